This design comes from an exercise in tuning for small area on the open sky130 flow, not from production work.
RTL that was checked went through simulation tests only; none was proved equivalent to the original.
Runs are listed by start time; runs that overlapped did not see each other's results, and the first one shown may already differ from the original design.
The series may have gaps, and a smaller design here may also do less where the tests do not look.
Function not checked in runs 2 to 5, 14 and 17: the RTL went through the layout flow alone.
The clock cells of runs 16 to 20 and 23 to 25 come from the design's own scripts or RTL, not from TritonCTS.
The clock input has no modelled driver; a real chip could not lean on it and would need a root buffer or a full tree.

===== design/flow/config.mk =====
export PLATFORM = sky130hd
export DESIGN_NAME = controlx
export DESIGN_NICKNAME = controlx
export VERILOG_FILES = /design/flow/design.v
export SDC_FILE = /design/flow/constraint.sdc
export NUM_CORES = 4
export LEC_CHECK = 0
export CAP_MARGIN = 20
export CORE_MARGIN = 2
export CORE_UTILIZATION = 40
export SLEW_MARGIN = 20

===== design/flow/constraint.sdc =====
create_clock -name core_clock -period 10.0 [get_ports {clk}]
set_input_delay 2.0000 -clock core_clock [delete_from_list [all_inputs] [get_ports {clk}]]
set_output_delay 2.0000 -clock core_clock [all_outputs]
set_load 0.01 [all_outputs]

===== design/flow/design.v =====
module controlx(
  input  wire        clk,
  input  wire [31:0] inp1, inp2,
  output wire [31:0] out,
  output wire        underflow,
  output wire        overflow
);
  reg  [5:0]  cnt;
  reg         bq;       
  reg  [24:0] acc;      
  reg  [22:0] mant;
  reg         nf;
  wire [63:0] bsel = {40'd0, 1'b1, inp2[22:0]};
  wire [23:0] ma   = {1'b1, inp1[22:0]};
  always @(posedge clk) begin
    cnt <= cnt + 6'd1;
    bq  <= bsel[cnt];
    acc <= {1'b0, acc[24:1]} + (bq ? {1'b0, ma} : 25'd0);
  end
  always @(posedge clk) begin
    if ((cnt == 6'd25 && !acc[24]) || (cnt == 6'd26 && acc[23])) begin
      mant <= acc[22:0];
      nf   <= cnt[1];
    end
  end
  wire [8:0] esum = {1'b0, inp1[30:23]} + {1'b0, inp2[30:23]};
  wire [9:0] d    = {1'b0, esum} - 10'd127;
  assign underflow = d[9];
  wire [8:0] st   = underflow ? 9'd1 : d[8:0];
  assign overflow  = st[8];
  assign out[31]    = inp1[31] ^ inp2[31];
  assign out[30:23] = st[7:0] + {7'd0, nf};
  assign out[22:0]  = mant;
endmodule

===== design/flow/run.sh =====
#!/bin/bash
# synth_recipe.tcl (not shown) runs the flow's synth.tcl, then flattens the netlist and writes it again
# the make line also repeats each setting of config.mk as NAME=value (left out here)
make -C /OpenROAD-flow-scripts/flow DESIGN_CONFIG=/design/flow/config.mk WORK_HOME=/design/flow/orfs CLKGATE_MAP_FILE= SYNTH_SCRIPT=/design/flow/synth_recipe.tcl finish

==> results_dict.tcl, run 1 <==
set metrics [dict create \
    drv_slew 0 \
    setup_ws_ns 2.11 \
    min_period_ns 7.89 \
    clock_latency_ns 0.30 \
    endpoint_kind "output port" \
    relSlewSlack 0.547 \
    drt-total-wl_mm 8.45 \
    antenna_found_initial 0 \
    mappedNetlistArea_sq_mm 0.00376 \
    drive_gt1_frac 0.0529 \
    timing.final.crit_share 0.789 \
    start_kind "input port" \
    core.rowCount 35 \
    yosysTopAreaCellShare 0.191 \
    synth-main-ff-cell "dfxtp_1" \
    vias 3057 \
    io_buffers 98 \
    yosys-top-cells-area "edfxtp_1 (19%), dfxtp_1 (17%), ha_1 (15%)" \
    h-tree-depth 2 \
    ioPinCount 99 \
    final_hold_viol_count 0 \
    critPathKind "in -> out" \
    track_usage 0.167 \
    fillers 879 \
    tritoncts "done" \
    min_path_type "reg -> reg" \
    core_sq_mm 0.00920 \
    seq_area_sq_mm 0.00136 \
    fin_area_sq_mm 0.00493 \
    clock_sinks 56 \
    yosys.area.top_type "edfxtp_1" \
    cts_buffer_depth 2 \
    status "timing/DRC/antenna clean" \
    ant_nets 0 \
    synth-warning-count 1 \
    arrival_ns 5.89 \
    hpwl_mm 6.56 \
    post_cts_resized 0 \
    synth_common_cells "ha_1 (44), dfxtp_1 (32), a21oi_1 (28)" \
    synth_cell_type_count 56 \
    fin_nets 583 \
    grt_pass1_vias 3011 \
    required_ns 8.00 \
    grt_overflow 0 \
    multiInputGateArea_sq_mm 0.00227 \
    skew_ns 0.0105 \
    die_y_microns 101 \
    syn_area_per_cell_sq_um 9.80 \
    drv_cap 0 \
    syn_inst 384 \
    ctsHoldBuffers 0 \
    fp.dieW_microns 101 \
    drtIter0Drc 65 \
    path_clk_slew_ns 0.10 \
    tightestPinTransition_ns 0.678 \
    synth_seq_area_share 0.362 \
    synth_edf_count 24 \
    utilization 0.536 \
    globalplace.congestion 0.814 \
    post-place-ws_ns 2.09 \
    clockRootBuffer "clkbuf_8" \
    area_growth_pct 30.9 \
    post-route-drc-count 0 \
    cts_buffers 5 \
    final-setup-viol-count 0 \
    grt_start_max_net_pins 25 \
    cts_setup_buffers 0 \
    yosysMostFrequentCell "ha_1" \
    post_drt_wl_per_cell_microns 14.5 \
    fmax_ghz 0.127 \
    start_util 0.409 \
    synth_nets 495 \
    grt_pass1_wl_mm 13.7 \
    vias_per_cell 5.23 \
    setup_tns_ns 0 \
    rsz0062_at_grt "no" \
    cp_max_fo 9 \
    firstDrtPassIters 4 \
    die_area_sq_mm 0.0102 \
    ys_ff_latch 56 \
    ys_async_sr_fraction 0 \
    antenna_cells 0 \
    place_area_sq_mm 0.00482 \
]
## sequential cells by signal, indices dropped and copies added, names as in the netlist
signal  count
acc        25
bq          1
cnt         6
mant       23
nf          1
## critical path: stages
cell and delay, ns:
clkdlybuf4s50_1 0.41, ha_1 0.30, ha_1 0.24, fa_1 0.41
a21oi_1 0.19, o211ai_1 0.14, a21oi_1 0.23, o21a_1 0.31
nand2b_1 0.16, ha_1 0.16, ha_1 0.18, nand2_1 0.06
nor2_1 0.17, nand3_1 0.11, xor2_1 0.16, nor2_1 0.09
clkdlybuf4s50_1 0.54
## final timing paths
kind,start,endpoint,slack (ns),cells past startpoint
worst max-delay path,inp1[24],out[29],2.11,17
worst min-delay path,acc[0],mant[0],0.43,0
worst max register to register,bq,acc[21],7.01,8
worst min register to register,acc[0],mant[0],0.43,0
## layer usage
metal  wire length, microns  GRT usage  vias to the layer above
li1                       -          -                     1563
met4                    107     0.0405                        0
met5                      0          0                        -
met1                   3850      0.223                     1412
met3                    433     0.0215                        7
met2                   4050      0.287                       75
## layout make-up
cell class	count	share of cell area
clock buffers	6	0.0147
clock inverters	2	0.00711
inverters	17	0.0130
multi-input cells	293	0.460
flip-flops and latches	56	0.276
well taps	111	0.0282
repair buffers	99	0.201
## placed cells by master, fill, tap and decap left out, types with 14 or more instances in the layout
cell type / Yosys / layout
ha_1: 44 / 44
dfxtp_1: 32 / 32
nand3_1: 16 / 16
clkdlybuf4s50_1: 0 / 98
a21oi_1: 28 / 28
xnor2_1: 18 / 18
and2_1: 26 / 26
o21ai_0: 14 / 14
inv_1: 17 / 17
edfxtp_1: 24 / 24
nor2_1: 23 / 23
nand2_1: 19 / 19
xor2_1: 17 / 17
## logic make-up after synthesis
| group | share of synthesized area |
|---|---|
| AOI/OAI and AO/OA | 0.161 |
| muxes | 0.0439 |
| adders and majority gates | 0.157 |
| buffers and inverters | 0.0379 |
| DFF | 0.362 |
| xor gates and xnor gates | 0.0814 |
| and+or+nand+nor | 0.157 |
## through the flow
step	hold WS, ns	std cells
2_1_floorplan	0.386	384
3_3_place_gp	0.408	576
3_5_place_dp	0.407	576
4_1_cts	0.437	584
5_1_grt	0.455	584
6_report	0.431	584
Power of run 1 is not shown: the default activity estimate is doubtful for this run.
==> inputs of run 2 (changes only) <==
==> design/flow/design.v (replaced) <==
module fa(
  input  wire a, b, ci,
  output wire s, co
);
  assign s  = a ^ b ^ ci;
  assign co = (a & b) | (a & ci) | (b & ci);
endmodule
module controlx(
  input  wire        clk,
  input  wire [31:0] inp1, inp2,
  output wire [31:0] out,
  output wire        underflow,
  output wire        overflow
);
  reg  [5:0]  cnt;
  reg         bq;       
  reg  [24:0] acc;      
  reg  [22:0] mant;
  reg         nf;
  wire [63:0] bsel = {40'd0, 1'b1, inp2[22:0]};
  wire [23:0] ma   = {1'b1, inp1[22:0]};
  always @(posedge clk) begin
    cnt <= cnt + 6'd1;
    bq  <= bsel[cnt];
    acc <= sum;
  end
  wire [23:0] x = acc[24:1];
  wire [23:0] y = ma & {24{bq}};
  wire [24:0] c;
  wire [24:0] sum;
  assign c[0] = 1'b0;
  genvar i;
  generate for (i = 0; i < 24; i = i + 1) begin : rc
    fa u (.a(x[i]), .b(y[i]), .ci(c[i]), .s(sum[i]), .co(c[i+1]));
  end endgenerate
  assign sum[24] = c[24];
  always @(posedge clk) begin
    if ((cnt == 6'd25 && !acc[24]) || (cnt == 6'd26 && acc[23])) begin
      mant <= acc[22:0];
      nf   <= cnt[1];
    end
  end
  wire [7:0] ea = inp1[30:23];
  wire [7:0] eb = inp2[30:23];
  wire [8:0] ec;
  wire [7:0] E;
  assign ec[0] = nf;
  generate for (i = 0; i < 8; i = i + 1) begin : ex
    fa u (.a(ea[i]), .b(eb[i]), .ci(ec[i]), .s(E[i]), .co(ec[i+1]));
  end endgenerate
  wire [7:0] ic;
  assign ic[0] = 1'b1;
  generate for (i = 0; i < 7; i = i + 1) begin : inc
    assign ic[i+1] = ic[i] & E[i];
  end endgenerate
  wire [7:0] e = (E ^ ic) ^ 8'h80;
  assign underflow = ~ec[8] & ~E[7] & (nf | ~ic[7]);
  assign overflow  = ec[8] & (E[7] | (~nf & ic[7]));
  assign out[31]    = inp1[31] ^ inp2[31];
  assign out[30:23] = underflow ? {6'd0, nf, ~nf} : e;
  assign out[22:0]  = mant;
endmodule
--- a/design/flow/config.mk
+++ b/design/flow/config.mk
@@ -8,4 +8,6 @@
 export CAP_MARGIN = 20
 export CORE_MARGIN = 2
-export CORE_UTILIZATION = 40
+export CORE_UTILIZATION = 70
 export SLEW_MARGIN = 20
+export SYNTH_HIERARCHICAL = 1
+export SYNTH_MINIMUM_KEEP_SIZE = 0
==> results_dict.tcl, run 2 <==
set metrics [dict create \
    die_y_microns 65.9 \
    fp.dieW_microns 65.9 \
    start_util 0.732 \
    syn_area_per_cell_sq_um 15.4 \
    haltStage "3_3_place_gp" \
    synth-warning-count 7 \
    synth_edf_count 24 \
    synth_seq_area_share 0.508 \
    ioPinCount 99 \
    core.rowCount 22 \
    io_buffers 98 \
    yosysTopAreaCellShare 0.269 \
    ys_ff_latch 56 \
    ys_async_sr_fraction 0 \
    error_message "[ERROR GPL-0301] Utilization 106.563 % exceeds 100%." \
    synth-main-ff-cell "dfxtp_1" \
    status "did not finish" \
    synth_common_cells "dfxtp_1 (32), fa_1 (32), edfxtp_1 (24)" \
    mappedNetlistArea_sq_mm 0.00268 \
    synth_nets 280 \
    synth_cell_type_count 28 \
    yosys-top-cells-area "edfxtp_1 (27%), dfxtp_1 (24%), fa_1 (24%)" \
    yosys.area.top_type "edfxtp_1" \
    syn_inst 174 \
]
==> run 2: kinds of logic after synthesis <==
family	after synthesis	synth area share
AO/OA/AOI/OAI	5	0.0145
multiplexers	12	0.0645
adder cells (fa/ha/maj)	41	0.281
flip-flops	56	0.508
AND/OR/NAND/NOR	44	0.0972
XOR/XNOR	5	0.0164
buffers and inverters	10	0.0168
other	1	0.00140
==> run 2: Yosys stat by module, one instance, submodules excluded <==
module    cell area, sq um  flops+latches
fa                    20.0              0
controlx              2040             56
==> inputs of run 3 (changes only) <==
==> design/flow/flow/run.sh (new file) <==
#!/bin/bash
# The standard layout, with the smallest buffer on the ports.
set -euo pipefail
bash standard.sh BUFFER_PORTS_ARGS="-buffer_cell sky130_fd_sc_hd__buf_1" finish > make.log 2>&1
==> design/flow/standard.sh (new file) <==
#!/bin/bash
# synth_recipe.tcl (not shown) runs the flow's synth.tcl, then flattens the netlist and writes it again
# the make line also repeats each setting of config.mk as NAME=value (left out here)
make -C /OpenROAD-flow-scripts/flow DESIGN_CONFIG=/design/flow/config.mk WORK_HOME=/design/flow/orfs CLKGATE_MAP_FILE= SYNTH_SCRIPT=/design/flow/synth_recipe.tcl "${@:-finish}"
removed: design/flow/run.sh
==> results_dict.tcl, run 3 <==
set metrics [dict create \
    status "finished with violations" \
    so.violations "negative setup slack" \
    skew_ns 0.00963 \
    drv_slew 0 \
    post_cts_resized 0 \
    ant_nets 0 \
    final_cell_count_no_fill 326 \
    critical_path.slowest_cell "fa_1" \
    synth_seq_area_share 0.508 \
    hpwl_mm 4.04 \
    grt_pass1_vias 1761 \
    topRoutingLayerUsed "met4" \
    largestRegisters "acc: 25 flops, mant: 23 flops, cnt: 6 flops" \
    met1_length_mm 1.72 \
    grt_overflow 0 \
    drive_gt1_frac 0.155 \
    grt_pass1_wl_mm 7.91 \
    cts_setup_buffers 0 \
    clockRootBuffer "clkbuf_8" \
    die_y_microns 65.9 \
    min_period_ns 10.51 \
    syn_area_per_cell_sq_um 15.4 \
    drtIter0Drc 83 \
    arrival_ns 10.70 \
    drv_cap 0 \
    track_usage 0.257 \
    antenna_cells 0 \
    slowest_delay_ns 0.42 \
    path_clk_slew_ns 0.10 \
    tritoncts "done" \
    synth_common_cells "dfxtp_1 (32), fa_1 (32), edfxtp_1 (24)" \
    post_drt_wl_per_cell_microns 15.1 \
    mappedNetlistArea_sq_mm 0.00268 \
    ys_async_sr_fraction 0 \
    h-tree-depth 2 \
    final_cell_mix "buf_1 (98), dfxtp_1 (32), edfxtp_1 (24)" \
    relSlewSlack 0.565 \
    synth_cell_type_count 28 \
    worst-path-buf-inv 1 \
    fin_area_sq_mm 0.00326 \
    synth-main-ff-cell "dfxtp_1" \
    cts_buffer_depth 2 \
    min_path_type "reg -> reg" \
    rsz0062_at_grt "yes" \
    syn_inst 174 \
    fmax_ghz 0.0952 \
    start_util 0.732 \
    wl_met2_mm 2.82 \
    die_area_sq_mm 0.00434 \
    synth-warning-count 7 \
    largest_register_ffs 25 \
    clock_latency_ns 0.31 \
    clock_sinks 56 \
    post-route-drc-count 0 \
    vias 1671 \
    yosysTopAreaCellShare 0.269 \
    vias_per_cell 5.13 \
    ioPinCount 99 \
    post-place-ws_ns -0.851 \
    timing.final.crit_share 1.05 \
    ys_ff_latch 56 \
    final-setup-viol-count 3 \
    fin_nets 383 \
    io_buffers 98 \
    area_growth_pct 21.7 \
    yosys.area.top_type "edfxtp_1" \
    place_area_sq_mm 0.00317 \
    drt-total-wl_mm 4.93 \
    globalplace.congestion 0.748 \
    cp_max_fo 1 \
    final_common_cell "buf_1" \
    core_sq_mm 0.00366 \
    grt_start_max_net_pins 25 \
    antenna_found_initial 0 \
    endpoint_kind "flop" \
    firstDrtPassIters 4 \
    yosys-top-cells-area "edfxtp_1 (27%), dfxtp_1 (24%), fa_1 (24%)" \
    worst_path_most_repeated_cell "fa_2" \
    core.rowCount 22 \
    ctsHoldBuffers 0 \
    place_inst 318 \
    setup_tns_ns -1.15 \
    synth_edf_count 24 \
    fp.dieW_microns 65.9 \
    cts_buffers 5 \
    start_kind "input port" \
    critPathKind "in -> reg" \
    required_ns 10.19 \
    top_register "acc" \
    final_hold_viol_count 0 \
    setup_ws_ns -0.506 \
    crit_family "adder cells" \
    tightestPinTransition_ns 0.651 \
    synth_nets 280 \
    met3WireLength_microns 327 \
]
run 3: logic make-up (layout without fill, tap and decap cells):
kind of cell	count (synthesis)	after routing	synth area share
simple gates	44	44	0.0972
fa+ha+maj	41	41	0.281
compound gates	5	5	0.0145
mux	12	12	0.0645
buf+inv	10	114	0.0168
xor+xnor	5	5	0.0164
other cells	1	1	0.00140
flops	56	56	0.508
run 3: path summary, 6_finish.rpt:
| path | startpoint | endpoint | slack, ns | cells past startpoint |
|---|---|---|---|---|
| max | inp1[0] | acc[23] | -0.51 | 26 |
| min | acc[0] | mant[0] | 0.41 | 0 |
| max reg2reg | bq | acc[23] | 0.73 | 26 |
| min reg2reg | acc[0] | mant[0] | 0.41 | 0 |
run 3: per-module statistics from Yosys (local to each module, per instance):
module	cell area, sq um	cells	copies in the design
controlx	2040	142	1
fa	20.0	1	32
run 3: area by class of cell:
cell class	instances	area, sq um
tap	48	60.1
sequential	56	1360
timing repair buffer	101	390
multi-input combinational	108	1340
clock buffer	5	68.8
fill	177	400
inverter	5	18.8
clock inverter	3	22.5
run 3: stage by stage:
stage                      util  hold slack [ns]
after global routing      0.891            0.433
after global placement    0.866            0.389
after CTS                 0.891            0.417
final                     0.891            0.415
after detailed placement  0.866            0.392
after floorplan               -            0.386
run 3: metal layers:
metal  vias to the layer above  GRT usage
met5                         -          0
met4                         0     0.0703
met1                       818      0.289
li1                        789          -
met2                        57      0.477
met3                         7     0.0681
Power of run 3 is not shown: the default activity estimate is doubtful for this run.
==> inputs of run 4 (changes only) <==
--- a/design/flow/design.v
+++ b/design/flow/design.v
@@ -5,4 +5,11 @@
   assign s  = a ^ b ^ ci;
   assign co = (a & b) | (a & ci) | (b & ci);
+endmodule
+module ha(
+  input  wire a, b,
+  output wire s, co
+);
+  assign s  = a ^ b;
+  assign co = a & b;
 endmodule
 module controlx(
@@ -15,4 +22,5 @@
   reg  [5:0]  cnt;
   reg         bq;       
+  reg  [1:0]  yq;       
   reg  [24:0] acc;      
   reg  [22:0] mant;
@@ -23,13 +31,14 @@
     cnt <= cnt + 6'd1;
     bq  <= bsel[cnt];
+    yq  <= inp1[1:0] & {2{bsel[cnt]}};
     acc <= sum;
   end
   wire [23:0] x = acc[24:1];
-  wire [23:0] y = ma & {24{bq}};
+  wire [23:0] y = {ma[23:2] & {22{bq}}, yq};
   wire [24:0] c;
   wire [24:0] sum;
-  assign c[0] = 1'b0;
   genvar i;
-  generate for (i = 0; i < 24; i = i + 1) begin : rc
+  ha u0 (.a(x[0]), .b(y[0]), .s(sum[0]), .co(c[1]));
+  generate for (i = 1; i < 24; i = i + 1) begin : rc
     fa u (.a(x[i]), .b(y[i]), .ci(c[i]), .s(sum[i]), .co(c[i+1]));
   end endgenerate
==> results_dict.tcl, run 4 <==
set metrics [dict create \
    status "timing/DRC/antenna clean" \
    grt_pass1_wl_mm 9.43 \
    synth-warning-count 7 \
    yosysTopAreaCellShare 0.263 \
    ys_async_sr_fraction 0 \
    final_hold_viol_count 0 \
    die_y_microns 66.6 \
    cp.depth 24 \
    path_clk_slew_ns 0.06 \
    grt.busiest_layer "met2" \
    relSlewSlack 0.528 \
    worstHoldStart "acc[0]" \
    min_path_type "reg -> reg" \
    synth_seq_area_share 0.510 \
    core.rowCount 22 \
    yosys-top-cells-area "edfxtp_1 (26%), dfxtp_1 (25%), fa_1 (23%)" \
    mappedNetlistArea_sq_mm 0.00275 \
    drtIter0Drc 66 \
    largestRegisters "acc: 25 flops, mant: 23 flops, cnt: 6 flops" \
    worstReg2RegEnd "acc[23]" \
    skew_ns 0.00604 \
    final-setup-viol-count 0 \
    fin_nets 397 \
    required_ns 10.21 \
    cts_buffers 9 \
    die_area_sq_mm 0.00444 \
    fp.dieW_microns 66.6 \
    synth_common_cells "dfxtp_1 (34), fa_1 (31), edfxtp_1 (24)" \
    critPathKind "in -> reg" \
    h-tree-depth 3 \
    clock_latency_ns 0.33 \
    holdWs_ns 0.412 \
    antenna_found_initial 0 \
    reg2reg_slack_ns 1.13 \
    use_met2 0.551 \
    crit_family "adder cells" \
    setup_ws_ns 0.143 \
    start_kind "input port" \
    drt-total-wl_mm 6.10 \
    cp_max_fo 1 \
    post-place-ws_ns -0.324 \
    start_util 0.739 \
    tritoncts "done" \
    synth_nets 291 \
    post_drt_wl_per_cell_microns 17.7 \
    met3_usage 0.123 \
    largest_register_ffs 25 \
    ioPinCount 99 \
    critical_path.slowest_cell "fa_1" \
    syn_area_per_cell_sq_um 14.8 \
    synth_edf_count 24 \
    fmax_ghz 0.101 \
    crit_path_start "inp1[2]" \
    timing.final.crit_share 0.986 \
    min_period_ns 9.86 \
    met1_usage 0.313 \
    worstReg2RegStart "acc[1]" \
    grt_pass1_vias 1985 \
    endpoint_kind "flop" \
    r2r_cells 24 \
    post-route-drc-count 0 \
    drv_slew 0 \
    final_cell_mix "buf_1 (98), dfxtp_1 (34), edfxtp_1 (24)" \
    ctsHoldBuffers 0 \
    clock_sinks 58 \
    final_common_cell "buf_1" \
    whs_path_depth 0 \
    worst-path-buf-inv 1 \
    grt_start_max_net_pins 23 \
    io_buffers 98 \
    yosys.area.top_type "edfxtp_1" \
    worst_path_most_repeated_cell "fa_2" \
    clockRootBuffer "clkbuf_8" \
    firstDrtPassIters 4 \
    slowest_delay_ns 0.42 \
    drive_gt1_frac 0.132 \
    ys_ff_latch 58 \
    area_growth_pct 23.2 \
    globalplace.congestion 0.725 \
    yosysMostFrequentCell "dfxtp_1" \
    hold_end "mant[0]" \
    drv_cap 0 \
    track_usage 0.314 \
    rsz0062_at_grt "no" \
    synth_cell_type_count 27 \
    cts_buffer_depth 2 \
    path_cells "buf_1, and2_1, fa_2, fa_2, fa_2, fa_2, fa_2, fa_2, fa_2, fa_2, fa_2, fa_2, fa_2, fa_2, fa_2, fa_2, fa_2, fa_2, fa_2, fa_2, fa_2, fa_2, fa_2, fa_1" \
    utilization 0.910 \
    core_sq_mm 0.00372 \
    ant_nets 0 \
    arrival_ns 10.07 \
    top_register "acc" \
    hpwl_mm 4.07 \
    tightestPinTransition_ns 0.708 \
    syn_inst 185 \
    vias_per_cell 5.34 \
    post_cts_resized 1 \
    grt_overflow 0 \
    antenna_cells 0 \
    synth-main-ff-cell "dfxtp_1" \
    cts_setup_buffers 0 \
    vias 1838 \
]
-- run 4: how the worst max path moves through the flow --
stage | to
final | acc[23]
after floorplan | acc[23]
after detailed placement | acc[23]
after CTS | acc[23]
after global placement | acc[23]
after global routing | acc[23]
-- run 4: per-stage QoR --
stage               setup TNS [ns]  instances  area, sq um
floorplan                        0        185         2790
global placement            -0.150        328         3210
detailed placement          -0.582        328         3210
CTS                              0        344         3380
global route                     0        344         3380
finish                           0        344         3380
-- run 4: kinds of logic (layout without fill, tap and decap cells) --
group,count (synthesis),in the layout,share of synthesized area
flip-flops,58,58,0.510
XOR/XNOR,5,5,0.0160
AND/OR/NAND/NOR,49,49,0.107
adder cells (fa/ha/maj),41,41,0.272
multiplexers,13,13,0.0588
buffers and inverters,12,123,0.0191
AO/OA/AOI/OAI,7,7,0.0173
-- run 4: per-module statistics from Yosys (local to each module, per instance) --
module / cells / cell area (sq um) / flops+latches / times used
ha: 1 / 12.5 / 0 / 1
controlx: 153 / 2110 / 58 / 1
fa: 1 / 20.0 / 0 / 31
-- run 4: per-layer routing --
| layer | up-vias | wire, microns |
|---|---|---|
| li1 | 833 | - |
| met1 | 892 | 2130 |
| met3 | 31 | 360 |
| met2 | 82 | 3290 |
| met4 | 0 | 322 |
| met5 | - | 0 |
-- run 4: layout make-up --
type                    count  area [sq um]
multi-input cells         115          1350
flip-flops and latches     58          1400
clock buffers              16           160
fillers                   164           335
repair buffers            100           383
inverters                   7          26.3
well taps                  48          60.1
Power of run 4 is not shown: the default activity estimate is doubtful for this run.
==> inputs of run 5 (changes only) <==
--- a/design/flow/design.v
+++ b/design/flow/design.v
@@ -22,5 +22,5 @@
   reg  [5:0]  cnt;
   reg         bq;       
-  reg  [1:0]  yq;       
+  reg  [2:0]  yq;       
   reg  [24:0] acc;      
   reg  [22:0] mant;
@@ -31,9 +31,9 @@
     cnt <= cnt + 6'd1;
     bq  <= bsel[cnt];
-    yq  <= inp1[1:0] & {2{bsel[cnt]}};
+    yq  <= inp1[2:0] & {3{bsel[cnt]}};
     acc <= sum;
   end
   wire [23:0] x = acc[24:1];
-  wire [23:0] y = {ma[23:2] & {22{bq}}, yq};
+  wire [23:0] y = {ma[23:3] & {21{bq}}, yq};
   wire [24:0] c;
   wire [24:0] sum;
--- a/design/flow/config.mk
+++ b/design/flow/config.mk
@@ -8,5 +8,8 @@
 export CAP_MARGIN = 20
 export CORE_MARGIN = 2
-export CORE_UTILIZATION = 70
+export CORE_UTILIZATION = 75
+export CTS_BUF_LIST = sky130_fd_sc_hd__clkbuf_4
+export CTS_CLUSTER_DIAMETER = 200
+export CTS_CLUSTER_SIZE = 30
 export SLEW_MARGIN = 20
 export SYNTH_HIERARCHICAL = 1
==> results_dict.tcl, run 5 <==
set metrics [dict create \
    status "timing/DRC/antenna clean" \
    post_drt_wl_per_cell_microns 20.4 \
    grt_pass1_vias 2136 \
    io_buffers 98 \
    yosysTopAreaCellShare 0.259 \
    worst_path_most_repeated_cell "fa_2" \
    skew_ns 0.0122 \
    path_cells "buf_1, and2_1, fa_1, fa_1, fa_1, fa_1, fa_2, fa_2, fa_1, fa_2, fa_2, fa_1, fa_2, fa_2, fa_2, fa_2, fa_2, fa_2, fa_2, fa_2, fa_2, fa_2, fa_1" \
    top_register "acc" \
    h-tree-depth 3 \
    mappedNetlistArea_sq_mm 0.00278 \
    grt_overflow 0 \
    antenna_cells 0 \
    drt-total-wl_mm 7.02 \
    track_usage 0.378 \
    critical_path.slowest_cell "fa_1" \
    area_growth_pct 22.1 \
    synth_xor_area_frac 0.0158 \
    start_util 0.770 \
    fmax_ghz 0.101 \
    clock_sinks 59 \
    core_sq_mm 0.00361 \
    yosys-top-cells-area "edfxtp_1 (26%), dfxtp_1 (25%), fa_1 (22%)" \
    tritoncts "done" \
    firstDrtPassIters 4 \
    cts_buffers 9 \
    ys_async_sr_fraction 0 \
    cp_max_fo 1 \
    die_y_microns 64.9 \
    cts_buffer_depth 2 \
    clock_latency_ns 0.41 \
    synth_common_cells "dfxtp_1 (35), fa_1 (31), edfxtp_1 (24)" \
    synth_edf_count 24 \
    min_path_type "reg -> reg" \
    yosys.area_share.adder 0.268 \
    synth_top_family_by_area "adder cells" \
    hpwl_mm 4.38 \
    timing.final.crit_share 0.986 \
    yosysMostFrequentCell "dfxtp_1" \
    crit_family "adder cells" \
    start_kind "input port" \
    largestRegisters "acc: 25 flops, mant: 23 flops, cnt: 6 flops" \
    final-setup-viol-count 0 \
    final_common_cell "buf_1" \
    synthMuxAreaShare 0.0568 \
    clockRootBuffer "clkbuf_4" \
    final_hold_viol_count 0 \
    yosys.area.top_type "edfxtp_1" \
    fp.dieW_microns 64.9 \
    fin_area_sq_mm 0.00339 \
    place_area_sq_mm 0.00319 \
    yosys.area_share.simple 0.0982 \
    worstReg2RegStart "acc[1]" \
    vias_per_cell 5.75 \
    required_ns 10.30 \
    relSlewSlack 0.508 \
    syn_area_per_cell_sq_um 14.8 \
    drive_gt1_frac 0.121 \
    drtIter0Drc 129 \
    ctsHoldBuffers 0 \
    die_area_sq_mm 0.00421 \
    post-route-drc-count 0 \
    synth_nets 294 \
    ioPinCount 99 \
    synth-main-ff-cell "dfxtp_1" \
    fillers 98 \
    grt_start_max_net_pins 25 \
    synth-warning-count 7 \
    largest_register_ffs 25 \
    endpoint_kind "flop" \
    final_cell_mix "buf_1 (98), dfxtp_1 (35), edfxtp_1 (24)" \
    fin_nets 398 \
    path_clk_slew_ns 0.11 \
    rsz0062_at_grt "no" \
    drv_cap 0 \
    core.rowCount 22 \
    drv_slew 0 \
    synth_compound_area_frac 0.0203 \
    grt_pass1_wl_mm 10.9 \
    synth_cell_type_count 29 \
    synth_seq_area_share 0.512 \
    globalplace.congestion 0.722 \
    syn_inst 188 \
    crit_path_start "inp1[3]" \
    ant_nets 0 \
    critPathKind "in -> reg" \
    worst-path-buf-inv 1 \
    vias 1985 \
    arrival_ns 10.15 \
    min_period_ns 9.86 \
    ys_ff_latch 59 \
    worstHoldStart "acc[0]" \
    tightestPinTransition_ns 0.737 \
    slowest_delay_ns 0.43 \
    antenna_found_initial 0 \
]
-- run 5: layout make-up --
class / instances / area [sq um] / area share
tap: 48 / 60.1 / 0.0177
multi-input combinational: 114 / 1320 / 0.389
clock inverter: 7 / 115 / 0.0339
timing repair buffer: 99 / 375 / 0.111
clock buffer: 9 / 67.6 / 0.0199
inverter: 9 / 33.8 / 0.00996
sequential: 59 / 1420 / 0.419
-- run 5: per-module statistics from Yosys (local to each module, per instance) --
| module | area, sq um | flops+latches | times used | cells |
|---|---|---|---|---|
| controlx | 2140 | 59 | 1 | 156 |
| fa | 20.0 | 0 | 31 | 1 |
| ha | 12.5 | 0 | 1 | 1 |
-- run 5: cell families (layout without fill, tap and decap cells) --
kind of cell	after synthesis	count (layout)
flops	59	59
simple gates	47	47
fa+ha+maj	41	41
buf+inv	15	124
mux	13	13
compound gates	8	8
xor+xnor	5	5
-- run 5: stage by stage --
step                      worst slack, ns  TNS, ns   util  std cells  hold WS [ns]
final                               0.145        0  0.940        345         0.438
after global routing               0.0323        0  0.940        345         0.444
after CTS                         0.00809        0  0.938        345         0.432
after detailed placement           -0.337   -0.593  0.885        329         0.406
after global placement             -0.242   -0.413  0.885        329         0.388
after floorplan                    0.0109        0      -        188         0.386
-- run 5: per-layer routing --
| layer | vias to the layer above | GRT usage | routed length, microns |
|---|---|---|---|
| met3 | 47 | 0.120 | 540 |
| met2 | 143 | 0.660 | 3650 |
| li1 | 845 | - | - |
| met5 | - | 0 | 0 |
| met4 | 0 | 0.223 | 484 |
| met1 | 950 | 0.397 | 2350 |
-- run 5: path summary, 6_finish.rpt --
kind                  end  slack [ns]  cells past startpoint
hold reg to reg   mant[0]        0.44                      0
hold / removal    mant[0]        0.44                      0
setup reg to reg  acc[23]        0.68                     24
setup / recovery  acc[23]        0.14                     23
-- run 5: timing repair --
| item | 4_1_cts | 5_1_grt |
|---|---|---|
| gates resized for setup | 2 | 4 |
| cloned | 0 | 0 |
| hold endpoints to repair | 0 | 0 |
| setup buffers | 0 | 0 |
| endpoints found under the setup margin | 2 | 2 |
Power of run 5 is not shown: the default activity estimate is doubtful for this run.
==> inputs of run 6 (changes only) <==
--- a/design/flow/design.v
+++ b/design/flow/design.v
@@ -22,5 +22,5 @@
   reg  [5:0]  cnt;
   reg         bq;       
-  reg  [2:0]  yq;       
+  reg  [4:0]  yq;       
   reg  [24:0] acc;      
   reg  [22:0] mant;
@@ -31,9 +31,9 @@
     cnt <= cnt + 6'd1;
     bq  <= bsel[cnt];
-    yq  <= inp1[2:0] & {3{bsel[cnt]}};
+    yq  <= inp1[4:0] & {5{bsel[cnt]}};
     acc <= sum;
   end
   wire [23:0] x = acc[24:1];
-  wire [23:0] y = {ma[23:3] & {21{bq}}, yq};
+  wire [23:0] y = {ma[23:5] & {19{bq}}, yq};
   wire [24:0] c;
   wire [24:0] sum;
==> design/flow/flow/run.sh (replaced) <==
#!/bin/bash
# The standard layout, with the smallest buffer on the ports and a clock tree
# of few large buffers without dummy loads.
set -euo pipefail
bash standard.sh \
  BUFFER_PORTS_ARGS="-buffer_cell sky130_fd_sc_hd__buf_1" \
  CTS_ARGS="-sink_clustering_enable -repair_clock_nets -dont_use_dummy_load -buf_list sky130_fd_sc_hd__clkbuf_16 -sink_clustering_size 64 -sink_clustering_max_diameter 500" \
  finish > make.log 2>&1
--- a/design/flow/config.mk
+++ b/design/flow/config.mk
@@ -9,7 +9,5 @@
 export CORE_MARGIN = 2
 export CORE_UTILIZATION = 75
-export CTS_BUF_LIST = sky130_fd_sc_hd__clkbuf_4
-export CTS_CLUSTER_DIAMETER = 200
-export CTS_CLUSTER_SIZE = 30
+export SETUP_SLACK_MARGIN = 0.1
 export SLEW_MARGIN = 20
 export SYNTH_HIERARCHICAL = 1
==> results_dict.tcl, run 6 <==
set metrics [dict create \
    syn_inst 185 \
    cp_max_fo 2 \
    min_period_ns 9.70 \
    grt_start_max_net_pins 25 \
    yosys.area.top_type "dfxtp_1" \
    start_util 0.780 \
    tritoncts "done" \
    syn_area_per_cell_sq_um 15.4 \
    globalplace.congestion 0.753 \
    mappedNetlistArea_sq_mm 0.00285 \
    critical_path.slowest_cell "fa_1" \
    worstReg2RegEnd "acc[23]" \
    track_usage 0.433 \
    h-tree-depth 3 \
    arrival_ns 9.89 \
    fmax_ghz 0.103 \
    fin_nets 396 \
    clock_latency_ns 0.32 \
    ys_async_sr_fraction 0 \
    clockRootBuffer "clkbuf_16" \
    cts_setup_buffers 0 \
    vias_per_cell 6.32 \
    yosysMostFrequentCell "dfxtp_1" \
    hold_end "mant[0]" \
    ioPinCount 99 \
    antenna_cells 0 \
    critPathKind "reg -> reg" \
    slowest_delay_ns 0.43 \
    final_cell_mix "buf_1 (98), dfxtp_1 (37), fa_1 (24), edfxtp_1 (24), and2_1 (18)" \
    synth_nets 291 \
    r2r_cells 24 \
    synth_edf_count 24 \
    whs_path_depth 0 \
    synth_cell_type_count 31 \
    drive_gt1_frac 0.108 \
    firstDrtPassIters 5 \
    io_buffers 98 \
    core.rowCount 22 \
    post_drt_wl_per_cell_microns 25.5 \
    timing.final.crit_share 0.970 \
    holdWs_ns 0.406 \
    grt_pass1_wl_mm 12.6 \
    post-route-drc-count 0 \
    worstReg2RegStart "acc[1]" \
    largestRegisters "acc: 25 flops, mant: 23 flops, cnt: 6 flops" \
    yosysTopAreaCellShare 0.260 \
    endpoint_kind "flop" \
    path_cells "ha_1, fa_2, fa_1, fa_1, fa_2, fa_2, fa_1, fa_1, fa_1, fa_1, fa_1, fa_2, fa_1, fa_1, fa_1, fa_1, fa_1, fa_1, fa_2, fa_2, fa_1, fa_1, fa_2, fa_1" \
    path_clk_slew_ns 0.05 \
    drv_slew 0 \
    drt-total-wl_mm 8.58 \
    worst_path_most_repeated_cell "fa_1" \
    min_path_type "reg -> reg" \
    yosys-top-cells-area "dfxtp_1 (26%), edfxtp_1 (25%), fa_1 (22%)" \
    tightestPinTransition_ns 0.805 \
    required_ns 10.19 \
    reg2reg_slack_ns 0.30 \
    vias 2125 \
    top_register "acc" \
    clock_sinks 61 \
    antenna_found_initial 0 \
    drv_cap 0 \
    grt_pass1_vias 2288 \
    setup_tns_ns 0 \
    synth-warning-count 7 \
    hpwl_mm 4.43 \
    die_y_microns 65.7 \
    rsz0062_at_grt "no" \
    ant_nets 0 \
    final-setup-viol-count 0 \
    area_growth_pct 22.5 \
    worstHoldStart "acc[0]" \
    final_common_cell "buf_1" \
    synth_seq_area_share 0.512 \
    drtIter0Drc 256 \
    relSlewSlack 0.462 \
    largest_register_ffs 25 \
    cts_buffer_depth 2 \
    start_kind "flop" \
    synth-main-ff-cell "dfxtp_1" \
    core_sq_mm 0.00366 \
    synth_common_cells "dfxtp_1 (37), fa_1 (31), edfxtp_1 (24)" \
    fp.dieW_microns 65.7 \
    ys_ff_latch 61 \
    grt_overflow 0 \
    die_area_sq_mm 0.00431 \
    cts_buffers 9 \
    status "timing/DRC/antenna clean" \
    final_hold_viol_count 0 \
    skew_ns 0.0119 \
]
==> run 6: changes by cell type after synthesis, sizes merged, moves of 3 or more <==
cell,change
inv,-4
a21boi,+5
nand3,-4
a31oi,-3
==> run 6: worst max path at each step <==
| stage | start | end | slack [ns] |
|---|---|---|---|
| floorplan | inp1[5] | acc[23] | 0.45 |
| CTS | acc[1] | acc[23] | 0.13 |
| global route | acc[1] | acc[23] | 0.15 |
| detailed placement | inp1[5] | acc[23] | 0.03 |
| finish | acc[1] | acc[23] | 0.30 |
| global placement | inp1[5] | acc[23] | 0.27 |
==> run 6: cell families (layout without fill, tap and decap cells) <==
| logic type | count (synthesis) | in the layout | share of synthesized area |
|---|---|---|---|
| buffers and inverters | 10 | 113 | 0.0215 |
| AO/OA/AOI/OAI | 13 | 13 | 0.0526 |
| flip-flops | 61 | 61 | 0.512 |
| XOR/XNOR | 5 | 5 | 0.0153 |
| multiplexers | 12 | 12 | 0.0535 |
| AND/OR/NAND/NOR | 43 | 43 | 0.0837 |
| adder cells (fa/ha/maj) | 41 | 41 | 0.261 |
==> run 6: final cells by class <==
cell class	count	area, sq um
Sequential cell	61	1460
Multi-Input combinational cell	114	1360
Timing Repair Buffer	99	375
Clock buffer	9	225
Fill cell	78	165
Tap cell	48	60.1
Inverter	5	18.8
==> run 6: through the flow <==
stage / std cells / worst slack [ns] / instance area [sq um] / utilization
after floorplan: 185 / 0.452 / 2850 / -
after global placement: 327 / 0.270 / 3250 / 0.889
after detailed placement: 327 / 0.0270 / 3250 / 0.889
after CTS: 336 / 0.128 / 3490 / 0.952
after global routing: 336 / 0.149 / 3500 / 0.955
final: 336 / 0.302 / 3500 / 0.955
==> run 6: critical path, delay by kind of cell (launching register included) <==
kind / cells / cell delay [ns]
flops: 1 / 0.32
fa+ha+maj: 24 / 9.24
==> run 6: per-layer routing <==
layer,track usage,share of wire
met5,0,0
met2,0.760,0.53
met4,0.307,0.064
met1,0.443,0.31
met3,0.110,0.098
==> run 6: repair_timing <==
item	in CTS	in global routing
hold buffers	0	0
resized for setup	3	4
endpoints found under the setup margin	2	2
==> run 6: Yosys stat by module, one instance, submodules excluded <==
| module | flip-flops and latches | cells inside | cell area (sq um) | times used |
|---|---|---|---|---|
| ha | 0 | 1 | 12.5 | 1 |
| fa | 0 | 1 | 20.0 | 31 |
| controlx | 61 | 153 | 2220 | 1 |
Power of run 6 is not shown: the default activity estimate is doubtful for this run.
==> inputs of run 7 (changes only) <==
==> design/flow/flow/run.sh (replaced) <==
#!/bin/bash
# The standard layout, with the smallest buffer on the ports and a clock tree
# of few large buffers without dummy loads.
set -euo pipefail
bash standard.sh \
  BUFFER_PORTS_ARGS="-buffer_cell sky130_fd_sc_hd__buf_1" \
  CTS_ARGS="-sink_clustering_enable -repair_clock_nets -dont_use_dummy_load -buf_list sky130_fd_sc_hd__clkbuf_8 -sink_clustering_size 32 -sink_clustering_max_diameter 300" \
  finish > make.log 2>&1
==> results_dict.tcl, run 7 <==
set metrics [dict create \
    final_hold_viol_count 0 \
    yosys.area.top_type "dfxtp_1" \
    drive_gt1_frac 0.108 \
    synth-warning-count 7 \
    fp.dieW_microns 65.7 \
    synth_nets 291 \
    grt_start_max_net_pins 25 \
    final-setup-viol-count 0 \
    clock_sinks 61 \
    die_y_microns 65.7 \
    core_sq_mm 0.00366 \
    mappedNetlistArea_sq_mm 0.00285 \
    io_buffers 98 \
    largestRegisters "acc: 25 flops, mant: 23 flops, cnt: 6 flops" \
    synth_top_family_by_area "adder cells" \
    post-place-ws_ns 0.0270 \
    endpoint_kind "flop" \
    yosys-top-cells-area "dfxtp_1 (26%), edfxtp_1 (25%), fa_1 (22%)" \
    grt_pass1_vias 2153 \
    ioPinCount 99 \
    grt_pass1_wl_mm 10.3 \
    syn_area_per_cell_sq_um 15.4 \
    fin_area_sq_mm 0.00339 \
    post-route-drc-count 0 \
    relSlewSlack 0.515 \
    place_area_sq_mm 0.00325 \
    yosysMostFrequentCell "dfxtp_1" \
    area_growth_pct 18.9 \
    skew_ns 0.0153 \
    setup_ws_ns 0.281 \
    yosys.area_share.adder 0.261 \
    track_usage 0.341 \
    cts_buffers 9 \
    drv_slew 0 \
    synth_compound_area_frac 0.0526 \
    final_common_cell "buf_1" \
    tritoncts "done" \
    core.rowCount 22 \
    antenna_cells 0 \
    fmax_ghz 0.103 \
    hpwl_mm 4.43 \
    clock_latency_ns 0.32 \
    yosysTopAreaCellShare 0.260 \
    path_clk_slew_ns 0.07 \
    start_util 0.780 \
    setup_tns_ns 0 \
    cts_setup_buffers 0 \
    synth_common_cells "dfxtp_1 (37), fa_1 (31), edfxtp_1 (24)" \
    required_ns 10.19 \
    status "timing/DRC/antenna clean" \
    vias_per_cell 5.72 \
    syn_inst 185 \
    h-tree-depth 3 \
    antenna_found_initial 0 \
    firstDrtPassIters 4 \
    synth-main-ff-cell "dfxtp_1" \
    rsz0062_at_grt "no" \
    ys_async_sr_fraction 0 \
    globalplace.congestion 0.753 \
    start_kind "flop" \
    ys_ff_latch 61 \
    post_drt_wl_per_cell_microns 19.6 \
    fin_nets 396 \
    drtIter0Drc 141 \
    drt-total-wl_mm 6.60 \
    final_cell_mix "buf_1 (98), dfxtp_1 (37), fa_1 (24), edfxtp_1 (24), and2_1 (18)" \
    tightestPinTransition_ns 0.710 \
    timing.final.crit_share 0.972 \
    min_period_ns 9.72 \
    synth_edf_count 24 \
    yosys.area_share.simple 0.0837 \
    drv_cap 0 \
    synth_cell_type_count 31 \
    clockRootBuffer "clkbuf_8" \
    vias 1921 \
    min_path_type "reg -> reg" \
    synth_seq_area_share 0.512 \
    largest_register_ffs 25 \
    cts_buffer_depth 2 \
    grt_overflow 0 \
    cp_max_fo 2 \
    top_register "acc" \
    critPathKind "reg -> reg" \
    synth_xor_area_frac 0.0153 \
    die_area_sq_mm 0.00431 \
    synthMuxAreaShare 0.0535 \
    ant_nets 0 \
    arrival_ns 9.90 \
]
run 7: Yosys stat by module, one instance, submodules excluded:
module / copies in the design / flip-flops and latches
controlx: 1 / 61
fa: 31 / 0
ha: 1 / 0
run 7: path summary, 6_finish.rpt:
path	startpoint	endpoint	slack (ns)	depth (start not counted)
setup / recovery	acc[1]	acc[23]	0.28	24
hold / removal	acc[0]	mant[0]	0.41	0
setup reg to reg	acc[1]	acc[23]	0.28	24
hold reg to reg	acc[0]	mant[0]	0.41	0
run 7: cell families (layout without fill, tap and decap cells):
kind of cell	count (synthesis)	in the layout
adders and majority gates	41	41
AOI/OAI and AO/OA	13	13
muxes	12	12
xor gates and xnor gates	5	5
and+or+nand+nor	43	43
buffers and inverters	10	113
DFF	61	61
run 7: final cells by class:
| cell class | count | area (sq um) |
|---|---|---|
| Tap cell | 48 | 60.1 |
| Multi-Input combinational cell | 114 | 1360 |
| Fill cell | 126 | 267 |
| Clock buffer | 9 | 124 |
| Timing Repair Buffer | 99 | 375 |
| Inverter | 5 | 18.8 |
| Sequential cell | 61 | 1460 |
run 7: repair_timing:
item,in CTS,in global routing
resized for setup,3,4
hold buffers,0,0
endpoints found under the setup margin,2,2
run 7: worst max-delay path, stage by stage, from the launching register on:
cell and delay [ns]:
dfxtp_1 0.33, ha_1 0.23, fa_1 0.40, fa_2 0.37
fa_2 0.37, fa_2 0.37, fa_1 0.39, fa_1 0.39
fa_1 0.40, fa_1 0.41, fa_1 0.41, fa_1 0.41
fa_2 0.37, fa_1 0.39, fa_1 0.38, fa_1 0.39
fa_2 0.38, fa_2 0.37, fa_1 0.40, fa_1 0.41
fa_2 0.37, fa_1 0.39, fa_1 0.40, fa_1 0.39
fa_1 0.44
run 7: layer usage:
layer | up-vias | GRT usage | wire length [microns]
met5 | - | 0.0278 | 0
met4 | 0 | 0.206 | 364
met3 | 30 | 0.0822 | 434
met2 | 126 | 0.616 | 3570
met1 | 933 | 0.350 | 2230
li1 | 832 | - | -
run 7: stage by stage:
stage / util / hold WS, ns / std cells
5_1_grt: 0.927 / 0.426 / 336
2_1_floorplan: - / 0.386 / 185
3_3_place_gp: 0.889 / 0.386 / 327
3_5_place_dp: 0.889 / 0.396 / 327
6_report: 0.927 / 0.409 / 336
4_1_cts: 0.924 / 0.412 / 336
Power of run 7 is not shown: the default activity estimate is doubtful for this run.
==> inputs of run 8 (changes only) <==
==> design/flow/flow/run.sh (replaced) <==
#!/bin/bash
# The standard layout, with the smallest buffer on the ports and a clock tree
# of clkbuf_4 cells without dummy loads.
set -euo pipefail
bash standard.sh \
  BUFFER_PORTS_ARGS="-buffer_cell sky130_fd_sc_hd__buf_1" \
  CTS_ARGS="-sink_clustering_enable -repair_clock_nets -dont_use_dummy_load -buf_list sky130_fd_sc_hd__clkbuf_4" \
  finish > make.log 2>&1
--- a/design/flow/config.mk
+++ b/design/flow/config.mk
@@ -8,6 +8,6 @@
 export CAP_MARGIN = 20
 export CORE_MARGIN = 2
-export CORE_UTILIZATION = 75
-export SETUP_SLACK_MARGIN = 0.1
+export CORE_UTILIZATION = 88
+export SETUP_SLACK_MARGIN = 0.05
 export SLEW_MARGIN = 20
 export SYNTH_HIERARCHICAL = 1
==> results_dict.tcl, run 8 <==
set metrics [dict create \
    synth_edf_count 24 \
    ys_async_sr_fraction 0 \
    synth_seq_area_share 0.512 \
    syn_inst 185 \
    io_buffers 98 \
    error_message "[ERROR GPL-0301] Utilization 105.944 % exceeds 100%." \
    haltStage "3_3_place_gp" \
    core.rowCount 20 \
    synth-main-ff-cell "dfxtp_1" \
    yosysTopAreaCellShare 0.260 \
    ioPinCount 99 \
    yosysMostFrequentCell "dfxtp_1" \
    status "did not finish" \
    mappedNetlistArea_sq_mm 0.00285 \
    yosys.area.top_type "dfxtp_1" \
    syn_area_per_cell_sq_um 15.4 \
    synth_nets 291 \
    die_y_microns 61.0 \
    start_util 0.927 \
    fp.dieW_microns 61.0 \
    synth_common_cells "dfxtp_1 (37), fa_1 (31), edfxtp_1 (24)" \
    synth-warning-count 7 \
    yosys-top-cells-area "dfxtp_1 (26%), edfxtp_1 (25%), fa_1 (22%)" \
    synth_cell_type_count 31 \
    ys_ff_latch 61 \
]
run 8: cell counts after synthesis:
Identical to the previous run, type by type.
run 8: modules after synthesis (local to each module, per instance):
module	copies in the design	area, sq um
ha	1	12.5
fa	31	20.0
controlx	1	2220
run 8: cell families after synthesis:
kind of cell | after synthesis | synth area share
AOI/OAI and AO/OA | 13 | 0.0526
adders and majority gates | 41 | 0.261
buffers and inverters | 10 | 0.0215
xor gates and xnor gates | 5 | 0.0153
muxes | 12 | 0.0535
and+or+nand+nor | 43 | 0.0837
DFF | 61 | 0.512
==> inputs of run 9 (changes only) <==
--- a/design/flow/config.mk
+++ b/design/flow/config.mk
@@ -8,6 +8,6 @@
 export CAP_MARGIN = 20
 export CORE_MARGIN = 2
-export CORE_UTILIZATION = 88
-export SETUP_SLACK_MARGIN = 0.05
+export CORE_UTILIZATION = 80
+export SETUP_SLACK_MARGIN = 0.1
 export SLEW_MARGIN = 20
 export SYNTH_HIERARCHICAL = 1
==> results_dict.tcl, run 9 <==
set metrics [dict create \
    synth-warning-count 7 \
    synth_seq_area_share 0.512 \
    hpwl_mm 5.69 \
    synth_cell_type_count 31 \
    synth_common_cells "dfxtp_1 (37), fa_1 (31), edfxtp_1 (24)" \
    post_cts_resized 9 \
    fp.dieW_microns 63.7 \
    cts_buffer_depth 2 \
    yosysTopAreaCellShare 0.260 \
    status "did not finish" \
    syn_area_per_cell_sq_um 15.4 \
    ctsHoldBuffers 0 \
    cts_buffers 9 \
    clock_sinks 61 \
    yosysMostFrequentCell "dfxtp_1" \
    synth-main-ff-cell "dfxtp_1" \
    ys_ff_latch 61 \
    synth_nets 291 \
    synth_edf_count 24 \
    core.rowCount 21 \
    h-tree-depth 3 \
    yosys.area.top_type "dfxtp_1" \
    yosys-top-cells-area "dfxtp_1 (26%), edfxtp_1 (25%), fa_1 (22%)" \
    error_message "[ERROR DPL-0033] detailed placement checks failed during check placement." \
    cts_setup_buffers 0 \
    haltStage "4_1_cts" \
    syn_inst 185 \
    ioPinCount 99 \
    die_y_microns 63.7 \
    mappedNetlistArea_sq_mm 0.00285 \
    globalplace.congestion 0.743 \
    ys_async_sr_fraction 0 \
    clockRootBuffer "clkbuf_4" \
    io_buffers 98 \
    start_util 0.842 \
]
[run 9: logic make-up after synthesis]
logic type | count (synthesis) | share of synthesized area
DFF | 61 | 0.512
and+or+nand+nor | 43 | 0.0837
adders and majority gates | 41 | 0.261
AOI/OAI and AO/OA | 13 | 0.0526
muxes | 12 | 0.0535
buffers and inverters | 10 | 0.0215
xor gates and xnor gates | 5 | 0.0153
[run 9: how the worst max path moves through the flow]
stage,from,endpoint,depth (start not counted)
after global placement,inp1[5],acc[23],21
after floorplan,inp1[5],acc[23],20
after detailed placement,inp1[5],acc[23],21
[run 9: stage by stage]
stage               hold WS, ns  std cells  TNS [ns]  cell area [sq um]  setup slack (ns)
detailed placement        0.415        326   -0.0313               3260           -0.0313
global placement          0.390        326         0               3260             0.290
floorplan                 0.386        185         0               2850             0.452
[run 9: Yosys stat by module (local to each module, per instance)]
module,cells,times used
ha,1,1
controlx,153,1
fa,1,31
==> inputs of run 10 (changes only) <==
--- a/design/flow/config.mk
+++ b/design/flow/config.mk
@@ -7,6 +7,9 @@
 export LEC_CHECK = 0
 export CAP_MARGIN = 20
+export CELL_PAD_IN_SITES_DETAIL_PLACEMENT = 0
+export CELL_PAD_IN_SITES_GLOBAL_PLACEMENT = 0
 export CORE_MARGIN = 2
-export CORE_UTILIZATION = 80
+export CORE_UTILIZATION = 82
+export PLACE_DENSITY = 0.9
 export SETUP_SLACK_MARGIN = 0.1
 export SLEW_MARGIN = 20
==> results_dict.tcl, run 10 <==
set metrics [dict create \
    start_util 0.855 \
    ys_ff_latch 61 \
    synth_common_cells "dfxtp_1 (37), fa_1 (31), edfxtp_1 (24)" \
    yosysTopAreaCellShare 0.260 \
    mappedNetlistArea_sq_mm 0.00285 \
    synth_nets 291 \
    io_buffers 98 \
    yosys.area.top_type "dfxtp_1" \
    globalplace.congestion 0.791 \
    yosys-top-cells-area "dfxtp_1 (26%), edfxtp_1 (25%), fa_1 (22%)" \
    yosysMostFrequentCell "dfxtp_1" \
    hpwl_mm 6.11 \
    synth_seq_area_share 0.512 \
    core.rowCount 21 \
    haltStage "3_5_place_dp" \
    syn_inst 185 \
    synth_cell_type_count 31 \
    error_message "[ERROR DPL-0033] detailed placement checks failed during check placement." \
    synth_edf_count 24 \
    status "did not finish" \
    die_y_microns 63.0 \
    ioPinCount 99 \
    synth-main-ff-cell "dfxtp_1" \
    synth-warning-count 7 \
    syn_area_per_cell_sq_um 15.4 \
    fp.dieW_microns 63.0 \
    ys_async_sr_fraction 0 \
]
## run 10: how the worst max path moves through the flow
stage	startpoint	end	slack [ns]
global placement	inp1[5]	acc[23]	0.28
floorplan	inp1[5]	acc[23]	0.45
## run 10: modules after synthesis, one instance, submodules excluded
module    flip-flops and latches  times used  cells inside  cell area (sq um)
controlx                      61           1           153               2220
fa                             0          31             1               20.0
ha                             0           1             1               12.5
## run 10: cell families after synthesis
kind of cell | after synthesis | synth area share
flops | 61 | 0.512
simple gates | 43 | 0.0837
fa+ha+maj | 41 | 0.261
compound gates | 13 | 0.0526
mux | 12 | 0.0535
buf+inv | 10 | 0.0215
xor+xnor | 5 | 0.0153
## run 10: through the flow
stage	hold slack (ns)	setup slack [ns]	std cells
after global placement	0.386	0.278	325
after floorplan	0.386	0.452	185
==> inputs of run 11 (changes only) <==
--- a/design/flow/config.mk
+++ b/design/flow/config.mk
@@ -7,9 +7,6 @@
 export LEC_CHECK = 0
 export CAP_MARGIN = 20
-export CELL_PAD_IN_SITES_DETAIL_PLACEMENT = 0
-export CELL_PAD_IN_SITES_GLOBAL_PLACEMENT = 0
 export CORE_MARGIN = 2
-export CORE_UTILIZATION = 82
-export PLACE_DENSITY = 0.9
+export CORE_UTILIZATION = 75
 export SETUP_SLACK_MARGIN = 0.1
 export SLEW_MARGIN = 20
==> results_dict.tcl, run 11 <==
set metrics [dict create \
    status "timing/DRC/antenna clean" \
    largest_register_ffs 25 \
    start_util 0.780 \
    synth_cell_type_count 31 \
    vias 1878 \
    die_area_sq_mm 0.00431 \
    ys_ff_latch 61 \
    min_period_ns 9.77 \
    final_cell_mix "buf_1 (98), dfxtp_1 (37), fa_1 (25)" \
    rsz0062_at_grt "no" \
    fp.dieW_microns 65.7 \
    clock_latency_ns 0.39 \
    reg2reg_slack_ns 0.23 \
    critPathKind "reg -> reg" \
    ys_async_sr_fraction 0 \
    post_cts_resized 1 \
    antenna_found_initial 0 \
    fin_nets 396 \
    ant_nets 0 \
    cts_setup_buffers 0 \
    syn_area_per_cell_sq_um 15.4 \
    drt-total-wl_mm 6.67 \
    post-route-drc-count 0 \
    io_buffers 98 \
    hpwl_mm 4.43 \
    yosysTopAreaCellShare 0.260 \
    globalplace.congestion 0.753 \
    yosys-top-cells-area "dfxtp_1 (26%), edfxtp_1 (25%), fa_1 (22%)" \
    grt_pass1_vias 1960 \
    synth-warning-count 7 \
    track_usage 0.315 \
    mappedNetlistArea_sq_mm 0.00285 \
    path_clk_slew_ns 0.10 \
    clock_sinks 61 \
    largestRegisters "acc: 25 flops, mant: 23 flops, cnt: 6 flops" \
    drtIter0Drc 151 \
    required_ns 10.26 \
    die_y_microns 65.7 \
    syn_inst 185 \
    clockRootBuffer "clkbuf_4" \
    ctsHoldBuffers 0 \
    cp_max_fo 2 \
    slowest_delay_ns 0.44 \
    met3WireLength_microns 464 \
    setup_tns_ns 0 \
    drv_slew 0 \
    path_cells "ha_1, fa_1, fa_2, fa_1, fa_1, fa_2, fa_1, fa_1, fa_1, fa_2, fa_2, fa_2, fa_1, fa_1, fa_1, fa_1, fa_1, fa_1, fa_1, fa_2, fa_1, fa_1, fa_1, fa_1" \
    tritoncts "done" \
    antenna_cells 0 \
    whs_path_depth 0 \
    firstDrtPassIters 4 \
    drive_gt1_frac 0.104 \
    synth_nets 291 \
    hold_end "mant[0]" \
    top_register "acc" \
    synth-main-ff-cell "dfxtp_1" \
    synth_edf_count 24 \
    grt_start_max_net_pins 25 \
    post_drt_wl_per_cell_microns 19.9 \
    area_growth_pct 16.9 \
    skew_ns 0.0231 \
    met1_length_mm 2.26 \
    tightestPinTransition_ns 0.710 \
    synth_common_cells "dfxtp_1 (37), fa_1 (31), edfxtp_1 (24)" \
    worstReg2RegEnd "acc[23]" \
    endpoint_kind "flop" \
    timing.final.crit_share 0.977 \
    core_sq_mm 0.00366 \
    critical_path.slowest_cell "fa_1" \
    worstHoldStart "acc[0]" \
    arrival_ns 10.03 \
    fmax_ghz 0.102 \
    cts_buffers 9 \
    cts_buffer_depth 2 \
    synth_seq_area_share 0.512 \
    relSlewSlack 0.526 \
    grt_pass1_wl_mm 9.46 \
    start_kind "flop" \
    worst_path_most_repeated_cell "fa_1" \
    min_path_type "reg -> reg" \
    yosysMostFrequentCell "dfxtp_1" \
    worstReg2RegStart "acc[1]" \
    h-tree-depth 3 \
    final_hold_viol_count 0 \
    core.rowCount 22 \
    final_common_cell "buf_1" \
    final-setup-viol-count 0 \
    vias_per_cell 5.59 \
    drv_cap 0 \
    ioPinCount 99 \
    r2r_cells 24 \
    topRoutingLayerUsed "met4" \
    yosys.area.top_type "dfxtp_1" \
    wl_met2_mm 3.65 \
    grt_overflow 0 \
]
run 11: cell type report:
class / instances / area, sq um
flip-flops and latches: 61 / 1460
inverters: 5 / 18.8
repair buffers: 99 / 375
multi-input cells: 114 / 1350
clock buffers: 9 / 67.6
fillers: 136 / 325
well taps: 48 / 60.1
run 11: cell families (layout without fill, tap and decap cells):
family / Yosys count / count (layout) / share of synthesized area
compound gates: 13 / 13 / 0.0526
xor+xnor: 5 / 5 / 0.0153
fa+ha+maj: 41 / 41 / 0.261
buf+inv: 10 / 113 / 0.0215
flops: 61 / 61 / 0.512
mux: 12 / 12 / 0.0535
simple gates: 43 / 43 / 0.0837
run 11: worst max-delay path, delay by kind of cell, from the launching register on:
kind	cells	cell delay (ns)
adders and majority gates	24	9.30
DFF	1	0.34
run 11: routing by layer:
layer  vias to the layer above  track usage
met2                       117        0.554
met4                         0        0.177
met1                       900        0.351
met3                        27       0.0685
li1                        834            -
met5                         -            0
run 11: how the worst max path moves through the flow:
stage | start | endpoint | slack [ns] | cells after the start
detailed placement | inp1[5] | acc[23] | 0.03 | 21
global route | acc[1] | acc[23] | 0.04 | 24
global placement | inp1[5] | acc[23] | 0.27 | 21
finish | acc[1] | acc[23] | 0.23 | 24
CTS | acc[1] | acc[23] | 0.10 | 24
floorplan | inp1[5] | acc[23] | 0.45 | 20
run 11: per-module statistics from Yosys, one instance, submodules excluded:
module	flops+latches	copies in the design	cell area, sq um	cells inside
fa	0	31	20.0	1
ha	0	1	12.5	1
controlx	61	1	2220	153
run 11: stage by stage:
stage | hold WS, ns | area [sq um] | setup WS (ns) | cells | util
floorplan | 0.386 | 2850 | 0.452 | 185 | -
global placement | 0.386 | 3250 | 0.270 | 327 | 0.889
detailed placement | 0.396 | 3250 | 0.0270 | 327 | 0.889
CTS | 0.449 | 3320 | 0.102 | 336 | 0.908
global route | 0.483 | 3340 | 0.0409 | 336 | 0.911
finish | 0.461 | 3340 | 0.229 | 336 | 0.911
Power of run 11 is not shown: the default activity estimate is doubtful for this run.
==> inputs of run 12 (changes only) <==
--- a/design/flow/flow/run.sh
+++ b/design/flow/flow/run.sh
@@ -6,3 +6,4 @@
   BUFFER_PORTS_ARGS="-buffer_cell sky130_fd_sc_hd__buf_1" \
   CTS_ARGS="-sink_clustering_enable -repair_clock_nets -dont_use_dummy_load -buf_list sky130_fd_sc_hd__clkbuf_4" \
+  RECOVER_POWER=100 \
   finish > make.log 2>&1
==> results_dict.tcl, run 12 <==
set metrics [dict create \
    worstReg2RegStart "acc[1]" \
    crit_path_end "acc[23]" \
    ys_ff_latch 61 \
    final_common_cell "buf_1" \
    drv_cap 0 \
    syn_inst 185 \
    top_register "acc" \
    io_buffers 98 \
    status "timing/DRC/antenna clean" \
    final_cell_count_no_fill 336 \
    drt-total-wl_mm 6.68 \
    cts_buffer_depth 2 \
    ys_async_sr_fraction 0 \
    tightestPinTransition_ns 1.43 \
    h-tree-depth 3 \
    synth-warning-count 7 \
    synth_common_cells "dfxtp_1 (37), fa_1 (31), edfxtp_1 (24)" \
    core_sq_mm 0.00366 \
    cp_max_fo 2 \
    largestRegisters "acc: 25 flops, mant: 23 flops, cnt: 6 flops" \
    critPathKind "reg -> reg" \
    vias_per_cell 5.64 \
    start_util 0.780 \
    synth-main-ff-cell "dfxtp_1" \
    min_period_ns 9.83 \
    ant_nets 0 \
    fin_nets 396 \
    drtIter0Drc 144 \
    track_usage 0.315 \
    yosysMostFrequentCell "dfxtp_1" \
    final_hold_viol_count 0 \
    antenna_found_initial 0 \
    r2r_cells 24 \
    fmax_ghz 0.102 \
    clockRootBuffer "clkbuf_4" \
    worstReg2RegEnd "acc[23]" \
    clock_sinks 61 \
    area_growth_pct 15.8 \
    arrival_ns 10.09 \
    min_path_type "reg -> reg" \
    largest_register_ffs 25 \
    fp.dieW_microns 65.7 \
    drive_gt1_frac 0.0764 \
    timing.final.crit_share 0.983 \
    syn_area_per_cell_sq_um 15.4 \
    vias 1894 \
    start_kind "flop" \
    yosys-top-cells-area "dfxtp_1 (26%), edfxtp_1 (25%), fa_1 (22%)" \
    die_y_microns 65.7 \
    grt_overflow 0 \
    final-setup-viol-count 0 \
    synth_edf_count 24 \
    endpoint_kind "flop" \
    yosys.area.top_type "dfxtp_1" \
    clock_latency_ns 0.39 \
    fillers 147 \
    reg2reg_slack_ns 0.17 \
    synth_seq_area_share 0.512 \
    antenna_cells 0 \
    firstDrtPassIters 4 \
    final_cell_mix "buf_1 (98), dfxtp_1 (37), fa_1 (26)" \
    post-route-drc-count 0 \
    cts_buffers 9 \
    grt_pass1_wl_mm 9.46 \
    globalplace.congestion 0.753 \
    skew_ns 0.0253 \
    path_clk_slew_ns 0.10 \
    grt_pass1_vias 1960 \
    synth_cell_type_count 31 \
    grt_start_max_net_pins 25 \
    hpwl_mm 4.43 \
    yosysTopAreaCellShare 0.260 \
    ioPinCount 99 \
    relSlewSlack 0.0441 \
    drv_slew 0 \
    post_drt_wl_per_cell_microns 19.9 \
    synth_nets 291 \
    die_area_sq_mm 0.00431 \
    required_ns 10.26 \
    crit_path_start "acc[1]" \
    core.rowCount 22 \
    ctsHoldBuffers 0 \
    place_inst 327 \
    tritoncts "done" \
    mappedNetlistArea_sq_mm 0.00285 \
]
## run 12: cell counts after synthesis
Identical to the previous run, type by type.
## run 12: what timing repair did
action / CTS / global route
resized for setup: 1 / 5
setup buffers: 0 / 0
endpoints found under the setup margin: 1 / 2
endpoints found under the hold margin: 0 / 0
## run 12: final cells by class
class	count	area, sq um	area share
Sequential cell	61	1460	0.442
Multi-Input combinational cell	114	1330	0.401
Timing Repair Buffer	99	372	0.112
Clock buffer	9	67.6	0.0204
Tap cell	48	60.1	0.0182
Inverter	5	18.8	0.00568
## run 12: per-stage QoR
step / setup slack (ns) / instance area [sq um] / utilization / hold slack [ns] / TNS (ns)
3_5_place_dp: 0.0270 / 3250 / 0.889 / 0.396 / 0
3_3_place_gp: 0.270 / 3250 / 0.889 / 0.386 / 0
2_1_floorplan: 0.452 / 2850 / - / 0.386 / 0
5_1_grt: -0.0148 / 3300 / 0.903 / 0.483 / -0.0148
6_report: 0.171 / 3300 / 0.903 / 0.461 / 0
4_1_cts: 0.102 / 3320 / 0.908 / 0.449 / 0
## run 12: per-module statistics from Yosys (local to each module, per instance)
module / area (sq um) / copies in the design / flops+latches / cells
controlx: 2220 / 1 / 61 / 153
ha: 12.5 / 1 / 0 / 1
fa: 20.0 / 31 / 0 / 1
## run 12: kinds of logic (layout without fill, tap and decap cells)
logic type / after synthesis / in the layout / synth area share
AOI/OAI and AO/OA: 13 / 13 / 0.0526
buffers and inverters: 10 / 113 / 0.0215
DFF: 61 / 61 / 0.512
adders and majority gates: 41 / 41 / 0.261
xor gates and xnor gates: 5 / 5 / 0.0153
and+or+nand+nor: 43 / 43 / 0.0837
muxes: 12 / 12 / 0.0535
## run 12: layer usage
metal / up-vias / GRT usage / wire length, microns
li1: 837 / - / -
met1: 915 / 0.351 / 2210
met2: 115 / 0.554 / 3690
met3: 27 / 0.0685 / 472
met4: 0 / 0.177 / 316
met5: - / 0 / 0
## run 12: critical path, cell delays in order, from the launching register on
cell and delay (ns):
dfxtp_1 0.34, ha_1 0.21, fa_1 0.41, fa_1 0.42, fa_1 0.44, fa_1 0.44, fa_2 0.37, fa_1 0.38
fa_1 0.39, fa_1 0.40, fa_2 0.37, fa_2 0.38, fa_2 0.37, fa_1 0.39, fa_1 0.39, fa_1 0.39
fa_1 0.42, fa_1 0.43, fa_1 0.40, fa_1 0.41, fa_2 0.36, fa_1 0.38, fa_1 0.40, fa_1 0.39
fa_1 0.43
## run 12: worst min-delay path by stage
stage                       from       to  slack [ns]  cells past startpoint
after global routing      acc[0]  mant[0]        0.48                      0
after CTS                 acc[0]  mant[0]        0.45                      0
after detailed placement  acc[0]  mant[0]        0.40                      0
after global placement    acc[0]  mant[0]        0.39                      0
final                     acc[0]  mant[0]        0.46                      0
after floorplan           acc[0]  mant[0]        0.39                      0
Power of run 12 is not shown: the default activity estimate is doubtful for this run.
==> inputs of run 13 (changes only) <==
--- a/design/flow/design.v
+++ b/design/flow/design.v
@@ -20,32 +20,42 @@
   output wire        overflow
 );
+  localparam integer K = 13;    
   reg  [5:0]  cnt;
   reg         bq;       
-  reg  [4:0]  yq;       
-  reg  [24:0] acc;      
+  reg         cs;       
+  reg  [25:0] acc;      
   reg  [22:0] mant;
   reg         nf;
   wire [63:0] bsel = {40'd0, 1'b1, inp2[22:0]};
   wire [23:0] ma   = {1'b1, inp1[22:0]};
+  wire [24:0] x = acc[25:1];
+  wire [24:0] y = {ma & {24{bq}}, 1'b0};
+  wire [25:0] c;
+  wire [25:0] sum;
+  wire        xs, cx;   
+  genvar i;
+  assign sum[0] = x[0];
+  ha u1 (.a(x[1]), .b(y[1]), .s(sum[1]), .co(c[2]));
+  ha uc (.a(x[K-1]), .b(cs), .s(xs), .co(cx));
+  generate for (i = 2; i < 25; i = i + 1) begin : rc
+    if (i == K - 1) begin : k1
+      fa u (.a(xs), .b(y[i]), .ci(c[i]), .s(sum[i]), .co(c[i+1]));
+    end else if (i == K) begin : k0
+      fa u (.a(x[i]), .b(y[i]), .ci(cx), .s(sum[i]), .co(c[i+1]));
+    end else begin : kn
+      fa u (.a(x[i]), .b(y[i]), .ci(c[i]), .s(sum[i]), .co(c[i+1]));
+    end
+  end endgenerate
+  assign sum[25] = c[25];
   always @(posedge clk) begin
     cnt <= cnt + 6'd1;
     bq  <= bsel[cnt];
-    yq  <= inp1[4:0] & {5{bsel[cnt]}};
+    cs  <= c[K];
     acc <= sum;
   end
-  wire [23:0] x = acc[24:1];
-  wire [23:0] y = {ma[23:5] & {19{bq}}, yq};
-  wire [24:0] c;
-  wire [24:0] sum;
-  genvar i;
-  ha u0 (.a(x[0]), .b(y[0]), .s(sum[0]), .co(c[1]));
-  generate for (i = 1; i < 24; i = i + 1) begin : rc
-    fa u (.a(x[i]), .b(y[i]), .ci(c[i]), .s(sum[i]), .co(c[i+1]));
-  end endgenerate
-  assign sum[24] = c[24];
   always @(posedge clk) begin
-    if ((cnt == 6'd25 && !acc[24]) || (cnt == 6'd26 && acc[23])) begin
+    if ((cnt == 6'd26 && !acc[24]) || (cnt == 6'd27 && acc[23])) begin
       mant <= acc[22:0];
-      nf   <= cnt[1];
+      nf   <= cnt[0];
     end
   end
==> results_dict.tcl, run 13 <==
set metrics [dict create \
    critPathKind "in -> out" \
    synth_cell_type_count 28 \
    core.rowCount 21 \
    tritoncts "done" \
    antenna_cells 0 \
    status "finished with violations" \
    min_path_type "reg -> reg" \
    path_cells "buf_1, fa_1, fa_1, fa_1, fa_1, fa_1, fa_1, fa_1, fa_1, a21oi_1, nor2b_1, mux2_2, buf_1" \
    rsz0062_at_grt "no" \
    met1_usage 0.416 \
    arrival_ns 7.06 \
    top_register "acc" \
    synth-warning-count 7 \
    multiInputGateArea_sq_mm 0.00127 \
    yosys.area.top_type "edfxtp_1" \
    fmax_ghz 0.110 \
    drive_gt1_frac 0.0528 \
    area_growth_pct 17.0 \
    min_period_ns 9.06 \
    syn_area_per_cell_sq_um 15.0 \
    antenna_found_initial 0 \
    timing.final.crit_share 0.906 \
    slowest_delay_ns 0.71 \
    vias_per_cell 6.59 \
    grt_start_max_net_pins 25 \
    die_y_microns 64.3 \
    globalplace.congestion 0.790 \
    endpoint_kind "output port" \
    h-tree-depth 3 \
    use_met2 0.766 \
    synth_nets 288 \
    synth_common_cells "dfxtp_1 (34), fa_1 (31), and2_1 (24), edfxtp_1 (24), ha_1 (10)" \
    fillers 99 \
    post-route-drc-count 0 \
    so.violations "max-capacitance violations, max-slew violations" \
    cts_setup_buffers 0 \
    grt.busiest_layer "met2" \
    yosysTopAreaCellShare 0.265 \
    mappedNetlistArea_sq_mm 0.00272 \
    clock_latency_ns 0.40 \
    core_sq_mm 0.00342 \
    drv_cap 1 \
    largest_register_ffs 26 \
    relSlewSlack -0.341 \
    post_drt_wl_per_cell_microns 27.2 \
    path_clk_slew_ns 0.09 \
    cts_buffer_depth 2 \
    syn_inst 182 \
    largestRegisters "acc: 26 flops, mant: 23 flops, cnt: 6 flops" \
    ys_ff_latch 58 \
    skew_ns 0.0353 \
    ant_nets 0 \
    cp_max_fo 8 \
    synth_edf_count 24 \
    ioPinCount 99 \
    post_cts_resized 0 \
    seq_area_sq_mm 0.00140 \
    clock_sinks 58 \
    start_util 0.797 \
    fp.dieW_microns 64.3 \
    required_ns 8.00 \
    met3_usage 0.111 \
    setup_tns_ns 0 \
    vias 2176 \
    ys_async_sr_fraction 0 \
    grt_pass1_wl_mm 12.2 \
    grt_pass1_vias 2346 \
    die_area_sq_mm 0.00413 \
    cts_buffers 9 \
    worst_path_most_repeated_cell "fa_1" \
    synth_seq_area_share 0.515 \
    clockRootBuffer "clkbuf_4" \
    yosys-top-cells-area "edfxtp_1 (26%), dfxtp_1 (25%), fa_1 (23%)" \
    final-setup-viol-count 0 \
    grt_overflow 0 \
    firstDrtPassIters 5 \
    fin_nets 392 \
    start_kind "input port" \
    final_cell_mix "buf_1 (98), dfxtp_1 (34), fa_1 (31)" \
    hpwl_mm 5.13 \
    ctsHoldBuffers 0 \
    critical_path.slowest_cell "nor2b_1" \
    final_common_cell "buf_1" \
    io_buffers 98 \
    drt-total-wl_mm 8.98 \
    drv_slew 11 \
    synth-main-ff-cell "dfxtp_1" \
    tightestPinTransition_ns 1.99 \
    drtIter0Drc 209 \
    track_usage 0.436 \
    yosysMostFrequentCell "dfxtp_1" \
    final_hold_viol_count 0 \
]
## run 13: cell types whose count changed after synthesis, moves of 2 or more
cell	before	now
nand2b_1	2	0
nor3_1	0	2
mux2i_1	7	4
and2_1	18	24
a21boi_2	5	0
buf_2	0	3
o2111ai_1	0	2
dfxtp_1	37	34
## run 13: cell families (layout without fill, tap and decap cells)
logic type | count (synthesis) | in the layout | synth area share
buf+inv | 11 | 113 | 0.0193
compound gates | 6 | 6 | 0.0175
xor+xnor | 5 | 5 | 0.0161
flops | 58 | 58 | 0.515
fa+ha+maj | 41 | 41 | 0.274
simple gates | 51 | 51 | 0.105
mux | 10 | 10 | 0.0533
## run 13: path summary, 6_finish.rpt
path	start	depth (start not counted)	end	slack (ns)
worst min register to register	acc[1]	0	acc[0]	0.37
worst max-delay path	inp1[23]	13	out[24]	0.94
worst min-delay path	acc[1]	0	acc[0]	0.37
worst max register to register	bq	13	acc[24]	3.89
## run 13: stage by stage
| step | cells | hold slack, ns | utilization | instance area (sq um) | setup WS [ns] |
|---|---|---|---|---|---|
| detailed placement | 321 | 0.355 | 0.916 | 3130 | 1.32 |
| global placement | 321 | 0.332 | 0.916 | 3130 | 1.58 |
| CTS | 330 | 0.369 | 0.936 | 3200 | 1.18 |
| finish | 330 | 0.370 | 0.933 | 3190 | 0.939 |
| floorplan | 182 | 0.327 | - | 2720 | 1.99 |
| global route | 330 | 0.376 | 0.933 | 3190 | 0.815 |
## run 13: worst max-delay path, delay by kind of cell
family	cells	cell delay (ns)
adders and majority gates	8	3.40
and+or+nand+nor	1	0.71
muxes	1	0.42
AOI/OAI and AO/OA	1	0.28
buffers and inverters	2	0.23
## run 13: metal layers
metal / vias up / share of wire
met5: - / 0
met4: 0 / 0.11
met3: 101 / 0.092
met2: 246 / 0.51
met1: 1011 / 0.29
li1: 818 / -
## run 13: cell type report
cell class | count | share of cell area
Inverter | 5 | 0.00589
Multi-Input combinational cell | 113 | 0.398
Timing Repair Buffer | 99 | 0.117
Clock buffer | 9 | 0.0212
Sequential cell | 58 | 0.440
Tap cell | 46 | 0.0181
## run 13: modules after synthesis, one instance, submodules excluded
| module | cells inside | flops+latches | cell area, sq um | copies in the design |
|---|---|---|---|---|
| fa | 1 | 0 | 20.0 | 31 |
| ha | 1 | 0 | 12.5 | 2 |
| controlx | 149 | 58 | 2080 | 1 |
Power of run 13 is not shown: the default activity estimate is doubtful for this run.
==> inputs of run 14 (changes only) <==
--- a/design/flow/design.v
+++ b/design/flow/design.v
@@ -22,5 +22,4 @@
   localparam integer K = 13;    
   reg  [5:0]  cnt;
-  reg         bq;       
   reg         cs;       
   reg  [25:0] acc;      
@@ -28,4 +27,5 @@
   reg         nf;
   wire [63:0] bsel = {40'd0, 1'b1, inp2[22:0]};
+  wire        bq   = bsel[cnt];    
   wire [23:0] ma   = {1'b1, inp1[22:0]};
   wire [24:0] x = acc[25:1];
@@ -50,12 +50,11 @@
   always @(posedge clk) begin
     cnt <= cnt + 6'd1;
-    bq  <= bsel[cnt];
     cs  <= c[K];
     acc <= sum;
   end
   always @(posedge clk) begin
-    if ((cnt == 6'd26 && !acc[24]) || (cnt == 6'd27 && acc[23])) begin
+    if ((cnt == 6'd25 && !acc[24]) || (cnt == 6'd26 && acc[23])) begin
       mant <= acc[22:0];
-      nf   <= cnt[0];
+      nf   <= cnt[1];
     end
   end
==> design/flow/flow/run.sh (replaced) <==
#!/bin/bash
# The standard layout, with the smallest buffer on the ports, a clock tree of
# clkbuf_4 cells without dummy loads, and power recovery (downsizing) after
# global routing followed by another slew/capacitance repair.
set -euo pipefail
bash standard.sh \
  BUFFER_PORTS_ARGS="-buffer_cell sky130_fd_sc_hd__buf_1" \
  CTS_ARGS="-sink_clustering_enable -repair_clock_nets -dont_use_dummy_load -buf_list sky130_fd_sc_hd__clkbuf_4" \
  RECOVER_POWER=100 \
  PRE_GLOBAL_ROUTE_TCL="$PWD/flow/grt_hook.tcl" \
  finish > make.log 2>&1
==> design/flow/flow/grt_hook.tcl (new file) <==
# Sourced before global routing: after the power-recovery downsizing, repair
# slew and capacitance again, since downsizing does not look at them.
proc recover_power_helper { } {
  if { $::env(RECOVER_POWER) == 0 } {
    return
  }
  log_cmd repair_timing -verbose -recover_power $::env(RECOVER_POWER) -match_cell_footprint
  log_cmd repair_design -verbose -slew_margin $::env(SLEW_MARGIN) -cap_margin $::env(CAP_MARGIN) -match_cell_footprint
  log_cmd detailed_placement
}
==> results_dict.tcl, run 14 <==
set metrics [dict create \
    track_usage 0.292 \
    syn_area_per_cell_sq_um 15.6 \
    ys_async_sr_fraction 0 \
    globalplace.congestion 0.752 \
    min_period_ns 8.54 \
    post-route-drc-count 0 \
    die_area_sq_mm 0.00436 \
    yosysTopAreaCellShare 0.249 \
    ys_ff_latch 57 \
    final_cell_count_no_fill 335 \
    post_drt_wl_per_cell_microns 16.3 \
    drive_gt1_frac 0.139 \
    largest_register_ffs 26 \
    final_hold_viol_count 0 \
    cp_max_fo 8 \
    synth_compound_area_frac 0.113 \
    endpoint_kind "output port" \
    rsz0062_at_grt "no" \
    final-setup-viol-count 0 \
    fin_nets 396 \
    path_clk_slew_ns 0.08 \
    io_buffers 98 \
    drv_slew 0 \
    place_inst 325 \
    synth_seq_area_share 0.478 \
    drt-total-wl_mm 5.46 \
    vias_per_cell 5.54 \
    arrival_ns 6.54 \
    worstReg2RegEnd "acc[24]" \
    yosys.area.top_type "edfxtp_1" \
    syn_inst 185 \
    synth_edf_count 24 \
    synth_common_cells "dfxtp_1 (33), fa_1 (31), edfxtp_1 (24)" \
    synth_top_family_by_area "adder cells" \
    yosys.area_share.adder 0.262 \
    relSlewSlack 0.364 \
    skew_ns 0.0182 \
    setup_tns_ns 0 \
    tritoncts "done" \
    status "timing/DRC/antenna clean" \
    start_kind "input port" \
    core.rowCount 22 \
    antenna_found_initial 0 \
    min_path_type "reg -> reg" \
    synthMuxAreaShare 0.0515 \
    antenna_cells 0 \
    yosysMostFrequentCell "dfxtp_1" \
    clock_latency_ns 0.39 \
    cts_setup_buffers 0 \
    final_cell_mix "buf_1 (99), dfxtp_1 (33), fa_1 (31)" \
    worstReg2RegStart "cnt[0]" \
    core_sq_mm 0.00369 \
    grt_overflow 0 \
    grt_start_max_net_pins 25 \
    mappedNetlistArea_sq_mm 0.00289 \
    hold_end "acc[0]" \
    cts_buffers 9 \
    vias 1856 \
    drtIter0Drc 75 \
    r2r_cells 16 \
    die_y_microns 66.1 \
    top_register "acc" \
    firstDrtPassIters 4 \
    ioPinCount 99 \
    post_cts_resized 0 \
    worstHoldStart "acc[1]" \
    ctsHoldBuffers 0 \
    synth_nets 292 \
    start_util 0.783 \
    grt_pass1_wl_mm 8.75 \
    critPathKind "in -> out" \
    fp.dieW_microns 66.1 \
    final_common_cell "buf_1" \
    area_growth_pct 15.2 \
    synth-main-ff-cell "dfxtp_1" \
    yosys-top-cells-area "edfxtp_1 (25%), dfxtp_1 (23%), fa_1 (21%)" \
    grt_pass1_vias 1830 \
    synth-warning-count 7 \
    synth_xor_area_frac 0.0152 \
    whs_path_depth 0 \
    fmax_ghz 0.117 \
    ant_nets 0 \
    clock_sinks 57 \
    required_ns 8.00 \
    timing.final.crit_share 0.854 \
    clockRootBuffer "clkbuf_4" \
    drv_cap 0 \
    yosys.area_share.simple 0.0437 \
    h-tree-depth 3 \
    tightestPinTransition_ns 0.953 \
    hpwl_mm 4.22 \
    largestRegisters "acc: 26 flops, mant: 23 flops, cnt: 6 flops" \
    synth_cell_type_count 30 \
    cts_buffer_depth 2 \
    reg2reg_slack_ns 2.59 \
]
[run 14: cell types whose count changed after synthesis, moves of 3 or more]
cell,delta
mux2i_1,+3
buf_6,+4
a21boi_0,+4
and2_1,-24
buf_2,-3
a21boi_2,+19
[run 14: worst max path at each step]
stage | startpoint | to | depth (start not counted)
floorplan | inp1[23] | out[24] | 12
global placement | inp1[23] | out[24] | 13
detailed placement | inp1[23] | out[24] | 13
CTS | inp1[23] | out[24] | 13
global route | inp1[23] | out[24] | 13
finish | inp1[23] | out[24] | 13
[run 14: layout make-up]
cell class | instances | area (sq um)
multi-input combinational | 115 | 1420
sequential | 57 | 1380
timing repair buffer | 101 | 384
fill | 155 | 359
clock buffer | 9 | 67.6
tap | 48 | 60.1
inverter | 5 | 18.8
[run 14: Yosys stat by module, one instance, submodules excluded]
module,cells inside,flops+latches,cell area [sq um],copies in the design
controlx,152,57,2240,1
fa,1,0,20.0,31
ha,1,0,12.5,2
[run 14: kinds of logic (layout without fill, tap and decap cells)]
group           count (synthesis)  in the layout
flops                          57             57
compound gates                 31             31
fa+ha+maj                      42             42
simple gates                   25             25
buf+inv                        13            115
xor+xnor                        5              5
mux                            12             12
[run 14: worst max-delay path, cell delays in order]
cell and delay (ns):
buf_1 0.09, fa_1 0.43, fa_1 0.39, fa_1 0.39, fa_1 0.39, fa_1 0.39
fa_1 0.39, fa_1 0.38, fa_1 0.48, a21oi_1 0.16, nor2b_1 0.52, mux2_2 0.40
buf_1 0.12
[run 14: routing by layer]
layer	vias to the layer above	part of all wire	track usage
met2	89	0.53	0.497
met4	0	0.017	0.0969
met5	-	0	0
li1	851	-	-
met3	10	0.070	0.112
met1	906	0.38	0.341
[run 14: metrics by stage]
stage	hold WS [ns]	area [sq um]	utilization	setup WS (ns)
2_1_floorplan	0.327	2890	-	1.84
3_3_place_gp	0.328	3260	0.885	1.61
3_5_place_dp	0.347	3260	0.885	1.45
4_1_cts	0.372	3330	0.903	1.45
5_1_grt	0.383	3330	0.903	1.26
6_report	0.369	3330	0.903	1.46
Power of run 14 is not shown: the default activity estimate is doubtful for this run.
==> inputs of run 15 (changes only) <==
--- a/design/flow/design.v
+++ b/design/flow/design.v
@@ -22,4 +22,5 @@
   localparam integer K = 13;    
   reg  [5:0]  cnt;
+  reg         bq;       
   reg         cs;       
   reg  [25:0] acc;      
@@ -27,5 +28,4 @@
   reg         nf;
   wire [63:0] bsel = {40'd0, 1'b1, inp2[22:0]};
-  wire        bq   = bsel[cnt];    
   wire [23:0] ma   = {1'b1, inp1[22:0]};
   wire [24:0] x = acc[25:1];
@@ -50,11 +50,12 @@
   always @(posedge clk) begin
     cnt <= cnt + 6'd1;
+    bq  <= bsel[cnt];
     cs  <= c[K];
     acc <= sum;
   end
   always @(posedge clk) begin
-    if ((cnt == 6'd25 && !acc[24]) || (cnt == 6'd26 && acc[23])) begin
+    if ((cnt == 6'd26 && !acc[24]) || (cnt == 6'd27 && acc[23])) begin
       mant <= acc[22:0];
-      nf   <= cnt[1];
+      nf   <= cnt[0];
     end
   end
==> results_dict.tcl, run 15 <==
set metrics [dict create \
    cts_setup_buffers 0 \
    tritoncts "done" \
    start_kind "input port" \
    critical_path.slowest_cell "nor2b_1" \
    grt_start_max_net_pins 25 \
    core_sq_mm 0.00342 \
    synth_compound_area_frac 0.0175 \
    yosysMostFrequentCell "dfxtp_1" \
    drive_gt1_frac 0.0596 \
    critPathKind "in -> out" \
    crit_family "adder cells" \
    rsz0062_at_grt "no" \
    ys_ff_latch 58 \
    synth-main-ff-cell "dfxtp_1" \
    drv_cap 0 \
    synth-warning-count 7 \
    yosys.area.top_type "edfxtp_1" \
    post_drt_wl_per_cell_microns 27.1 \
    path_clk_slew_ns 0.09 \
    min_path_type "reg -> reg" \
    relSlewSlack 0.432 \
    drv_slew 0 \
    syn_inst 182 \
    die_y_microns 64.3 \
    yosys.area_share.simple 0.105 \
    fp.dieW_microns 64.3 \
    yosys.area_share.adder 0.274 \
    drtIter0Drc 288 \
    area_growth_pct 17.5 \
    core.rowCount 21 \
    place_area_sq_mm 0.00313 \
    yosysTopAreaCellShare 0.265 \
    ctsHoldBuffers 0 \
    setup_tns_ns 0 \
    syn_area_per_cell_sq_um 15.0 \
    globalplace.congestion 0.790 \
    h-tree-depth 3 \
    clock_sinks 58 \
    status "timing/DRC/antenna clean" \
    synth_edf_count 24 \
    cts_buffers 9 \
    vias_per_cell 6.63 \
    synth_cell_type_count 28 \
    slowest_delay_ns 0.68 \
    clockRootBuffer "clkbuf_4" \
    post-route-drc-count 0 \
    grt_pass1_wl_mm 12.2 \
    die_area_sq_mm 0.00413 \
    final-setup-viol-count 0 \
    grt_overflow 0 \
    synth_top_family_by_area "adder cells" \
    ys_async_sr_fraction 0 \
    io_buffers 98 \
    top_register "acc" \
    final_cell_mix "buf_1 (99), dfxtp_1 (34), fa_1 (31)" \
    endpoint_kind "output port" \
    skew_ns 0.0330 \
    synth_seq_area_share 0.515 \
    track_usage 0.436 \
    worst_path_most_repeated_cell "fa_1" \
    largestRegisters "acc: 26 flops, mant: 23 flops, cnt: 6 flops" \
    final_common_cell "buf_1" \
    path_cells "buf_1, fa_1, fa_1, fa_1, fa_1, fa_1, fa_1, fa_1, fa_1, a21oi_1, nor2b_1, mux2_2, buf_1" \
    required_ns 8.00 \
    drt-total-wl_mm 8.96 \
    fin_nets 393 \
    grt_pass1_vias 2346 \
    synthMuxAreaShare 0.0533 \
    cp_max_fo 8 \
    post_cts_resized 0 \
    cts_buffer_depth 2 \
    synth_xor_area_frac 0.0161 \
    start_util 0.797 \
    clock_latency_ns 0.39 \
    worst-path-buf-inv 2 \
    final_hold_viol_count 0 \
    synth_nets 288 \
    fin_area_sq_mm 0.00320 \
    synth_common_cells "dfxtp_1 (34), fa_1 (31), and2_1 (24), edfxtp_1 (24), ha_1 (10)" \
    ioPinCount 99 \
    firstDrtPassIters 5 \
    mappedNetlistArea_sq_mm 0.00272 \
    fillers 96 \
    antenna_cells 0 \
    largest_register_ffs 26 \
    yosys-top-cells-area "edfxtp_1 (26%), dfxtp_1 (25%), fa_1 (23%)" \
    tightestPinTransition_ns 0.852 \
    antenna_found_initial 0 \
    fmax_ghz 0.111 \
    vias 2195 \
    min_period_ns 9.02 \
    ant_nets 0 \
    timing.final.crit_share 0.902 \
    arrival_ns 7.02 \
    hpwl_mm 5.13 \
]
-- run 15: worst register-to-register path, cell delays in order (launching register included) --
cell     delay (ns)
dfxtp_1        0.58
and2_0         0.31
fa_1           0.44
fa_1           0.45
fa_1           0.43
fa_1           0.44
fa_1           0.39
fa_1           0.39
fa_1           0.39
fa_1           0.44
fa_1           0.42
fa_1           0.44
fa_1           0.43
fa_1           0.45
-- run 15: cells by family (layout without fill, tap and decap cells) --
kind of cell,after synthesis,after routing
buffers and inverters,11,114
flip-flops,58,58
adder cells (fa/ha/maj),41,41
multiplexers,10,10
AND/OR/NAND/NOR,51,51
XOR/XNOR,5,5
AO/OA/AOI/OAI,6,6
-- run 15: routing by layer --
metal | global-route usage | vias to the layer above | part of all wire
met2 | 0.766 | 258 | 0.50
met3 | 0.111 | 96 | 0.098
li1 | - | 821 | -
met1 | 0.416 | 1020 | 0.28
met5 | 0 | - | 0
met4 | 0.378 | 0 | 0.12
-- run 15: Yosys stat by module (local to each module, per instance) --
module	area, sq um	copies in the design
controlx	2080	1
fa	20.0	31
ha	12.5	2
-- run 15: final cells by class --
| class | instances | area (sq um) | share of cell area |
|---|---|---|---|
| clock buffers | 9 | 67.6 | 0.0211 |
| inverters | 5 | 18.8 | 0.00587 |
| multi-input cells | 113 | 1270 | 0.399 |
| flip-flops and latches | 58 | 1400 | 0.438 |
| well taps | 46 | 57.6 | 0.0180 |
| repair buffers | 100 | 379 | 0.118 |
-- run 15: final timing paths --
check        slack (ns)       to  depth (start not counted)     start
min reg2reg        0.37   acc[0]                          0    acc[1]
min                0.37   acc[0]                          0    acc[1]
max                0.98  out[24]                         13  inp1[23]
max reg2reg        3.87  acc[24]                         13        bq
-- run 15: stage by stage --
step	worst slack, ns	hold slack [ns]	utilization	std cells
after floorplan	1.99	0.327	-	182
after global placement	1.58	0.332	0.916	321
after detailed placement	1.32	0.355	0.916	321
after CTS	1.18	0.369	0.936	330
after global routing	0.815	0.376	0.937	331
final	0.978	0.371	0.937	331
Power of run 15 is not shown: the default activity estimate is doubtful for this run.
==> inputs of run 16 (changes only) <==
==> design/flow/flow/run.sh (replaced) <==
#!/bin/bash
# The standard layout, with the smallest buffer on the ports, a hand-built
# clock tree of two clkbuf_16 cells (flow/cts_hook.tcl), and power recovery (downsizing) after
# global routing followed by another slew/capacitance repair.
set -euo pipefail
bash standard.sh \
  BUFFER_PORTS_ARGS="-buffer_cell sky130_fd_sc_hd__buf_1" \
  PRE_CTS_TCL="$PWD/flow/cts_hook.tcl" \
  RECOVER_POWER=100 \
  PRE_GLOBAL_ROUTE_TCL="$PWD/flow/grt_hook.tcl" \
  finish > make.log 2>&1
==> design/flow/flow/cts_hook.tcl (new file) <==
# Sourced before clock tree synthesis. The clock tree is built by hand: the
# clock port drives NX*NY buffers directly, each driving the flip-flops of one
# region of the placement (sinks split into NX columns by x, each column into
# NY groups by y). clock_tree_synthesis is replaced by this construction.
proc manual_clock_tree {master_name nx ny} {
  set block [ord::get_db_block]
  set db [ord::get_db]
  set master [$db findMaster $master_name]
  set clknet [$block findNet clk]
  set sinks {}
  foreach it [$clknet getITerms] {
    set i [$it getInst]
    set loc [$i getLocation]
    lappend sinks [list $it [lindex $loc 0] [lindex $loc 1]]
  }
  set n [llength $sinks]
  set byx [lsort -integer -index 1 $sinks]
  set per_col [expr {int(ceil(double($n) / $nx))}]
  set k 0
  for {set cx 0} {$cx < $nx} {incr cx} {
    set col [lrange $byx [expr {$cx * $per_col}] [expr {($cx + 1) * $per_col - 1}]]
    set col [lsort -integer -index 2 $col]
    set m [llength $col]
    set per_cell [expr {int(ceil(double($m) / $ny))}]
    for {set cy 0} {$cy < $ny} {incr cy} {
      set grp [lrange $col [expr {$cy * $per_cell}] [expr {($cy + 1) * $per_cell - 1}]]
      if {[llength $grp] == 0} continue
      set net [odb::dbNet_create $block clknet_leaf_$k]
      $net setSigType CLOCK
      set inst [odb::dbInst_create $block $master clkbuf_leaf_$k]
      set xs 0; set ys 0
      foreach s $grp {
        set it [lindex $s 0]
        $it disconnect
        $it connect $net
        set xs [expr {$xs + [lindex $s 1]}]; set ys [expr {$ys + [lindex $s 2]}]
      }
      [$inst findITerm A] connect $clknet
      [$inst findITerm X] connect $net
      $inst setLocation [expr {$xs / [llength $grp]}] [expr {$ys / [llength $grp]}]
      $inst setPlacementStatus PLACED
      puts "clock leaf $k drives [llength $grp] sinks"
      incr k
    }
  }
}

rename clock_tree_synthesis orfs_clock_tree_synthesis
proc clock_tree_synthesis { args } {
  manual_clock_tree sky130_fd_sc_hd__clkbuf_16 1 2
  set_propagated_clock [all_clocks]
}
==> results_dict.tcl, run 16 <==
set metrics [dict create \
    worstReg2RegEnd "acc[24]" \
    grt_pass1_wl_mm 11.3 \
    arrival_ns 6.82 \
    largest_register_ffs 26 \
    area_growth_pct 16.8 \
    cp_max_fo 8 \
    ys_ff_latch 58 \
    worstReg2RegStart "bq" \
    yosys-top-cells-area "edfxtp_1 (26%), dfxtp_1 (25%), fa_1 (23%)" \
    largestRegisters "acc: 26 flops, mant: 23 flops, cnt: 6 flops" \
    ctsHoldBuffers 0 \
    drv_cap 0 \
    yosysMostFrequentCell "dfxtp_1" \
    mappedNetlistArea_sq_mm 0.00272 \
    reg2reg_slack_ns 3.95 \
    final_hold_viol_count 0 \
    relSlewSlack 0.457 \
    grt_pass1_vias 2117 \
    final_common_cell "buf_1" \
    ant_nets 0 \
    rsz0062_at_grt "no" \
    die_y_microns 64.3 \
    start_util 0.797 \
    firstDrtPassIters 4 \
    grt_overflow 0 \
    skew_ns 0.00984 \
    antenna_cells 0 \
    critPathKind "in -> out" \
    syn_area_per_cell_sq_um 15.0 \
    top_register "acc" \
    fp.dieW_microns 64.3 \
    synth_seq_area_share 0.515 \
    yosys.area.top_type "edfxtp_1" \
    post-route-drc-count 0 \
    synth-main-ff-cell "dfxtp_1" \
    drv_slew 0 \
    synth_nets 288 \
    yosysTopAreaCellShare 0.265 \
    drt-total-wl_mm 7.13 \
    synth_cell_type_count 28 \
    grt_start_max_net_pins 30 \
    status "timing/DRC/antenna clean" \
    timing.final.crit_share 0.882 \
    syn_inst 182 \
    vias 1902 \
    core_sq_mm 0.00342 \
    vias_per_cell 5.87 \
    setup_tns_ns 0 \
    globalplace.congestion 0.790 \
    post_drt_wl_per_cell_microns 22.0 \
    path_clk_slew_ns 0.10 \
    ioPinCount 99 \
    utilization 0.931 \
    endpoint_kind "output port" \
    min_path_type "reg -> reg" \
    post_cts_resized 0 \
    whs_path_depth 0 \
    cts_setup_buffers 0 \
    antenna_found_initial 0 \
    clock_latency_ns 0.17 \
    post-place-ws_ns 1.32 \
    synth_common_cells "dfxtp_1 (34), fa_1 (31), and2_1 (24), edfxtp_1 (24), ha_1 (10)" \
    synth-warning-count 7 \
    drive_gt1_frac 0.0324 \
    io_buffers 98 \
    die_area_sq_mm 0.00413 \
    r2r_cells 13 \
    hpwl_mm 5.13 \
    min_period_ns 8.82 \
    core.rowCount 21 \
    fin_nets 386 \
    worstHoldStart "acc[1]" \
    start_kind "input port" \
    fmax_ghz 0.113 \
    setup_ws_ns 1.18 \
    ys_async_sr_fraction 0 \
    hold_end "acc[0]" \
    drtIter0Drc 146 \
    final-setup-viol-count 0 \
    track_usage 0.379 \
    tightestPinTransition_ns 0.815 \
    synth_edf_count 24 \
    required_ns 8.00 \
    final_cell_mix "buf_1 (99), dfxtp_1 (34), fa_1 (31)" \
]
[run 16: cell counts after synthesis]
Identical to the previous run, type by type.
[run 16: routing by layer]
layer / global-route usage / share of wire
met1: 0.406 / 0.31
met2: 0.723 / 0.55
met3: 0.0493 / 0.071
met4: 0.194 / 0.063
met5: 0 / 0
[run 16: area by class of cell]
| type | instances | area, sq um |
|---|---|---|
| Multi-Input combinational cell | 113 | 1270 |
| Inverter | 5 | 18.8 |
| Timing Repair Buffer | 100 | 377 |
| Buffer | 2 | 50.0 |
| Fill cell | 120 | 236 |
| Tap cell | 46 | 57.6 |
| Sequential cell | 58 | 1400 |
[run 16: metrics by stage]
| step | hold WS [ns] | std cells | area [sq um] |
|---|---|---|---|
| after global placement | 0.332 | 321 | 3130 |
| after floorplan | 0.327 | 182 | 2720 |
| after detailed placement | 0.355 | 321 | 3130 |
| final | 0.369 | 324 | 3180 |
| after CTS | 0.369 | 323 | 3180 |
| after global routing | 0.378 | 324 | 3180 |
[run 16: cells by family (layout without fill, tap and decap cells)]
logic type | after synthesis | count (layout) | share of synthesized area
flops | 58 | 58 | 0.515
simple gates | 51 | 51 | 0.105
fa+ha+maj | 41 | 41 | 0.274
buf+inv | 11 | 107 | 0.0193
mux | 10 | 10 | 0.0533
compound gates | 6 | 6 | 0.0175
xor+xnor | 5 | 5 | 0.0161
[run 16: per-module statistics from Yosys, one instance, submodules excluded]
module / cells inside / area (sq um)
fa: 1 / 20.0
controlx: 149 / 2080
ha: 1 / 12.5
[run 16: worst max-delay path by stage]
stage	startpoint	to	slack, ns	cells past startpoint
after floorplan	inp1[23]	out[24]	1.99	12
after global placement	inp1[23]	out[24]	1.58	13
after detailed placement	inp1[23]	out[24]	1.32	13
after CTS	inp1[23]	out[24]	1.19	13
after global routing	inp1[23]	out[24]	1.04	13
final	inp1[23]	out[24]	1.18	13
[run 16: critical path, stage by stage]
cell     delay, ns
buf_1         0.09
fa_1          0.44
fa_1          0.41
fa_1          0.41
fa_1          0.41
fa_1          0.39
fa_1          0.41
fa_1          0.41
fa_1          0.52
a21oi_1       0.22
nor2b_1       0.55
mux2_1        0.41
buf_1         0.15
Power of run 16 is not shown: the default activity estimate is doubtful for this run.
==> inputs of run 17 (changes only) <==
--- a/design/flow/design.v
+++ b/design/flow/design.v
@@ -13,4 +13,16 @@
   assign co = a & b;
 endmodule
+module aoi222(
+  input  wire a0, b0, a1, b1, a2, b2,
+  output wire y
+);
+  assign y = ~((a0 & b0) | (a1 & b1) | (a2 & b2));
+endmodule
+module aoi221(
+  input  wire a0, b0, a1, b1, c,
+  output wire y
+);
+  assign y = ~((a0 & b0) | (a1 & b1) | c);
+endmodule
 module controlx(
   input  wire        clk,
@@ -21,4 +33,5 @@
 );
   localparam integer K = 13;    
+  genvar i;
   reg  [5:0]  cnt;
   reg         bq;       
@@ -27,5 +40,12 @@
   reg  [22:0] mant;
   reg         nf;
-  wire [63:0] bsel = {40'd0, 1'b1, inp2[22:0]};
+  wire [23:0] mb = {1'b1, inp2[22:0]};
+  wire [2:0]  grp = {cnt[5:3] == 3'd2, cnt[5:3] == 3'd1, cnt[5:3] == 3'd0};
+  wire [7:0]  col;      
+  generate for (i = 0; i < 7; i = i + 1) begin : bs
+    aoi222 u (.a0(grp[0]), .b0(mb[i]), .a1(grp[1]), .b1(mb[8+i]), .a2(grp[2]), .b2(mb[16+i]), .y(col[i]));
+  end endgenerate
+  aoi221 u7 (.a0(grp[0]), .b0(mb[7]), .a1(grp[1]), .b1(mb[15]), .c(grp[2]), .y(col[7]));   
+  wire bnext = ~col[cnt[2:0]];
   wire [23:0] ma   = {1'b1, inp1[22:0]};
   wire [24:0] x = acc[25:1];
@@ -34,5 +54,4 @@
   wire [25:0] sum;
   wire        xs, cx;   
-  genvar i;
   assign sum[0] = x[0];
   ha u1 (.a(x[1]), .b(y[1]), .s(sum[1]), .co(c[2]));
@@ -50,5 +69,5 @@
   always @(posedge clk) begin
     cnt <= cnt + 6'd1;
-    bq  <= bsel[cnt];
+    bq  <= bnext;
     cs  <= c[K];
     acc <= sum;
==> results_dict.tcl, run 17 <==
set metrics [dict create \
    status "timing/DRC/antenna clean" \
    path_cells "buf_1, fa_1, fa_1, fa_1, fa_1, fa_1, fa_1, fa_1, fa_1, a211oi_2, mux2_4, buf_1" \
    grt_overflow 0 \
    grt_start_max_net_pins 30 \
    met1_length_mm 2.37 \
    timing.final.crit_share 0.862 \
    fp.dieW_microns 63.6 \
    required_ns 8.00 \
    skew_ns 0.00701 \
    post_cts_resized 0 \
    critPathKind "in -> out" \
    globalplace.congestion 0.789 \
    synth-warning-count 7 \
    fmax_ghz 0.116 \
    worstHoldStart "acc[1]" \
    ys_async_sr_fraction 0 \
    place_area_sq_mm 0.00311 \
    track_usage 0.387 \
    relSlewSlack 0.333 \
    whs_path_depth 0 \
    slowest_delay_ns 0.63 \
    wl_met2_mm 3.86 \
    synth_edf_count 24 \
    drtIter0Drc 195 \
    rsz0062_at_grt "no" \
    antenna_found_initial 0 \
    synth_cell_type_count 28 \
    post-route-drc-count 0 \
    antenna_cells 0 \
    vias_per_cell 6.07 \
    met3WireLength_microns 396 \
    synth_common_cells "dfxtp_1 (34), fa_1 (31), edfxtp_1 (24)" \
    setup_tns_ns 0 \
    fin_area_sq_mm 0.00314 \
    largest_register_ffs 26 \
    worst-path-buf-inv 2 \
    crit_family "adder cells" \
    top_register "acc" \
    cp.depth 12 \
    hold_end "acc[0]" \
    final_hold_viol_count 0 \
    ioPinCount 99 \
    path_clk_slew_ns 0.10 \
    ant_nets 0 \
    largestRegisters "acc: 26 flops, mant: 23 flops, cnt: 6 flops" \
    start_util 0.787 \
    grt_pass1_vias 2053 \
    die_y_microns 63.6 \
    min_path_type "reg -> reg" \
    synth-main-ff-cell "dfxtp_1" \
    post_drt_wl_per_cell_microns 23.3 \
    ys_ff_latch 58 \
    start_kind "input port" \
    syn_inst 167 \
    cts_setup_buffers 0 \
    area_growth_pct 17.5 \
    core_sq_mm 0.00339 \
    tightestPinTransition_ns 0.998 \
    yosysMostFrequentCell "dfxtp_1" \
    firstDrtPassIters 4 \
    final_common_cell "buf_1" \
    drt-total-wl_mm 7.29 \
    r2r_cells 13 \
    reg2reg_slack_ns 4.00 \
    core.rowCount 21 \
    drive_gt1_frac 0.0487 \
    arrival_ns 6.62 \
    synth_nets 273 \
    topRoutingLayerUsed "met4" \
    worstReg2RegStart "bq" \
    grt_pass1_wl_mm 11.1 \
    hpwl_mm 4.93 \
    clock_latency_ns 0.17 \
    final_cell_mix "buf_1 (100), dfxtp_1 (34), fa_1 (31)" \
    worst_path_most_repeated_cell "fa_1" \
    yosysTopAreaCellShare 0.270 \
    die_area_sq_mm 0.00405 \
    endpoint_kind "output port" \
    drv_cap 0 \
    worstReg2RegEnd "acc[24]" \
    io_buffers 98 \
    critical_path.slowest_cell "a211oi_2" \
    mappedNetlistArea_sq_mm 0.00267 \
    fin_nets 375 \
    cp_max_fo 8 \
    drv_slew 0 \
    ctsHoldBuffers 0 \
    final-setup-viol-count 0 \
    synth_seq_area_share 0.525 \
    syn_area_per_cell_sq_um 16.0 \
    min_period_ns 8.62 \
    yosys.area.top_type "edfxtp_1" \
    vias 1901 \
    fillers 114 \
    yosys-top-cells-area "edfxtp_1 (27%), dfxtp_1 (26%), fa_1 (23%)" \
]
## run 17: cell types whose count changed in the layout (fill, tap and decap cells not counted), moves of 3 or more
cell,change
a222oi_1,+7
and2b_2,+5
nand2_1,-4
nor2_1,-3
nor2b_1,-6
## run 17: how the worst max path moves through the flow
stage	startpoint	to	slack, ns
final	inp1[23]	out[24]	1.38
after global routing	inp1[23]	out[24]	1.26
after CTS	inp1[23]	out[24]	1.55
after detailed placement	inp1[23]	out[24]	1.64
after global placement	inp1[23]	out[24]	1.83
after floorplan	inp1[23]	out[24]	2.03
## run 17: Yosys stat by module (local to each module, per instance)
module    cells  cell area (sq um)
controlx    126               1940
aoi221        1               15.0
aoi222        1               10.0
fa            1               20.0
ha            1               12.5
## run 17: through the flow
| step | util | hold slack (ns) | setup WS [ns] | std cells |
|---|---|---|---|---|
| after floorplan | - | 0.327 | 2.03 | 167 |
| after global placement | 0.917 | 0.334 | 1.83 | 311 |
| after detailed placement | 0.917 | 0.362 | 1.64 | 311 |
| after CTS | 0.931 | 0.382 | 1.55 | 313 |
| after global routing | 0.925 | 0.388 | 1.26 | 313 |
| final | 0.925 | 0.383 | 1.38 | 313 |
## run 17: kinds of logic after synthesis
logic type                 synth area share
xor gates and xnor gates             0.0164
buffers and inverters               0.00844
DFF                                   0.525
muxes                                0.0300
AOI/OAI and AO/OA                    0.0441
adders and majority gates             0.280
and+or+nand+nor                      0.0962
## run 17: area by class of cell
cell class                      instances  area [sq um]  area share
Inverter                                4          15.0     0.00479
Buffer                                  2          50.0      0.0160
Timing Repair Buffer                  100           375       0.120
Multi-Input combinational cell        103          1240       0.394
Tap cell                               46          57.6      0.0184
Sequential cell                        58          1400       0.447
## run 17: layer usage
layer | vias to the layer above | track usage
met4 | 0 | 0.255
met5 | - | 0
li1 | 787 | -
met3 | 59 | 0.0500
met2 | 149 | 0.721
met1 | 906 | 0.402
Power of run 17 is not shown: the default activity estimate is doubtful for this run.
==> inputs of run 18 (changes only) <==
--- a/design/flow/design.v
+++ b/design/flow/design.v
@@ -49,4 +49,12 @@
   wire bnext = ~col[cnt[2:0]];
   wire [23:0] ma   = {1'b1, inp1[22:0]};
+  wire [5:0] cnt_n;
+  wire [5:1] cc;
+  assign cnt_n[0] = ~cnt[0];
+  assign cc[1]    = cnt[0];
+  generate for (i = 1; i < 5; i = i + 1) begin : ct
+    ha u (.a(cnt[i]), .b(cc[i]), .s(cnt_n[i]), .co(cc[i+1]));
+  end endgenerate
+  assign cnt_n[5] = cnt[5] ^ cc[5];
   wire [24:0] x = acc[25:1];
   wire [24:0] y = {ma & {24{bq}}, 1'b0};
@@ -68,5 +76,5 @@
   assign sum[25] = c[25];
   always @(posedge clk) begin
-    cnt <= cnt + 6'd1;
+    cnt <= cnt_n;
     bq  <= bnext;
     cs  <= c[K];
==> results_dict.tcl, run 18 <==
set metrics [dict create \
    syn_area_per_cell_sq_um 16.2 \
    synth_cell_type_count 24 \
    cp_max_fo 8 \
    endpoint_kind "output port" \
    vias 1942 \
    mappedNetlistArea_sq_mm 0.00265 \
    post-route-drc-count 0 \
    drv_cap 0 \
    fp.dieW_microns 63.4 \
    fin_nets 373 \
    fmax_ghz 0.115 \
    drt-total-wl_mm 7.68 \
    synth-main-ff-cell "dfxtp_1" \
    path_clk_slew_ns 0.10 \
    io_buffers 98 \
    skew_ns 0.0141 \
    core.rowCount 21 \
    ys_ff_latch 58 \
    core_sq_mm 0.00336 \
    min_path_type "reg -> reg" \
    final_hold_viol_count 0 \
    grt_overflow 0 \
    area_growth_pct 18.1 \
    firstDrtPassIters 8 \
    start_kind "input port" \
    final_cell_mix "buf_1 (99), dfxtp_1 (34), fa_1 (31)" \
    grt_start_max_net_pins 30 \
    synth_edf_count 24 \
    synth-warning-count 7 \
    clock_latency_ns 0.17 \
    rsz0062_at_grt "no" \
    vias_per_cell 6.28 \
    ys_async_sr_fraction 0 \
    ctsHoldBuffers 0 \
    relSlewSlack 0.393 \
    largestRegisters "acc: 26 flops, mant: 23 flops, cnt: 6 flops" \
    syn_inst 163 \
    seq_area_sq_mm 0.00140 \
    largest_register_ffs 26 \
    grt_pass1_vias 2070 \
    yosysMostFrequentCell "dfxtp_1" \
    setup_tns_ns 0 \
    tightestPinTransition_ns 0.904 \
    fillers 102 \
    final-setup-viol-count 0 \
    synth_nets 271 \
    track_usage 0.409 \
    globalplace.congestion 0.768 \
    top_register "acc" \
    die_area_sq_mm 0.00402 \
    drtIter0Drc 270 \
    yosys-top-cells-area "edfxtp_1 (27%), dfxtp_1 (26%), fa_1 (23%)" \
    drive_gt1_frac 0.0570 \
    start_util 0.786 \
    antenna_cells 0 \
    yosysTopAreaCellShare 0.272 \
    status "timing/DRC/antenna clean" \
    arrival_ns 6.67 \
    synth_seq_area_share 0.530 \
    synth_common_cells "dfxtp_1 (34), fa_1 (31), edfxtp_1 (24)" \
    drv_slew 0 \
    required_ns 8.00 \
    critPathKind "in -> out" \
    multiInputGateArea_sq_mm 0.00123 \
    final_common_cell "buf_1" \
    post_drt_wl_per_cell_microns 24.9 \
    post_cts_resized 0 \
    die_y_microns 63.4 \
    yosys.area.top_type "edfxtp_1" \
    hpwl_mm 5.41 \
    grt_pass1_wl_mm 11.6 \
    antenna_found_initial 0 \
    min_period_ns 8.67 \
    ant_nets 0 \
    ioPinCount 99 \
    timing.final.crit_share 0.867 \
    cts_setup_buffers 0 \
]
-- run 18: cell types whose count changed in the layout (fill, tap and decap cells not counted), moves of 2 or more --
cell,delta
ha_1,+2
inv_1,-2
nand3_1,-2
xnor2_1,-2
-- run 18: kinds of logic (layout without fill, tap and decap cells) --
family          Yosys count  count (layout)  share of synthesized area
flops                    58              58                      0.530
simple gates             40              40                     0.0927
fa+ha+maj                43              43                      0.291
compound gates           11              11                     0.0435
xor+xnor                  2               2                    0.00662
buf+inv                   4             104                    0.00567
mux                       5               5                     0.0303
-- run 18: per-module statistics from Yosys (local to each module, per instance) --
module	copies in the design	flops+latches	area, sq um
controlx	1	58	1860
aoi221	1	0	15.0
ha	6	0	12.5
aoi222	7	0	10.0
fa	31	0	20.0
-- run 18: layout make-up --
| cell class | instances | share of cell area |
|---|---|---|
| Timing Repair Buffer | 100 | 0.121 |
| Multi-Input combinational cell | 101 | 0.393 |
| Inverter | 2 | 0.00240 |
| Tap cell | 46 | 0.0184 |
| Buffer | 2 | 0.0160 |
| Sequential cell | 58 | 0.449 |
-- run 18: critical path, stage by stage --
cell,delay (ns)
buf_1,0.09
fa_1,0.44
fa_1,0.39
fa_1,0.41
fa_1,0.44
fa_1,0.40
fa_1,0.40
fa_1,0.40
fa_1,0.53
a211oi_2,0.68
mux2_4,0.37
buf_1,0.13
-- run 18: path summary, 6_finish.rpt --
| kind | start | end | slack, ns | depth (start not counted) |
|---|---|---|---|---|
| setup reg to reg | bq | acc[24] | 4.07 | 13 |
| hold / removal | acc[1] | acc[0] | 0.37 | 0 |
| setup / recovery | inp1[23] | out[24] | 1.33 | 12 |
| hold reg to reg | acc[1] | acc[0] | 0.37 | 0 |
-- run 18: stage by stage --
step | area, sq um | hold slack [ns] | instances | worst slack (ns) | utilization
5_1_grt | 3120 | 0.379 | 309 | 1.20 | 0.929
2_1_floorplan | 2650 | 0.327 | 163 | 2.03 | -
3_5_place_dp | 3090 | 0.335 | 306 | 1.61 | 0.917
3_3_place_gp | 3080 | 0.332 | 306 | 1.83 | 0.915
6_report | 3120 | 0.371 | 309 | 1.33 | 0.929
4_1_cts | 3140 | 0.369 | 308 | 1.51 | 0.932
-- run 18: per-layer routing --
metal / up-vias / track usage / share of wire
met5: - / 0 / 0
met4: 0 / 0.239 / 0.086
met3: 55 / 0.0464 / 0.071
met2: 174 / 0.757 / 0.55
met1: 939 / 0.448 / 0.29
li1: 774 / - / -
Power of run 18 is not shown: the default activity estimate is doubtful for this run.
==> inputs of run 19 (changes only) <==
--- a/design/flow/flow/run.sh
+++ b/design/flow/flow/run.sh
@@ -1,5 +1,5 @@
 #!/bin/bash
 # The standard layout, with the smallest buffer on the ports, a hand-built
-# clock tree of two clkbuf_16 cells (flow/cts_hook.tcl), and power recovery (downsizing) after
+# clock tree of four buf_6 cells (flow/cts_hook.tcl), and power recovery (downsizing) after
 # global routing followed by another slew/capacitance repair.
 set -euo pipefail
--- a/design/flow/flow/cts_hook.tcl
+++ b/design/flow/flow/cts_hook.tcl
@@ -48,5 +48,5 @@
 rename clock_tree_synthesis orfs_clock_tree_synthesis
 proc clock_tree_synthesis { args } {
-  manual_clock_tree sky130_fd_sc_hd__clkbuf_16 1 2
+  manual_clock_tree sky130_fd_sc_hd__buf_6 2 2
   set_propagated_clock [all_clocks]
 }
--- a/design/flow/config.mk
+++ b/design/flow/config.mk
@@ -9,5 +9,4 @@
 export CORE_MARGIN = 2
 export CORE_UTILIZATION = 75
-export SETUP_SLACK_MARGIN = 0.1
 export SLEW_MARGIN = 20
 export SYNTH_HIERARCHICAL = 1
==> results_dict.tcl, run 19 <==
set metrics [dict create \
    vias 1781 \
    ant_nets 0 \
    syn_area_per_cell_sq_um 16.2 \
    fmax_ghz 0.117 \
    critical_path.slowest_cell "a211oi_2" \
    final_cell_count_no_fill 311 \
    yosys.area_share.simple 0.0927 \
    final_cell_mix "buf_1 (99), dfxtp_1 (34), fa_1 (31)" \
    post_cts_resized 0 \
    post_drt_wl_per_cell_microns 20.8 \
    fillers 120 \
    synth_nets 271 \
    yosys-top-cells-area "edfxtp_1 (27%), dfxtp_1 (26%), fa_1 (23%)" \
    relSlewSlack 0.404 \
    yosysMostFrequentCell "dfxtp_1" \
    min_path_type "reg -> reg" \
    met3_usage 0.0571 \
    yosys.area_share.adder 0.291 \
    arrival_ns 6.56 \
    synthMuxAreaShare 0.0303 \
    grt_pass1_vias 2015 \
    min_period_ns 8.56 \
    drt-total-wl_mm 6.47 \
    io_buffers 98 \
    use_met2 0.683 \
    track_usage 0.352 \
    die_area_sq_mm 0.00402 \
    synth_cell_type_count 24 \
    holdWs_ns 0.351 \
    reg2reg_slack_ns 4.17 \
    place_inst 306 \
    largest_register_ffs 26 \
    cp_max_fo 8 \
    whs_path_depth 0 \
    die_y_microns 63.4 \
    path_cells "buf_1, fa_1, fa_1, fa_1, fa_1, fa_1, fa_1, fa_1, fa_1, a211oi_2, mux2_4, buf_1" \
    synth_edf_count 24 \
    skew_ns 0.0119 \
    clock_latency_ns 0.13 \
    setup_tns_ns 0 \
    timing.final.crit_share 0.856 \
    required_ns 8.00 \
    worst-path-buf-inv 2 \
    top_register "acc" \
    synth_xor_area_frac 0.00662 \
    largestRegisters "acc: 26 flops, mant: 23 flops, cnt: 6 flops" \
    endpoint_kind "output port" \
    final_hold_viol_count 0 \
    fin_nets 375 \
    rsz0062_at_grt "no" \
    hpwl_mm 5.41 \
    fp.dieW_microns 63.4 \
    synth_compound_area_frac 0.0435 \
    synth_common_cells "dfxtp_1 (34), fa_1 (31), edfxtp_1 (24)" \
    status "timing/DRC/antenna clean" \
    ys_ff_latch 58 \
    ioPinCount 99 \
    critPathKind "in -> out" \
    vias_per_cell 5.73 \
    final-setup-viol-count 0 \
    core.rowCount 21 \
    firstDrtPassIters 6 \
    globalplace.congestion 0.768 \
    antenna_found_initial 0 \
    r2r_cells 13 \
    synth-main-ff-cell "dfxtp_1" \
    synth-warning-count 7 \
    synth_top_family_by_area "adder cells" \
    tightestPinTransition_ns 0.888 \
    worstReg2RegStart "bq" \
    grt_start_max_net_pins 25 \
    drtIter0Drc 140 \
    grt_pass1_wl_mm 10.3 \
    post-route-drc-count 0 \
    worstReg2RegEnd "acc[24]" \
    syn_inst 163 \
    drv_cap 0 \
    antenna_cells 0 \
    worstHoldStart "acc[1]" \
    yosys.area.top_type "edfxtp_1" \
    crit_family "adder cells" \
    grt_overflow 0 \
    slowest_delay_ns 0.69 \
    drv_slew 0 \
    final_common_cell "buf_1" \
    hold_end "acc[0]" \
    grt.busiest_layer "met2" \
    start_util 0.786 \
    mappedNetlistArea_sq_mm 0.00265 \
    cts_setup_buffers 0 \
    met1_usage 0.356 \
    ctsHoldBuffers 0 \
    synth_seq_area_share 0.530 \
    worst_path_most_repeated_cell "fa_1" \
    yosysTopAreaCellShare 0.272 \
    path_clk_slew_ns 0.08 \
    drive_gt1_frac 0.0642 \
    core_sq_mm 0.00336 \
    start_kind "input port" \
    area_growth_pct 17.8 \
    ys_async_sr_fraction 0 \
]
-- run 19: cell counts after synthesis --
Identical to the previous run, type by type.
-- run 19: modules after synthesis, one instance, submodules excluded --
module	flops+latches	area, sq um	cells	times used
aoi221	0	15.0	1	1
ha	0	12.5	1	6
fa	0	20.0	1	31
controlx	58	1860	118	1
aoi222	0	10.0	1	7
-- run 19: worst max-delay path by stage --
stage	end	cells after the start	slack (ns)	startpoint
after detailed placement	out[24]	12	1.61	inp1[23]
after global routing	out[24]	12	1.33	inp1[23]
after global placement	out[24]	12	1.83	inp1[23]
after CTS	out[24]	12	1.61	inp1[23]
final	out[24]	12	1.44	inp1[23]
after floorplan	out[24]	10	2.03	inp1[23]
-- run 19: kinds of logic (layout without fill, tap and decap cells) --
kind of cell | count (synthesis) | count (layout)
and+or+nand+nor | 40 | 40
xor gates and xnor gates | 2 | 2
AOI/OAI and AO/OA | 11 | 11
buffers and inverters | 4 | 106
adders and majority gates | 43 | 43
DFF | 58 | 58
muxes | 5 | 5
-- run 19: area by class of cell --
| class | count | area [sq um] | area share |
|---|---|---|---|
| timing repair buffer | 100 | 377 | 0.121 |
| multi-input combinational | 101 | 1230 | 0.394 |
| buffer | 4 | 45.0 | 0.0145 |
| inverter | 2 | 7.51 | 0.00241 |
| sequential | 58 | 1400 | 0.450 |
| tap | 46 | 57.6 | 0.0185 |
-- run 19: through the flow --
| stage | utilization | worst slack [ns] | area, sq um |
|---|---|---|---|
| 2_1_floorplan | - | 2.03 | 2650 |
| 3_3_place_gp | 0.915 | 1.83 | 3080 |
| 3_5_place_dp | 0.917 | 1.61 | 3090 |
| 4_1_cts | 0.931 | 1.61 | 3130 |
| 5_1_grt | 0.926 | 1.33 | 3120 |
| 6_report | 0.926 | 1.44 | 3120 |
-- run 19: layer usage --
metal  vias to the layer above  routed length [microns]
li1                        775                        -
met1                       863                     1990
met2                       102                     3740
met3                        41                      321
met4                         0                      426
met5                         -                        0
Power of run 19 is not shown: the default activity estimate is doubtful for this run.
==> inputs of run 20 (changes only) <==
==> design/flow/flow/grt_hook.tcl (replaced) <==
# Sourced before global routing. Power recovery (downsizing) is followed by a
# pass that tries each logic cell at smaller drive strengths of the same
# function, keeping a change only while timing, slew and capacitance stay met,
# and then by another slew/capacitance repair.
proc downsize_logic_cells { } {
  set kept 0
  foreach inst [get_cells *] {
    set cell [get_property $inst ref_name]
    if { [regexp {df|dl|tap|fill|decap|conb|clkbuf|buf_} $cell] } {
      continue
    }
    if { ![regexp {^(sky130_fd_sc_hd__[a-z0-9]+)_([0-9]+)$} $cell -> base size] } {
      continue
    }
    set cands {}
    foreach lc [get_lib_cells */${base}_*] {
      set name [get_name $lc]
      if { [regexp "^${base}_(\[0-9\]+)\$" $name -> s] && $s < $size } {
        lappend cands [list $s $name]
      }
    }
    foreach c [lsort -integer -index 0 $cands] {
      replace_cell $inst [lindex $c 1]
      if { [sta::worst_slack -max] > 0.3 && [sta::worst_slack -min] > 0.05
           && [sta::max_slew_violation_count] == 0
           && [sta::max_capacitance_violation_count] == 0 } {
        incr kept
        puts "downsized [get_name $inst] $cell -> [lindex $c 1]"
        break
      }
      replace_cell $inst $cell
    }
  }
  puts "downsized $kept cells"
}

proc recover_power_helper { } {
  if { $::env(RECOVER_POWER) == 0 } {
    return
  }
  log_cmd repair_timing -verbose -recover_power $::env(RECOVER_POWER) -match_cell_footprint
  downsize_logic_cells
  log_cmd repair_design -verbose -slew_margin $::env(SLEW_MARGIN) -cap_margin $::env(CAP_MARGIN) -match_cell_footprint
  log_cmd detailed_placement
}
==> results_dict.tcl, run 20 <==
set metrics [dict create \
    status "timing/DRC/antenna clean" \
    vias_per_cell 5.73 \
    hold_end "acc[0]" \
    fin_nets 375 \
    largestRegisters "acc: 26 flops, mant: 23 flops, cnt: 6 flops" \
    holdWs_ns 0.351 \
    final-setup-viol-count 0 \
    yosysTopAreaCellShare 0.272 \
    grt_start_max_net_pins 25 \
    crit_path_start "inp1[23]" \
    relSlewSlack 0.404 \
    worstReg2RegEnd "acc[24]" \
    grt_overflow 0 \
    final_cell_mix "buf_1 (99), dfxtp_1 (34), fa_1 (31)" \
    worstHoldStart "acc[1]" \
    drv_cap 0 \
    yosysMostFrequentCell "dfxtp_1" \
    synth_cell_type_count 24 \
    top_register "acc" \
    final_hold_viol_count 0 \
    fp.dieW_microns 63.4 \
    grt_pass1_wl_mm 10.3 \
    drive_gt1_frac 0.0642 \
    largest_register_ffs 26 \
    synth_edf_count 24 \
    cp_max_fo 8 \
    drt-total-wl_mm 6.47 \
    ant_nets 0 \
    globalplace.congestion 0.768 \
    hpwl_mm 5.41 \
    syn_inst 163 \
    grt_pass1_vias 2015 \
    cts_setup_buffers 0 \
    endpoint_kind "output port" \
    die_y_microns 63.4 \
    mappedNetlistArea_sq_mm 0.00265 \
    synth_common_cells "dfxtp_1 (34), fa_1 (31), edfxtp_1 (24)" \
    yosys.area.top_type "edfxtp_1" \
    min_period_ns 8.56 \
    drtIter0Drc 140 \
    yosys-top-cells-area "edfxtp_1 (27%), dfxtp_1 (26%), fa_1 (23%)" \
    ys_ff_latch 58 \
    core_sq_mm 0.00336 \
    required_ns 8.00 \
    synth-warning-count 7 \
    post_drt_wl_per_cell_microns 20.8 \
    tightestPinTransition_ns 0.888 \
    ys_async_sr_fraction 0 \
    worstReg2RegStart "bq" \
    start_util 0.786 \
    skew_ns 0.0119 \
    antenna_found_initial 0 \
    syn_area_per_cell_sq_um 16.2 \
    firstDrtPassIters 6 \
    post-route-drc-count 0 \
    area_growth_pct 17.8 \
    path_clk_slew_ns 0.08 \
    die_area_sq_mm 0.00402 \
    ctsHoldBuffers 0 \
    fmax_ghz 0.117 \
    arrival_ns 6.56 \
    min_path_type "reg -> reg" \
    utilization 0.926 \
    clock_latency_ns 0.13 \
    reg2reg_slack_ns 4.17 \
    synth-main-ff-cell "dfxtp_1" \
    core.rowCount 21 \
    final_common_cell "buf_1" \
    drv_slew 0 \
    rsz0062_at_grt "no" \
    r2r_cells 13 \
    synth_nets 271 \
    io_buffers 98 \
    ioPinCount 99 \
    timing.final.crit_share 0.856 \
    antenna_cells 0 \
    track_usage 0.352 \
    start_kind "input port" \
    post_cts_resized 0 \
    critPathKind "in -> out" \
    vias 1781 \
    whs_path_depth 0 \
    setup_tns_ns 0 \
    synth_seq_area_share 0.530 \
]
[run 20: cell counts in the layout (fill, tap and decap cells not counted)]
No cell type changed its count.
[run 20: kinds of logic (layout without fill, tap and decap cells)]
| group | count (synthesis) | in the layout | share of synthesized area |
|---|---|---|---|
| buffers and inverters | 4 | 106 | 0.00567 |
| xor gates and xnor gates | 2 | 2 | 0.00662 |
| and+or+nand+nor | 40 | 40 | 0.0927 |
| adders and majority gates | 43 | 43 | 0.291 |
| muxes | 5 | 5 | 0.0303 |
| AOI/OAI and AO/OA | 11 | 11 | 0.0435 |
| DFF | 58 | 58 | 0.530 |
[run 20: critical path, stage by stage]
cell and delay [ns]:
buf_1 0.09, fa_1 0.44, fa_1 0.39, fa_1 0.39, fa_1 0.39, fa_1 0.38, fa_1 0.39, fa_1 0.38
fa_1 0.51, a211oi_2 0.69, mux2_4 0.37, buf_1 0.13
[run 20: how the worst max path moves through the flow]
stage / slack, ns / cells past startpoint / to
global placement: 1.83 / 12 / out[24]
floorplan: 2.03 / 10 / out[24]
global route: 1.33 / 12 / out[24]
finish: 1.44 / 12 / out[24]
detailed placement: 1.61 / 12 / out[24]
CTS: 1.61 / 12 / out[24]
[run 20: layer usage]
metal	vias to the layer above	global-route usage	wire [microns]
met5	-	0	0
met4	0	0.177	426
met3	41	0.0571	321
met2	102	0.683	3740
met1	863	0.356	1990
li1	775	-	-
[run 20: through the flow]
step	cells	setup WS, ns	instance area (sq um)
after global placement	306	1.83	3080
after CTS	310	1.61	3130
final	311	1.44	3120
after detailed placement	306	1.61	3090
after global routing	311	1.33	3120
after floorplan	163	2.03	2650
[run 20: modules after synthesis, one instance, submodules excluded]
module / cells / cell area [sq um]
controlx: 118 / 1860
ha: 1 / 12.5
aoi221: 1 / 15.0
aoi222: 1 / 10.0
fa: 1 / 20.0
[run 20: cell type report]
type | count | area (sq um)
Tap cell | 46 | 57.6
Sequential cell | 58 | 1400
Buffer | 4 | 45.0
Multi-Input combinational cell | 101 | 1230
Timing Repair Buffer | 100 | 377
Inverter | 2 | 7.51
Fill cell | 120 | 248
Power of run 20 is not shown: the default activity estimate is doubtful for this run.
==> inputs of run 21 (changes only) <==
--- a/design/flow/flow/grt_hook.tcl
+++ b/design/flow/flow/grt_hook.tcl
@@ -3,6 +3,14 @@
 # function, keeping a change only while timing, slew and capacitance stay met,
 # and then by another slew/capacitance repair.
+proc cell_area { name } {
+  set m [[ord::get_db] findMaster $name]
+  return [expr { [$m getWidth] * [$m getHeight] }]
+}
+
 proc downsize_logic_cells { } {
   set kept 0
+  set slews [sta::max_slew_violation_count]
+  set caps [sta::max_capacitance_violation_count]
+  puts "downsize start: setup [sta::worst_slack -max] hold [sta::worst_slack -min] slew $slews cap $caps"
   foreach inst [get_cells *] {
     set cell [get_property $inst ref_name]
@@ -16,5 +24,6 @@
     foreach lc [get_lib_cells */${base}_*] {
       set name [get_name $lc]
-      if { [regexp "^${base}_(\[0-9\]+)\$" $name -> s] && $s < $size } {
+      if { [regexp "^${base}_(\[0-9\]+)\$" $name -> s] && $s < $size
+           && [cell_area $name] < [cell_area $cell] } {
         lappend cands [list $s $name]
       }
@@ -23,6 +32,6 @@
       replace_cell $inst [lindex $c 1]
       if { [sta::worst_slack -max] > 0.3 && [sta::worst_slack -min] > 0.05
-           && [sta::max_slew_violation_count] == 0
-           && [sta::max_capacitance_violation_count] == 0 } {
+           && [sta::max_slew_violation_count] <= $slews
+           && [sta::max_capacitance_violation_count] <= $caps } {
         incr kept
         puts "downsized [get_name $inst] $cell -> [lindex $c 1]"
--- a/design/flow/config.mk
+++ b/design/flow/config.mk
@@ -7,6 +7,9 @@
 export LEC_CHECK = 0
 export CAP_MARGIN = 20
+export CELL_PAD_IN_SITES_DETAIL_PLACEMENT = 0
+export CELL_PAD_IN_SITES_GLOBAL_PLACEMENT = 0
 export CORE_MARGIN = 2
-export CORE_UTILIZATION = 75
+export CORE_UTILIZATION = 86
+export PLACE_DENSITY = 0.92
 export SLEW_MARGIN = 20
 export SYNTH_HIERARCHICAL = 1
==> results_dict.tcl, run 21 <==
set metrics [dict create \
    yosys.area.top_type "edfxtp_1" \
    haltStage "3_3_place_gp" \
    yosys-top-cells-area "edfxtp_1 (27%), dfxtp_1 (26%), fa_1 (23%)" \
    status "did not finish" \
    ys_async_sr_fraction 0 \
    syn_inst 163 \
    ys_ff_latch 58 \
    syn_area_per_cell_sq_um 16.2 \
    core.rowCount 20 \
    io_buffers 98 \
    die_y_microns 59.5 \
    synth_nets 271 \
    yosysMostFrequentCell "dfxtp_1" \
    synth_seq_area_share 0.530 \
    synth_edf_count 24 \
    synth_cell_type_count 24 \
    synth-main-ff-cell "dfxtp_1" \
    ioPinCount 99 \
    start_util 0.888 \
    fp.dieW_microns 59.5 \
    synth-warning-count 7 \
    mappedNetlistArea_sq_mm 0.00265 \
    synth_common_cells "dfxtp_1 (34), fa_1 (31), edfxtp_1 (24)" \
    error_message "[ERROR GPL-0301] Utilization 102.004 % exceeds 100%." \
    yosysTopAreaCellShare 0.272 \
]
[run 21: Yosys stat by module (local to each module, per instance)]
module    cells inside  flip-flops and latches  copies in the design  cell area, sq um
ha                   1                       0                     6              12.5
fa                   1                       0                    31              20.0
aoi221               1                       0                     1              15.0
controlx           118                      58                     1              1860
aoi222               1                       0                     7              10.0
[run 21: cell families after synthesis]
family                   count (synthesis)  share of synthesized area
adder cells (fa/ha/maj)                 43                      0.291
flip-flops                              58                      0.530
XOR/XNOR                                 2                    0.00662
AND/OR/NAND/NOR                         40                     0.0927
buffers and inverters                    4                    0.00567
AO/OA/AOI/OAI                           11                     0.0435
multiplexers                             5                     0.0303
==> inputs of run 22 (changes only) <==
--- a/design/flow/config.mk
+++ b/design/flow/config.mk
@@ -10,6 +10,6 @@
 export CELL_PAD_IN_SITES_GLOBAL_PLACEMENT = 0
 export CORE_MARGIN = 2
-export CORE_UTILIZATION = 86
-export PLACE_DENSITY = 0.92
+export CORE_UTILIZATION = 80
+export PLACE_DENSITY = 0.85
 export SLEW_MARGIN = 20
 export SYNTH_HIERARCHICAL = 1
==> results_dict.tcl, run 22 <==
set metrics [dict create \
    error_message "Error: detail_place.tcl, 38 bad optional access" \
    start_util 0.852 \
    synth-warning-count 7 \
    io_buffers 98 \
    globalplace.congestion 0.743 \
    yosys.area.top_type "edfxtp_1" \
    synth_top_family_by_area "adder cells" \
    haltStage "3_5_place_dp" \
    synth_xor_area_frac 0.00662 \
    synth_nets 271 \
    syn_area_per_cell_sq_um 16.2 \
    synth_edf_count 24 \
    synth_compound_area_frac 0.0435 \
    ioPinCount 99 \
    yosysMostFrequentCell "dfxtp_1" \
    yosys.area_share.simple 0.0927 \
    status "did not finish" \
    syn_inst 163 \
    synth-main-ff-cell "dfxtp_1" \
    yosys-top-cells-area "edfxtp_1 (27%), dfxtp_1 (26%), fa_1 (23%)" \
    yosysTopAreaCellShare 0.272 \
    synth_seq_area_share 0.530 \
    yosys.area_share.adder 0.291 \
    synth_common_cells "dfxtp_1 (34), fa_1 (31), edfxtp_1 (24)" \
    synthMuxAreaShare 0.0303 \
    synth_cell_type_count 24 \
    fp.dieW_microns 61.5 \
    ys_ff_latch 58 \
    ys_async_sr_fraction 0 \
    core.rowCount 20 \
    mappedNetlistArea_sq_mm 0.00265 \
    die_y_microns 61.5 \
]
-- run 22: cell counts after synthesis --
Identical to the previous run, type by type.
-- run 22: cell families after synthesis --
group	Yosys count
buffers and inverters	4
adders and majority gates	43
muxes	5
xor gates and xnor gates	2
DFF	58
and+or+nand+nor	40
AOI/OAI and AO/OA	11
-- run 22: how the worst max path moves through the flow --
| stage | slack (ns) | endpoint | from | depth (start not counted) |
|---|---|---|---|---|
| 2_1_floorplan | 2.03 | out[24] | inp1[23] | 10 |
| 3_3_place_gp | 1.83 | out[24] | inp1[23] | 12 |
-- run 22: per-module statistics from Yosys, one instance, submodules excluded --
module	copies in the design	flops+latches
aoi221	1	0
aoi222	7	0
controlx	1	58
fa	31	0
ha	6	0
-- run 22: per-stage QoR --
stage | area [sq um] | setup slack, ns | cells | hold slack [ns]
after global placement | 3070 | 1.83 | 304 | 0.331
after floorplan | 2650 | 2.03 | 163 | 0.327
==> inputs of run 23 (changes only) <==
--- a/design/flow/config.mk
+++ b/design/flow/config.mk
@@ -7,9 +7,6 @@
 export LEC_CHECK = 0
 export CAP_MARGIN = 20
-export CELL_PAD_IN_SITES_DETAIL_PLACEMENT = 0
-export CELL_PAD_IN_SITES_GLOBAL_PLACEMENT = 0
 export CORE_MARGIN = 2
-export CORE_UTILIZATION = 80
-export PLACE_DENSITY = 0.85
+export CORE_UTILIZATION = 75
 export SLEW_MARGIN = 20
 export SYNTH_HIERARCHICAL = 1
==> results_dict.tcl, run 23 <==
set metrics [dict create \
    status "timing/DRC/antenna clean" \
    grt_pass1_wl_mm 10.3 \
    synth_seq_area_share 0.530 \
    fp.dieW_microns 63.4 \
    setup_tns_ns 0 \
    yosys-top-cells-area "edfxtp_1 (27%), dfxtp_1 (26%), fa_1 (23%)" \
    ioPinCount 99 \
    hpwl_mm 5.41 \
    core_sq_mm 0.00336 \
    firstDrtPassIters 4 \
    drive_gt1_frac 0.0377 \
    area_growth_pct 17.2 \
    largestRegisters "acc: 26 flops, mant: 23 flops, cnt: 6 flops" \
    endpoint_kind "output port" \
    synth_nets 271 \
    skew_ns 0.0123 \
    synth_edf_count 24 \
    critPathKind "in -> out" \
    antenna_found_initial 0 \
    r2r_cells 13 \
    place_area_sq_mm 0.00309 \
    min_period_ns 8.61 \
    cp_max_fo 8 \
    drv_cap 0 \
    syn_area_per_cell_sq_um 16.2 \
    ys_async_sr_fraction 0 \
    final_cell_mix "buf_1 (99), dfxtp_1 (34), fa_1 (31)" \
    track_usage 0.352 \
    drt-total-wl_mm 6.47 \
    required_ns 8.00 \
    timing.final.crit_share 0.861 \
    reg2reg_slack_ns 4.17 \
    ant_nets 0 \
    fin_area_sq_mm 0.00310 \
    synth_common_cells "dfxtp_1 (34), fa_1 (31), edfxtp_1 (24)" \
    grt_pass1_vias 2015 \
    min_path_type "reg -> reg" \
    post_drt_wl_per_cell_microns 20.8 \
    globalplace.congestion 0.768 \
    worstReg2RegStart "bq" \
    critical_path.slowest_cell "a211oi_2" \
    worst-path-buf-inv 2 \
    multiInputGateArea_sq_mm 0.00121 \
    fillers 129 \
    path_clk_slew_ns 0.08 \
    synth-warning-count 7 \
    clock_latency_ns 0.13 \
    vias 1788 \
    grt_start_max_net_pins 25 \
    seq_area_sq_mm 0.00140 \
    fmax_ghz 0.116 \
    final_common_cell "buf_1" \
    die_y_microns 63.4 \
    worstReg2RegEnd "acc[24]" \
    worst_path_most_repeated_cell "fa_1" \
    slowest_delay_ns 0.66 \
    largest_register_ffs 26 \
    cts_setup_buffers 0 \
    top_register "acc" \
    syn_inst 163 \
    final-setup-viol-count 0 \
    fin_nets 375 \
    relSlewSlack 0.444 \
    core.rowCount 21 \
    mappedNetlistArea_sq_mm 0.00265 \
    final_hold_viol_count 0 \
    antenna_cells 0 \
    synth_cell_type_count 24 \
    ys_ff_latch 58 \
    tightestPinTransition_ns 0.828 \
    worstHoldStart "acc[1]" \
    yosysMostFrequentCell "dfxtp_1" \
    start_util 0.786 \
    ctsHoldBuffers 0 \
    crit_family "adder cells" \
    whs_path_depth 0 \
    io_buffers 98 \
    grt_overflow 0 \
    yosysTopAreaCellShare 0.272 \
    synth-main-ff-cell "dfxtp_1" \
    arrival_ns 6.61 \
    die_area_sq_mm 0.00402 \
    yosys.area.top_type "edfxtp_1" \
    start_kind "input port" \
    hold_end "acc[0]" \
    rsz0062_at_grt "no" \
    post-route-drc-count 0 \
    post_cts_resized 0 \
    path_cells "buf_1, fa_1, fa_1, fa_1, fa_1, fa_1, fa_1, fa_1, fa_1, a211oi_2, mux2_1, buf_1" \
    drv_slew 0 \
    drtIter0Drc 150 \
    vias_per_cell 5.75 \
]
-- run 23: cell counts after synthesis --
Identical to the previous run, type by type.
-- run 23: cell families after synthesis --
logic type	count (synthesis)	share of synthesized area
adders and majority gates	43	0.291
xor gates and xnor gates	2	0.00662
buffers and inverters	4	0.00567
AOI/OAI and AO/OA	11	0.0435
and+or+nand+nor	40	0.0927
muxes	5	0.0303
DFF	58	0.530
-- run 23: per-module statistics from Yosys, one instance, submodules excluded --
module | flip-flops and latches | cells inside | area, sq um | copies in the design
controlx | 58 | 118 | 1860 | 1
fa | 0 | 1 | 20.0 | 31
aoi221 | 0 | 1 | 15.0 | 1
ha | 0 | 1 | 12.5 | 6
aoi222 | 0 | 1 | 10.0 | 7
-- run 23: metal layers --
metal	vias up	GRT usage	part of all wire
li1	775	-	-
met1	875	0.356	0.31
met2	99	0.683	0.57
met3	39	0.0571	0.053
met4	0	0.177	0.069
met5	-	0	0
-- run 23: through the flow --
step,utilization,hold WS [ns],cells,worst slack [ns]
2_1_floorplan,-,0.327,163,2.03
3_3_place_gp,0.915,0.332,306,1.83
6_report,0.922,0.352,311,1.39
3_5_place_dp,0.917,0.335,306,1.61
4_1_cts,0.931,0.353,310,1.61
5_1_grt,0.922,0.360,311,1.27
-- run 23: layout make-up --
type | count | area share
flip-flops and latches | 58 | 0.452
plain buffers | 4 | 0.0145
repair buffers | 100 | 0.122
inverters | 2 | 0.00242
well taps | 46 | 0.0186
multi-input cells | 101 | 0.391
-- run 23: worst max-delay path by stage --
stage	to	slack [ns]	start	cells after the start
floorplan	out[24]	2.03	inp1[23]	10
detailed placement	out[24]	1.61	inp1[23]	12
global route	out[24]	1.27	inp1[23]	12
finish	out[24]	1.39	inp1[23]	12
CTS	out[24]	1.61	inp1[23]	12
global placement	out[24]	1.83	inp1[23]	12
Power of run 23 is not shown: the default activity estimate is doubtful for this run.
==> inputs of run 24 (changes only) <==
--- a/design/flow/config.mk
+++ b/design/flow/config.mk
@@ -8,5 +8,5 @@
 export CAP_MARGIN = 20
 export CORE_MARGIN = 2
-export CORE_UTILIZATION = 75
+export CORE_UTILIZATION = 78
 export SLEW_MARGIN = 20
 export SYNTH_HIERARCHICAL = 1
==> results_dict.tcl, run 24 <==
set metrics [dict create \
    status "timing/DRC/antenna clean" \
    met3_usage 0.0453 \
    start_kind "input port" \
    vias_per_cell 6.22 \
    top_register "acc" \
    synth_edf_count 24 \
    ys_ff_latch 58 \
    post_drt_wl_per_cell_microns 23.6 \
    final_cell_mix "buf_1 (99), dfxtp_1 (34), fa_1 (31)" \
    setup_tns_ns 0 \
    ant_nets 0 \
    fp.dieW_microns 62.2 \
    synth_nets 271 \
    ioPinCount 99 \
    drtIter0Drc 239 \
    vias 1935 \
    hpwl_mm 5.06 \
    critPathKind "in -> out" \
    drv_cap 0 \
    r2r_cells 13 \
    cts_setup_buffers 0 \
    antenna_cells 0 \
    drv_slew 0 \
    fmax_ghz 0.111 \
    relSlewSlack 0.252 \
    final_common_cell "buf_1" \
    post-place-ws_ns 1.69 \
    firstDrtPassIters 5 \
    synth_cell_type_count 24 \
    hold_end "acc[0]" \
    rsz0062_at_grt "no" \
    use_met2 0.679 \
    path_clk_slew_ns 0.09 \
    min_period_ns 9.05 \
    yosys-top-cells-area "edfxtp_1 (27%), dfxtp_1 (26%), fa_1 (23%)" \
    antenna_found_initial 0 \
    place_area_sq_mm 0.00309 \
    post_cts_resized 0 \
    clock_latency_ns 0.13 \
    die_y_microns 62.2 \
    area_growth_pct 17.1 \
    syn_area_per_cell_sq_um 16.2 \
    core_sq_mm 0.00328 \
    endpoint_kind "output port" \
    yosysMostFrequentCell "dfxtp_1" \
    drt-total-wl_mm 7.33 \
    cp_max_fo 8 \
    synth_seq_area_share 0.530 \
    mappedNetlistArea_sq_mm 0.00265 \
    whs_path_depth 0 \
    post-route-drc-count 0 \
    timing.final.crit_share 0.905 \
    core.rowCount 21 \
    grt_overflow 0 \
    grt_start_max_net_pins 25 \
    worstReg2RegStart "bq" \
    arrival_ns 7.05 \
    final-setup-viol-count 0 \
    largest_register_ffs 26 \
    fillers 91 \
    tightestPinTransition_ns 1.12 \
    reg2reg_slack_ns 4.10 \
    grt.busiest_layer "met2" \
    synth-main-ff-cell "dfxtp_1" \
    yosysTopAreaCellShare 0.272 \
    die_area_sq_mm 0.00387 \
    met1_usage 0.359 \
    io_buffers 98 \
    worstHoldStart "acc[1]" \
    track_usage 0.348 \
    utilization 0.943 \
    syn_inst 163 \
    min_path_type "reg -> reg" \
    ctsHoldBuffers 0 \
    fin_nets 375 \
    yosys.area.top_type "edfxtp_1" \
    largestRegisters "acc: 26 flops, mant: 23 flops, cnt: 6 flops" \
    worstReg2RegEnd "acc[24]" \
    synth-warning-count 7 \
    grt_pass1_vias 2017 \
    ys_async_sr_fraction 0 \
    setup_ws_ns 0.951 \
    required_ns 8.00 \
    globalplace.congestion 0.758 \
    start_util 0.805 \
    final_hold_viol_count 0 \
    synth_common_cells "dfxtp_1 (34), fa_1 (31), edfxtp_1 (24)" \
    drive_gt1_frac 0.0340 \
    skew_ns 0.0137 \
    fin_area_sq_mm 0.00310 \
    grt_pass1_wl_mm 9.96 \
]
[run 24: cell counts after synthesis]
Identical to the previous run, type by type.
[run 24: routing by layer]
metal | vias up | wire (microns)
met1 | 946 | 2110
li1 | 782 | -
met3 | 43 | 482
met5 | - | 0
met2 | 164 | 4160
met4 | 0 | 579
[run 24: cell families (layout without fill, tap and decap cells)]
logic type | count (synthesis) | after routing | synth area share
flip-flops | 58 | 58 | 0.530
adder cells (fa/ha/maj) | 43 | 43 | 0.291
AND/OR/NAND/NOR | 40 | 40 | 0.0927
AO/OA/AOI/OAI | 11 | 11 | 0.0435
multiplexers | 5 | 5 | 0.0303
buffers and inverters | 4 | 106 | 0.00567
XOR/XNOR | 2 | 2 | 0.00662
[run 24: layout make-up]
type	count	area, sq um	share of cell area
plain buffers	4	45.0	0.0145
multi-input cells	101	1210	0.389
inverters	2	7.51	0.00242
repair buffers	100	379	0.122
well taps	46	57.6	0.0186
flip-flops and latches	58	1400	0.453
[run 24: worst max path at each step]
stage,startpoint,endpoint
after floorplan,inp1[23],out[24]
after global placement,inp1[23],out[24]
after detailed placement,inp1[23],out[24]
after CTS,inp1[23],out[24]
after global routing,inp1[23],out[24]
final,inp1[23],out[24]
[run 24: through the flow]
step	hold slack (ns)	cells
final	0.374	311
after global routing	0.385	311
after CTS	0.372	310
after detailed placement	0.360	306
after global placement	0.332	306
after floorplan	0.327	163
[run 24: Yosys stat by module, one instance, submodules excluded]
| module | cells inside | area, sq um | times used | flip-flops and latches |
|---|---|---|---|---|
| aoi221 | 1 | 15.0 | 1 | 0 |
| aoi222 | 1 | 10.0 | 7 | 0 |
| ha | 1 | 12.5 | 6 | 0 |
| controlx | 118 | 1860 | 1 | 58 |
| fa | 1 | 20.0 | 31 | 0 |
[run 24: critical path: stages]
cell and delay [ns]:
buf_1 0.09, fa_1 0.44, fa_1 0.42, fa_1 0.42
fa_1 0.43, fa_1 0.43, fa_1 0.41, fa_1 0.41
fa_1 0.53, a211oi_1 0.94, mux2_1 0.39, buf_1 0.13
Power of run 24 is not shown: the default activity estimate is doubtful for this run.
==> inputs of run 25 (changes only) <==
--- a/design/flow/flow/grt_hook.tcl
+++ b/design/flow/flow/grt_hook.tcl
@@ -1,3 +1,4 @@
-# Sourced before global routing. Power recovery (downsizing) is followed by a
+# Sourced before global routing. Power recovery (downsizing) and a slew and
+# capacitance repair are followed by a
 # pass that tries each logic cell at smaller drive strengths of the same
 # function, keeping a change only while timing, slew and capacitance stay met,
@@ -15,5 +16,5 @@
   foreach inst [get_cells *] {
     set cell [get_property $inst ref_name]
-    if { [regexp {df|dl|tap|fill|decap|conb|clkbuf|buf_} $cell] } {
+    if { [regexp {df|dl|tap|fill|decap|conb|clkbuf} $cell] || [string match input* [get_name $inst]] || [string match output* [get_name $inst]] || [string match clkbuf_leaf* [get_name $inst]] } {
       continue
     }
@@ -49,4 +50,5 @@
   }
   log_cmd repair_timing -verbose -recover_power $::env(RECOVER_POWER) -match_cell_footprint
+  log_cmd repair_design -verbose -slew_margin $::env(SLEW_MARGIN) -cap_margin $::env(CAP_MARGIN) -match_cell_footprint
   downsize_logic_cells
   log_cmd repair_design -verbose -slew_margin $::env(SLEW_MARGIN) -cap_margin $::env(CAP_MARGIN) -match_cell_footprint
==> results_dict.tcl, run 25 <==
set metrics [dict create \
    ys_ff_latch 58 \
    clock_latency_ns 0.13 \
    post-place-ws_ns 1.69 \
    required_ns 8.00 \
    post_cts_resized 0 \
    fillers 96 \
    grt_start_max_net_pins 25 \
    vias 1914 \
    antenna_found_initial 0 \
    relSlewSlack 0.305 \
    post-route-drc-count 0 \
    critical_path.slowest_cell "a211oi_1" \
    synth_common_cells "dfxtp_1 (34), fa_1 (31), edfxtp_1 (24)" \
    ctsHoldBuffers 0 \
    io_buffers 98 \
    synth_cell_type_count 24 \
    yosysTopAreaCellShare 0.272 \
    hpwl_mm 5.06 \
    mappedNetlistArea_sq_mm 0.00265 \
    grt_pass1_wl_mm 9.96 \
    rsz0062_at_grt "no" \
    endpoint_kind "output port" \
    synth-warning-count 7 \
    tightestPinTransition_ns 1.04 \
    post_drt_wl_per_cell_microns 23.4 \
    drtIter0Drc 252 \
    worst_path_most_repeated_cell "fa_1" \
    worst-path-buf-inv 2 \
    synth-main-ff-cell "dfxtp_1" \
    synth_xor_area_frac 0.00662 \
    min_period_ns 8.97 \
    yosys-top-cells-area "edfxtp_1 (27%), dfxtp_1 (26%), fa_1 (23%)" \
    die_y_microns 62.2 \
    synthMuxAreaShare 0.0303 \
    vias_per_cell 6.13 \
    fmax_ghz 0.111 \
    status "timing/DRC/antenna clean" \
    synth_top_family_by_area "adder cells" \
    fin_nets 376 \
    final-setup-viol-count 0 \
    drv_slew 0 \
    path_cells "buf_1, fa_1, fa_1, fa_1, fa_1, fa_1, fa_1, fa_1, fa_1, a211oi_1, mux2_1, buf_1" \
    die_area_sq_mm 0.00387 \
    top_register "acc" \
    drive_gt1_frac 0.0263 \
    drv_cap 0 \
    arrival_ns 6.97 \
    synth_compound_area_frac 0.0435 \
    yosys.area_share.simple 0.0927 \
    final_hold_viol_count 0 \
    fp.dieW_microns 62.2 \
    start_kind "input port" \
    yosys.area.top_type "edfxtp_1" \
    synth_seq_area_share 0.530 \
    yosysMostFrequentCell "dfxtp_1" \
    path_clk_slew_ns 0.09 \
    area_growth_pct 16.8 \
    start_util 0.805 \
    antenna_cells 0 \
    yosys.area_share.adder 0.291 \
    globalplace.congestion 0.758 \
    critPathKind "in -> out" \
    firstDrtPassIters 5 \
    ant_nets 0 \
    syn_inst 163 \
    min_path_type "reg -> reg" \
    cp_max_fo 8 \
    cts_setup_buffers 0 \
    crit_family "adder cells" \
    final_common_cell "buf_1" \
    slowest_delay_ns 0.88 \
    track_usage 0.348 \
    grt_pass1_vias 2017 \
    final_cell_mix "buf_1 (101), dfxtp_1 (34), fa_1 (31)" \
    core_sq_mm 0.00328 \
    drt-total-wl_mm 7.31 \
    setup_ws_ns 1.03 \
    synth_edf_count 24 \
    grt_overflow 0 \
    ioPinCount 99 \
    syn_area_per_cell_sq_um 16.2 \
    skew_ns 0.00773 \
    timing.final.crit_share 0.897 \
    setup_tns_ns 0 \
    synth_nets 271 \
    largest_register_ffs 26 \
    ys_async_sr_fraction 0 \
    largestRegisters "acc: 26 flops, mant: 23 flops, cnt: 6 flops" \
    core.rowCount 21 \
]
run 25: cell counts after synthesis:
Identical to the previous run, type by type.
run 25: layout make-up:
type	instances	area (sq um)	area share
buffer	4	45.0	0.0146
inverter	2	7.51	0.00243
multi-input combinational	101	1200	0.388
sequential	58	1400	0.453
tap	46	57.6	0.0186
timing repair buffer	101	379	0.123
run 25: final timing paths:
kind	from	slack, ns	cells past startpoint	endpoint
hold reg to reg	acc[1]	0.38	0	acc[0]
hold / removal	acc[1]	0.38	0	acc[0]
setup / recovery	inp1[23]	1.03	12	out[24]
setup reg to reg	bq	4.01	13	acc[24]
run 25: cell families (layout without fill, tap and decap cells):
family                     Yosys count  count (layout)
muxes                                5               5
and+or+nand+nor                     40              40
AOI/OAI and AO/OA                   11              11
adders and majority gates           43              43
buffers and inverters                4             107
xor gates and xnor gates             2               2
DFF                                 58              58
run 25: per-layer routing:
metal	wire (microns)	track usage	up-vias
li1	-	-	782
met1	2060	0.359	922
met2	4010	0.679	156
met3	469	0.0453	54
met4	772	0.183	0
met5	0	0	-
run 25: through the flow:
step | util | cells | hold slack (ns) | cell area [sq um]
floorplan | - | 163 | 0.327 | 2650
global placement | 0.937 | 306 | 0.332 | 3080
detailed placement | 0.939 | 306 | 0.360 | 3090
CTS | 0.953 | 310 | 0.372 | 3130
global route | 0.941 | 312 | 0.382 | 3090
finish | 0.941 | 312 | 0.380 | 3090
run 25: modules after synthesis, one instance, submodules excluded:
module | copies in the design | flops+latches | cell area, sq um | cells inside
controlx | 1 | 58 | 1860 | 118
fa | 31 | 0 | 20.0 | 1
aoi221 | 1 | 0 | 15.0 | 1
ha | 6 | 0 | 12.5 | 1
aoi222 | 7 | 0 | 10.0 | 1
Power of run 25 is not shown: the default activity estimate is doubtful for this run.

## static timing again, ports no longer ideal
The flow's constraints put no driver on any port. The routed layouts listed below were extracted and timed again, unchanged, in two steps. Step 1 (the two cells are an assumption about what drives the block):
set clk [get_ports {clk}]
set_driving_cell -lib_cell sky130_fd_sc_hd__clkbuf_16 $clk
set_driving_cell -lib_cell sky130_fd_sc_hd__buf_2 [delete_from_list [all_inputs] $clk]
Step 2 also shifts input and output timing later by t, the mid clock arrival at the registers, as if the neighbouring blocks saw the same clock. Slacks: no drivers / after step 1 / after step 2; pairs: no drivers / after step 1.
| run | t (ns) | setup slack, ns | worst setup path after step 2 |
|---|---|---|---|
| run 1 | 0.331 | 2.113 / 2.083 / 2.083 | input to output |
| run 3 | 0.334 | -0.506 / -0.501 / -0.835 | input to register |
| run 4 | 0.350 | 0.143 / 0.147 / -0.203 | input to register |
| run 5 | 0.428 | 0.145 / 0.143 / -0.285 | input to register |
| run 6 | 0.347 | 0.302 / 0.302 / 0.137 | input to register |
| run 7 | 0.340 | 0.281 / 0.281 / 0.091 | input to register |
| run 11 | 0.404 | 0.229 / 0.230 / 0.180 | input to register |
| run 12 | 0.404 | 0.171 / 0.171 / 0.171 | register to register |
| run 13 | 0.403 | 0.939 / 0.918 / 0.918 | input to output |
| run 14 | 0.400 | 1.460 / 1.436 / 1.395 | input to register |
| run 15 | 0.401 | 0.978 / 0.957 / 0.957 | input to output |
| run 16 | 0.207 | 1.180 / 1.159 / 1.159 | input to output |
| run 17 | 0.207 | 1.381 / 1.358 / 1.358 | input to output |
| run 18 | 0.208 | 1.332 / 1.311 / 1.311 | input to output |
| run 19 | 0.178 | 1.436 / 1.416 / 1.416 | input to output |
| run 20 | 0.178 | 1.436 / 1.416 / 1.416 | input to output |
| run 23 | 0.178 | 1.395 / 1.374 / 1.374 | input to output |
| run 24 | 0.183 | 0.951 / 0.930 / 0.930 | input to output |
| run 25 | 0.178 | 1.030 / 1.009 / 1.009 | input to output |
Met with ideal ports but missed after step 2: setup timing in run 4 and run 5. The setup slack of run 5, which loses most, moves by -0.002 ns with the drivers and by -0.430 ns with both steps.
